Background: an optimization exercise with open tools, aiming at small area. Do not read the settings as production practice.
Where RTL was checked, it was by simulation tests only, not by an equivalence proof against the original.
Runs are listed by start time; runs that overlapped did not see each other's results, and the first one shown may already differ from the original design.
The series may have gaps, and a smaller design here may also do less where the tests do not look.
Only the layout flow was run in runs 2, 7 and 8; the RTL was not checked for function there.

File: run.sh
#!/bin/bash
# synth_recipe.tcl (not shown) runs the flow's synth.tcl, then flattens the netlist and writes it again
# the make line also repeats each setting of config.mk as NAME=value (left out here)
make -C /OpenROAD-flow-scripts/flow DESIGN_CONFIG=/design/flow/config.mk WORK_HOME=/design/flow/orfs CLKGATE_MAP_FILE= SYNTH_SCRIPT=/design/flow/synth_recipe.tcl finish
File: config.mk
export PLATFORM = sky130hd
export DESIGN_NAME = freq_meter
export DESIGN_NICKNAME = freq_meter
export VERILOG_FILES = /design/flow/design.v
export SDC_FILE = /design/flow/constraint.sdc
export NUM_CORES = 4
export LEC_CHECK = 0
export CAP_MARGIN = 20
export CORE_MARGIN = 2
export CORE_UTILIZATION = 40
export SLEW_MARGIN = 20
File: constraint.sdc
create_clock -name core_clock -period 150.0 [get_ports {clk}]
set_input_delay 30.0000 -clock core_clock [delete_from_list [all_inputs] [get_ports {clk}]]
set_output_delay 30.0000 -clock core_clock [all_outputs]
set_load 0.01 [all_outputs]
File: design.v
module cymometer
   #(parameter    CLK_FS = 30'd200_000_000) 
    (    
        input                 clk_fs ,     
        input                 rst_n  ,     
        input                 sig_fx ,      
        output   reg [25:0]   data_fx      
);
localparam   GATE_TIME = 18'd10_000;       
reg             gate_pre    ;              
reg             gate        ;              
reg             gate_fx_r   ;
reg             gate_fs_d0  ;               
reg             gate_fs_d1  ;               
reg             gate_fx_d0  ;               
reg             gate_fx_d1  ;               
reg    [25:0]   gate_cnt    ;              
reg    [31:0]   fs_cnt      ;              
reg    [31:0]   fs_cnt_tmp  ;               
reg    [31:0]   fx_cnt      ;              
reg    [31:0]   fx_cnt_tmp  ;               
reg    [40:0]   data_fx_tmp ;
wire   [40:0]   fx_scaled   ;               
wire            neg_gate_fs;               
wire            neg_gate_fx;
reg    [2:0]    fx_sync     ;               
wire            fx_en       ;               
assign neg_gate_fs = gate_fs_d1 & (~gate_fs_d0);
assign neg_gate_fx = gate_fx_d0 & (~gate);
assign fx_en       = fx_sync[1] & (~fx_sync[2]);
always @(posedge clk_fs or negedge rst_n) begin
    if(!rst_n)
        fx_sync <= 3'd0;
    else
        fx_sync <= {fx_sync[1:0], sig_fx};
end
always @(posedge clk_fs or negedge rst_n) begin
    if(!rst_n)
        gate_cnt <= 26'd0;
    else if(gate_cnt == GATE_TIME - 1)
        gate_cnt <= 26'd0;
    else
        gate_cnt <= gate_cnt + 1'b1;
end
always @(posedge clk_fs or negedge rst_n) begin
    if(!rst_n)
        gate_pre <= 1'b0;
    else if(gate_cnt == GATE_TIME - 1)
        gate_pre <= ~gate_pre;
end
always @(posedge clk_fs or negedge rst_n) begin
    if(!rst_n) begin
        gate_fx_r <= 1'b0;
        gate      <= 1'b0;
    end
    else if(fx_en) begin
        gate_fx_r <= gate_pre;
        gate      <= gate_fx_r;
    end
end
always @(posedge clk_fs or negedge rst_n) begin
    if(!rst_n) begin
        gate_fs_d0 <= 1'b0;
        gate_fs_d1 <= 1'b0;
    end
    else begin
        gate_fs_d0 <= gate;
        gate_fs_d1 <= gate_fs_d0;
    end
end
always @(posedge clk_fs or negedge rst_n) begin
    if(!rst_n) begin
        gate_fx_d0 <= 1'b0;
        gate_fx_d1 <= 1'b0;
    end
    else if(fx_en) begin
        gate_fx_d0 <= gate;
        gate_fx_d1 <= gate_fx_d0;
    end
end
always @(posedge clk_fs or negedge rst_n) begin
    if(!rst_n) begin
        fx_cnt_tmp <= 32'd0;
        fx_cnt     <= 32'd0;
    end
    else if(fx_en && gate)
        fx_cnt_tmp <= fx_cnt_tmp + 1'b1;
    else if(fx_en && neg_gate_fx) begin
        fx_cnt_tmp <= 32'd0;
        fx_cnt     <= fx_cnt_tmp;
    end
end
always @(posedge clk_fs or negedge rst_n) begin
    if(!rst_n) begin
        fs_cnt_tmp <= 32'd0;
        fs_cnt     <= 32'd1;
    end
    else if(gate)
        fs_cnt_tmp <= fs_cnt_tmp + 1'b1;
    else if(neg_gate_fs) begin
        fs_cnt_tmp <= 32'd0;
        fs_cnt     <= fs_cnt_tmp;
    end
end
assign fx_scaled = CLK_FS * fx_cnt[12:0];
always @(*) begin
    data_fx_tmp = fx_scaled / fs_cnt[13:0];
end
always @(posedge clk_fs or negedge rst_n) begin
    if(!rst_n)
        data_fx <= 26'd0;
    else
        data_fx <= data_fx_tmp;
end
endmodule
module data_deal(
	input					clk,
	input					rst_n,
	input	[25:0]			data_fx,
	output	reg  			txd_fre_clk,	
	output	reg  [87:0]		data_uart,
	output	reg  [14:0]		data_k
	);
reg	 [18:0]		uart_fre_cnt;
reg  [14:0]		period_time	;
parameter		UART_FRE 		= 18'd20_000; 
always @(posedge clk or negedge rst_n)
begin
	if(!rst_n)begin
		uart_fre_cnt <= 19'd0;
	end
	else begin
		if(uart_fre_cnt < UART_FRE/2 - 1'd1) begin
			uart_fre_cnt <= uart_fre_cnt + 1'd1;
		end
		else begin
			uart_fre_cnt <= 19'd0;
		end
	end
end
always @(posedge clk or negedge rst_n)
begin
	if(!rst_n)begin
		txd_fre_clk <= 1'd0;
	end
	else begin
		if(uart_fre_cnt == UART_FRE/2 - 1'd1)begin
			txd_fre_clk <= ~txd_fre_clk;
		end
		else begin
			txd_fre_clk <= txd_fre_clk;
		end
	end	
end
always @(posedge clk or negedge rst_n)
begin
	if(!rst_n)begin
		period_time <= 15'd0;
	end
	else begin
		if((uart_fre_cnt != UART_FRE/2 - 1'd1) || txd_fre_clk)begin
			period_time <= period_time;
		end
		else if(period_time < 15'd9999)begin
			period_time <= period_time + 1'd1;
		end
		else begin
			period_time <= 15'd0;
		end
	end	
end
always @(posedge clk or negedge rst_n)
begin
	if(!rst_n)begin
		data_uart <= 88'd0;
		data_k	<=  15'd0;
	end
	else begin
		data_k	<=  data_fx/1000;
		data_uart[ 7: 0] <=  8'd65;
  		data_uart[15: 8] <=  data_k/1000+8'd48;
  		data_uart[23:16] <=  data_k/100%10+8'd48;
  		data_uart[31:24] <=  data_k/10%10+8'd48	;
  		data_uart[39:32] <=  data_k%10+8'd48;
  		data_uart[47:40] <=  8'd66;
  		data_uart[55:48] <=  period_time/1000+8'd48;
  		data_uart[63:56] <=  period_time/100%10+8'd48;
  		data_uart[71:64] <=  period_time/10%10+8'd48	;
  		data_uart[79:72] <=  period_time%10+8'd48;
  		data_uart[87:80] <=  8'd67;
	end
end
endmodule
`timescale 1ns/ 1ps
module
SegLed
( 
	input	           clk_24m,
	input              rst_n,
    output	wire [7:0] sm_seg,
    output	wire [3:0] sm_bit,
    input        [14:0]data
);
parameter CNT_10MS = 2400;  
reg [15:0]	sm_bit_num;
reg [2:0]   sm_num_bit;
reg [17:0] 	cnt_w;
reg [3:0] 	sm_bit_reg;
reg [3:0] 	sm_seg_num;
reg [7:0]	sm_seg_reg;	
localparam
			S0 = 4'b0000 ,
			S1 = 4'b0001 ,
			S2 = 4'b0010 ,
			S3 = 4'b0011 ,
			S4 = 4'b0100 ,
			S5 = 4'b0101 ,
			S6 = 4'b0110 ,
			S7 = 4'b0111 ,
			S8 = 4'b1000 ,
			S9 = 4'b1001 ;		
always@(posedge clk_24m or negedge rst_n)
begin
	if(!rst_n)
		cnt_w <= 18'd0;
	else if(cnt_w == CNT_10MS)  
		cnt_w <= 18'd0;
	else
		cnt_w <= cnt_w + 1;
end
always@(posedge clk_24m or negedge rst_n)
begin
	if(!rst_n)begin
		sm_bit_num <= 16'd0;
	end	
	else begin
		sm_bit_num[ 3: 0] <= data%10;
		sm_bit_num[ 7: 4] <= data/10%10;
		sm_bit_num[11: 8] <= data/100%10;
		sm_bit_num[15:12] <= data/1000%10;
	end
end
always@(posedge clk_24m or negedge rst_n)
begin
	if(!rst_n)
		sm_num_bit <= 3'd0;
	else if(cnt_w == CNT_10MS)  
		begin 
			if(sm_num_bit < 2'b11)
				sm_num_bit <= sm_num_bit + 1'd1;
			else
			    sm_num_bit <= 2'b00;
		end
    else
    	sm_num_bit <= sm_num_bit;	
end
always@(posedge clk_24m or negedge rst_n)
begin
	if(!rst_n)
		sm_seg_num   <= 4'h0;
	else
	begin
		case(sm_num_bit)
		2'b000:sm_seg_num   <= sm_bit_num[ 3: 0]; 
		2'b001:sm_seg_num   <= sm_bit_num[ 7: 4]; 
		2'b010:sm_seg_num   <= sm_bit_num[11: 8]; 
		2'b011:sm_seg_num   <= sm_bit_num[15:12]; 
		endcase
	end
end
always@(posedge clk_24m or negedge rst_n)
begin
	if(!rst_n)
		sm_bit_reg <= 4'b1111;
	else
	begin
		case( sm_num_bit )
		2'b00:sm_bit_reg <= 4'b1110; 
		2'b01:sm_bit_reg <= 4'b1101; 
		2'b10:sm_bit_reg <= 4'b1011; 
		2'b11:sm_bit_reg <= 4'b0111; 
		endcase
	end
end
always@(*)
begin
	case ( sm_seg_num )
	S0:  
		sm_seg_reg <= 8'hc0;
	S1:             
		sm_seg_reg <= 8'hf9;
	S2:             
		sm_seg_reg <= 8'ha4;
	S3:                
		sm_seg_reg <= 8'hb0;
	S4:                
		sm_seg_reg <= 8'h99;
	S5:                
		sm_seg_reg <= 8'h92;
	S6:                 
		sm_seg_reg <= 8'h82;
	S7:                 
		sm_seg_reg <= 8'hf8;
	S8:              
		sm_seg_reg <= 8'h80;
	S9:                
		sm_seg_reg <= 8'h90;
	default:
		sm_seg_reg <= 8'hc0;		
	endcase
end	
assign sm_seg = sm_seg_reg;	
assign sm_bit = sm_bit_reg;	
endmodule
module uart_transfer
(
	input			sys_clk,
	input			sys_rst_n,
	output  reg 	txd,
	input	 		txd_en,
	input [87:0]	txd_data
);
parameter    	CLK_FS	 	= 26'd24000000;  
parameter  		UART_BPS 	= 460800;      
parameter 		BPS_CNT 	= CLK_FS/UART_BPS;
reg 			txd_data_0;
reg 			txd_data_1;
reg	[15:0]		clk_cnt;
reg [ 3:0]		txd_cnt;
reg 			tx_flag;
reg	[ 7:0]		txd_data_check;
reg [ 3:0]		txd_state;
wire  en_flag;
assign en_flag = (~txd_data_1) & txd_data_0;
always @(posedge sys_clk or negedge sys_rst_n) begin         
    if (!sys_rst_n) begin
        txd_data_0 <= 1'b0;                                  
        txd_data_1 <= 1'b0;
    end                                                      
    else begin                                               
        txd_data_0 <= txd_en;                               
        txd_data_1 <= txd_data_0;                            
    end
end
always @(posedge sys_clk or negedge sys_rst_n)
begin
	if(!sys_rst_n)begin
		tx_flag <= 1'd0;
		txd_state <= 4'd0;
	end
	else if(en_flag == 1'd1)begin
		tx_flag <= 1'd1;
	end
	else if (tx_flag)begin
		if((txd_cnt == 4'd9)&&(clk_cnt == BPS_CNT/2))begin	
			if(txd_state < 4'd10)begin
				txd_state <= txd_state + 1'd1;
			end			
			else begin
				tx_flag <= 1'd0;
				txd_state <= 4'd0;		
			end	
		end
	end
	else begin
		tx_flag <= tx_flag;
	end
end
always @(posedge sys_clk or negedge sys_rst_n)
begin
	if(!sys_rst_n) begin
		txd_data_check <= 8'd0;
	end
	else if(tx_flag)begin
		case(txd_state)
			4'd0: txd_data_check <= txd_data[ 7:0];
			4'd1: txd_data_check <= txd_data[15:8];
			4'd2: txd_data_check <= txd_data[23:16];
			4'd3: txd_data_check <= txd_data[31:24];
			4'd4: txd_data_check <= txd_data[39:32];
			4'd5: txd_data_check <= txd_data[47:40];
			4'd6: txd_data_check <= txd_data[55:48];
			4'd7: txd_data_check <= txd_data[63:56];
			4'd8: txd_data_check <= txd_data[71:64];
			4'd9: txd_data_check <= txd_data[79:72];
			4'd10:txd_data_check <= txd_data[87:80];
			default:;
		endcase
	end
	else begin
		txd_data_check <= 8'd0;
	end
end
always @(posedge sys_clk or negedge sys_rst_n)
begin
	if(!sys_rst_n) begin
		clk_cnt <= 16'd0;
		txd_cnt  <= 4'd0;
	end
	else if(tx_flag) begin
		if(clk_cnt < BPS_CNT -1'd1) begin
			clk_cnt <= clk_cnt + 1'd1;
			txd_cnt 	<= txd_cnt;
		end
		else begin
			clk_cnt <= 16'd0;
			txd_cnt <= txd_cnt + 1'd1;
		end
	end
	else begin
		clk_cnt <= 16'd0;
		txd_cnt  <= 4'd0;
	end	
end
always @(posedge sys_clk or negedge sys_rst_n)
begin
	if(!sys_rst_n)
		txd <= 1'b1;
	else if(tx_flag)
		begin
			case(txd_cnt)
				4'd0:  txd <= 1'b0;
				4'd1:  txd <= txd_data_check[0];
				4'd2:  txd <= txd_data_check[1];
				4'd3:  txd <= txd_data_check[2];
				4'd4:  txd <= txd_data_check[3];
				4'd5:  txd <= txd_data_check[4];
				4'd6:  txd <= txd_data_check[5];
				4'd7:  txd <= txd_data_check[6];
				4'd8:  txd <= txd_data_check[7];
				4'd9:  txd <= 1'b1;
				default:;	
			endcase		
		end
	else
		txd <= 1'b1;	
end
endmodule
module freq_meter(
    input               clk,
    input               rst_n,
    input               sig_fx,
    output  wire [7:0]  sm_seg,
    output  wire [3:0]  sm_bit,
    output              uart_txd
);
parameter       CLK_FS_200MHZ   = 28'd200_000_000;
wire [25:0]     data_fx;
wire [87:0]     data_uart;
wire            txd_fre_clk;
wire [14:0]     data_k;
data_deal u_data_deal(
    .clk            (clk),
    .rst_n          (rst_n),
    .data_fx        (data_fx),
    .txd_fre_clk    (txd_fre_clk),
    .data_uart      (data_uart),
    .data_k         (data_k)
    );
cymometer #(.CLK_FS(CLK_FS_200MHZ)
) u_cymometer(
    .clk_fs      (clk),
    .rst_n       (rst_n),
    .sig_fx      (sig_fx),
    .data_fx     (data_fx)
);
SegLed u_SegLed
(
    .clk_24m            (clk),
    .rst_n              (rst_n),
    .sm_seg             (sm_seg),
    .sm_bit             (sm_bit),
    .data               (data_k)
);
uart_transfer u_uart_transfer
(
    .sys_clk            (clk),
    .sys_rst_n          (rst_n),
    .txd                (uart_txd),
    .txd_en             (txd_fre_clk),
    .txd_data           (data_uart)
);
endmodule
==> results_dict.tcl, run 1 <==
set metrics [dict create \
    fp.dieH_um 394 \
    synth_compound_area_frac 0.287 \
    yosysWarnings 4 \
    core_area_sq_mm 0.150 \
    cp-start-kind "register" \
    worstReg2RegStart "u_cymometer.fx_cnt[2]" \
    num_vias 62043 \
    whs_endpoint "u_cymometer.fx_sync[1]" \
    ys_types 128 \
    synth_xor_area_frac 0.0860 \
    antenna_found_initial 0 \
    crit_fanout 46 \
    synth-simple-area-share 0.264 \
    syn_inst 8376 \
    setup.worst_path.start "u_cymometer.fx_cnt[2]" \
    synth_area_leader_cell "ha_1" \
    ff2ff_setup_slack_ns 12.60 \
    cts_root_buf "clkbuf_16" \
    hold_viol_final 0 \
    regMostFlops "u_data_deal.data_uart" \
    io-pin-count 16 \
    syn_to_final_growth_pct 5.62 \
    rsz0062_at_grt "false" \
    fin_nets 8874 \
    rr_worst_depth 580 \
    synth.most_common_cell "nor2_1" \
    max_cap_viol_count 0 \
    cp_num_buf_inv 35 \
    cts_tree "done" \
    fmax_mhz 7.28 \
    ant_nets 0 \
    initialDrtViolationCount 4499 \
    grt_pass1_vias 58401 \
    vias_per_cell 6.06 \
    hold_start "u_cymometer.fx_sync[0]" \
    netlist_top_cells_count "nor2_1 (840), nand2_1 (735), ha_1 (590), a21oi_1 (582), o21ai_0 (479)" \
    cp-end-kind "register" \
    io_buffers 14 \
    path_depth 580 \
    criticalPathCategory "register to register" \
    crit_path_end "u_cymometer.data_fx[3]" \
    crit_path_frequent_cell "o21a_1" \
    synthAdderAreaFrac 0.156 \
    clk_pin_slew_ns 0.07 \
    htree_levels 2 \
    cts_inserted_buffers 38 \
    layout_min_cycle_time_ns 137.40 \
    drv_slew 0 \
    overflow 0 \
    netlist_area_sq_mm 0.0607 \
    reg.largest.list "u_data_deal.data_uart: 50 flops, u_cymometer.gate_cnt: 26 flops, u_cymometer.data_fx: 23 flops" \
    status "complete, no violations" \
    gp_congestion 0.953 \
    drive_gt1_frac 0.0602 \
    avgSynthCellArea_sq_um 7.25 \
    grt_max_degree 110 \
    cts_buffer_depth 3 \
    antenna_cells 0 \
    ys_seq_elements 293 \
    min_path_type "register to register" \
    grt_pass1_wl_um 303000 \
    num_rows 142 \
    synth_top_family_by_area "compound AO/OA/AOI/OAI gates" \
    cts.sinks 293 \
    cpLargestDelayFamily "compound AO/OA/AOI/OAI gates" \
    cpMaxStageDelayCell "a41oi_2" \
    dpl.hpwl_um 145000 \
    whs_path_depth 0 \
    holdBufCountCts 0 \
    arrival_ns 137.89 \
    synth.top_cell.area_share 0.122 \
    die-area_sq_mm 0.155 \
    synth.area.mux_share 0.0393 \
    max-slew-margin-rel 0.263 \
    start_util 0.404 \
    synth_flop_cell "dfrtp_1" \
    largest_register_ffs 50 \
    finalWirelength_um 186000 \
    crit_required_ns 150.49 \
    ys_seq_area_frac 0.121 \
    worst_pin_slew_ns 1.09 \
    cts_resized 0 \
    die_w_um 394 \
    synthArstFlopShare 1.00 \
    timing.rr.end "u_cymometer.data_fx[3]" \
    slowest_delay_ns 0.87 \
    cts_setup_buffers 0 \
    setup_viol 0 \
    drt_drc_violations_left 0 \
    whs_ns 0.356 \
    finalClockSkew_ns 0.0285 \
    track_usage 0.230 \
    setup_tns_ns 0 \
    first_pass_iters 7 \
    fin_crit_sh 0.916 \
    clock_latency_ns 0.59 \
    post_drt_wl_per_cell_um 18.1 \
    synth-edff-count 0 \
    synth.area.top_cells "ha_1 (12%), dfrtp_1 (12%), xnor2_1 (5.7%)" \
]
[cell families after synthesis]
kind of cell	count (synthesis)
xor gates and xnor gates	596
muxes	224
and+or+nand+nor	3231
buffers and inverters	722
AOI/OAI and AO/OA	2590
other	2
adders and majority gates	718
DFF	293
[per-stage QoR]
| stage | utilization | cell area (sq um) | setup slack, ns | std cells |
|---|---|---|---|---|
| 6_report | 0.427 | 64100 | 12.60 | 10244 |
| 5_1_grt | 0.427 | 64100 | 1.33 | 10244 |
| 4_1_cts | 0.426 | 64100 | 13.66 | 10242 |
| 3_5_place_dp | 0.417 | 62700 | 14.11 | 10174 |
| 3_3_place_gp | 0.417 | 62700 | 18.24 | 10174 |
| 2_1_floorplan | - | 60800 | 24.76 | 8391 |
[placed cells by master, fill, tap and decap left out, types with 98 or more instances in the layout]
cell type / count
a21o_1: 179
a21oi_1: 582
a31oi_1: 98
and2_1: 112
dfrtp_1: 287
ha_1: 590
inv_1: 371
mux2i_1: 121
nand2_1: 735
nand2b_1: 115
nand3_1: 228
nand4_1: 101
nor2_1: 840
nor3_1: 411
o21a_1: 307
o21ai_0: 479
o31ai_1: 157
or2_2: 107
xnor2_1: 394
xor2_1: 202
[metal layers]
metal	routed length, um	track usage	vias up
met5	0	0	-
li1	-	-	30673
met2	86800	0.394	1584
met1	84800	0.306	29486
met3	8210	0.0188	300
met4	5780	0.0695	0
[layout make-up]
cell class	instances	area, sq um
Clock inverter	16	278
Tap cell	2016	2520
Inverter	404	1520
Clock buffer	52	1080
Timing Repair Buffer	87	694
Fill cell	15452	86200
Multi-Input combinational cell	7376	50700
Sequential cell	293	7340
Power of run 1 is not shown: the default activity estimate is doubtful for this run.
==> run 2: changes to the inputs <==
==> design.v (replaced) <==
module cymometer(
    input               clk,
    input               rst_n,
    input               sig_fx,
    input               gate_pre,
    input               sweep,
    input       [5:0]   step,
    output reg  [5:0]   kilo,
    output reg  [11:0]  low_bcd
);
localparam [31:0] FX_SCALE = 32'd390625;    
reg         fx_d;
reg         gate_fx_r;
reg         gate;
reg         seen;           
wire        fx_en = sig_fx & ~fx_d;
always @(posedge clk or negedge rst_n) begin
    if (!rst_n) begin
        fx_d      <= 1'b0;
        gate_fx_r <= 1'b0;
        gate      <= 1'b0;
        seen      <= 1'b0;
    end else begin
        fx_d <= sig_fx;
        if (fx_en) begin
            gate_fx_r <= gate_pre;
            gate      <= gate_fx_r;
        end
        if (gate)
            seen <= 1'b1;
    end
end
reg [13:0]  fs;
reg [31:0]  num;
always @(posedge clk) begin
    if (sweep & (step == 6'd51))
        fs <= 14'd0;
    else
        fs <= fs + gate;
    if (sweep)
        num <= {num[30:0], 1'b0};
    else if (fx_en & gate)
        num <= num + FX_SCALE;
end
reg  [13:0] rem;
wire [14:0] rem2 = {(step == 6'd0) ? 14'd0 : rem, num[31]};
wire [15:0] rem_sub = {1'b0, rem2} - {2'b0, fs};
wire        q_bit = ~rem_sub[15];
always @(posedge clk)
    rem <= q_bit ? rem_sub[13:0] : rem2[13:0];
reg  [9:0]  rem_k;
wire [10:0] rem_k2 = {(step == 6'd15) ? 10'd0 : rem_k, q_bit};
wire        k_bit = (rem_k2 >= 11'd1000);
always @(posedge clk)
    rem_k <= k_bit ? rem_k2 - 11'd1000 : rem_k2;
function [3:0] dd_adj(input [3:0] d);
    dd_adj = (d > 4'd4) ? d + 4'd3 : d;
endfunction
wire        dd_clr = (step == 6'd26);
wire        dd_en  = sweep & seen & (step >= 6'd26) & (step <= 6'd40);
wire [3:0]  a0 = dd_adj(dd_clr ? 4'd0 : low_bcd[3:0]);
wire [3:0]  a1 = dd_adj(dd_clr ? 4'd0 : low_bcd[7:4]);
wire [3:0]  a2 = dd_adj(dd_clr ? 4'd0 : low_bcd[11:8]);
wire [5:0]  ak = dd_clr ? 6'd0 : kilo;
always @(posedge clk or negedge rst_n) begin
    if (!rst_n) begin
        kilo    <= 6'd0;
        low_bcd <= 12'd0;
    end else if (dd_en) begin
        kilo    <= {ak[4:0], a2[3]};
        low_bcd <= {a2[2:0], a1[3], a1[2:0], a0[3], a0[2:0], k_bit};
    end
end
endmodule
module data_deal(
    input               clk,
    input               rst_n,
    output reg          half,
    output reg [3:0]    byte_i,
    output reg [3:0]    bit_i,
    output reg [5:0]    tick,
    output              sweep,
    output reg [15:0]   frame_bcd
);
wire last_byte = byte_i[3] & byte_i[2];           
wire wrap      = last_byte & (tick == 6'd15);     
wire tick_end  = (tick == 6'd51);
always @(posedge clk or negedge rst_n) begin
    if (!rst_n) begin
        half   <= 1'b0;
        byte_i <= 4'd12;
        bit_i  <= 4'd0;
        tick   <= 6'd13;
    end else begin
        if (last_byte & (tick == 6'd10))
            half <= ~half;
        if (wrap | tick_end)
            tick <= 6'd0;
        else
            tick <= tick + 1'b1;
        if (tick_end)
            bit_i <= bit_i + 1'b1;
        if (wrap)
            byte_i <= 4'd0;
        else if (tick_end & (&bit_i))
            byte_i <= byte_i + 1'b1;
    end
end
assign sweep = ~half & (byte_i == 4'd2) & (bit_i == 4'd7);
always @(posedge clk or negedge rst_n) begin
    if (!rst_n)
        frame_bcd <= 16'd0;
    else if (wrap & ~half) begin
        if (frame_bcd[3:0] != 4'd9)
            frame_bcd[3:0] <= frame_bcd[3:0] + 1'b1;
        else begin
            frame_bcd[3:0] <= 4'd0;
            if (frame_bcd[7:4] != 4'd9)
                frame_bcd[7:4] <= frame_bcd[7:4] + 1'b1;
            else begin
                frame_bcd[7:4] <= 4'd0;
                if (frame_bcd[11:8] != 4'd9)
                    frame_bcd[11:8] <= frame_bcd[11:8] + 1'b1;
                else begin
                    frame_bcd[11:8] <= 4'd0;
                    if (frame_bcd[15:12] != 4'd9)
                        frame_bcd[15:12] <= frame_bcd[15:12] + 1'b1;
                    else
                        frame_bcd[15:12] <= 4'd0;
                end
            end
        end
    end
end
endmodule
module SegLed(
    input               clk,
    input               rst_n,
    input       [5:0]   kilo,
    input       [11:0]  low_bcd,
    output reg  [7:0]   sm_seg,
    output reg  [3:0]   sm_bit
);
parameter CNT_10MS = 2400;
reg [11:0]  cnt_w;
wire        adv = (cnt_w == CNT_10MS);
always @(posedge clk or negedge rst_n) begin
    if (!rst_n) begin
        cnt_w  <= CNT_10MS;
        sm_bit <= 4'b1111;
    end else begin
        cnt_w <= adv ? 12'd0 : cnt_w + 1'b1;
        if (adv)
            sm_bit <= {sm_bit[2:0], sm_bit[3] & ~(&sm_bit[2:0])};
    end
end
wire [3:0] thousands = kilo % 10;
reg  [3:0] digit;
always @(*) begin
    digit = 4'd0;
    if (!sm_bit[0]) digit = low_bcd[3:0];
    if (!sm_bit[1]) digit = low_bcd[7:4];
    if (!sm_bit[2]) digit = low_bcd[11:8];
    if (!sm_bit[3]) digit = thousands;
end
always @(*) begin
    case (digit)
    4'd0: sm_seg = 8'hc0;
    4'd1: sm_seg = 8'hf9;
    4'd2: sm_seg = 8'ha4;
    4'd3: sm_seg = 8'hb0;
    4'd4: sm_seg = 8'h99;
    4'd5: sm_seg = 8'h92;
    4'd6: sm_seg = 8'h82;
    4'd7: sm_seg = 8'hf8;
    4'd8: sm_seg = 8'h80;
    4'd9: sm_seg = 8'h90;
    default: sm_seg = 8'hc0;
    endcase
end
endmodule
module uart_transfer(
    input               half,
    input       [3:0]   byte_i,
    input       [3:0]   bit_i,
    input       [5:0]   kilo,
    input       [11:0]  low_bcd,
    input       [15:0]  frame_bcd,
    output              txd
);
reg [7:0] char;
always @(*) begin
    case (byte_i)
    4'd0:    char = 8'h41;
    4'd1:    char = {2'b00, kilo} + 8'd48;
    4'd2:    char = {4'h3, low_bcd[11:8]};
    4'd3:    char = {4'h3, low_bcd[7:4]};
    4'd4:    char = {4'h3, low_bcd[3:0]};
    4'd5:    char = 8'h42;
    4'd6:    char = {4'h3, frame_bcd[15:12]};
    4'd7:    char = {4'h3, frame_bcd[11:8]};
    4'd8:    char = {4'h3, frame_bcd[7:4]};
    4'd9:    char = {4'h3, frame_bcd[3:0]};
    default: char = 8'h43;
    endcase
end
wire [3:0] bit_m1 = bit_i - 1'b1;
wire       sending = half & (byte_i <= 4'd10) & (bit_i <= 4'd8);
assign txd = ~sending | ((bit_i != 4'd0) & char[bit_m1[2:0]]);
endmodule
module freq_meter(
    input               clk,
    input               rst_n,
    input               sig_fx,
    output  wire [7:0]  sm_seg,
    output  wire [3:0]  sm_bit,
    output              uart_txd
);
wire        half;           
wire [3:0]  byte_i;         
wire [3:0]  bit_i;          
wire [5:0]  tick;           
wire [15:0] frame_bcd;      
wire        sweep;          
wire [5:0]  kilo;           
wire [11:0] low_bcd;        
data_deal u_data_deal(
    .clk        (clk),
    .rst_n      (rst_n),
    .half       (half),
    .byte_i     (byte_i),
    .bit_i      (bit_i),
    .tick       (tick),
    .sweep      (sweep),
    .frame_bcd  (frame_bcd)
);
cymometer u_cymometer(
    .clk        (clk),
    .rst_n      (rst_n),
    .sig_fx     (sig_fx),
    .gate_pre   (half),
    .sweep      (sweep),
    .step       (tick),
    .kilo       (kilo),
    .low_bcd    (low_bcd)
);
SegLed u_SegLed(
    .clk        (clk),
    .rst_n      (rst_n),
    .kilo       (kilo),
    .low_bcd    (low_bcd),
    .sm_seg     (sm_seg),
    .sm_bit     (sm_bit)
);
uart_transfer u_uart_transfer(
    .half       (half),
    .byte_i     (byte_i),
    .bit_i      (bit_i),
    .kilo       (kilo),
    .low_bcd    (low_bcd),
    .frame_bcd  (frame_bcd),
    .txd        (uart_txd)
);
endmodule
--- a/config.mk
+++ b/config.mk
@@ -7,2 +7,3 @@
 export LEC_CHECK = 0
+export ABC_AREA = 1
 export CAP_MARGIN = 20
==> run 2 against run 1 <==
Clock skew shrank 0.018 ns. Worst setup slack gained 100 ns. Still clean on timing, DRC and antenna. Maximum frequency grew to 4.0 times the previous value. Critical endpoint is now sm_seg[3]. Worst hold slack gained 0.074 ns. Global-route usage shrank 6.3 points. Register-to-register slack gained 130 ns. First-iteration DRC count shrank 91%. Area after synthesis shrank 85%. Clock-buffer cell count shrank 26. Design area shrank 85%. Routed wire length shrank 90%.
==> results_dict.tcl, run 2 <==
set metrics [dict create \
    status "complete, no violations" \
    post_drt_wl_per_cell_um 12.6 \
    crit_path_frequent_cell "nand2_1" \
    die_w_um 153 \
    track_usage 0.167 \
    overflow 0 \
    cts_tree "done" \
    dpl.hpwl_um 13600 \
    cts_resized 0 \
    die-area_sq_mm 0.0233 \
    core_area_sq_mm 0.0218 \
    syn_to_final_growth_pct 10.9 \
    drv_slew 0 \
    max-slew-margin-rel 0.401 \
    synth.most_common_cell "nand2_1" \
    synth_flop_cell "dfrtp_1" \
    gp_congestion 0.827 \
    hold_viol_final 0 \
    antenna_found_initial 0 \
    synth_top_family_by_area "simple AND/OR/NAND/NOR gates" \
    syn_inst 1184 \
    vias_per_cell 5.04 \
    synth_xor_area_frac 0.0476 \
    synth-edff-count 31 \
    cpMaxStageDelayCell "clkdlybuf4s50_1" \
    initialDrtViolationCount 426 \
    synthAdderAreaFrac 0.0674 \
    cp_num_buf_inv 3 \
    clk_pin_slew_ns 0.06 \
    reg.largest.list "u_cymometer.num: 32 flops, u_data_deal.frame_bcd: 16 flops" \
    num_rows 54 \
    cts_setup_buffers 0 \
    finalClockSkew_ns 0.0103 \
    first_pass_iters 7 \
    fp.dieH_um 153 \
    netlist_area_sq_mm 0.00884 \
    grt_pass1_vias 7068 \
    ant_nets 0 \
    drt_drc_violations_left 0 \
    timing.rr.end "u_cymometer.rem[3]" \
    fmax_mhz 29.4 \
    synth_compound_area_frac 0.141 \
    largest_register_ffs 32 \
    fillers 2211 \
    regMostFlops "u_cymometer.num" \
    cts_buffer_depth 2 \
    num_vias 7539 \
    ys_seq_elements 139 \
    synthArstFlopShare 0.496 \
    ff2ff_setup_slack_ns 146.27 \
    slowest_delay_ns 0.54 \
    drive_gt1_frac 0.0583 \
    hold_start "u_cymometer.rem_k[1]" \
    rr_worst_depth 15 \
    whs_endpoint "u_cymometer.rem_k[2]" \
    criticalPathCategory "register to output port" \
    setup_viol 0 \
    holdBufCountCts 0 \
    antenna_cells 0 \
    arrival_ns 4.01 \
    io_buffers 14 \
    avgSynthCellArea_sq_um 7.46 \
    cp-start-kind "register" \
    cts_root_buf "clkbuf_16" \
    min_path_type "register to register" \
    yosysWarnings 4 \
    whs_path_depth 2 \
    cts.sinks 139 \
    worstReg2RegStart "u_data_deal.tick[4]" \
    ys_types 55 \
    synth-simple-area-share 0.259 \
    synth.top_cell.area_share 0.159 \
    cpLargestDelayFamily "simple AND/OR/NAND/NOR gates" \
    finalWirelength_um 18900 \
    synth.area.mux_share 0 \
    synth_area_leader_cell "dfrtp_1" \
    crit_required_ns 120.00 \
    mostFrequentLayoutCells "nand2_1 (234), inv_1 (195), nor2_1 (115), nand3_1 (86), o21ai_0 (85)" \
    cp-end-kind "output port" \
    htree_levels 4 \
    start_util 0.406 \
    layout_min_cycle_time_ns 34.01 \
    ys_seq_area_frac 0.391 \
    grt_pass1_wl_um 32800 \
    grt_max_degree 70 \
    cts_inserted_buffers 17 \
    max_cap_viol_count 0 \
    setup_tns_ns 0 \
    final_common_cell "nand2_1" \
    netlist_top_cells_count "nand2_1 (234), inv_1 (195), nor2_1 (115), nand3_1 (86), o21ai_0 (85)" \
    io-pin-count 16 \
    clock_latency_ns 0.42 \
    crit_fanout 6 \
    worst_pin_slew_ns 0.898 \
    rsz0062_at_grt "false" \
    fin_nets 1254 \
    synth.area.top_cells "dfrtp_1 (16%), edfxtp_1 (11%), nand2_1 (9.9%)" \
    cp_cell_sequence "inv_1 -> ha_1 -> or2_2 -> ha_1 -> nand2_1 -> nand2_1 -> nor2_1 -> nand2_1 -> nand3_1 -> nand2_1 -> nor2_1 -> nand2_1 -> nand2_1 -> nand3_1 -> nand2_1 -> inv_1 -> ha_1 -> nor2_1 -> nor2_1 -> clkdlybuf4s50_1" \
    fin_crit_sh 0.227 \
]
## run 2: area by class of cell
class	count	area [sq um]	share of cell area
timing repair buffer	18	163	0.0166
clock inverter	6	38.8	0.00396
tap	280	350	0.0357
clock buffer	26	499	0.0509
multi-input combinational	829	4550	0.464
sequential	139	3450	0.352
inverter	199	749	0.0764
## run 2: worst max path at each step
stage	startpoint	endpoint	slack, ns	depth (start not counted)
global placement	u_cymometer.kilo[4]	sm_seg[3]	116.55	20
finish	u_cymometer.kilo[4]	sm_seg[3]	115.99	20
global route	u_cymometer.kilo[4]	sm_seg[0]	115.53	21
floorplan	u_cymometer.kilo[4]	sm_seg[3]	117.25	19
CTS	u_cymometer.kilo[4]	sm_seg[3]	115.99	20
detailed placement	u_cymometer.kilo[4]	sm_seg[3]	116.47	20
## run 2: worst min-delay path, cell delays in order, from the launching register on
cell	delay [ns]
dfxtp_1	0.30
inv_1	0.04
nor2_1	0.05
## run 2: cells by family after synthesis
kind of cell | after synthesis
flops | 139
xor+xnor | 48
buf+inv | 216
simple gates | 511
compound gates | 222
other cells | 1
fa+ha+maj | 47
## run 2: routing by layer
layer  vias to the layer above  wire (um)  GRT usage
li1                       3952          -          -
met1                      3449       9840      0.234
met5                         -          0          0
met4                         0        265     0.0485
met2                       112       8240      0.263
met3                        26        574     0.0330
## run 2: stage by stage
stage	area, sq um	utilization	setup WS, ns	std cells	hold WS (ns)
floorplan	8840	-	117.25	1184	0.405
global placement	9260	0.426	116.55	1464	0.421
detailed placement	9260	0.426	116.47	1464	0.425
CTS	9800	0.450	115.99	1496	0.438
global route	9800	0.451	115.53	1497	0.460
finish	9800	0.451	115.99	1497	0.429
Power of run 2 is not shown: the default activity estimate is doubtful for this run.
==> run 3: changes to the inputs <==
--- a/design.v
+++ b/design.v
@@ -10,3 +10,3 @@
 );
-localparam [31:0] FX_SCALE = 32'd390625;    
+localparam [18:0] FX_SCALE = 19'd390625;    
 reg         fx_d;
@@ -32,30 +32,79 @@
 end
-reg [13:0]  fs;
-reg [31:0]  num;
+wire        clr     = sweep & step[5] & step[4];
+reg  [12:0] fs;
+reg  [12:0] fs_inc;
+reg         c;
+integer     i;
+always @(*) begin
+    c = gate;
+    for (i = 0; i < 13; i = i + 1) begin fs_inc[i] = fs[i] ^ c; c = c & fs[i]; end
+end
+always @(posedge clk)
+    fs <= clr ? 13'd0 : fs_inc;
+reg  [13:0] rem;
+reg  [18:0] num_lo;
+wire        num_en = fx_en & gate;
+reg  [31:0] num_add;
+always @(*) begin
+    c = 1'b0;
+    for (i = 0; i < 19; i = i + 1) begin
+        num_add[i] = num_lo[i] ^ (num_en & FX_SCALE[i]) ^ c;
+        c = (num_lo[i] & (num_en & FX_SCALE[i])) | (c & (num_lo[i] ^ (num_en & FX_SCALE[i])));
+    end
+    for (i = 19; i < 32; i = i + 1) begin
+        num_add[i] = rem[i - 19] ^ c;
+        c = c & rem[i - 19];
+    end
+end
+wire [14:0] rem2 = {rem, num_lo[18]};
+wire [13:0] fs_full = {1'b1, fs};
+reg  [13:0] rem_sub;
+reg         b;
+always @(*) begin
+    b = 1'b0;
+    for (i = 0; i < 14; i = i + 1) begin
+        rem_sub[i] = rem2[i] ^ fs_full[i] ^ b;
+        b = (~rem2[i] & fs_full[i]) | (b & ~(rem2[i] ^ fs_full[i]));
+    end
+end
+wire        q_bit = rem2[14] | ~b;       
 always @(posedge clk) begin
-    if (sweep & (step == 6'd51))
-        fs <= 14'd0;
+    if (clr)
+        rem <= 14'd0;
+    else if (sweep)
+        rem <= q_bit ? rem_sub : rem2[13:0];
     else
-        fs <= fs + gate;
+        rem <= {1'b0, num_add[31:19]};
     if (sweep)
-        num <= {num[30:0], 1'b0};
-    else if (fx_en & gate)
-        num <= num + FX_SCALE;
+        num_lo <= {num_lo[17:0], 1'b0};
+    else
+        num_lo <= num_add[18:0];
 end
-reg  [13:0] rem;
-wire [14:0] rem2 = {(step == 6'd0) ? 14'd0 : rem, num[31]};
-wire [15:0] rem_sub = {1'b0, rem2} - {2'b0, fs};
-wire        q_bit = ~rem_sub[15];
-always @(posedge clk)
-    rem <= q_bit ? rem_sub[13:0] : rem2[13:0];
+localparam [10:0] THOUSAND = 11'd1000;
 reg  [9:0]  rem_k;
-wire [10:0] rem_k2 = {(step == 6'd15) ? 10'd0 : rem_k, q_bit};
-wire        k_bit = (rem_k2 >= 11'd1000);
+wire [10:0] rem_k2 = {(step == 6'd2) ? 10'd0 : rem_k, q_bit};
+reg  [9:0]  rem_k_sub;
+reg         bk;
+always @(*) begin
+    bk = 1'b0;
+    for (i = 0; i < 10; i = i + 1) begin
+        rem_k_sub[i] = rem_k2[i] ^ THOUSAND[i] ^ bk;
+        bk = (~rem_k2[i] & THOUSAND[i]) | (bk & ~(rem_k2[i] ^ THOUSAND[i]));
+    end
+end
+wire        k_bit = rem_k2[10] | ~bk;    
 always @(posedge clk)
-    rem_k <= k_bit ? rem_k2 - 11'd1000 : rem_k2;
+    rem_k <= k_bit ? rem_k_sub : rem_k2[9:0];
 function [3:0] dd_adj(input [3:0] d);
-    dd_adj = (d > 4'd4) ? d + 4'd3 : d;
+    case (d)
+    4'd5: dd_adj = 4'd8;
+    4'd6: dd_adj = 4'd9;
+    4'd7: dd_adj = 4'd10;
+    4'd8: dd_adj = 4'd11;
+    4'd9: dd_adj = 4'd12;
+    default: dd_adj = d;
+    endcase
 endfunction
-wire        dd_clr = (step == 6'd26);
-wire        dd_en  = sweep & seen & (step >= 6'd26) & (step <= 6'd40);
+wire        dd_clr = (step == 6'd13);
+wire        dd_en  = sweep & seen & (step >= 6'd12) & (step <= 6'd27);
 wire [3:0]  a0 = dd_adj(dd_clr ? 4'd0 : low_bcd[3:0]);
@@ -87,2 +136,14 @@
 wire tick_end  = (tick == 6'd51);
+reg [5:0] tick_inc;
+reg [3:0] bit_inc, byte_inc;
+reg       c;
+integer   i;
+always @(*) begin
+    c = 1'b1;
+    for (i = 0; i < 6; i = i + 1) begin tick_inc[i] = tick[i] ^ c; c = c & tick[i]; end
+    c = 1'b1;
+    for (i = 0; i < 4; i = i + 1) begin bit_inc[i] = bit_i[i] ^ c; c = c & bit_i[i]; end
+    c = 1'b1;
+    for (i = 0; i < 4; i = i + 1) begin byte_inc[i] = byte_i[i] ^ c; c = c & byte_i[i]; end
+end
 always @(posedge clk or negedge rst_n) begin
@@ -99,5 +160,5 @@
         else
-            tick <= tick + 1'b1;
+            tick <= tick_inc;
         if (tick_end)
-            bit_i <= bit_i + 1'b1;
+            bit_i <= bit_inc;
         if (wrap)
@@ -105,3 +166,3 @@
         else if (tick_end & (&bit_i))
-            byte_i <= byte_i + 1'b1;
+            byte_i <= byte_inc;
     end
@@ -109,2 +170,21 @@
 assign sweep = ~half & (byte_i == 4'd2) & (bit_i == 4'd7);
+function [3:0] bcd_inc(input [3:0] d);
+    case (d)
+    4'd0: bcd_inc = 4'd1;
+    4'd1: bcd_inc = 4'd2;
+    4'd2: bcd_inc = 4'd3;
+    4'd3: bcd_inc = 4'd4;
+    4'd4: bcd_inc = 4'd5;
+    4'd5: bcd_inc = 4'd6;
+    4'd6: bcd_inc = 4'd7;
+    4'd7: bcd_inc = 4'd8;
+    4'd8: bcd_inc = 4'd9;
+    default: bcd_inc = 4'd0;
+    endcase
+endfunction
+wire [3:0] nine;
+assign nine[0] = frame_bcd[3]  & frame_bcd[0];
+assign nine[1] = frame_bcd[7]  & frame_bcd[4];
+assign nine[2] = frame_bcd[11] & frame_bcd[8];
+assign nine[3] = frame_bcd[15] & frame_bcd[12];
 always @(posedge clk or negedge rst_n) begin
@@ -113,21 +193,9 @@
     else if (wrap & ~half) begin
-        if (frame_bcd[3:0] != 4'd9)
-            frame_bcd[3:0] <= frame_bcd[3:0] + 1'b1;
-        else begin
-            frame_bcd[3:0] <= 4'd0;
-            if (frame_bcd[7:4] != 4'd9)
-                frame_bcd[7:4] <= frame_bcd[7:4] + 1'b1;
-            else begin
-                frame_bcd[7:4] <= 4'd0;
-                if (frame_bcd[11:8] != 4'd9)
-                    frame_bcd[11:8] <= frame_bcd[11:8] + 1'b1;
-                else begin
-                    frame_bcd[11:8] <= 4'd0;
-                    if (frame_bcd[15:12] != 4'd9)
-                        frame_bcd[15:12] <= frame_bcd[15:12] + 1'b1;
-                    else
-                        frame_bcd[15:12] <= 4'd0;
-                end
-            end
-        end
+        frame_bcd[3:0] <= bcd_inc(frame_bcd[3:0]);
+        if (nine[0])
+            frame_bcd[7:4] <= bcd_inc(frame_bcd[7:4]);
+        if (nine[0] & nine[1])
+            frame_bcd[11:8] <= bcd_inc(frame_bcd[11:8]);
+        if (nine[0] & nine[1] & nine[2])
+            frame_bcd[15:12] <= bcd_inc(frame_bcd[15:12]);
     end
@@ -143,11 +211,12 @@
 );
-parameter CNT_10MS = 2400;
-reg [11:0]  cnt_w;
-wire        adv = (cnt_w == CNT_10MS);
+localparam [11:0] CNT_FIRST = 12'h05a;    
+localparam [11:0] CNT_LAST  = 12'ha29;    
+reg  [11:0] cnt_w;
+wire        adv = (cnt_w == CNT_LAST);
 always @(posedge clk or negedge rst_n) begin
     if (!rst_n) begin
-        cnt_w  <= CNT_10MS;
+        cnt_w  <= CNT_LAST;
         sm_bit <= 4'b1111;
     end else begin
-        cnt_w <= adv ? 12'd0 : cnt_w + 1'b1;
+        cnt_w <= adv ? CNT_FIRST : {cnt_w[10:0], cnt_w[11] ^ cnt_w[0]};
         if (adv)
@@ -156,3 +225,21 @@
 end
-wire [3:0] thousands = kilo % 10;
+reg  [3:0] thousands;      
+always @(*) begin
+    case (kilo)
+    6'd10, 6'd11, 6'd12, 6'd13, 6'd14, 6'd15, 6'd16, 6'd17, 6'd18, 6'd19:
+        thousands = kilo - 6'd10;
+    6'd20, 6'd21, 6'd22, 6'd23, 6'd24, 6'd25, 6'd26, 6'd27, 6'd28, 6'd29:
+        thousands = kilo - 6'd20;
+    6'd30, 6'd31, 6'd32, 6'd33, 6'd34, 6'd35, 6'd36, 6'd37, 6'd38, 6'd39:
+        thousands = kilo - 6'd30;
+    6'd40, 6'd41, 6'd42, 6'd43, 6'd44, 6'd45, 6'd46, 6'd47, 6'd48, 6'd49:
+        thousands = kilo - 6'd40;
+    6'd50, 6'd51, 6'd52, 6'd53, 6'd54, 6'd55, 6'd56, 6'd57, 6'd58, 6'd59:
+        thousands = kilo - 6'd50;
+    6'd60, 6'd61, 6'd62, 6'd63:
+        thousands = kilo - 6'd60;
+    default:
+        thousands = kilo[3:0];
+    endcase
+end
 reg  [3:0] digit;
@@ -191,2 +278,11 @@
 reg [7:0] char;
+reg [2:0] kilo_hi;         
+always @(*) begin
+    case (kilo[5:4])
+    2'd0: kilo_hi = 3'd3;
+    2'd1: kilo_hi = 3'd4;
+    2'd2: kilo_hi = 3'd5;
+    default: kilo_hi = 3'd6;
+    endcase
+end
 always @(*) begin
@@ -194,3 +290,3 @@
     4'd0:    char = 8'h41;
-    4'd1:    char = {2'b00, kilo} + 8'd48;
+    4'd1:    char = {1'b0, kilo_hi, kilo[3:0]};
     4'd2:    char = {4'h3, low_bcd[11:8]};
@@ -206,5 +302,18 @@
 end
-wire [3:0] bit_m1 = bit_i - 1'b1;
-wire       sending = half & (byte_i <= 4'd10) & (bit_i <= 4'd8);
-assign txd = ~sending | ((bit_i != 4'd0) & char[bit_m1[2:0]]);
+reg data_bit;
+always @(*) begin
+    case (bit_i)
+    4'd0:    data_bit = 1'b0;
+    4'd1:    data_bit = char[0];
+    4'd2:    data_bit = char[1];
+    4'd3:    data_bit = char[2];
+    4'd4:    data_bit = char[3];
+    4'd5:    data_bit = char[4];
+    4'd6:    data_bit = char[5];
+    4'd7:    data_bit = char[6];
+    4'd8:    data_bit = char[7];
+    default: data_bit = 1'b1;
+    endcase
+end
+assign txd = ~half | (byte_i > 4'd10) | data_bit;
 endmodule
--- a/config.mk
+++ b/config.mk
@@ -7,3 +7,4 @@
 export LEC_CHECK = 0
-export ABC_AREA = 1
+export ABC_AREA = 0
+export ABC_CLOCK_PERIOD_IN_PS = 150000
 export CAP_MARGIN = 20
@@ -11,2 +12,5 @@
 export CORE_UTILIZATION = 40
+export CTS_BUF_LIST = sky130_fd_sc_hd__clkbuf_8
+export CTS_CLUSTER_DIAMETER = 150
+export CTS_CLUSTER_SIZE = 40
 export SLEW_MARGIN = 20
==> run 3 against run 2 <==
Still clean. Clock-buffer cell count is 7 lower. Clock skew increased by 0.0027 ns. Area after synthesis down 14%. Global-route usage down 1.1 points. Register-to-register slack worse by 5.7 ns. Synthesized cell count down 30%. Maximum frequency is 13% lower. Final cell count down 29%. Largest cell class unchanged.
==> results_dict.tcl, run 3 <==
set metrics [dict create \
    final_common_cell "nand2_1" \
    synth_xor_area_frac 0.0127 \
    rsz0062_at_grt "false" \
    io-pin-count 16 \
    overflow 0 \
    cts_tree "done" \
    core_area_sq_mm 0.0186 \
    finalClockSkew_ns 0.0131 \
    criticalPathCategory "primary input to register" \
    antenna_found_initial 0 \
    cpMaxStageDelayCell "clkdlybuf4s50_1" \
    track_usage 0.156 \
    synth.most_common_cell "nand2_1" \
    synthAdderAreaFrac 0.189 \
    hold_start "u_SegLed.cnt_w[6]" \
    drt_drc_violations_left 0 \
    hold_viol_final 0 \
    ff2ff_setup_slack_ns 140.56 \
    synth.area.top_cells "dfrtp_1 (18%), dfxtp_1 (15%), ha_1 (13%)" \
    netlist_top_cells_count "nand2_1 (102), ha_1 (76), inv_1 (66), dfxtp_1 (56), dfrtp_1 (55)" \
    cp-start-kind "primary input" \
    dpl.hpwl_um 10000 \
    cts_setup_buffers 0 \
    whs_path_depth 0 \
    io_buffers 14 \
    antenna_cells 0 \
    fin_crit_sh 0.261 \
    syn_inst 829 \
    fillers 1857 \
    cts_root_buf "clkbuf_8" \
    fmax_mhz 25.5 \
    whs_endpoint "u_SegLed.cnt_w[7]" \
    max_cap_viol_count 0 \
    netlist_area_sq_mm 0.00758 \
    synth-simple-area-share 0.175 \
    synth-edff-count 0 \
    regMostFlops "u_cymometer.num_lo" \
    max-slew-margin-rel 0.348 \
    mostFrequentLayoutCells "nand2_1 (102), ha_1 (76), inv_1 (69), dfxtp_1 (56), dfrtp_1 (55)" \
    synth_flop_cell "dfxtp_1" \
    setup_tns_ns 0 \
    die_w_um 142 \
    synthArstFlopShare 0.552 \
    initialDrtViolationCount 274 \
    synth.area.mux_share 0.0274 \
    num_rows 50 \
    post_drt_wl_per_cell_um 13.6 \
    cp-end-kind "register" \
    first_pass_iters 5 \
    slowest_delay_ns 0.44 \
    grt_pass1_wl_um 25300 \
    crit_fanout 8 \
    avgSynthCellArea_sq_um 9.14 \
    num_vias 5510 \
    grt_max_degree 70 \
    synth_top_family_by_area "adder cells" \
    crit_required_ns 150.30 \
    synth_compound_area_frac 0.154 \
    arrival_ns 39.50 \
    holdBufCountCts 0 \
    timing.rr.end "u_cymometer.rem[12]" \
    min_path_type "register to register" \
    reg.largest.list "u_cymometer.num_lo: 19 flops, u_data_deal.frame_bcd: 16 flops, u_cymometer.rem: 14 flops" \
    finalWirelength_um 14400 \
    clk_pin_slew_ns 0.08 \
    gp_congestion 0.819 \
    fin_nets 913 \
    die-area_sq_mm 0.0201 \
    ys_types 67 \
    cts_inserted_buffers 17 \
    vias_per_cell 5.21 \
    synth_area_leader_cell "dfrtp_1" \
    ys_seq_area_frac 0.378 \
    worstReg2RegStart "u_cymometer.gate" \
    cts.sinks 125 \
    htree_levels 4 \
    grt_pass1_vias 5203 \
    largest_register_ffs 19 \
    setup_viol 0 \
    layout_min_cycle_time_ns 39.20 \
    clock_latency_ns 0.44 \
    syn_to_final_growth_pct 8.60 \
    cts_buffer_depth 2 \
    synth.top_cell.area_share 0.182 \
    rr_worst_depth 43 \
    yosysWarnings 4 \
    crit_path_frequent_cell "ha_1" \
    fp.dieH_um 142 \
    drive_gt1_frac 0.0875 \
    status "complete, no violations" \
    start_util 0.407 \
    drv_slew 0 \
    cts_resized 0 \
    ant_nets 0 \
    ys_seq_elements 125 \
    worst_pin_slew_ns 0.969 \
]
[run 3: critical path, delay by kind of cell]
family,cells,cell delay (ns)
simple gates,2,0.44
fa+ha+maj,31,7.55
compound gates,1,0.10
xor+xnor,1,0.17
buf+inv,10,1.23
[run 3: final cells by class]
class	instances	area, sq um	area share
Multi-Input combinational cell	582	4250	0.516
Sequential cell	125	2870	0.348
Tap cell	234	293	0.0356
Clock buffer	19	262	0.0318
Inverter	66	248	0.0301
Timing Repair Buffer	18	165	0.0201
Clock inverter	13	149	0.0181
[run 3: layer usage]
layer,part of all wire,track usage,wire length [um],up-vias
met2,0.46,0.243,6580,70
met3,0.027,0.0348,393,12
met1,0.50,0.214,7240,2635
li1,-,-,-,2793
met4,0.014,0.0542,204,0
met5,0,0,0,-
[run 3: cells by family (layout without fill, tap and decap cells)]
family          after synthesis  in the layout
mux                          19             19
xor+xnor                     11             11
other cells                   1              1
fa+ha+maj                   100            100
compound gates              181            181
flops                       125            125
simple gates                270            270
buf+inv                     122            116
[run 3: worst max path at each step]
stage | startpoint | to | slack (ns) | cells past startpoint
final | sig_fx | u_cymometer.rem[12] | 110.80 | 45
after global routing | sig_fx | u_cymometer.rem[12] | 110.15 | 45
after CTS | sig_fx | u_cymometer.rem[12] | 110.70 | 45
after detailed placement | sig_fx | u_cymometer.rem[12] | 110.24 | 45
after global placement | sig_fx | u_cymometer.rem[12] | 110.35 | 45
after floorplan | sig_fx | u_cymometer.rem[12] | 111.23 | 44
[run 3: through the flow]
stage	util	hold WS [ns]	instance area, sq um	worst slack (ns)	std cells
after CTS	0.441	0.377	8220	110.70	1057
after global routing	0.442	0.393	8230	110.15	1057
after floorplan	-	0.406	7580	111.23	829
after global placement	0.419	0.359	7810	110.35	1025
after detailed placement	0.419	0.364	7810	110.24	1025
final	0.442	0.373	8230	110.80	1057
Power of run 3 is not shown: the default activity estimate is doubtful for this run.
==> run 4: changes to the inputs <==
--- a/config.mk
+++ b/config.mk
@@ -12,5 +12,5 @@
 export CORE_UTILIZATION = 40
-export CTS_BUF_LIST = sky130_fd_sc_hd__clkbuf_8
-export CTS_CLUSTER_DIAMETER = 150
-export CTS_CLUSTER_SIZE = 40
+export CTS_BUF_LIST = sky130_fd_sc_hd__clkbuf_4
+export CTS_CLUSTER_DIAMETER = 60
+export CTS_CLUSTER_SIZE = 20
 export SLEW_MARGIN = 20
==> run 4 against run 3 <==
Still clean. Design area down 1.4%. Via count up 0.15%. Core utilization down 0.60 points. Sequential cell count unchanged. Sequential share of layout area up 0.48 points. Maximum frequency up 0.33%. Die area unchanged. Synthesized cell count unchanged. Register-to-register slack about the same.
==> results_dict.tcl, run 4 <==
set metrics [dict create \
    netlist_top_cells_count "nand2_1 (102), ha_1 (76), inv_1 (66), dfxtp_1 (56), dfrtp_1 (55)" \
    synth.most_common_cell "nand2_1" \
    hold_viol_final 0 \
    cts.sinks 125 \
    ys_seq_elements 125 \
    ys_types 67 \
    fillers 1877 \
    holdBufCountCts 0 \
    min_path_type "register to register" \
    register_area_sq_mm 0.00287 \
    grt_pass1_vias 5187 \
    reg.largest.list "u_cymometer.num_lo: 19 flops, u_data_deal.frame_bcd: 16 flops, u_cymometer.rem: 14 flops" \
    max-slew-margin-rel 0.361 \
    largest_register_ffs 19 \
    cts_tree "done" \
    syn_inst 829 \
    cpLargestDelayFamily "adder cells" \
    num_rows 50 \
    arrival_ns 39.49 \
    max_cap_viol_count 0 \
    clk_pin_slew_ns 0.12 \
    mostFrequentLayoutCells "nand2_1 (102), ha_1 (76), inv_1 (66), dfxtp_1 (56), dfrtp_1 (55)" \
    synth.area.top_cells "dfrtp_1 (18%), dfxtp_1 (15%), ha_1 (13%)" \
    die-area_sq_mm 0.0201 \
    gp_congestion 0.819 \
    die_w_um 142 \
    finalClockSkew_ns 0.0210 \
    cp-end-kind "register" \
    drive_gt1_frac 0.0887 \
    worst_pin_slew_ns 0.950 \
    synthArstFlopShare 0.552 \
    grt_pass1_wl_um 25200 \
    track_usage 0.155 \
    overflow 0 \
    io-pin-count 16 \
    antenna_found_initial 1 \
    avgSynthCellArea_sq_um 9.14 \
    drv_slew 0 \
    fp.dieH_um 142 \
    fmax_mhz 25.6 \
    setup_tns_ns 0 \
    post_drt_wl_per_cell_um 13.6 \
    dpl.hpwl_um 10000 \
    crit_fanout 8 \
    grt_max_degree 70 \
    layout_min_cycle_time_ns 39.07 \
    synth_area_leader_cell "dfrtp_1" \
    setup_viol 0 \
    first_pass_iters 7 \
    criticalPathCategory "primary input to register" \
    ys_seq_area_frac 0.378 \
    finalWirelength_um 14400 \
    netlist_area_sq_mm 0.00758 \
    cts_resized 0 \
    yosysWarnings 4 \
    crit_path_frequent_cell "ha_1" \
    cp_num_buf_inv 10 \
    regMostFlops "u_cymometer.num_lo" \
    crit_required_ns 150.41 \
    num_vias 5518 \
    cts_root_buf "clkbuf_4" \
    cts_inserted_buffers 17 \
    multi_input_comb_area_sq_mm 0.00425 \
    ant_nets 0 \
    synth.top_cell.area_share 0.182 \
    htree_levels 4 \
    cp-start-kind "primary input" \
    synth_flop_cell "dfxtp_1" \
    core_area_sq_mm 0.0186 \
    synth-edff-count 0 \
    drt_drc_violations_left 0 \
    fin_nets 913 \
    slowest_delay_ns 0.44 \
    rsz0062_at_grt "false" \
    status "complete, no violations" \
    final_common_cell "nand2_1" \
    io_buffers 14 \
    clock_latency_ns 0.54 \
    vias_per_cell 5.22 \
    cpMaxStageDelayCell "clkdlybuf4s50_1" \
    cts_setup_buffers 0 \
    start_util 0.407 \
    syn_to_final_growth_pct 7.11 \
    initialDrtViolationCount 310 \
    fin_crit_sh 0.260 \
    cts_buffer_depth 2 \
]
[run 4: final timing paths]
check | startpoint | to | slack (ns) | cells after the start
setup / recovery | sig_fx | u_cymometer.rem[12] | 110.93 | 45
hold / removal | u_SegLed.cnt_w[6] | u_SegLed.cnt_w[7] | 0.38 | 0
setup reg to reg | u_cymometer.gate | u_cymometer.rem[12] | 140.56 | 43
hold reg to reg | u_SegLed.cnt_w[6] | u_SegLed.cnt_w[7] | 0.38 | 0
max in group asynchronous | rst_n | u_cymometer.kilo[5] | 119.74 | 2
min in group asynchronous | rst_n | u_data_deal.frame_bcd[8] | 29.66 | 2
[run 4: final cells by class]
class,instances,share of cell area
multi-input combinational,582,0.524
sequential,125,0.353
tap,234,0.0361
inverter,66,0.0305
timing repair buffer,18,0.0203
clock buffer,20,0.0185
clock inverter,12,0.0179
antenna,1,0.000308
[run 4: cell families after synthesis]
family / share of synthesized area
other: 0.000495
multiplexers: 0.0274
AO/OA/AOI/OAI: 0.154
XOR/XNOR: 0.0127
AND/OR/NAND/NOR: 0.175
flip-flops: 0.378
adder cells (fa/ha/maj): 0.189
buffers and inverters: 0.0634
[run 4: layer usage]
layer,GRT usage,vias up,routed length [um]
li1,-,2798,-
met3,0.0358,15,398
met1,0.213,2632,7160
met5,0,-,0
met4,0.0542,0,204
met2,0.242,73,6640
[run 4: metrics by stage]
step	worst slack (ns)	std cells	util	cell area [sq um]	hold WS, ns
detailed placement	110.24	1025	0.419	7810	0.364
finish	110.93	1058	0.436	8120	0.378
global placement	110.35	1025	0.419	7810	0.359
global route	110.30	1058	0.436	8120	0.395
CTS	110.84	1057	0.435	8110	0.381
floorplan	111.23	829	-	7580	0.406
Power of run 4 is not shown: the default activity estimate is doubtful for this run.
==> run 5: changes to the inputs <==
==> flow/run.sh (new file) <==
#!/bin/bash
set -uo pipefail
bash standard.sh \
  "CTS_ARGS=-sink_clustering_enable -repair_clock_nets -buf_list sky130_fd_sc_hd__clkbuf_4 -sink_clustering_size 20 -sink_clustering_max_diameter 60 -dont_use_dummy_load" \
  "BUFFER_PORTS_ARGS=-buffer_cell sky130_fd_sc_hd__buf_1" \
  finish > standard.log 2>&1
==> standard.sh (new file) <==
#!/bin/bash
# synth_recipe.tcl (not shown) runs the flow's synth.tcl, then flattens the netlist and writes it again
# the make line also repeats each setting of config.mk as NAME=value (left out here)
make -C /OpenROAD-flow-scripts/flow DESIGN_CONFIG=/design/flow/config.mk WORK_HOME=/design/flow/orfs CLKGATE_MAP_FILE= SYNTH_SCRIPT=/design/flow/synth_recipe.tcl "${@:-finish}"
removed: run.sh
==> run 5 against run 4 <==
Clock skew increased by 0.021 ns. Still clean on timing, DRC and antenna. Critical path type unchanged. Worst setup slack better by 0.29 ns. Global-route usage fell by 0.52 points. Maximum frequency is 0.74% higher. Sequential cell count stayed put. Register-to-register slack worse by 0.07 ns. Design area fell by 3.1%. Die area did not move. First-iteration DRC count decreased by 20%.
==> results_dict.tcl, run 5 <==
set metrics [dict create \
    whs_endpoint "u_SegLed.cnt_w[7]" \
    post_drt_wl_per_cell_um 13.4 \
    cp-end-kind "register" \
    dp.cells 1026 \
    io-pin-count 16 \
    track_usage 0.150 \
    cts_buffer_depth 2 \
    whs_path_depth 0 \
    cts_setup_buffers 0 \
    setup_viol 0 \
    final_common_cell "nand2_1" \
    hold_viol_final 0 \
    crit_path_frequent_cell "ha_1" \
    first_pass_iters 4 \
    overflow 0 \
    die_w_um 142 \
    placed_cell_area_sq_mm 0.00774 \
    synth_area_leader_cell "dfrtp_1" \
    initialDrtViolationCount 248 \
    crit_required_ns 150.40 \
    fin_crit_sh 0.259 \
    netlist_area_sq_mm 0.00758 \
    cts_tree "done" \
    ff2ff_setup_slack_ns 140.49 \
    grt_max_degree 70 \
    reg.largest.list "u_cymometer.num_lo: 19 flops, u_data_deal.frame_bcd: 16 flops, u_cymometer.rem: 14 flops" \
    worstReg2RegStart "u_cymometer.gate" \
    syn_inst 829 \
    synth_flop_cell "dfxtp_1" \
    max-slew-margin-rel 0.393 \
    cts_root_buf "clkbuf_4" \
    cts.sinks 125 \
    crit_fanout 8 \
    max_cap_viol_count 0 \
    worst_pin_slew_ns 0.903 \
    finalClockSkew_ns 0.0422 \
    slowest_delay_ns 0.43 \
    synthArstFlopShare 0.552 \
    largest_register_ffs 19 \
    htree_levels 4 \
    gp_congestion 0.780 \
    cp-start-kind "primary input" \
    finalWirelength_um 14000 \
    layout_min_cycle_time_ns 38.79 \
    fin_nets 914 \
    criticalPathCategory "primary input to register" \
    cts_inserted_buffers 17 \
    fp.dieH_um 142 \
    yosysWarnings 4 \
    core_area_sq_mm 0.0186 \
    dpl.hpwl_um 9860 \
    synth.top_cell.area_share 0.182 \
    ys_seq_elements 125 \
    drt_drc_violations_left 0 \
    die-area_sq_mm 0.0201 \
    syn_to_final_growth_pct 3.85 \
    setup_tns_ns 0 \
    rsz0062_at_grt "false" \
    whs_ns 0.378 \
    rr_worst_depth 43 \
    mostFrequentLayoutCells "nand2_1 (102), ha_1 (76), inv_1 (66), dfxtp_1 (56), dfrtp_1 (55)" \
    synth-edff-count 0 \
    regMostFlops "u_cymometer.num_lo" \
    io_buffers 14 \
    drive_gt1_frac 0.0754 \
    antenna_found_initial 1 \
    clock_latency_ns 0.54 \
    cpMaxStageDelayCell "fa_1" \
    stdcell_area_sq_mm 0.00787 \
    ant_nets 0 \
    cts_resized 0 \
    grt_pass1_wl_um 24400 \
    vias_per_cell 5.18 \
    synth.area.top_cells "dfrtp_1 (18%), dfxtp_1 (15%), ha_1 (13%)" \
    num_rows 50 \
    arrival_ns 39.19 \
    min_path_type "register to register" \
    timing.rr.end "u_cymometer.rem[12]" \
    drv_slew 0 \
    ys_seq_area_frac 0.378 \
    netlist_top_cells_count "nand2_1 (102), ha_1 (76), inv_1 (66), dfxtp_1 (56), dfrtp_1 (55)" \
    final_cell_count_no_fill 1044 \
    synth.most_common_cell "nand2_1" \
    holdBufCountCts 0 \
    fmax_mhz 25.8 \
    hold_start "u_SegLed.cnt_w[6]" \
    avgSynthCellArea_sq_um 9.14 \
    num_vias 5411 \
    status "complete, no violations" \
    clk_pin_slew_ns 0.10 \
    ys_types 67 \
    start_util 0.407 \
    grt_pass1_vias 5113 \
]
[run 5: logic make-up (layout without fill, tap and decap cells)]
kind of cell               after synthesis  count (layout)  share of synthesized area
and+or+nand+nor                        270             270                      0.175
AOI/OAI and AO/OA                      181             181                      0.154
DFF                                    125             125                      0.378
buffers and inverters                  122             102                     0.0634
adders and majority gates              100             100                      0.189
muxes                                   19              19                     0.0274
xor gates and xnor gates                11              11                     0.0127
other                                    1               2                   0.000495
[run 5: final cells by class]
type,count,area (sq um)
tap,234,293
multi-input combinational,582,4240
antenna,1,2.50
inverter,66,248
clock buffer,17,128
fill,1869,10800
sequential,125,2870
timing repair buffer,19,91.3
[run 5: layer usage]
| metal | part of all wire | global-route usage |
|---|---|---|
| met4 | 0.016 | 0.0532 |
| met1 | 0.51 | 0.207 |
| met3 | 0.028 | 0.0361 |
| met2 | 0.44 | 0.231 |
| met5 | 0 | 0 |
[run 5: through the flow]
step           worst slack, ns  utilization
2_1_floorplan           111.23            -
3_5_place_dp            110.52        0.415
3_3_place_gp            110.71        0.415
5_1_grt                 110.60        0.422
4_1_cts                 111.13        0.422
6_report                111.22        0.422
[run 5: worst max path at each step]
stage,slack [ns],endpoint,from,cells past startpoint
after floorplan,111.23,u_cymometer.rem[12],sig_fx,44
after global placement,110.71,u_cymometer.rem[12],sig_fx,45
after detailed placement,110.52,u_cymometer.rem[12],sig_fx,45
after CTS,111.13,u_cymometer.rem[12],sig_fx,45
after global routing,110.60,u_cymometer.rem[12],sig_fx,45
final,111.22,u_cymometer.rem[12],sig_fx,45
[run 5: critical path: cells and delay by family]
kind	cells	cell delay (ns)
compound gates	1	0.10
xor+xnor	1	0.19
fa+ha+maj	31	7.60
buf+inv	10	0.88
simple gates	2	0.44
Power of run 5 is not shown: the default activity estimate is doubtful for this run.
==> run 6: changes to the inputs <==
--- a/design.v
+++ b/design.v
@@ -97,3 +97,3 @@
     rem_k <= k_bit ? rem_k_sub : rem_k2[9:0];
-function [3:0] dd_adj(input [3:0] d);
+function [3:0] dd_adj(input [3:0] d);      
     case (d)
@@ -104,2 +104,4 @@
     4'd9: dd_adj = 4'd12;
+    4'd10, 4'd12, 4'd14: dd_adj = 4'd11;     
+    4'd11, 4'd13, 4'd15: dd_adj = 4'd12;
     default: dd_adj = d;
@@ -133,7 +135,26 @@
 );
-wire last_byte = byte_i[3] & byte_i[2];           
-wire wrap      = last_byte & (tick == 6'd15);     
+wire last_byte = ~byte_i[3] & byte_i[2] & byte_i[0];    
+wire wrap      = last_byte & (tick == 6'd15);            
 wire tick_end  = (tick == 6'd51);
+wire byte_end  = tick_end & (bit_i == 4'd14);
+function [3:0] byte_next(input [3:0] b);
+    case (b)
+    4'd0:  byte_next = 4'd8;      
+    4'd1:  byte_next = 4'd8;
+    4'd2:  byte_next = 4'd12;
+    4'd3:  byte_next = 4'd4;
+    4'd4:  byte_next = 4'd5;
+    4'd8:  byte_next = 4'd9;
+    4'd9:  byte_next = 4'd10;
+    4'd10: byte_next = 4'd11;
+    4'd11: byte_next = 4'd2;
+    4'd12: byte_next = 4'd13;
+    4'd13: byte_next = 4'd14;
+    4'd14: byte_next = 4'd15;
+    4'd15: byte_next = 4'd3;
+    default: byte_next = 4'd5;    
+    endcase
+endfunction
 reg [5:0] tick_inc;
-reg [3:0] bit_inc, byte_inc;
+reg [3:0] bit_inc;
 reg       c;
@@ -143,6 +164,4 @@
     for (i = 0; i < 6; i = i + 1) begin tick_inc[i] = tick[i] ^ c; c = c & tick[i]; end
-    c = 1'b1;
+    c = tick_end;
     for (i = 0; i < 4; i = i + 1) begin bit_inc[i] = bit_i[i] ^ c; c = c & bit_i[i]; end
-    c = 1'b1;
-    for (i = 0; i < 4; i = i + 1) begin byte_inc[i] = byte_i[i] ^ c; c = c & byte_i[i]; end
 end
@@ -151,4 +170,4 @@
         half   <= 1'b0;
-        byte_i <= 4'd12;
-        bit_i  <= 4'd0;
+        byte_i <= 4'd5;
+        bit_i  <= 4'd15;
         tick   <= 6'd13;
@@ -161,23 +180,25 @@
             tick <= tick_inc;
-        if (tick_end)
-            bit_i <= bit_inc;
+        bit_i <= bit_inc;
         if (wrap)
-            byte_i <= 4'd0;
-        else if (tick_end & (&bit_i))
-            byte_i <= byte_inc;
+            byte_i <= 4'd1;
+        else if (byte_end)
+            byte_i <= byte_next(byte_i);
     end
 end
-assign sweep = ~half & (byte_i == 4'd2) & (bit_i == 4'd7);
-function [3:0] bcd_inc(input [3:0] d);
-    case (d)
-    4'd0: bcd_inc = 4'd1;
-    4'd1: bcd_inc = 4'd2;
-    4'd2: bcd_inc = 4'd3;
-    4'd3: bcd_inc = 4'd4;
-    4'd4: bcd_inc = 4'd5;
-    4'd5: bcd_inc = 4'd6;
-    4'd6: bcd_inc = 4'd7;
-    4'd7: bcd_inc = 4'd8;
-    4'd8: bcd_inc = 4'd9;
-    default: bcd_inc = 4'd0;
+assign sweep = ~half & (byte_i == 4'd9) & (bit_i == 4'd6);
+function [3:0] bcd_step(input en, input [3:0] d);    
+    case ({en, d})
+    5'h10: bcd_step = 4'd1;
+    5'h11: bcd_step = 4'd2;
+    5'h12: bcd_step = 4'd3;
+    5'h13: bcd_step = 4'd4;
+    5'h14: bcd_step = 4'd5;
+    5'h15: bcd_step = 4'd6;
+    5'h16: bcd_step = 4'd7;
+    5'h17: bcd_step = 4'd8;
+    5'h18: bcd_step = 4'd9;
+    5'h19: bcd_step = 4'd0;
+    5'h0a, 5'h0c, 5'h0e, 5'h1a, 5'h1c, 5'h1e: bcd_step = {en ? 4'd9 : 4'd8};
+    5'h0b, 5'h0d, 5'h0f, 5'h1b, 5'h1d, 5'h1f: bcd_step = {en ? 4'd0 : 4'd9};
+    default: bcd_step = d;
     endcase
@@ -189,2 +210,3 @@
 assign nine[3] = frame_bcd[15] & frame_bcd[12];
+wire       inc0 = wrap & ~half;
 always @(posedge clk or negedge rst_n) begin
@@ -192,10 +214,7 @@
         frame_bcd <= 16'd0;
-    else if (wrap & ~half) begin
-        frame_bcd[3:0] <= bcd_inc(frame_bcd[3:0]);
-        if (nine[0])
-            frame_bcd[7:4] <= bcd_inc(frame_bcd[7:4]);
-        if (nine[0] & nine[1])
-            frame_bcd[11:8] <= bcd_inc(frame_bcd[11:8]);
-        if (nine[0] & nine[1] & nine[2])
-            frame_bcd[15:12] <= bcd_inc(frame_bcd[15:12]);
+    else begin
+        frame_bcd[3:0]   <= bcd_step(inc0, frame_bcd[3:0]);
+        frame_bcd[7:4]   <= bcd_step(inc0 & nine[0], frame_bcd[7:4]);
+        frame_bcd[11:8]  <= bcd_step(inc0 & nine[0] & nine[1], frame_bcd[11:8]);
+        frame_bcd[15:12] <= bcd_step(inc0 & nine[0] & nine[1] & nine[2], frame_bcd[15:12]);
     end
@@ -220,3 +239,3 @@
     end else begin
-        cnt_w <= adv ? CNT_FIRST : {cnt_w[10:0], cnt_w[11] ^ cnt_w[0]};
+        cnt_w <= {cnt_w[10], cnt_w[9] & ~adv, cnt_w[8:3], cnt_w[2] | adv, cnt_w[1:0], cnt_w[11] ^ cnt_w[0]};
         if (adv)
@@ -228,16 +247,66 @@
     case (kilo)
-    6'd10, 6'd11, 6'd12, 6'd13, 6'd14, 6'd15, 6'd16, 6'd17, 6'd18, 6'd19:
-        thousands = kilo - 6'd10;
-    6'd20, 6'd21, 6'd22, 6'd23, 6'd24, 6'd25, 6'd26, 6'd27, 6'd28, 6'd29:
-        thousands = kilo - 6'd20;
-    6'd30, 6'd31, 6'd32, 6'd33, 6'd34, 6'd35, 6'd36, 6'd37, 6'd38, 6'd39:
-        thousands = kilo - 6'd30;
-    6'd40, 6'd41, 6'd42, 6'd43, 6'd44, 6'd45, 6'd46, 6'd47, 6'd48, 6'd49:
-        thousands = kilo - 6'd40;
-    6'd50, 6'd51, 6'd52, 6'd53, 6'd54, 6'd55, 6'd56, 6'd57, 6'd58, 6'd59:
-        thousands = kilo - 6'd50;
-    6'd60, 6'd61, 6'd62, 6'd63:
-        thousands = kilo - 6'd60;
-    default:
-        thousands = kilo[3:0];
+    6'd0: thousands = 4'd0;
+    6'd1: thousands = 4'd1;
+    6'd2: thousands = 4'd2;
+    6'd3: thousands = 4'd3;
+    6'd4: thousands = 4'd4;
+    6'd5: thousands = 4'd5;
+    6'd6: thousands = 4'd6;
+    6'd7: thousands = 4'd7;
+    6'd8: thousands = 4'd8;
+    6'd9: thousands = 4'd9;
+    6'd10: thousands = 4'd0;
+    6'd11: thousands = 4'd1;
+    6'd12: thousands = 4'd2;
+    6'd13: thousands = 4'd3;
+    6'd14: thousands = 4'd4;
+    6'd15: thousands = 4'd5;
+    6'd16: thousands = 4'd6;
+    6'd17: thousands = 4'd7;
+    6'd18: thousands = 4'd8;
+    6'd19: thousands = 4'd9;
+    6'd20: thousands = 4'd0;
+    6'd21: thousands = 4'd1;
+    6'd22: thousands = 4'd2;
+    6'd23: thousands = 4'd3;
+    6'd24: thousands = 4'd4;
+    6'd25: thousands = 4'd5;
+    6'd26: thousands = 4'd6;
+    6'd27: thousands = 4'd7;
+    6'd28: thousands = 4'd8;
+    6'd29: thousands = 4'd9;
+    6'd30: thousands = 4'd0;
+    6'd31: thousands = 4'd1;
+    6'd32: thousands = 4'd2;
+    6'd33: thousands = 4'd1;
+    6'd34: thousands = 4'd2;
+    6'd35: thousands = 4'd3;
+    6'd36: thousands = 4'd4;
+    6'd37: thousands = 4'd5;
+    6'd38: thousands = 4'd6;
+    6'd39: thousands = 4'd7;
+    6'd40: thousands = 4'd8;
+    6'd41: thousands = 4'd9;
+    6'd42: thousands = 4'd0;
+    6'd43: thousands = 4'd1;
+    6'd44: thousands = 4'd2;
+    6'd45: thousands = 4'd3;
+    6'd46: thousands = 4'd4;
+    6'd47: thousands = 4'd5;
+    6'd48: thousands = 4'd6;
+    6'd49: thousands = 4'd7;
+    6'd50: thousands = 4'd8;
+    6'd51: thousands = 4'd9;
+    6'd52: thousands = 4'd0;
+    6'd53: thousands = 4'd1;
+    6'd54: thousands = 4'd2;
+    6'd55: thousands = 4'd3;
+    6'd56: thousands = 4'd4;
+    6'd57: thousands = 4'd5;
+    6'd58: thousands = 4'd6;
+    6'd59: thousands = 4'd7;
+    6'd60: thousands = 4'd8;
+    6'd61: thousands = 4'd9;
+    6'd62: thousands = 4'd0;
+    6'd63: thousands = 4'd1;
     endcase
@@ -264,3 +333,4 @@
     4'd9: sm_seg = 8'h90;
-    default: sm_seg = 8'hc0;
+    4'd10, 4'd12, 4'd14: sm_seg = 8'h80;    
+    default: sm_seg = 8'h90;
     endcase
@@ -277,43 +347,33 @@
 );
-reg [7:0] char;
-reg [2:0] kilo_hi;         
+reg  [3:0]  digit;
 always @(*) begin
-    case (kilo[5:4])
-    2'd0: kilo_hi = 3'd3;
-    2'd1: kilo_hi = 3'd4;
-    2'd2: kilo_hi = 3'd5;
-    default: kilo_hi = 3'd6;
+    case ({byte_i[2], byte_i[1:0]})
+    3'd0: digit = kilo[3:0];
+    3'd1: digit = low_bcd[11:8];
+    3'd2: digit = low_bcd[7:4];
+    3'd3: digit = low_bcd[3:0];
+    3'd4: digit = frame_bcd[15:12];
+    3'd5: digit = frame_bcd[11:8];
+    3'd6: digit = frame_bcd[7:4];
+    default: digit = frame_bcd[3:0];
     endcase
 end
+wire        letter = ~byte_i[3];                          
+wire        kilo_b = byte_i[3] & ~byte_i[2] & ~byte_i[1] & ~byte_i[0];
+reg         low_bit, high_bit;
 always @(*) begin
-    case (byte_i)
-    4'd0:    char = 8'h41;
-    4'd1:    char = {1'b0, kilo_hi, kilo[3:0]};
-    4'd2:    char = {4'h3, low_bcd[11:8]};
-    4'd3:    char = {4'h3, low_bcd[7:4]};
-    4'd4:    char = {4'h3, low_bcd[3:0]};
-    4'd5:    char = 8'h42;
-    4'd6:    char = {4'h3, frame_bcd[15:12]};
-    4'd7:    char = {4'h3, frame_bcd[11:8]};
-    4'd8:    char = {4'h3, frame_bcd[7:4]};
-    4'd9:    char = {4'h3, frame_bcd[3:0]};
-    default: char = 8'h43;
-    endcase
-end
-reg data_bit;
-always @(*) begin
-    case (bit_i)
-    4'd0:    data_bit = 1'b0;
-    4'd1:    data_bit = char[0];
-    4'd2:    data_bit = char[1];
-    4'd3:    data_bit = char[2];
-    4'd4:    data_bit = char[3];
-    4'd5:    data_bit = char[4];
-    4'd6:    data_bit = char[5];
-    4'd7:    data_bit = char[6];
-    4'd8:    data_bit = char[7];
-    default: data_bit = 1'b1;
+    if (letter)
+        low_bit = (bit_i[1:0] == 2'd0) ? byte_i[0] : (bit_i[1:0] == 2'd1) ? byte_i[1] : 1'b0;
+    else
+        low_bit = digit[bit_i[1:0]];
+    case (bit_i[1:0])
+    2'd0:    high_bit = letter ? 1'b0 : kilo_b ? ~kilo[4] : 1'b1;
+    2'd1:    high_bit = letter ? 1'b0 : kilo_b ? ~(kilo[5] | kilo[4]) : 1'b1;
+    2'd2:    high_bit = letter ? 1'b1 : kilo_b & (kilo[5] | kilo[4]);
+    default: high_bit = 1'b0;
     endcase
 end
-assign txd = ~half | (byte_i > 4'd10) | data_bit;
+wire sending = half & (byte_i[3] | ~byte_i[2]);
+wire start   = &bit_i;
+assign txd = ~sending | (~start & (bit_i[3] | (bit_i[2] ? high_bit : low_bit)));
 endmodule
==> run 6 against run 5 <==
Still clean on timing, DRC and antenna. Worst hold slack improved by 0.0031 ns. Die area decreased by 8.3%. Register-to-register slack improved by 0.34 ns. Critical path depth increased by 2. Clock-buffer cell count unchanged. Via count decreased by 13%. Global-route usage increased by 0.16 points. Final cell count decreased by 12%. Area after synthesis decreased by 8.6%. Critical endpoint unchanged.
==> results_dict.tcl, run 6 <==
set metrics [dict create \
    cp-end-kind "register" \
    syn_inst 696 \
    track_usage 0.152 \
    synth_top_family_by_area "adder cells" \
    synth_xor_area_frac 0.0215 \
    grt_pass1_wl_um 22300 \
    synth_compound_area_frac 0.128 \
    die-area_sq_mm 0.0184 \
    synth.area.mux_share 0.0455 \
    drive_gt1_frac 0.0968 \
    finalClockSkew_ns 0.0463 \
    post_drt_wl_per_cell_um 13.9 \
    clock_latency_ns 0.53 \
    synth_area_leader_cell "dfrtp_1" \
    final_cell_count_no_fill 918 \
    netlist_area_sq_mm 0.00693 \
    start_util 0.405 \
    grt_max_degree 70 \
    max-slew-margin-rel 0.361 \
    vias_per_cell 5.13 \
    ys_seq_elements 125 \
    yosysWarnings 4 \
    cts_inserted_buffers 17 \
    largest_register_ffs 19 \
    crit_fanout 7 \
    cts.sinks 125 \
    max_cap_viol_count 0 \
    ant_nets 0 \
    drt_drc_violations_left 0 \
    cts_tree "done" \
    synthArstFlopShare 0.552 \
    hold_viol_final 0 \
    status "complete, no violations" \
    syn_to_final_growth_pct 4.26 \
    fin_nets 777 \
    reg.largest.list "u_cymometer.num_lo: 19 flops, u_data_deal.frame_bcd: 16 flops, u_cymometer.rem: 14 flops" \
    worstReg2RegStart "u_cymometer.gate" \
    drv_slew 0 \
    worst_pin_slew_ns 0.958 \
    fp.dieH_um 136 \
    ys_seq_area_frac 0.414 \
    gp_congestion 0.843 \
    setup.worst_path.start "sig_fx" \
    min_path_type "register to register" \
    finalWirelength_um 12700 \
    regMostFlops "u_cymometer.num_lo" \
    cpLargestDelayFamily "adder cells" \
    synth.area.top_cells "dfrtp_1 (18%), dfxtp_1 (16%), ha_1 (10%)" \
    arrival_ns 38.82 \
    hold_start "u_SegLed.cnt_w[3]" \
    overflow 0 \
    initialDrtViolationCount 244 \
    io_buffers 14 \
    num_vias 4711 \
    synth.top_cell.area_share 0.184 \
    io-pin-count 16 \
    ys_types 70 \
    crit_required_ns 150.38 \
    cpMaxStageDelayCell "fa_1" \
    setup_tns_ns 0 \
    mostFrequentLayoutCells "nand2_1 (89), ha_1 (57), dfxtp_1 (56), dfrtp_1 (51), inv_1 (49)" \
    criticalPathCategory "primary input to register" \
    antenna_found_initial 1 \
    clk_pin_slew_ns 0.10 \
    die_w_um 136 \
    first_pass_iters 5 \
    fin_crit_sh 0.256 \
    cp-start-kind "primary input" \
    setup_viol 0 \
    cts_setup_buffers 0 \
    rsz0062_at_grt "false" \
    cts_root_buf "clkbuf_4" \
    synth-simple-area-share 0.168 \
    synth-edff-count 0 \
    cp_num_buf_inv 12 \
    dpl.hpwl_um 8970 \
    layout_min_cycle_time_ns 38.44 \
    cts_buffer_depth 2 \
    final_common_cell "nand2_1" \
    synth_flop_cell "dfxtp_1" \
    synth.most_common_cell "nand2_1" \
    cts_resized 0 \
    synthAdderAreaFrac 0.169 \
    slowest_delay_ns 0.43 \
    fmax_mhz 26.0 \
    crit_path_frequent_cell "ha_1" \
    holdBufCountCts 0 \
    netlist_top_cells_count "nand2_1 (89), ha_1 (57), dfxtp_1 (56), dfrtp_1 (51), inv_1 (49)" \
    grt_pass1_vias 4765 \
    dp.cells 900 \
    num_rows 48 \
    avgSynthCellArea_sq_um 9.96 \
    htree_levels 4 \
    core_area_sq_mm 0.0171 \
]
[run 6: cell families after synthesis]
family / Yosys count
and+or+nand+nor: 229
buffers and inverters: 85
adders and majority gates: 80
AOI/OAI and AO/OA: 135
xor gates and xnor gates: 17
muxes: 24
DFF: 125
other: 1
[run 6: final cells by class]
class                   instances  area (sq um)
inverters                      49           184
clock buffers                  17           128
repair buffers                 15          61.3
fillers                      1622          9890
well taps                     225           282
flip-flops and latches        125          2870
diodes                          1          2.50
multi-input cells             486          3700
[run 6: final timing paths]
check                                            to  slack (ns)  depth (start not counted)
setup / recovery                u_cymometer.rem[12]      111.56                         47
hold / removal                    u_SegLed.cnt_w[4]        0.38                          0
setup reg to reg                u_cymometer.rem[12]      140.83                         45
hold reg to reg                   u_SegLed.cnt_w[4]        0.38                          0
max in group asynchronous         u_SegLed.cnt_w[1]      119.71                          2
min in group asynchronous  u_data_deal.frame_bcd[0]       29.67                          2
[run 6: per-stage QoR]
stage	utilization	area (sq um)	setup WS, ns	hold WS, ns
after floorplan	-	6930	111.61	0.355
after global placement	0.415	7100	111.09	0.359
after detailed placement	0.415	7100	110.90	0.368
after CTS	0.422	7220	111.49	0.384
after global routing	0.422	7230	110.92	0.383
final	0.422	7230	111.56	0.381
[run 6: metal layers]
layer  share of wire  GRT usage  vias to the layer above
met4           0.010     0.0521                        0
met1            0.48      0.188                     2265
met2            0.48      0.255                       60
li1                -          -                     2376
met5               0          0                        -
met3           0.032     0.0426                       10
Power of run 6 is not shown: the default activity estimate is doubtful for this run.
==> run 7: changes to the inputs <==
--- a/design.v
+++ b/design.v
@@ -33,4 +33,4 @@
 wire        clr     = sweep & step[5] & step[4];
-reg  [12:0] fs;
-reg  [12:0] fs_inc;
+reg  [11:0] fs;
+reg  [11:0] fs_inc;
 reg         c;
@@ -39,10 +39,11 @@
     c = gate;
-    for (i = 0; i < 13; i = i + 1) begin fs_inc[i] = fs[i] ^ c; c = c & fs[i]; end
+    for (i = 0; i < 12; i = i + 1) begin fs_inc[i] = fs[i] ^ c; c = c & fs[i]; end
 end
 always @(posedge clk)
-    fs <= clr ? 13'd0 : fs_inc;
-reg  [13:0] rem;
+    fs <= clr ? 12'd0 : fs_inc;
+reg  [14:0] rem;
 reg  [18:0] num_lo;
 wire        num_en = fx_en & gate;
-reg  [31:0] num_add;
+reg  [18:0] num_add;
+reg         c_lo;
 always @(*) begin
@@ -53,30 +54,21 @@
     end
-    for (i = 19; i < 32; i = i + 1) begin
-        num_add[i] = rem[i - 19] ^ c;
-        c = c & rem[i - 19];
-    end
+    c_lo = c;
 end
-wire [14:0] rem2 = {rem, num_lo[18]};
-wire [13:0] fs_full = {1'b1, fs};
-reg  [13:0] rem_sub;
-reg         b;
+wire        neg     = rem[14];
+wire [15:0] fs_full = {4'b0010, fs};
+wire [15:0] add_a   = sweep ? {rem, num_lo[18]} : {1'b0, rem};
+wire [15:0] add_b   = sweep ? (neg ? fs_full : ~fs_full) : 16'd0;
+wire        add_c   = sweep ? ~neg : c_lo;
+reg  [15:0] add_s;
 always @(*) begin
-    b = 1'b0;
-    for (i = 0; i < 14; i = i + 1) begin
-        rem_sub[i] = rem2[i] ^ fs_full[i] ^ b;
-        b = (~rem2[i] & fs_full[i]) | (b & ~(rem2[i] ^ fs_full[i]));
+    c = add_c;
+    for (i = 0; i < 16; i = i + 1) begin
+        add_s[i] = add_a[i] ^ add_b[i] ^ c;
+        c = (add_a[i] & add_b[i]) | (c & (add_a[i] ^ add_b[i]));
     end
 end
-wire        q_bit = rem2[14] | ~b;       
+wire        q_bit = ~add_s[15];          
 always @(posedge clk) begin
-    if (clr)
-        rem <= 14'd0;
-    else if (sweep)
-        rem <= q_bit ? rem_sub : rem2[13:0];
-    else
-        rem <= {1'b0, num_add[31:19]};
-    if (sweep)
-        num_lo <= {num_lo[17:0], 1'b0};
-    else
-        num_lo <= num_add[18:0];
+    rem    <= clr ? 15'd0 : add_s[14:0];
+    num_lo <= sweep ? {num_lo[17:0], 1'b0} : num_add;
 end
--- a/config.mk
+++ b/config.mk
@@ -11,6 +11,4 @@
 export CORE_MARGIN = 2
-export CORE_UTILIZATION = 40
-export CTS_BUF_LIST = sky130_fd_sc_hd__clkbuf_4
-export CTS_CLUSTER_DIAMETER = 60
-export CTS_CLUSTER_SIZE = 20
+export CORE_UTILIZATION = 70
+export PLACE_DENSITY = 0.85
 export SLEW_MARGIN = 20
==> run 7 against run 6 <==
Still clean. Worst hold slack better by 0.0019 ns. Clock skew down 0.018 ns. Area after synthesis down 0.60%. First-iteration DRC count up 4.1%. Final cell count down 9.2%. Sequential share of layout area up 0.59 points. Synthesized cell count up 0.86%. Highest routed layer unchanged.
==> results_dict.tcl, run 7 <==
set metrics [dict create \
    whs_endpoint "u_SegLed.cnt_w[8]" \
    start_util 0.711 \
    criticalPathCategory "primary input to register" \
    syn_to_final_growth_pct 3.36 \
    clk_pin_slew_ns 0.09 \
    dpl.hpwl_um 8900 \
    synthArstFlopShare 0.552 \
    cpMaxStageDelayCell "fa_1" \
    ys_seq_elements 125 \
    ant_nets 0 \
    setup_viol 0 \
    cpLargestDelayFamily "adder cells" \
    status "complete, no violations" \
    die-area_sq_mm 0.0107 \
    max-slew-margin-rel 0.441 \
    io-pin-count 16 \
    wl_met3_um 433 \
    grt_max_degree 70 \
    highest_layer "met4" \
    drive_gt1_frac 0.0984 \
    grt_pass1_wl_um 21400 \
    cp-end-kind "register" \
    track_usage 0.259 \
    avgSynthCellArea_sq_um 9.81 \
    grt_pass1_vias 4739 \
    register_area_sq_mm 0.00287 \
    regMostFlops "u_cymometer.num_lo" \
    clock_latency_ns 0.54 \
    timing.rr.end "u_cymometer.rem[14]" \
    syn_inst 702 \
    synth.most_common_cell "nand2_1" \
    core_area_sq_mm 0.00968 \
    htree_levels 4 \
    antenna_cells 0 \
    vias_per_cell 5.84 \
    netlist_area_sq_mm 0.00689 \
    synth_area_leader_cell "dfrtp_1" \
    final_common_cell "nand2_1" \
    min_path_type "register to register" \
    setup_tns_ns 0 \
    initialDrtViolationCount 254 \
    post_drt_wl_per_cell_um 15.1 \
    wl_met2_um 6570 \
    ys_seq_area_frac 0.417 \
    overflow 0 \
    worstReg2RegStart "u_data_deal.byte_i[0]" \
    fin_nets 774 \
    fillers 692 \
    synth.top_cell.area_share 0.185 \
    hold_start "u_SegLed.cnt_w[7]" \
    cts_resized 0 \
    rsz0062_at_grt "false" \
    cts_tree "done" \
    fmax_mhz 27.6 \
    max_cap_viol_count 0 \
    cp-start-kind "primary input" \
    multi_input_comb_area_sq_mm 0.00374 \
    crit_path_frequent_cell "fa_1" \
    cts_root_buf "clkbuf_4" \
    finalWirelength_um 12600 \
    largest_register_ffs 19 \
    netlist_top_cells_count "nand2_1 (107), dfxtp_1 (56), dfrtp_1 (51), nor2_1 (48), o21ai_0 (47)" \
    mostFrequentLayoutCells "nand2_1 (107), dfxtp_1 (56), dfrtp_1 (51), nor2_1 (48), o21ai_0 (47)" \
    synth.area.top_cells "dfrtp_1 (19%), dfxtp_1 (16%), ha_1 (7.8%)" \
    drv_slew 0 \
    cts_setup_buffers 0 \
    drt_drc_violations_left 0 \
    synth_flop_cell "dfxtp_1" \
    first_pass_iters 5 \
    fin_crit_sh 0.242 \
    crit_required_ns 150.42 \
    rr_worst_depth 23 \
    slowest_delay_ns 0.43 \
    worst_pin_slew_ns 0.838 \
    cp_num_buf_inv 8 \
    yosysWarnings 6 \
    layout_min_cycle_time_ns 36.23 \
    arrival_ns 36.65 \
    cts_buffer_depth 2 \
    gp_congestion 0.845 \
    io_buffers 14 \
    whs_path_depth 0 \
    hold_viol_final 0 \
    antenna_found_initial 0 \
    wl_met1_um 5400 \
    cts.sinks 125 \
    cts_inserted_buffers 17 \
    synth-edff-count 0 \
    crit_fanout 8 \
    fp.dieH_um 103 \
    reg.largest.list "u_cymometer.num_lo: 19 flops, u_data_deal.frame_bcd: 16 flops, u_cymometer.rem: 15 flops" \
    finalClockSkew_ns 0.0284 \
    num_vias 4867 \
    ff2ff_setup_slack_ns 141.89 \
    die_w_um 103 \
    holdBufCountCts 0 \
    num_rows 36 \
    ys_types 63 \
]
## run 7: cell count changes in the layout (fill, tap and decap cells not counted), moves of 6 or more
cell,previous run,this run
nor2_1,41,48
o31ai_1,18,4
inv_1,49,30
o22ai_1,6,0
mux2i_1,9,21
nor2b_1,6,20
o21ai_0,39,47
ha_1,57,43
nand2_1,89,107
nand3_1,7,15
and2_1,29,15
xnor2_1,11,25
## run 7: routing by layer
metal  vias up  GRT usage
li1       2361          -
met1      2383      0.319
met2        98      0.446
met3        25     0.0544
met4         0      0.105
met5         -          0
## run 7: kinds of logic after synthesis
group	after synthesis	synth area share
AOI/OAI and AO/OA	114	0.105
DFF	125	0.417
and+or+nand+nor	262	0.193
muxes	33	0.0518
other	1	0.000544
xor gates and xnor gates	32	0.0407
buffers and inverters	67	0.0420
adders and majority gates	68	0.151
## run 7: area by class of cell
cell class              count  share of cell area
clock buffers              17              0.0179
well taps                 133              0.0234
flip-flops and latches    125               0.403
multi-input cells         510               0.526
repair buffers             19              0.0139
inverters                  30              0.0158
## run 7: how the worst max path moves through the flow
stage	from	to	cells past startpoint
2_1_floorplan	sig_fx	u_cymometer.num_lo[18]	30
3_3_place_gp	sig_fx	u_cymometer.num_lo[18]	31
3_5_place_dp	sig_fx	u_cymometer.num_lo[18]	31
4_1_cts	sig_fx	u_cymometer.num_lo[18]	31
5_1_grt	sig_fx	u_cymometer.num_lo[18]	31
6_report	sig_fx	u_cymometer.num_lo[18]	31
## run 7: through the flow
stage / worst slack (ns) / hold WS [ns] / std cells / util / cell area, sq um
3_5_place_dp: 113.12 / 0.373 / 816 / 0.721 / 6980
3_3_place_gp: 113.32 / 0.364 / 816 / 0.721 / 6980
4_1_cts: 113.70 / 0.389 / 833 / 0.734 / 7110
2_1_floorplan: 113.63 / 0.355 / 702 / - / 6890
6_report: 113.77 / 0.383 / 834 / 0.735 / 7120
5_1_grt: 113.27 / 0.399 / 834 / 0.735 / 7120
Power of run 7 is not shown: the default activity estimate is doubtful for this run.
==> run 8: changes to the inputs <==
--- a/config.mk
+++ b/config.mk
@@ -11,4 +11,6 @@
 export CORE_MARGIN = 2
-export CORE_UTILIZATION = 70
-export PLACE_DENSITY = 0.85
+export CORE_UTILIZATION = 40
+export CTS_BUF_LIST = sky130_fd_sc_hd__clkbuf_4
+export CTS_CLUSTER_DIAMETER = 60
+export CTS_CLUSTER_SIZE = 20
 export SLEW_MARGIN = 20
==> run 8 against run 7 <==
Still clean on timing, DRC and antenna. Global-route usage down 11 points. Clock skew up 0.0081 ns. First-iteration DRC count down 19%. Core utilization down 30 points. Synthesized cell count unchanged.
==> results_dict.tcl, run 8 <==
set metrics [dict create \
    ys_seq_area_frac 0.417 \
    num_vias 4649 \
    holdBufCountCts 0 \
    die_w_um 135 \
    cp-start-kind "primary input" \
    antenna_cells 0 \
    antenna_found_initial 0 \
    vias_per_cell 5.05 \
    drt_drc_violations_left 0 \
    regMostFlops "u_cymometer.num_lo" \
    grt_pass1_vias 4670 \
    cts_resized 0 \
    layout_min_cycle_time_ns 36.30 \
    max-slew-margin-rel 0.416 \
    fin_crit_sh 0.242 \
    largest_register_ffs 19 \
    ys_seq_elements 125 \
    fp.dieH_um 135 \
    ant_nets 0 \
    first_pass_iters 4 \
    cts_tree "done" \
    avgSynthCellArea_sq_um 9.81 \
    grt_pass1_wl_um 22300 \
    synth_flop_cell "dfxtp_1" \
    rsz0062_at_grt "false" \
    die-area_sq_mm 0.0183 \
    dpl.hpwl_um 8690 \
    htree_levels 4 \
    drive_gt1_frac 0.0984 \
    post_drt_wl_per_cell_um 13.5 \
    crit_required_ns 150.40 \
    setup_viol 0 \
    ys_types 63 \
    track_usage 0.152 \
    netlist_top_cells_count "nand2_1 (107), dfxtp_1 (56), dfrtp_1 (51), nor2_1 (48), o21ai_0 (47)" \
    syn_to_final_growth_pct 4.94 \
    synth-edff-count 0 \
    worst_pin_slew_ns 0.868 \
    gp_congestion 0.800 \
    max_cap_viol_count 0 \
    synth.top_cell.area_share 0.185 \
    slowest_delay_ns 0.44 \
    cts_root_buf "clkbuf_4" \
    cpMaxStageDelayCell "fa_1" \
    finalClockSkew_ns 0.0365 \
    initialDrtViolationCount 206 \
    arrival_ns 36.70 \
    hold_viol_final 0 \
    core_area_sq_mm 0.0167 \
    setup_tns_ns 0 \
    rr_worst_depth 23 \
    min_path_type "register to register" \
    cts.sinks 125 \
    drv_slew 0 \
    yosysWarnings 6 \
    path_depth 31 \
    crit_path_frequent_cell "fa_1" \
    finalWirelength_um 12400 \
    fin_nets 774 \
    fmax_mhz 27.5 \
    reg.largest.list "u_cymometer.num_lo: 19 flops, u_data_deal.frame_bcd: 16 flops, u_cymometer.rem: 15 flops" \
    ff2ff_setup_slack_ns 142.03 \
    criticalPathCategory "primary input to register" \
    final_common_cell "nand2_1" \
    cpLargestDelayFamily "adder cells" \
    synth.most_common_cell "nand2_1" \
    cp-end-kind "register" \
    cts_inserted_buffers 17 \
    cts_buffer_depth 2 \
    synth_area_leader_cell "dfrtp_1" \
    mostFrequentLayoutCells "nand2_1 (107), dfxtp_1 (56), dfrtp_1 (51), nor2_1 (48), o21ai_0 (47)" \
    synth.area.top_cells "dfrtp_1 (19%), dfxtp_1 (16%), ha_1 (7.8%)" \
    clock_latency_ns 0.52 \
    netlist_area_sq_mm 0.00689 \
    num_rows 47 \
    grt_max_degree 70 \
    syn_inst 702 \
    synthArstFlopShare 0.552 \
    cts_setup_buffers 0 \
    whs_path_depth 0 \
    start_util 0.412 \
    overflow 0 \
    clk_pin_slew_ns 0.11 \
    io_buffers 14 \
    io-pin-count 16 \
    status "complete, no violations" \
    cp_num_buf_inv 8 \
    crit_fanout 8 \
]
-- run 8: cell counts after synthesis --
No cell type changed its count.
-- run 8: cell families (layout without fill, tap and decap cells) --
logic type      after synthesis  count (layout)  share of synthesized area
buf+inv                      67              66                     0.0420
xor+xnor                     32              32                     0.0407
mux                          33              33                     0.0518
simple gates                262             262                      0.193
flops                       125             125                      0.417
fa+ha+maj                    68              68                      0.151
other cells                   1               1                   0.000544
compound gates              114             114                      0.105
-- run 8: metrics by stage --
stage / std cells / setup WS (ns) / hold WS (ns) / area (sq um) / utilization
detailed placement: 903 / 113.02 / 0.366 / 7090 / 0.424
finish: 921 / 113.70 / 0.387 / 7230 / 0.433
global placement: 903 / 113.26 / 0.361 / 7090 / 0.424
global route: 921 / 113.21 / 0.392 / 7230 / 0.433
floorplan: 702 / 113.63 / 0.355 / 6890 / -
CTS: 920 / 113.61 / 0.387 / 7210 / 0.432
-- run 8: final timing paths --
check / from / end
worst min-delay path: u_SegLed.cnt_w[1] / u_SegLed.cnt_w[2]
max in group asynchronous: rst_n / u_data_deal.half
min in group asynchronous: rst_n / u_cymometer.seen
worst max-delay path: sig_fx / u_cymometer.num_lo[18]
worst min register to register: u_SegLed.cnt_w[1] / u_SegLed.cnt_w[2]
worst max register to register: u_data_deal.byte_i[0] / u_cymometer.rem[14]
-- run 8: worst register-to-register path, stage by stage (launching register included) --
cell and delay, ns:
dfstp_2 0.94, nand2_1 0.18, nor4_4 0.16, buf_4 0.41
mux2i_1 0.17, fa_1 0.47, fa_1 0.40, fa_1 0.40
fa_1 0.39, fa_1 0.40, fa_1 0.39, fa_1 0.39
fa_1 0.38, fa_1 0.38, fa_1 0.39, fa_1 0.39
fa_1 0.37, inv_1 0.08, fa_1 0.16, inv_1 0.05
fa_1 0.35, inv_1 0.08, fa_1 0.40, nor2b_1 0.13
-- run 8: area by class of cell --
type                            count  area [sq um]
Timing Repair Buffer               19          98.8
Tap cell                          220           275
Fill cell                        1663          9470
Inverter                           30           113
Clock buffer                       17           128
Multi-Input combinational cell    510          3740
Sequential cell                   125          2870
-- run 8: metal layers --
metal	wire length, um	share of wire	GRT usage
met3	382	0.031	0.0404
met2	5950	0.48	0.247
met1	6000	0.48	0.201
met4	68	0.0055	0.0417
met5	0	0	0
Power of run 8 is not shown: the default activity estimate is doubtful for this run.
==> run 9: changes to the inputs <==
--- a/design.v
+++ b/design.v
@@ -8,3 +8,4 @@
     output reg  [5:0]   kilo,
-    output reg  [11:0]  low_bcd
+    output reg  [11:0]  low_bcd,
+    output reg          valid       
 );
@@ -35,7 +36,10 @@
 reg  [11:0] fs_inc;
-reg         c;
-integer     i;
+reg         c_fs;
+integer     i_fs;
 always @(*) begin
-    c = gate;
-    for (i = 0; i < 12; i = i + 1) begin fs_inc[i] = fs[i] ^ c; c = c & fs[i]; end
+    c_fs = gate;
+    for (i_fs = 0; i_fs < 12; i_fs = i_fs + 1) begin
+        fs_inc[i_fs] = fs[i_fs] ^ c_fs;
+        c_fs = c_fs & fs[i_fs];
+    end
 end
@@ -48,9 +52,9 @@
 reg         c_lo;
+integer     i_lo;
 always @(*) begin
-    c = 1'b0;
-    for (i = 0; i < 19; i = i + 1) begin
-        num_add[i] = num_lo[i] ^ (num_en & FX_SCALE[i]) ^ c;
-        c = (num_lo[i] & (num_en & FX_SCALE[i])) | (c & (num_lo[i] ^ (num_en & FX_SCALE[i])));
+    c_lo = 1'b0;
+    for (i_lo = 0; i_lo < 19; i_lo = i_lo + 1) begin
+        num_add[i_lo] = num_lo[i_lo] ^ (num_en & FX_SCALE[i_lo]) ^ c_lo;
+        c_lo = (num_lo[i_lo] & (num_en & FX_SCALE[i_lo])) | (c_lo & (num_lo[i_lo] ^ (num_en & FX_SCALE[i_lo])));
     end
-    c_lo = c;
 end
@@ -62,7 +66,9 @@
 reg  [15:0] add_s;
+reg         c_s;
+integer     i_s;
 always @(*) begin
-    c = add_c;
-    for (i = 0; i < 16; i = i + 1) begin
-        add_s[i] = add_a[i] ^ add_b[i] ^ c;
-        c = (add_a[i] & add_b[i]) | (c & (add_a[i] ^ add_b[i]));
+    c_s = add_c;
+    for (i_s = 0; i_s < 16; i_s = i_s + 1) begin
+        add_s[i_s] = add_a[i_s] ^ add_b[i_s] ^ c_s;
+        c_s = (add_a[i_s] & add_b[i_s]) | (c_s & (add_a[i_s] ^ add_b[i_s]));
     end
@@ -79,2 +85,3 @@
 reg         bk;
+integer     i;
 always @(*) begin
@@ -107,7 +114,4 @@
 wire [5:0]  ak = dd_clr ? 6'd0 : kilo;
-always @(posedge clk or negedge rst_n) begin
-    if (!rst_n) begin
-        kilo    <= 6'd0;
-        low_bcd <= 12'd0;
-    end else if (dd_en) begin
+always @(posedge clk) begin
+    if (dd_en) begin
         kilo    <= {ak[4:0], a2[3]};
@@ -116,2 +120,8 @@
 end
+always @(posedge clk or negedge rst_n) begin
+    if (!rst_n)
+        valid <= 1'b0;
+    else if (dd_en)
+        valid <= 1'b1;
+end
 endmodule
@@ -181,17 +191,6 @@
 function [3:0] bcd_step(input en, input [3:0] d);    
-    case ({en, d})
-    5'h10: bcd_step = 4'd1;
-    5'h11: bcd_step = 4'd2;
-    5'h12: bcd_step = 4'd3;
-    5'h13: bcd_step = 4'd4;
-    5'h14: bcd_step = 4'd5;
-    5'h15: bcd_step = 4'd6;
-    5'h16: bcd_step = 4'd7;
-    5'h17: bcd_step = 4'd8;
-    5'h18: bcd_step = 4'd9;
-    5'h19: bcd_step = 4'd0;
-    5'h0a, 5'h0c, 5'h0e, 5'h1a, 5'h1c, 5'h1e: bcd_step = {en ? 4'd9 : 4'd8};
-    5'h0b, 5'h0d, 5'h0f, 5'h1b, 5'h1d, 5'h1f: bcd_step = {en ? 4'd0 : 4'd9};
-    default: bcd_step = d;
-    endcase
+    bcd_step = {d[3] ^ (en & d[0] & (d[3] | (d[2] & d[1]))),
+                d[2] ^ (en & d[0] & d[1]),
+                d[1] ^ (en & d[0] & ~d[3]),
+                d[0] ^ en};
 endfunction
@@ -219,19 +218,26 @@
     input       [11:0]  low_bcd,
+    input               valid,
     output reg  [7:0]   sm_seg,
-    output reg  [3:0]   sm_bit
+    output      [3:0]   sm_bit
 );
-localparam [11:0] CNT_FIRST = 12'h05a;    
-localparam [11:0] CNT_LAST  = 12'ha29;    
+localparam [11:0] CNT_FIRST = 12'h38d;    
+localparam [11:0] CNT_LAST  = 12'h1d6;    
+localparam [11:0] CNT_RESET = 12'h1c6;    
 reg  [11:0] cnt_w;
-wire        adv = (cnt_w == CNT_LAST);
+reg  [1:0]  digit_i;       
+wire        adv   = ((cnt_w | 12'h010) == (CNT_LAST | 12'h010));
+wire        blank = adv & ~cnt_w[4];
 always @(posedge clk or negedge rst_n) begin
     if (!rst_n) begin
-        cnt_w  <= CNT_LAST;
-        sm_bit <= 4'b1111;
+        cnt_w   <= CNT_RESET;
+        digit_i <= 2'd3;
     end else begin
-        cnt_w <= {cnt_w[10], cnt_w[9] & ~adv, cnt_w[8:3], cnt_w[2] | adv, cnt_w[1:0], cnt_w[11] ^ cnt_w[0]};
-        if (adv)
-            sm_bit <= {sm_bit[2:0], sm_bit[3] & ~(&sm_bit[2:0])};
+        cnt_w   <= {cnt_w[10:5], cnt_w[4] & ~adv, cnt_w[3:0], (cnt_w[11] ^ cnt_w[0]) | adv};
+        digit_i <= {digit_i[1] ^ (digit_i[0] & adv), digit_i[0] ^ adv};
     end
 end
+assign sm_bit[0] = blank | (digit_i != 2'd0);
+assign sm_bit[1] = blank | (digit_i != 2'd1);
+assign sm_bit[2] = blank | (digit_i != 2'd2);
+assign sm_bit[3] = blank | (digit_i != 2'd3);
 reg  [3:0] thousands;      
@@ -307,7 +313,10 @@
 always @(*) begin
-    digit = 4'd0;
-    if (!sm_bit[0]) digit = low_bcd[3:0];
-    if (!sm_bit[1]) digit = low_bcd[7:4];
-    if (!sm_bit[2]) digit = low_bcd[11:8];
-    if (!sm_bit[3]) digit = thousands;
+    case (digit_i)
+    2'd0:    digit = low_bcd[3:0];
+    2'd1:    digit = low_bcd[7:4];
+    2'd2:    digit = low_bcd[11:8];
+    default: digit = thousands;
+    endcase
+    if (!valid)
+        digit = 4'd0;
 end
@@ -336,2 +345,3 @@
     input       [11:0]  low_bcd,
+    input               valid,
     input       [15:0]  frame_bcd,
@@ -359,7 +369,7 @@
     else
-        low_bit = digit[bit_i[1:0]];
+        low_bit = digit[bit_i[1:0]] & (valid | byte_i[2]);
     case (bit_i[1:0])
-    2'd0:    high_bit = letter ? 1'b0 : kilo_b ? ~kilo[4] : 1'b1;
-    2'd1:    high_bit = letter ? 1'b0 : kilo_b ? ~(kilo[5] | kilo[4]) : 1'b1;
-    2'd2:    high_bit = letter ? 1'b1 : kilo_b & (kilo[5] | kilo[4]);
+    2'd0:    high_bit = letter ? 1'b0 : kilo_b ? ~(valid & kilo[4]) : 1'b1;
+    2'd1:    high_bit = letter ? 1'b0 : kilo_b ? ~(valid & (kilo[5] | kilo[4])) : 1'b1;
+    2'd2:    high_bit = letter ? 1'b1 : kilo_b & valid & (kilo[5] | kilo[4]);
     default: high_bit = 1'b0;
@@ -387,2 +397,3 @@
 wire [11:0] low_bcd;        
+wire        valid;          
 data_deal u_data_deal(
@@ -405,3 +416,4 @@
     .kilo       (kilo),
-    .low_bcd    (low_bcd)
+    .low_bcd    (low_bcd),
+    .valid      (valid)
 );
@@ -412,2 +424,3 @@
     .low_bcd    (low_bcd),
+    .valid      (valid),
     .sm_seg     (sm_seg),
@@ -421,2 +434,3 @@
     .low_bcd    (low_bcd),
+    .valid      (valid),
     .frame_bcd  (frame_bcd),
==> run 9 against run 8 <==
Still clean. Non-clock buffer count down 1. Global-route usage down 0.96 points. Via count down 6.8%. Final cell count down 6.4%. Sequential cell count down 1. Maximum frequency down 11%. Core utilization down 1.0 points. Clock skew up 0.00050 ns. Worst hold slack worse by 0.027 ns.
==> results_dict.tcl, run 9 <==
set metrics [dict create \
    min_path_type "register to register" \
    dp.cells 845 \
    die-area_sq_mm 0.0177 \
    finalWirelength_um 11500 \
    num_rows 47 \
    mostFrequentLayoutCells "nand2_1 (88), dfxtp_1 (56), nor2_1 (55), ha_1 (47), dfrtp_1 (34)" \
    synth_area_leader_cell "dfxtp_1" \
    dpl.hpwl_um 8170 \
    regMostFlops "u_cymometer.num_lo" \
    antenna_cells 0 \
    cts_root_buf "clkbuf_4" \
    core_area_sq_mm 0.0165 \
    synth.most_common_cell "nand2_1" \
    ant_nets 0 \
    yosysWarnings 4 \
    hold_viol_final 0 \
    gp_congestion 0.839 \
    cts_setup_buffers 0 \
    max-slew-margin-rel 0.345 \
    synth-edff-count 18 \
    track_usage 0.142 \
    synthAdderAreaFrac 0.166 \
    crit_fanout 9 \
    fin_nets 720 \
    first_pass_iters 4 \
    grt_pass1_wl_um 20200 \
    start_util 0.405 \
    multi_input_comb_area_sq_mm 0.00342 \
    criticalPathCategory "primary input to register" \
    cpMaxStageDelayCell "fa_1" \
    setup_tns_ns 0 \
    ys_seq_area_frac 0.440 \
    htree_levels 4 \
    synthArstFlopShare 0.403 \
    clk_pin_slew_ns 0.11 \
    register_area_sq_mm 0.00293 \
    antenna_found_initial 0 \
    holdBufCountCts 0 \
    num_vias 4332 \
    cts_resized 0 \
    io-pin-count 16 \
    final_cell_count_no_fill 862 \
    rsz0062_at_grt "false" \
    vias_per_cell 5.03 \
    synth.top_cell.area_share 0.168 \
    ys_types 61 \
    cp-start-kind "primary input" \
    drive_gt1_frac 0.0966 \
    drt_drc_violations_left 0 \
    netlist_area_sq_mm 0.00667 \
    arrival_ns 41.29 \
    synth.area.mux_share 0.0690 \
    crit_required_ns 150.38 \
    cts_buffer_depth 2 \
    synth-simple-area-share 0.162 \
    finalClockSkew_ns 0.0370 \
    syn_to_final_growth_pct 4.37 \
    grt_max_degree 51 \
    cts_tree "done" \
    worst_pin_slew_ns 0.982 \
    post_drt_wl_per_cell_um 13.3 \
    slowest_delay_ns 0.50 \
    initialDrtViolationCount 313 \
    largest_register_ffs 19 \
    fin_crit_sh 0.273 \
    setup_viol 0 \
    fmax_mhz 24.4 \
    final_common_cell "nand2_1" \
    avgSynthCellArea_sq_um 10.3 \
    netlist_top_cells_count "nand2_1 (88), dfxtp_1 (56), nor2_1 (55), ha_1 (47), dfrtp_1 (34)" \
    reg.largest.list "u_cymometer.num_lo: 19 flops, u_data_deal.frame_bcd: 16 flops, u_cymometer.rem: 15 flops" \
    max_cap_viol_count 0 \
    synth_compound_area_frac 0.0765 \
    synth_xor_area_frac 0.0381 \
    fillers 1592 \
    die_w_um 133 \
    status "complete, no violations" \
    layout_min_cycle_time_ns 40.92 \
    synth.area.top_cells "dfxtp_1 (17%), dfrtp_1 (13%), ha_1 (8.8%)" \
    grt_pass1_vias 4304 \
    crit_path_frequent_cell "fa_1" \
    cts.sinks 124 \
    io_buffers 14 \
    cp-end-kind "register" \
    cts_inserted_buffers 17 \
    synth_top_family_by_area "adder cells" \
    ys_seq_elements 124 \
    clock_latency_ns 0.55 \
    synth_flop_cell "dfxtp_1" \
    drv_slew 0 \
    fp.dieH_um 133 \
    overflow 0 \
    syn_inst 645 \
]
==> run 9: cell types whose count changed in the layout (fill, tap and decap cells not counted), moves of 6 or more <==
cell,delta
mux2i_1,+7
o21ai_0,-32
nand2_1,-19
dfrtp_1,-17
nor2_1,+7
edfxtp_1,+18
nand3_1,-8
a22o_1,-6
nand3b_1,-7
==> run 9: final timing paths <==
| path | cells past startpoint | endpoint | slack [ns] | startpoint |
|---|---|---|---|---|
| min | 0 | u_SegLed.cnt_w[6] | 0.36 | u_SegLed.cnt_w[5] |
| max | 48 | u_cymometer.rem[14] | 109.08 | sig_fx |
| max in group asynchronous | 2 | u_data_deal.frame_bcd[7] | 119.96 | rst_n |
| max reg2reg | 47 | u_cymometer.rem[14] | 138.29 | u_cymometer.fx_d |
| min in group asynchronous | 2 | u_SegLed.cnt_w[0] | 29.55 | rst_n |
| min reg2reg | 0 | u_SegLed.cnt_w[6] | 0.36 | u_SegLed.cnt_w[5] |
==> run 9: cell type report <==
class                   instances  area share
clock buffers                  17      0.0183
inverters                      32      0.0173
flip-flops and latches        124       0.421
multi-input cells             451       0.492
repair buffers                 18      0.0120
well taps                     220      0.0395
==> run 9: kinds of logic after synthesis <==
group                    after synthesis
AO/OA/AOI/OAI                         81
XOR/XNOR                              29
adder cells (fa/ha/maj)               73
buffers and inverters                 70
flip-flops                           124
multiplexers                          41
other                                  1
AND/OR/NAND/NOR                      226
==> run 9: worst max-delay path, delay by kind of cell <==
family	cells	cell delay [ns]
adders and majority gates	34	9.68
buffers and inverters	10	1.01
and+or+nand+nor	3	0.51
AOI/OAI and AO/OA	1	0.07
==> run 9: layer usage <==
metal	track usage	up-vias	share of wire
met5	0	-	0
met4	0.0579	0	0.018
met3	0.0392	17	0.033
met2	0.240	52	0.48
met1	0.173	2111	0.47
li1	-	2152	-
==> run 9: stage by stage <==
stage	utilization	hold WS (ns)	instance area, sq um	worst slack [ns]
detailed placement	0.415	0.358	6830	108.41
finish	0.423	0.361	6960	109.08
global route	0.423	0.374	6960	108.30
global placement	0.415	0.352	6830	108.63
CTS	0.423	0.358	6960	108.98
floorplan	-	0.351	6670	109.24
Power of run 9 is not shown: the default activity estimate is doubtful for this run.
==> run 10: changes to the inputs <==
--- a/config.mk
+++ b/config.mk
@@ -9,8 +9,5 @@
 export ABC_CLOCK_PERIOD_IN_PS = 150000
-export CAP_MARGIN = 20
+export CAP_MARGIN = 0
 export CORE_MARGIN = 2
 export CORE_UTILIZATION = 40
-export CTS_BUF_LIST = sky130_fd_sc_hd__clkbuf_4
-export CTS_CLUSTER_DIAMETER = 60
-export CTS_CLUSTER_SIZE = 20
-export SLEW_MARGIN = 20
+export SLEW_MARGIN = 0
==> run 10 against run 9 <==
Still clean on timing, DRC and antenna. Core utilization unchanged. Via count unchanged. Sequential share of layout area stayed put. Area after synthesis did not move.
==> results_dict.tcl, run 10 <==
set metrics [dict create \
    status "complete, no violations" \
    synth_flop_cell "dfxtp_1" \
    criticalPathCategory "primary input to register" \
    netlist_area_sq_mm 0.00667 \
    cp_num_buf_inv 10 \
    grt_pass1_wl_um 20200 \
    hold_viol_final 0 \
    initialDrtViolationCount 313 \
    drive_gt1_frac 0.0966 \
    synthArstFlopShare 0.403 \
    min_path_type "register to register" \
    drv_slew 0 \
    path_depth 48 \
    cts_resized 0 \
    ys_seq_elements 124 \
    whs_path_depth 0 \
    fin_nets 720 \
    setup_tns_ns 0 \
    cts_tree "done" \
    synth.top_cell.area_share 0.168 \
    drt_drc_violations_left 0 \
    syn_inst 645 \
    syn_to_final_growth_pct 4.37 \
    post_drt_wl_per_cell_um 13.3 \
    fp.dieH_um 133 \
    vias_per_cell 5.03 \
    worst_pin_slew_ns 0.982 \
    io_buffers 14 \
    die-area_sq_mm 0.0177 \
    arrival_ns 41.29 \
    synth_area_leader_cell "dfxtp_1" \
    cts_root_buf "clkbuf_4" \
    dpl.hpwl_um 8170 \
    largest_register_ffs 19 \
    cp-end-kind "register" \
    synth-edff-count 18 \
    fin_ws_ns 109.08 \
    grt_pass1_vias 4304 \
    layout_min_cycle_time_ns 40.92 \
    mostFrequentLayoutCells "nand2_1 (88), dfxtp_1 (56), nor2_1 (55), ha_1 (47), dfrtp_1 (34)" \
    netlist_top_cells_count "nand2_1 (88), dfxtp_1 (56), nor2_1 (55), ha_1 (47), dfrtp_1 (34)" \
    antenna_found_initial 0 \
    place_ws_ns 108.41 \
    cts_setup_buffers 0 \
    ys_types 61 \
    clock_latency_ns 0.55 \
    fin_crit_sh 0.273 \
    finalWirelength_um 11500 \
    crit_required_ns 150.38 \
    num_rows 47 \
    start_util 0.405 \
    setup_viol 0 \
    antenna_cells 0 \
    max-slew-margin-rel 0.345 \
    cts.sinks 124 \
    grt_max_degree 51 \
    crit_fanout 9 \
    cpLargestDelayFamily "adder cells" \
    finalClockSkew_ns 0.0370 \
    die_w_um 133 \
    ys_seq_area_frac 0.440 \
    cp-start-kind "primary input" \
    regMostFlops "u_cymometer.num_lo" \
    cts_inserted_buffers 17 \
    overflow 0 \
    htree_levels 4 \
    num_vias 4332 \
    gp_congestion 0.839 \
    fin_util 0.423 \
    rsz0062_at_grt "false" \
    track_usage 0.142 \
    first_pass_iters 4 \
    placed_cell_area_sq_mm 0.00683 \
    final_common_cell "nand2_1" \
    max_cap_viol_count 0 \
    reg.largest.list "u_cymometer.num_lo: 19 flops, u_data_deal.frame_bcd: 16 flops, u_cymometer.rem: 15 flops" \
    io-pin-count 16 \
    fmax_mhz 24.4 \
    rr_worst_depth 47 \
    slowest_delay_ns 0.50 \
    clk_pin_slew_ns 0.11 \
    crit_path_frequent_cell "fa_1" \
    cpMaxStageDelayCell "fa_1" \
    cts_buffer_depth 2 \
    avgSynthCellArea_sq_um 10.3 \
    synth.most_common_cell "nand2_1" \
    ant_nets 0 \
    stdcell_area_sq_mm 0.00696 \
    core_area_sq_mm 0.0165 \
    synth.area.top_cells "dfxtp_1 (17%), dfrtp_1 (13%), ha_1 (8.8%)" \
    yosysWarnings 4 \
    holdBufCountCts 0 \
]
-- run 10: cell counts after synthesis --
No cell type changed its count.
-- run 10: kinds of logic (layout without fill, tap and decap cells) --
| group | count (synthesis) | in the layout | share of synthesized area |
|---|---|---|---|
| AO/OA/AOI/OAI | 81 | 81 | 0.0765 |
| XOR/XNOR | 29 | 29 | 0.0381 |
| adder cells (fa/ha/maj) | 73 | 73 | 0.166 |
| buffers and inverters | 70 | 67 | 0.0482 |
| flip-flops | 124 | 124 | 0.440 |
| multiplexers | 41 | 41 | 0.0690 |
| other | 1 | 1 | 0.000562 |
| AND/OR/NAND/NOR | 226 | 226 | 0.162 |
-- run 10: final cells by class --
cell class	instances	area [sq um]
clock buffer	17	128
fill	1592	9500
inverter	32	120
multi-input combinational	451	3420
sequential	124	2930
tap	220	275
timing repair buffer	18	83.8
-- run 10: metrics by stage --
stage	hold WS [ns]	std cells
global placement	0.352	845
CTS	0.358	862
global route	0.374	862
detailed placement	0.358	845
finish	0.361	862
floorplan	0.351	645
-- run 10: metal layers --
layer / routed length [um] / global-route usage / vias to the layer above / part of all wire
met5: 0 / 0 / - / 0
met4: 204 / 0.0579 / 0 / 0.018
met3: 384 / 0.0392 / 17 / 0.033
met2: 5540 / 0.240 / 52 / 0.48
met1: 5360 / 0.173 / 2111 / 0.47
li1: - / - / 2152 / -
-- run 10: worst paths after layout --
path                              startpoint                        to  slack (ns)
max                                   sig_fx       u_cymometer.rem[14]      109.08
max in group asynchronous              rst_n  u_data_deal.frame_bcd[7]      119.96
min reg2reg                u_SegLed.cnt_w[5]         u_SegLed.cnt_w[6]        0.36
min in group asynchronous              rst_n         u_SegLed.cnt_w[0]       29.55
max reg2reg                 u_cymometer.fx_d       u_cymometer.rem[14]      138.29
min                        u_SegLed.cnt_w[5]         u_SegLed.cnt_w[6]        0.36
Power of run 10 is not shown: the default activity estimate is doubtful for this run.
==> run 11: changes to the inputs <==
--- a/design.v
+++ b/design.v
@@ -80,6 +80,6 @@
 end
-localparam [10:0] THOUSAND = 11'd1000;
-reg  [9:0]  rem_k;
-wire [10:0] rem_k2 = {(step == 6'd2) ? 10'd0 : rem_k, q_bit};
-reg  [9:0]  rem_k_sub;
+localparam [7:0] K125 = 8'd125;
+reg  [6:0]  rem_k;
+wire [7:0]  rem_k2 = {(step == 6'd2) ? 7'd0 : rem_k, q_bit};
+reg  [6:0]  rem_k_sub;
 reg         bk;
@@ -88,10 +88,10 @@
     bk = 1'b0;
-    for (i = 0; i < 10; i = i + 1) begin
-        rem_k_sub[i] = rem_k2[i] ^ THOUSAND[i] ^ bk;
-        bk = (~rem_k2[i] & THOUSAND[i]) | (bk & ~(rem_k2[i] ^ THOUSAND[i]));
+    for (i = 0; i < 7; i = i + 1) begin
+        rem_k_sub[i] = rem_k2[i] ^ K125[i] ^ bk;
+        bk = (~rem_k2[i] & K125[i]) | (bk & ~(rem_k2[i] ^ K125[i]));
     end
 end
-wire        k_bit = rem_k2[10] | ~bk;    
+wire        k_bit = rem_k2[7] | ~bk;     
 always @(posedge clk)
-    rem_k <= k_bit ? rem_k_sub : rem_k2[9:0];
+    rem_k <= k_bit ? rem_k_sub : rem_k2[6:0];
 function [3:0] dd_adj(input [3:0] d);      
@@ -108,4 +108,4 @@
 endfunction
-wire        dd_clr = (step == 6'd13);
-wire        dd_en  = sweep & seen & (step >= 6'd12) & (step <= 6'd27);
+wire        dd_clr = (step == 6'd10);
+wire        dd_en  = sweep & seen & (step >= 6'd8) & (step <= 6'd24);
 wire [3:0]  a0 = dd_adj(dd_clr ? 4'd0 : low_bcd[3:0]);
--- a/config.mk
+++ b/config.mk
@@ -9,5 +9,8 @@
 export ABC_CLOCK_PERIOD_IN_PS = 150000
-export CAP_MARGIN = 0
+export CAP_MARGIN = 20
 export CORE_MARGIN = 2
 export CORE_UTILIZATION = 40
-export SLEW_MARGIN = 0
+export CTS_BUF_LIST = sky130_fd_sc_hd__clkbuf_4
+export CTS_CLUSTER_DIAMETER = 60
+export CTS_CLUSTER_SIZE = 20
+export SLEW_MARGIN = 20
==> run 11 against run 10 <==
Sequential share of layout area down 0.75 points. Critical path depth increased by 8. Worst hold slack worse by 0.0072 ns. Clock-buffer cell count did not move. Clock skew is 0.0053 ns lower. First-iteration DRC count down 37%. Largest cell class unchanged.
==> results_dict.tcl, run 11 <==
set metrics [dict create \
    netlist_area_sq_mm 0.00661 \
    place_ws_ns 106.54 \
    synth.top_cell.area_share 0.160 \
    vias_per_cell 5.01 \
    ys_seq_area_frac 0.435 \
    track_usage 0.147 \
    num_vias 4301 \
    syn_to_final_growth_pct 5.02 \
    netlist_top_cells_count "nand2_1 (83), dfxtp_1 (53), nor2_1 (50), ha_1 (46), dfrtp_1 (34)" \
    start_util 0.404 \
    dpl.hpwl_um 8610 \
    htree_levels 4 \
    die_w_um 133 \
    drive_gt1_frac 0.110 \
    syn_inst 636 \
    io_buffers 14 \
    post_drt_wl_per_cell_um 13.8 \
    crit_fanout 9 \
    drv_slew 0 \
    final_cell_count_no_fill 858 \
    min_path_type "register to register" \
    synth_area_leader_cell "dfxtp_1" \
    grt_pass1_vias 4498 \
    ff2ff_setup_slack_ns 136.40 \
    overflow 0 \
    fin_crit_sh 0.286 \
    initialDrtViolationCount 196 \
    fin_nets 714 \
    fillers 1618 \
    setup_viol 0 \
    cts_setup_buffers 0 \
    finalClockSkew_ns 0.0318 \
    core_area_sq_mm 0.0163 \
    dp.cells 840 \
    whs_path_depth 0 \
    cts_root_buf "clkbuf_4" \
    slowest_delay_ns 0.47 \
    crit_path_frequent_cell "fa_1" \
    avgSynthCellArea_sq_um 10.4 \
    cts_tree "done" \
    worst_pin_slew_ns 0.978 \
    ant_nets 0 \
    gp_congestion 0.780 \
    regMostFlops "u_cymometer.num_lo" \
    finalWirelength_um 11900 \
    clock_latency_ns 0.52 \
    worstReg2RegStart "u_cymometer.fx_d" \
    synth.area.top_cells "dfxtp_1 (16%), dfrtp_1 (13%), ha_1 (8.7%)" \
    grt_pass1_wl_um 20800 \
    mostFrequentLayoutCells "nand2_1 (83), dfxtp_1 (53), nor2_1 (50), ha_1 (46), dfrtp_1 (34)" \
    arrival_ns 43.22 \
    holdBufCountCts 0 \
    cp-start-kind "primary input" \
    cpMaxStageDelayCell "inv_1" \
    rsz0062_at_grt "false" \
    fin_ws_ns 107.16 \
    fp.dieH_um 133 \
    die-area_sq_mm 0.0176 \
    hold_viol_final 0 \
    largest_register_ffs 19 \
    synth_flop_cell "dfxtp_1" \
    first_pass_iters 4 \
    clk_pin_slew_ns 0.09 \
    cts_inserted_buffers 17 \
    cts.sinks 121 \
    antenna_found_initial 1 \
    timing.rr.end "u_cymometer.rem_k[5]" \
    fmax_mhz 23.3 \
    hold_start "u_SegLed.cnt_w[7]" \
    crit_required_ns 150.38 \
    layout_min_cycle_time_ns 42.84 \
    setup_tns_ns 0 \
    rr_worst_depth 55 \
    io-pin-count 16 \
    ys_types 68 \
    whs_endpoint "u_SegLed.cnt_w[8]" \
    max_cap_viol_count 0 \
    cts_buffer_depth 2 \
    cp-end-kind "register" \
    grt_max_degree 51 \
    reg.largest.list "u_cymometer.num_lo: 19 flops, u_data_deal.frame_bcd: 16 flops, u_cymometer.rem: 15 flops" \
    final_common_cell "nand2_1" \
    synthArstFlopShare 0.413 \
    drt_drc_violations_left 0 \
    cts_resized 0 \
    yosysWarnings 4 \
    synth.most_common_cell "nand2_1" \
    max-slew-margin-rel 0.348 \
    num_rows 47 \
    criticalPathCategory "primary input to register" \
    status "complete, no violations" \
    ys_seq_elements 121 \
    synth-edff-count 18 \
]
run 11: worst max path at each step:
stage / start / endpoint / slack [ns] / cells after the start
2_1_floorplan: sig_fx / u_cymometer.rem_k[2] / 107.58 / 56
3_3_place_gp: sig_fx / u_cymometer.rem_k[2] / 106.99 / 56
3_5_place_dp: sig_fx / u_cymometer.rem_k[5] / 106.54 / 56
4_1_cts: sig_fx / u_cymometer.rem_k[5] / 107.04 / 56
5_1_grt: sig_fx / u_cymometer.rem_k[5] / 106.38 / 56
6_report: sig_fx / u_cymometer.rem_k[5] / 107.16 / 56
run 11: through the flow:
stage / utilization / instance area, sq um / hold slack [ns]
2_1_floorplan: - / 6610 / 0.351
3_3_place_gp: 0.417 / 6810 / 0.354
3_5_place_dp: 0.417 / 6810 / 0.356
4_1_cts: 0.425 / 6940 / 0.355
5_1_grt: 0.425 / 6940 / 0.363
6_report: 0.425 / 6940 / 0.353
run 11: cell type report:
cell class | instances | area, sq um | share of cell area
Antenna cell | 1 | 2.50 | 0.000360
Clock buffer | 17 | 128 | 0.0184
Inverter | 30 | 113 | 0.0162
Multi-Input combinational cell | 450 | 3460 | 0.498
Sequential cell | 121 | 2870 | 0.414
Tap cell | 220 | 275 | 0.0396
Timing Repair Buffer | 19 | 91.3 | 0.0132
run 11: logic make-up (layout without fill, tap and decap cells):
| group | Yosys count | count (layout) | share of synthesized area |
|---|---|---|---|
| buffers and inverters | 65 | 66 | 0.0437 |
| multiplexers | 37 | 37 | 0.0649 |
| AND/OR/NAND/NOR | 223 | 223 | 0.168 |
| flip-flops | 121 | 121 | 0.435 |
| XOR/XNOR | 28 | 28 | 0.0371 |
| other | 1 | 2 | 0.000567 |
| AO/OA/AOI/OAI | 89 | 89 | 0.0852 |
| adder cells (fa/ha/maj) | 72 | 72 | 0.166 |
run 11: metal layers:
metal / up-vias / GRT usage / wire, um
met5: - / 0 / 0
met4: 0 / 0.0484 / 142
met3: 13 / 0.0414 / 394
met2: 48 / 0.240 / 5610
met1: 2089 / 0.188 / 5710
li1: 2151 / - / -
run 11: critical path, delay by kind of cell:
kind	cells	cell delay (ns)
compound gates	2	0.37
mux	1	0.34
xor+xnor	1	0.17
fa+ha+maj	40	10.81
buf+inv	10	1.03
simple gates	2	0.49
Power of run 11 is not shown: the default activity estimate is doubtful for this run.
==> run 12: changes to the inputs <==
--- a/design.v
+++ b/design.v
@@ -63,4 +63,5 @@
 wire [15:0] add_a   = sweep ? {rem, num_lo[18]} : {1'b0, rem};
-wire [15:0] add_b   = sweep ? (neg ? fs_full : ~fs_full) : 16'd0;
-wire        add_c   = sweep ? ~neg : c_lo;
+wire        div     = sweep & ~step[5];
+wire [15:0] add_b   = div ? (neg ? fs_full : ~fs_full) : 16'd0;
+wire        add_c   = sweep ? (div & ~neg) : c_lo;
 reg  [15:0] add_s;
@@ -77,3 +78,3 @@
 always @(posedge clk) begin
-    rem    <= clr ? 15'd0 : add_s[14:0];
+    rem    <= add_s[14:0];
     num_lo <= sweep ? {num_lo[17:0], 1'b0} : num_add;
==> run 12 against run 11 <==
Clock skew rose by 0.0062 ns. Final cell count fell by 1.3%. Sequential cell count did not move. Via count fell by 0.79%. Area after synthesis fell by 1.5%. Core utilization rose by 0.69 points. Worst hold slack got worse by 0.0044 ns. Routed wire length fell by 4.6%. Still clean. Clock-buffer cell count did not move. Design area fell by 1.2%. Maximum frequency rose by 0.67%.
==> results_dict.tcl, run 12 <==
set metrics [dict create \
    synth.area.top_cells "dfxtp_1 (16%), dfrtp_1 (13%), ha_1 (8.8%)" \
    synth-edff-count 18 \
    initialDrtViolationCount 223 \
    final_common_cell "nand2_1" \
    reg.largest.list "u_cymometer.num_lo: 19 flops, u_data_deal.frame_bcd: 16 flops, u_cymometer.rem: 15 flops" \
    clock_latency_ns 0.52 \
    setup.worst_path.start "sig_fx" \
    cpMaxStageDelayCell "inv_1" \
    cts_root_buf "clkbuf_4" \
    rr_worst_depth 55 \
    cp-start-kind "primary input" \
    max-slew-margin-rel 0.437 \
    finalWirelength_um 11300 \
    io_buffers 14 \
    worstReg2RegStart "u_cymometer.fx_d" \
    syn_to_final_growth_pct 5.28 \
    dpl.hpwl_um 8120 \
    use_met3 0.0394 \
    fmax_mhz 23.5 \
    drv_slew 0 \
    worst_pin_slew_ns 0.844 \
    holdBufCountCts 0 \
    synth_xor_area_frac 0.0377 \
    setup_tns_ns 0 \
    ant_nets 0 \
    netlist_area_sq_mm 0.00651 \
    grt_pass1_vias 4329 \
    netlist_top_cells_count "nand2_1 (75), dfxtp_1 (53), ha_1 (46), inv_1 (43), nor2_1 (42)" \
    cts_resized 0 \
    fp.dieH_um 132 \
    fin_nets 707 \
    overflow 0 \
    track_usage 0.144 \
    num_vias 4267 \
    die_w_um 132 \
    crit_required_ns 150.38 \
    placed_cell_area_sq_mm 0.00673 \
    ff2ff_setup_slack_ns 136.67 \
    synth-simple-area-share 0.151 \
    grt_use_met2 0.224 \
    hold_viol_final 0 \
    synth.most_common_cell "nand2_1" \
    num_rows 46 \
    grt_pass1_wl_um 20400 \
    post_drt_wl_per_cell_um 13.4 \
    slowest_delay_ns 0.45 \
    first_pass_iters 4 \
    cts_tree "done" \
    cts_setup_buffers 0 \
    fin_crit_sh 0.284 \
    htree_levels 4 \
    yosysWarnings 4 \
    synth_area_leader_cell "dfxtp_1" \
    status "complete, no violations" \
    cts_inserted_buffers 17 \
    crit_path_frequent_cell "fa_1" \
    synth_flop_cell "dfxtp_1" \
    ys_types 56 \
    timing.rr.end "u_cymometer.rem_k[2]" \
    cts.sinks 121 \
    vias_per_cell 5.04 \
    min_path_type "register to register" \
    layout_min_cycle_time_ns 42.55 \
    setup_viol 0 \
    busiest_layer "met2" \
    crit_path_end "u_cymometer.rem_k[2]" \
    synthArstFlopShare 0.413 \
    clk_pin_slew_ns 0.10 \
    largest_register_ffs 19 \
    drt_drc_violations_left 0 \
    grt_max_degree 51 \
    ys_seq_area_frac 0.441 \
    arrival_ns 42.93 \
    ys_seq_elements 121 \
    criticalPathCategory "primary input to register" \
    antenna_found_initial 1 \
    avgSynthCellArea_sq_um 10.4 \
    cp-end-kind "register" \
    finalClockSkew_ns 0.0380 \
    synth_top_family_by_area "adder cells" \
    grtUsageMet1 0.193 \
    start_util 0.410 \
    syn_inst 628 \
    core_area_sq_mm 0.0159 \
    mostFrequentLayoutCells "nand2_1 (75), dfxtp_1 (53), ha_1 (46), inv_1 (43), nor2_1 (42)" \
    synthAdderAreaFrac 0.168 \
    stdcell_area_sq_mm 0.00686 \
    io-pin-count 16 \
    cts_buffer_depth 2 \
    crit_fanout 9 \
    synth.area.mux_share 0.0680 \
    die-area_sq_mm 0.0173 \
    regMostFlops "u_cymometer.num_lo" \
    rsz0062_at_grt "false" \
    drive_gt1_frac 0.0968 \
    synth.top_cell.area_share 0.163 \
    max_cap_viol_count 0 \
    synth_compound_area_frac 0.0870 \
    gp_congestion 0.752 \
]
-- run 12: cell families (layout without fill, tap and decap cells) --
family | count (synthesis) | in the layout
AO/OA/AOI/OAI | 88 | 88
XOR/XNOR | 28 | 28
adder cells (fa/ha/maj) | 72 | 72
buffers and inverters | 76 | 78
flip-flops | 121 | 121
multiplexers | 40 | 40
other | 1 | 2
AND/OR/NAND/NOR | 202 | 202
-- run 12: how the worst min path moves through the flow --
stage                                 start           endpoint  cells past startpoint
after floorplan           u_SegLed.cnt_w[1]  u_SegLed.cnt_w[2]                      0
after global placement    u_SegLed.cnt_w[1]  u_SegLed.cnt_w[2]                      0
after detailed placement  u_SegLed.cnt_w[7]  u_SegLed.cnt_w[8]                      0
after CTS                 u_SegLed.cnt_w[6]  u_SegLed.cnt_w[7]                      0
after global routing      u_SegLed.cnt_w[6]  u_SegLed.cnt_w[7]                      0
final                     u_SegLed.cnt_w[6]  u_SegLed.cnt_w[7]                      0
-- run 12: stage by stage --
stage	instances	worst slack, ns	util	hold WS (ns)
after global routing	847	106.43	0.432	0.350
after detailed placement	829	106.75	0.423	0.355
after CTS	846	107.31	0.431	0.346
final	847	107.45	0.432	0.349
after global placement	829	107.04	0.423	0.352
after floorplan	628	107.49	-	0.351
-- run 12: layout make-up --
class	instances	area, sq um
Tap cell	216	270
Inverter	43	161
Antenna cell	1	2.50
Fill cell	1544	9030
Sequential cell	121	2870
Multi-Input combinational cell	431	3340
Clock buffer	17	128
Timing Repair Buffer	18	83.8
-- run 12: critical path: cells and delay by family --
family	cells	cell delay (ns)
AOI/OAI and AO/OA	2	0.34
xor gates and xnor gates	1	0.21
adders and majority gates	40	10.63
buffers and inverters	10	0.99
muxes	1	0.30
and+or+nand+nor	2	0.45
-- run 12: layer usage --
| metal | up-vias | share of wire |
|---|---|---|
| met5 | - | 0 |
| met4 | 0 | 0.017 |
| met3 | 21 | 0.041 |
| met2 | 69 | 0.46 |
| met1 | 2049 | 0.48 |
| li1 | 2128 | - |
Power of run 12 is not shown: the default activity estimate is doubtful for this run.
==> run 13: changes to the inputs <==
--- a/design.v
+++ b/design.v
@@ -83,3 +83,4 @@
 reg  [6:0]  rem_k;
-wire [7:0]  rem_k2 = {(step == 6'd2) ? 7'd0 : rem_k, q_bit};
+wire        q_in   = q_bit & ~step[5] & (|step[4:1]);
+wire [7:0]  rem_k2 = {rem_k, q_in};
 reg  [6:0]  rem_k_sub;
@@ -94,3 +95,3 @@
 end
-wire        k_bit = rem_k2[7] | ~bk;     
+wire        k_bit = (rem_k2[7] | ~bk) & ~step[5];    
 always @(posedge clk)
==> run 13 against run 12 <==
Still clean. Sequential cell count unchanged. Clock-buffer cell count unchanged. Global-route usage is 0.54 points higher.
==> results_dict.tcl, run 13 <==
set metrics [dict create \
    status "complete, no violations" \
    io-pin-count 16 \
    rsz0062_at_grt "false" \
    synth.most_common_cell "nand2_1" \
    cts_root_buf "clkbuf_4" \
    synth.area.mux_share 0.0626 \
    cts_buffer_depth 2 \
    post_drt_wl_per_cell_um 13.6 \
    finalClockSkew_ns 0.0352 \
    cp-start-kind "primary input" \
    synth_flop_cell "dfxtp_1" \
    drv_slew 0 \
    hold_viol_final 0 \
    max-slew-margin-rel 0.348 \
    clk_pin_slew_ns 0.12 \
    synth.top_cell.area_share 0.163 \
    io_buffers 14 \
    regMostFlops "u_cymometer.num_lo" \
    synthArstFlopShare 0.413 \
    fin_crit_sh 0.287 \
    cts_tree "done" \
    gp_congestion 0.843 \
    avgSynthCellArea_sq_um 10.2 \
    layout_min_cycle_time_ns 43.08 \
    synth.area.top_cells "dfxtp_1 (16%), dfrtp_1 (13%), ha_1 (8.9%)" \
    wl_met2_um 5300 \
    vias_per_cell 4.96 \
    die-area_sq_mm 0.0173 \
    wl_met1_um 5750 \
    grt_pass1_vias 4315 \
    core_area_sq_mm 0.0159 \
    crit_path_frequent_cell "fa_1" \
    track_usage 0.150 \
    netlist_area_sq_mm 0.00650 \
    cts_resized 0 \
    highest_layer "met4" \
    overflow 0 \
    initialDrtViolationCount 251 \
    fp.dieH_um 131 \
    netlist_top_cells_count "nand2_1 (95), dfxtp_1 (53), ha_1 (46), inv_1 (46), nor2_1 (42)" \
    die_w_um 131 \
    synthAdderAreaFrac 0.169 \
    start_util 0.409 \
    finalWirelength_um 11700 \
    final_common_cell "nand2_1" \
    num_vias 4246 \
    largest_register_ffs 19 \
    reg.largest.list "u_cymometer.num_lo: 19 flops, u_data_deal.frame_bcd: 16 flops, u_cymometer.rem: 15 flops" \
    min_path_type "register to register" \
    arrival_ns 43.48 \
    synth_top_family_by_area "adder cells" \
    fmax_mhz 23.2 \
    antenna_found_initial 1 \
    ys_seq_area_frac 0.442 \
    crit_fanout 9 \
    htree_levels 4 \
    mostFrequentLayoutCells "nand2_1 (95), dfxtp_1 (53), inv_1 (46), ha_1 (46), nor2_1 (42)" \
    cp-end-kind "register" \
    cpMaxStageDelayCell "inv_1" \
    ys_seq_elements 121 \
    synth-simple-area-share 0.163 \
    yosysWarnings 4 \
    fillers 1575 \
    grt_pass1_wl_um 20700 \
    crit_required_ns 150.40 \
    dpl.hpwl_um 8390 \
    syn_inst 637 \
    holdBufCountCts 0 \
    num_rows 46 \
    ys_types 60 \
    drive_gt1_frac 0.0845 \
    worst_pin_slew_ns 0.978 \
    synth_xor_area_frac 0.0364 \
    slowest_delay_ns 0.46 \
    drt_drc_violations_left 0 \
    synth-edff-count 18 \
    wl_met3_um 446 \
    fin_nets 716 \
    setup_tns_ns 0 \
    ant_nets 0 \
    synth_compound_area_frac 0.0780 \
    first_pass_iters 4 \
    max_cap_viol_count 0 \
    synth_area_leader_cell "dfxtp_1" \
    syn_to_final_growth_pct 5.26 \
    clock_latency_ns 0.53 \
    cts_inserted_buffers 17 \
    criticalPathCategory "primary input to register" \
    setup_viol 0 \
    grt_max_degree 51 \
    cts_setup_buffers 0 \
    cts.sinks 121 \
]
-- run 13: critical path, delay by kind of cell --
family	cells	cell delay (ns)
adders and majority gates	40	10.82
and+or+nand+nor	5	1.02
AOI/OAI and AO/OA	1	0.07
xor gates and xnor gates	1	0.11
buffers and inverters	11	1.18
muxes	1	0.32
-- run 13: per-stage QoR --
step / util / hold WS, ns / worst slack, ns / cells / cell area (sq um)
3_5_place_dp: 0.422 / 0.355 / 106.30 / 838 / 6710
5_1_grt: 0.431 / 0.384 / 106.00 / 856 / 6840
4_1_cts: 0.430 / 0.376 / 106.86 / 855 / 6840
2_1_floorplan: - / 0.351 / 107.19 / 637 / 6500
6_report: 0.431 / 0.373 / 106.93 / 856 / 6840
3_3_place_gp: 0.422 / 0.354 / 106.79 / 838 / 6700
-- run 13: area by class of cell --
type	count	area (sq um)	share of cell area
Clock buffer	17	128	0.0187
Sequential cell	121	2870	0.420
Timing Repair Buffer	17	76.3	0.0112
Multi-Input combinational cell	438	3320	0.485
Tap cell	216	270	0.0395
Inverter	46	173	0.0252
Antenna cell	1	2.50	0.000366
-- run 13: logic make-up after synthesis --
kind of cell	Yosys count
DFF	121
muxes	36
AOI/OAI and AO/OA	82
other	1
adders and majority gates	72
and+or+nand+nor	220
xor gates and xnor gates	27
buffers and inverters	78
-- run 13: path summary, 6_finish.rpt --
path / start / endpoint / slack (ns) / depth (start not counted)
max reg2reg: u_cymometer.fx_d / u_cymometer.rem_k[0] / 136.16 / 58
min in group asynchronous: rst_n / u_data_deal.frame_bcd[7] / 29.58 / 2
min: u_SegLed.cnt_w[6] / u_SegLed.cnt_w[7] / 0.37 / 0
max in group asynchronous: rst_n / u_data_deal.tick[1] / 119.95 / 2
max: sig_fx / u_cymometer.rem_k[0] / 106.93 / 59
min reg2reg: u_SegLed.cnt_w[6] / u_SegLed.cnt_w[7] / 0.37 / 0
-- run 13: routing by layer --
layer  vias up  track usage
li1       2138            -
met1      2037        0.203
met2        57        0.227
met3        14       0.0405
met4         0       0.0610
met5         -            0
Power of run 13 is not shown: the default activity estimate is doubtful for this run.

## what the ideal ports hide
The results above use ideal ports. As a check the final layouts listed here were re-extracted and re-timed, cells and wires unchanged. Step 1: set_driving_cell puts a clkbuf_16 on clk and a buf_2 on each other input, an assumption about the parent block. Step 2, shift: input delay + t, output delay - t, t = (earliest + latest rising clock arrival at the registers) / 2. This alone moves slack from input paths to output paths. Slacks: ideal / step 1 / step 2; pairs: ideal / step 1.
| run | t, ns | slack for setup (ns) | hold slack, ns |
|---|---|---|---|
| run 1 | 0.644 | 12.596 / 12.596 / 12.596 | 0.356 / 0.356 / 0.356 |
| run 2 | 0.468 | 115.990 / 115.941 / 116.409 | 0.429 / 0.429 / 0.429 |
| run 3 | 0.475 | 110.799 / 110.819 / 110.344 | 0.373 / 0.373 / 0.373 |
| run 4 | 0.574 | 110.929 / 110.948 / 110.374 | 0.378 / 0.378 / 0.378 |
| run 5 | 0.558 | 111.215 / 111.234 / 110.676 | 0.378 / 0.378 / 0.378 |
| run 6 | 0.542 | 111.557 / 111.568 / 111.026 | 0.381 / 0.381 / 0.381 |
| run 7 | 0.565 | 113.770 / 113.780 / 113.215 | 0.383 / 0.383 / 0.383 |
| run 8 | 0.533 | 113.700 / 113.718 / 113.185 | 0.387 / 0.387 / 0.387 |
| run 9 | 0.558 | 109.083 / 109.093 / 108.535 | 0.361 / 0.361 / 0.361 |
| run 10 | 0.558 | 109.083 / 109.093 / 108.535 | 0.361 / 0.361 / 0.361 |
| run 11 | 0.542 | 107.160 / 107.175 / 106.633 | 0.353 / 0.353 / 0.353 |
| run 12 | 0.533 | 107.447 / 107.456 / 106.923 | 0.349 / 0.349 / 0.349 |
| run 13 | 0.545 | 106.925 / 106.937 / 106.392 | 0.373 / 0.373 / 0.373 |
After both steps every run listed still meets setup and hold.
